What follows belongs to an exercise in optimizing a design on an open flow for small area and a short achievable clock period; a production flow would make more cautious choices. Only simulation tests tie the RTL to the original design; equivalence was not proved. The runs stand in the order in which they began. Some may have run side by side, so a run need not build on the results above it, and the first need not be the original design. Not every run is shown, and edits may drop behaviour that the tests do not exercise.

<file path="run.sh">
#!/bin/bash
# synth_recipe.tcl (not shown) runs the flow's synth.tcl, then flattens the netlist and writes it again
# the make line also repeats each setting of config.mk as NAME=value (left out here)
make -C /OpenROAD-flow-scripts/flow DESIGN_CONFIG=/design/flow/config.mk WORK_HOME=/design/flow/orfs CLKGATE_MAP_FILE= SYNTH_SCRIPT=/design/flow/synth_recipe.tcl finish
</file>
<file path="constraint.sdc">
create_clock -name core_clock -period 11.0 [get_ports {clk}]
set_input_delay 2.2000 -clock core_clock [delete_from_list [all_inputs] [get_ports {clk}]]
set_output_delay 2.2000 -clock core_clock [all_outputs]
set_load 0.01 [all_outputs]
</file>
<file path="design.v">
`timescale 1 ns / 1 ns 
package SPARQ_PKG;
localparam ARRAY_DIMENSION = 8;
localparam IN_BUFFER_SIZE    = 32'h10000;
localparam OUT_BUFFER_SIZE   = 32'h10000;
localparam QSIZE=8;
localparam FSIZE=32;
localparam COMMAND_WIDTH=8;
localparam PE_COMMAND_WIDTH=4;
localparam ACCUM_COMMAND_WIDTH=1;
localparam STATE_WIDTH=4;
localparam BUFFER_READ_LATENCY=2;
typedef struct  packed {
  logic valid;
  logic [COMMAND_WIDTH-1:0] command;
  logic [FSIZE-1:0] data0;
  logic [FSIZE-1:0] data1;
} CommandDataPort;
typedef struct  packed {
  logic [FSIZE-1:0] state0;	 
  logic [FSIZE-1:0] state1;	 
  logic [FSIZE-1:0] state2;	 
  logic [FSIZE-1:0] state3;	 
  logic [FSIZE-1:0] state4;	 
  logic [FSIZE-1:0] state5;	 
  logic [FSIZE-1:0] state6;	 
  logic [FSIZE-1:0] state7;	 
} StatePort;
localparam COMMAND_PE_RESET = 1;
localparam COMMAND_GEMM0 = 2;
localparam COMMAND_GEMM1 = 3;
localparam COMMAND_GEMM2 = 4;
localparam COMMAND_AXI_A_LOAD0 = 5;
localparam COMMAND_AXI_A_LOAD1 = 6;
localparam COMMAND_AXI_A_LOAD2 = 7;
localparam COMMAND_AXI_A_META_LOAD0 = 8;
localparam COMMAND_AXI_A_META_LOAD1 = 9;
localparam COMMAND_AXI_A_META_LOAD2 = 10;
localparam COMMAND_AXI_B_LOAD0 = 11;
localparam COMMAND_AXI_B_LOAD1 = 12;
localparam COMMAND_AXI_B_LOAD2 = 13;
localparam COMMAND_AXI_C_LOAD0 = 14;
localparam COMMAND_AXI_C_LOAD1 = 15;
localparam COMMAND_AXI_C_LOAD2 = 16;
localparam COMMAND_AXI_C_STORE0 = 17;
localparam COMMAND_AXI_C_STORE1 = 18;
localparam COMMAND_AXI_C_STORE2 = 19;
localparam STATE_IDLE = 0;
localparam STATE_WORKING = 1;
localparam PE_COMMAND_IDLE      =  0;
localparam PE_COMMAND_NORMAL    =  1;
localparam PE_COMMAND_RESET     =  3;
localparam PE_COMMAND_LOAD      =  4;
localparam ACCUMULATOR_COMMAND_ACCUM = 1;
localparam ACCUMULATOR_COMMAND_NEW_ACCUM = 0;
localparam MULTIPLIER_DELAY = 4;  
localparam ADDER_DELAY = 6;
localparam EXP_SIZE = 5;
localparam MANT_SIZE = 10;
localparam BIAS = 15;
localparam FLOAT_SIZE = 1 + EXP_SIZE + MANT_SIZE;
localparam INT_SIZE = 4;
localparam META_SIZE = 4;
typedef struct packed {
  logic [PE_COMMAND_WIDTH-1:0] command;
  logic [META_SIZE-1:0] meta;
  logic signed [INT_SIZE-1:0] data;
} PE_A_Input;
typedef struct packed {
  logic [PE_COMMAND_WIDTH-1:0] command;
  logic signed [FLOAT_SIZE-1:0] data;
} PE_B_Input;
typedef struct packed  {
  logic [PE_COMMAND_WIDTH-1:0] command;
  logic phase;
  logic [1:0] id;
  logic signed [FLOAT_SIZE-1:0] data;
} PE_C_Result;
typedef struct packed  {
  logic valid;
  logic phase;
  logic [1:0] id;
  logic [1:0] skip_id;
} PE_C_Inter_Req;
typedef struct packed  {
  logic [1:0] pos_0;
  logic [1:0] pos_1;
} PE_D_Output;
endpackage: SPARQ_PKG
`timescale 1 ns / 1 ns 
import SPARQ_PKG::*;
module FifoBuffer #(
		parameter DATA_SIZE     = FSIZE,
		parameter integer CYCLES        = 2
	) (	
	  input logic	                        clk,	
    input logic   [DATA_SIZE-1:0]       in,
    output logic  [DATA_SIZE-1:0]       out
  );
  typedef struct packed {   
    logic [CYCLES-1:0][DATA_SIZE-1:0] data;
  } Registers;
  Registers reg_current,reg_next;
  always_comb begin
    reg_next = reg_current;
    reg_next.data[0] = in;
    for(int i = 0; i < CYCLES-1; i ++) begin
      reg_next.data[i+1] = reg_current.data[i];
    end
  end
  assign out = reg_current.data[CYCLES-1];
  always @ (posedge clk) begin
    reg_current <= reg_next;
	end
endmodule
`timescale 1 ns / 1 ns 
import SPARQ_PKG::*;
module count_leading_zeros( 
    input [(MANT_SIZE+1+INT_SIZE)-1:0] vector,
    output reg [$clog2(MANT_SIZE+1+INT_SIZE)-1:0] num_zeros
);
  generate
    if (MANT_SIZE == 10 && INT_SIZE == 4) begin
      always @(*) begin
        casez(vector)
          15'b1??????????????: num_zeros = 0;
          15'b01?????????????: num_zeros = 1;
          15'b001????????????: num_zeros = 2;
          15'b0001???????????: num_zeros = 3;
          15'b00001??????????: num_zeros = 4;
          15'b000001?????????: num_zeros = 5;
          15'b0000001????????: num_zeros = 6;
          15'b00000001???????: num_zeros = 7;
          15'b000000001??????: num_zeros = 8;
          15'b0000000001?????: num_zeros = 9;
          15'b00000000001????: num_zeros = 10;
          15'b000000000001???: num_zeros = 11;
          15'b0000000000001??: num_zeros = 12;
          15'b00000000000001?: num_zeros = 13;
          15'b000000000000001: num_zeros = 14;
          15'b000000000000000: num_zeros = 15;
          default: num_zeros = 15;
        endcase
      end
    end      
    else if (MANT_SIZE == 7 && INT_SIZE == 4) begin
      always @(*) begin
        casez(vector)
          12'b1???????????: num_zeros = 0;
          12'b01??????????: num_zeros = 1;
          12'b001?????????: num_zeros = 2;
          12'b0001????????: num_zeros = 3;
          12'b00001???????: num_zeros = 4;
          12'b000001??????: num_zeros = 5;
          12'b0000001?????: num_zeros = 6;
          12'b00000001????: num_zeros = 7;
          12'b000000001???: num_zeros = 8;
          12'b0000000001??: num_zeros = 9;
          12'b00000000001?: num_zeros = 10;
          12'b000000000001: num_zeros = 11;
          12'b000000000000: num_zeros = 12;
          default: num_zeros = 12;
        endcase
      end
    end      
  endgenerate
endmodule
module float_multiplier (
  input [FLOAT_SIZE-1:0] in_A,
  input [INT_SIZE-1:0] in_B,
  output reg [FLOAT_SIZE-1:0] out
);
  logic sign_A, sign_B;
  logic [EXP_SIZE-1:0] exp_A;
  logic signed [EXP_SIZE+1:0] exponent_A;
  logic [MANT_SIZE-1:0] mant_A;
  logic [MANT_SIZE:0] frac_A;
  logic [(MANT_SIZE+1+INT_SIZE)-1:0] frac_mult;
  logic signed [$clog2(INT_SIZE-1)-1:0] exponent_B;
  logic [INT_SIZE-1:0] frac_B;
  /*verilator lint_off UNOPTFLAT*/
  logic [$clog2(MANT_SIZE+1+INT_SIZE)-1:0] frac_mult_lzc;
  /*verilator lint_on UNOPTFLAT*/
  count_leading_zeros count_leading_zeros(frac_mult,frac_mult_lzc);
  logic [(MANT_SIZE+1+INT_SIZE)-1:0] res_frac;
  logic signed [EXP_SIZE+1:0] res_exponent;
  logic [EXP_SIZE-1:0] res_exp;
  logic [MANT_SIZE-1:0] res_mant;
  logic res_sign;
  logic signed [EXP_SIZE-1:0] shift_amount;
  always_comb begin
    sign_A = in_A[EXP_SIZE+MANT_SIZE];
    exp_A = in_A[EXP_SIZE+MANT_SIZE-1:MANT_SIZE];
    mant_A = in_A[MANT_SIZE-1:0];
    if (exp_A == '0) begin   
      frac_A = {1'b0,mant_A};
      exponent_A = - (BIAS-1);
    end
    else begin   
      frac_A = {1'b1,mant_A};
      exponent_A = exp_A - BIAS;
    end
    sign_B = in_B[INT_SIZE-1];
    exponent_B = INT_SIZE-1;
    frac_B = {1'b0,in_B[INT_SIZE-2:0]};
    if (sign_B == 1'b1) begin
      frac_B = ~in_B + 1'b1;
    end
    frac_mult = frac_A * frac_B;   
    res_exponent = exponent_A + exponent_B - (frac_mult_lzc - 1);
    if (frac_mult_lzc == (MANT_SIZE+1+INT_SIZE)) begin  
      res_exp = 0;
      shift_amount = 0;
      res_frac = 0;
      res_mant = 0;
    end    
    else if(res_exponent >= -(BIAS-1) ) begin  
      res_exp = res_exponent + BIAS;
      shift_amount = frac_mult_lzc;
      res_frac = frac_mult << shift_amount;
      res_mant = res_frac[(MANT_SIZE+1+INT_SIZE)-2:INT_SIZE];
    end
    else begin   
      res_exp = 0;
      shift_amount = (res_exponent + (BIAS -1 ) + frac_mult_lzc);
      if (shift_amount >= 0)
        res_frac = frac_mult << shift_amount;
      else
        res_frac = frac_mult >> -shift_amount;
      res_mant = res_frac[(MANT_SIZE+1+INT_SIZE)-2:INT_SIZE];
    end
    res_sign = sign_A ^ sign_B;
    out = {res_sign,res_exp,res_mant};
  end
endmodule
module fsize_multiplier (		
    input logic	                  aclk,	
    input logic                   s_axis_a_tvalid,
    input logic [FLOAT_SIZE-1:0]  s_axis_a_tdata,
    input logic                   s_axis_b_tvalid,
    input logic [INT_SIZE-1:0]    s_axis_b_tdata,
    output logic                  m_axis_result_tvalid,
    output logic [FLOAT_SIZE-1:0] m_axis_result_tdata
  );
  logic [FLOAT_SIZE-1:0] multiplier_result;
  float_multiplier float_multiplier(s_axis_a_tdata,s_axis_b_tdata,multiplier_result);
  FifoBuffer #(.DATA_SIZE(1), .CYCLES(MULTIPLIER_DELAY)) valid_fifo (.clk(aclk), .in(s_axis_a_tvalid), .out(m_axis_result_tvalid) );
  FifoBuffer #(.DATA_SIZE(FLOAT_SIZE), .CYCLES(MULTIPLIER_DELAY)) out_fifo (.clk(aclk), .in(multiplier_result), .out(m_axis_result_tdata) );
endmodule
`timescale 1 ns / 1 ns 
import SPARQ_PKG::*;
module count_leading_zeros_add(
    input [MANT_SIZE+1:0] vector,
    output reg [$clog2(MANT_SIZE+1)-1:0] num_zeros
);
  generate
    if (MANT_SIZE == 23) begin
      always @(*) begin
          casez(vector)
              25'b1????????????????????????: num_zeros = 0;
              25'b01???????????????????????: num_zeros = 1;
              25'b001??????????????????????: num_zeros = 2;
              25'b0001?????????????????????: num_zeros = 3;
              25'b00001????????????????????: num_zeros = 4;
              25'b000001???????????????????: num_zeros = 5;
              25'b0000001??????????????????: num_zeros = 6;
              25'b00000001?????????????????: num_zeros = 7;
              25'b000000001????????????????: num_zeros = 8;
              25'b0000000001???????????????: num_zeros = 9;
              25'b00000000001??????????????: num_zeros = 10;
              25'b000000000001?????????????: num_zeros = 11;
              25'b0000000000001????????????: num_zeros = 12;
              25'b00000000000001???????????: num_zeros = 13;
              25'b000000000000001??????????: num_zeros = 14;
              25'b0000000000000001?????????: num_zeros = 15;
              25'b00000000000000001????????: num_zeros = 16;
              25'b000000000000000001???????: num_zeros = 17;
              25'b0000000000000000001??????: num_zeros = 18;
              25'b00000000000000000001?????: num_zeros = 19;
              25'b000000000000000000001????: num_zeros = 20;
              25'b0000000000000000000001???: num_zeros = 21;
              25'b00000000000000000000001??: num_zeros = 22;
              25'b000000000000000000000001?: num_zeros = 23;
              25'b0000000000000000000000001: num_zeros = 24;
              25'b0000000000000000000000000: num_zeros = 25;
              default: num_zeros = 25;
          endcase
      end
    end
    else if (MANT_SIZE == 10) begin
      always @(*) begin
          casez(vector)
              12'b1???????????: num_zeros = 0;
              12'b01??????????: num_zeros = 1;
              12'b001?????????: num_zeros = 2;
              12'b0001????????: num_zeros = 3;
              12'b00001???????: num_zeros = 4;
              12'b000001??????: num_zeros = 5;
              12'b0000001?????: num_zeros = 6;
              12'b00000001????: num_zeros = 7;
              12'b000000001???: num_zeros = 8;
              12'b0000000001??: num_zeros = 9;
              12'b00000000001?: num_zeros = 10;
              12'b000000000001: num_zeros = 11;
              12'b000000000000: num_zeros = 12;
              default: num_zeros = 12;
          endcase
      end
    end
    else if (MANT_SIZE == 7) begin
      always @(*) begin
          casez(vector)
              9'b1????????: num_zeros = 0;
              9'b01???????: num_zeros = 1;
              9'b001??????: num_zeros = 2;
              9'b0001?????: num_zeros = 3;
              9'b00001????: num_zeros = 4;
              9'b000001???: num_zeros = 5;
              9'b0000001??: num_zeros = 6;
              9'b00000001?: num_zeros = 7;
              9'b000000001: num_zeros = 8;
              9'b000000000: num_zeros = 9;
              default: num_zeros = 9;
          endcase
      end
    end
  endgenerate
endmodule
module float_adder (
  input [FLOAT_SIZE-1:0] in_A,
  input [FLOAT_SIZE-1:0] in_B,
  output reg [FLOAT_SIZE-1:0] out
);
  logic sign_A, sign_B;
  logic [EXP_SIZE-1:0] exp_A, exp_B;
  logic signed [EXP_SIZE:0] exponent_A, exponent_B;
  logic [MANT_SIZE-1:0] mant_A, mant_B;
  logic [MANT_SIZE:0] frac_A, frac_B;
  logic is_A_larger;
  logic [EXP_SIZE-1:0] exp_diff;  
  logic [MANT_SIZE+1:0] frac_add;
  /*verilator lint_off UNOPTFLAT*/
  logic [$clog2(MANT_SIZE+1)-1:0] frac_add_lzc;
  /*verilator lint_on UNOPTFLAT*/
  count_leading_zeros_add count_leading_zeros_add(frac_add,frac_add_lzc);
  logic signed [EXP_SIZE:0] res_exponent;
  logic [MANT_SIZE+1:0] res_frac;
  logic [EXP_SIZE-1:0] res_exp;
  logic [MANT_SIZE-1:0] res_mant;
  logic res_sign;
  logic signed [EXP_SIZE-1:0] shift_amount;
  always_comb begin
    res_exponent = '0;   
    sign_A = in_A[EXP_SIZE+MANT_SIZE];
    sign_B = in_B[EXP_SIZE+MANT_SIZE];
    exp_A = in_A[EXP_SIZE+MANT_SIZE-1:MANT_SIZE];
    exp_B = in_B[EXP_SIZE+MANT_SIZE-1:MANT_SIZE];
    mant_A = in_A[MANT_SIZE-1:0];
    mant_B = in_B[MANT_SIZE-1:0];
    if (exp_A == '0) begin   
      frac_A = {1'b0,mant_A};
      exponent_A = - (BIAS-1);
    end
    else begin   
      frac_A = {1'b1,mant_A};
      exponent_A = exp_A - BIAS;
    end
    if (exp_B == '0) begin   
      frac_B = {1'b0,mant_B};
      exponent_B = - (BIAS-1);
    end
    else begin   
      frac_B = {1'b1,mant_B};
      exponent_B = exp_B - BIAS;
    end
    if( exponent_A > exponent_B ) begin
      is_A_larger = 1;
    end
    else if( exponent_A < exponent_B ) begin
      is_A_larger = 0;
    end
    else begin
      if( frac_A >= frac_B ) begin
        is_A_larger = 1;
      end
      else begin
        is_A_larger = 0;
      end
    end
    if(is_A_larger) begin
      exp_diff = exponent_A - exponent_B;
      frac_B = frac_B >> exp_diff;
    end
    else begin
      exp_diff = exponent_B - exponent_A;
      frac_A = frac_A >> exp_diff;
    end
    if (sign_A == sign_B) begin
      res_sign = sign_A;
      frac_add = frac_A + frac_B;  
    end
    else begin
      if(is_A_larger) begin
        res_sign = sign_A;
        frac_add = frac_A - frac_B;  
      end
      else begin
        res_sign = sign_B;
        frac_add = frac_B - frac_A;  
      end
    end
    if (frac_add_lzc == MANT_SIZE+2) begin   
      res_exp = '0;
      shift_amount = 0;
    end
    else begin
      if (is_A_larger) begin
        res_exponent = exponent_A - (frac_add_lzc -1);
      end
      else begin
        res_exponent = exponent_B - (frac_add_lzc -1);
      end
      if ( res_exponent >= -(BIAS -1) ) begin  
        res_exp = res_exponent + BIAS;
        shift_amount = frac_add_lzc;            
      end
      else begin   
        res_exp = 0;
        shift_amount = res_exponent + (BIAS-1) +  frac_add_lzc;            
      end
    end
    if (shift_amount >= 0)
      res_frac = frac_add << shift_amount;
    else
      res_frac = frac_add >> -shift_amount;
    res_mant = res_frac[MANT_SIZE:1];
    out = {res_sign,res_exp,res_mant};
  end
endmodule
module fsize_adder (		
    input logic	                  aclk,	
    input logic                   s_axis_a_tvalid,
    input logic [FLOAT_SIZE-1:0]  s_axis_a_tdata,
    input logic                   s_axis_b_tvalid,
    input logic [FLOAT_SIZE-1:0]  s_axis_b_tdata,
    output logic                  m_axis_result_tvalid,
    output logic [FLOAT_SIZE-1:0] m_axis_result_tdata
  );
  logic [FLOAT_SIZE-1:0] adder_result;
  float_adder float_adder(s_axis_a_tdata,s_axis_b_tdata,adder_result);
  FifoBuffer #(.DATA_SIZE(1), .CYCLES(ADDER_DELAY)) valid_fifo (.clk(aclk), .in(s_axis_a_tvalid), .out(m_axis_result_tvalid) );
  FifoBuffer #(.DATA_SIZE(FLOAT_SIZE), .CYCLES(ADDER_DELAY)) out_fifo (.clk(aclk), .in(adder_result), .out(m_axis_result_tdata) );
endmodule
`timescale 1 ns / 1 ns
import SPARQ_PKG::*;
module sparq_dot8 (
  input  logic                                 clk,
  input  logic                                 rstn,
  input  logic                                 w_load,
  input  logic [ARRAY_DIMENSION*FLOAT_SIZE-1:0] w_data,
  input  logic                                 in_valid,
  input  logic [ARRAY_DIMENSION*INT_SIZE-1:0]   in_act,
  input  logic [FLOAT_SIZE-1:0]                in_acc,
  output logic                                 out_valid,
  output logic [FLOAT_SIZE-1:0]                out_data
);
  localparam STAGE_DELAY = 1 + ADDER_DELAY + 1;
  localparam TOTAL_DELAY = 1 + MULTIPLIER_DELAY + ARRAY_DIMENSION*STAGE_DELAY;
  logic [FLOAT_SIZE-1:0] weight [0:ARRAY_DIMENSION-1];
  always @ (posedge clk) begin
    if (w_load) begin
      for (int i = 0; i < ARRAY_DIMENSION; i++)
        weight[i] <= w_data[FLOAT_SIZE*i +: FLOAT_SIZE];
    end
  end
  logic [ARRAY_DIMENSION*INT_SIZE-1:0] in_act_buf;
  logic [FLOAT_SIZE-1:0]               in_acc_buf;
  always @ (posedge clk) begin
    in_act_buf <= in_act;
    in_acc_buf <= in_acc;
  end
  logic [FLOAT_SIZE-1:0] psum [0:ARRAY_DIMENSION];
  FifoBuffer #(.DATA_SIZE(FLOAT_SIZE), .CYCLES(MULTIPLIER_DELAY)) acc_skew (.clk(clk), .in(in_acc_buf), .out(psum[0]));
  genvar gi;
  generate
    for (gi = 0; gi < ARRAY_DIMENSION; gi++) begin : pe_col
      logic [INT_SIZE-1:0] act;
      if (gi == 0) begin : no_skew
        assign act = in_act_buf[INT_SIZE*gi +: INT_SIZE];
      end
      else begin : skew
        FifoBuffer #(.DATA_SIZE(INT_SIZE), .CYCLES(gi*STAGE_DELAY)) act_skew (.clk(clk), .in(in_act_buf[INT_SIZE*gi +: INT_SIZE]), .out(act));
      end
      logic                  mult_valid_next;
      logic [FLOAT_SIZE-1:0] mult_out_next;
      logic [FLOAT_SIZE-1:0] mult_out;
      fsize_multiplier multiplier (
        .aclk(clk),
        .s_axis_a_tvalid(1'b1),
        .s_axis_a_tdata(weight[gi]),
        .s_axis_b_tvalid(1'b1),
        .s_axis_b_tdata(act),
        .m_axis_result_tvalid(mult_valid_next),
        .m_axis_result_tdata(mult_out_next)
      );
      logic [FLOAT_SIZE-1:0] psum_in_buf;
      logic                  add_valid_next;
      logic [FLOAT_SIZE-1:0] add_out_next;
      logic [FLOAT_SIZE-1:0] add_out;
      fsize_adder adder (
        .aclk(clk),
        .s_axis_a_tvalid(1'b1),
        .s_axis_a_tdata(mult_out),
        .s_axis_b_tvalid(1'b1),
        .s_axis_b_tdata(psum_in_buf),
        .m_axis_result_tvalid(add_valid_next),
        .m_axis_result_tdata(add_out_next)
      );
      always @ (posedge clk) begin
        mult_out    <= mult_out_next;
        psum_in_buf <= psum[gi];
        add_out     <= add_out_next;
      end
      assign psum[gi+1] = add_out;
    end
  endgenerate
  logic [TOTAL_DELAY-1:0] valid_pipe;
  always @ (posedge clk) begin
    if (!rstn) valid_pipe <= '0;
    else       valid_pipe <= {valid_pipe[TOTAL_DELAY-2:0], in_valid};
  end
  assign out_valid = valid_pipe[TOTAL_DELAY-1];
  assign out_data  = psum[ARRAY_DIMENSION];
endmodule
</file>
<file path="config.mk">
export PLATFORM = sky130hd
export DESIGN_NAME = sparq_dot8
export DESIGN_NICKNAME = sparq_dot8
export VERILOG_FILES = /design/flow/design.v
export SDC_FILE = /design/flow/constraint.sdc
export NUM_CORES = 4
export LEC_CHECK = 0
export CAP_MARGIN = 20
export CORE_MARGIN = 2
export CORE_UTILIZATION = 40
export PLACE_DENSITY = 0.6
export SLEW_MARGIN = 20
</file>
==> results of run 1 <==
## registers in the layout (all words and copies together) (netlist names)
register	cells
in_act_buf	32
pe_col.skew.act_skew.reg_current	896
weight	128
in_acc_buf	16
pe_col.mult_out	128
pe_col.psum_in_buf	128
acc_skew.reg_current	64
pe_col.adder.out_fifo.reg_current	768
pe_col.add_out	128
pe_col.multiplier.out_fifo.reg_current	512
valid_pipe	69
## cell type report
| type | count | area [um2] |
|---|---|---|
| clock inverters | 130 | 1670 |
| multi-input cells | 8902 | 65600 |
| inverters | 977 | 3680 |
| repair buffers | 636 | 5340 |
| diodes | 7 | 17.5 |
| well taps | 4305 | 5390 |
| fillers | 30578 | 173000 |
| clock buffers | 397 | 8160 |
| flip-flops and latches | 2869 | 58700 |
## path summary, 6_finish.rpt
kind | start | endpoint | slack (ps)
hold / removal | pe_col[3].adder.out_fifo.reg_current[72]$_DFF_P_ | pe_col[3].adder.out_fifo.reg_current[88]$_DFF_P_ | 270
setup / recovery | pe_col[5].psum_in_buf[10]$_DFF_P_ | pe_col[5].adder.out_fifo.reg_current[6]$_DFF_P_ | 640
setup reg to reg | pe_col[5].psum_in_buf[10]$_DFF_P_ | pe_col[5].adder.out_fifo.reg_current[6]$_DFF_P_ | 640
hold reg to reg | pe_col[3].adder.out_fifo.reg_current[72]$_DFF_P_ | pe_col[3].adder.out_fifo.reg_current[88]$_DFF_P_ | 270
## cell usage after synthesis, types with 33 or more instances
cell      count
dfxtp_1    2741
nand2_1     968
inv_1       942
ha_1        920
nor2_1      901
a21oi_1     783
o21ai_0     610
mux2i_1     494
clkbuf_1    354
and2_1      293
nor3_1      287
xnor2_1     284
nand3_1     264
nor2b_1     251
xor2_1      225
fa_1        216
a21o_1      170
a211oi_1    140
edfxtp_1    128
o211ai_1    128
o22ai_1     115
nand2b_1    111
and3_1      106
a31oi_1     103
mux2_2       99
o31ai_1      77
o21a_1       73
or2_2        73
or3_1        71
nand4_1      58
nor4_1       56
a22oi_1      54
a221oi_1     46
a22o_1       46
buf_2        43
o21bai_1     42
a211o_1      36
a21boi_0     35
mux4_2       33
## timing repair
item                       4_1_cts  5_1_grt
hold buffers                     0        0
buffers inserted                 0       14
setup endpoints to repair        0       86
gates resized for setup          0       89
## per-layer routing
| metal | routed length [um] | share of wire | vias to the layer above |
|---|---|---|---|
| li1 | - | - | 47043 |
| met1 | 141000 | 0.48 | 43838 |
| met2 | 130000 | 0.44 | 2346 |
| met3 | 15600 | 0.053 | 517 |
| met4 | 8140 | 0.028 | 24 |
| met5 | 149 | 0.00051 | - |
## critical path: cells and delay by family, from the launching register on
kind | cells | cell delay, ps
AOI/OAI and AO/OA | 15 | 3210
and+or+nand+nor | 11 | 2710
muxes | 2 | 500
DFF | 1 | 350
xor gates and xnor gates | 1 | 270
adders and majority gates | 6 | 1900
buffers and inverters | 7 | 1270
## per-stage QoR
stage | cell area, um2 | setup WS (ps) | std cells | utilization
after floorplan | 130000 | 587 | 13213 | -
after global placement | 138000 | 313 | 17675 | 0.430
after detailed placement | 138000 | 183 | 17675 | 0.430
after CTS | 148000 | 80.2 | 18202 | 0.460
after global routing | 149000 | -65.1 | 18219 | 0.462
final | 149000 | 639 | 18223 | 0.462
## cells by family (layout without fill, tap and decap cells)
group,after synthesis,count (layout),synth area share
AOI/OAI and AO/OA,2952,2952,0.151
xor gates and xnor gates,515,515,0.0353
adders and majority gates,1151,1151,0.123
buffers and inverters,1442,2140,0.0436
DFF,2869,2869,0.453
muxes,637,637,0.0536
other,0,7,0
and+or+nand+nor,3647,3647,0.140
==> summary.txt, run 1 <==
Run status
  • Status: timing/DRC/antenna clean

Synthesis
  • Number of synthesized flops with an enable pin: 128
  • Post-synth top flop: dfxtp_1
  • Seq/Total Area, Yosys: 0.453
  • Synth Register Bits: 2869
  • Synth Cell Area: 0.130 mm2
  • Syn Inst Count: 13213
  • Syn. warnings: 20
  • Area share of the largest cell type after synthesis: 0.424
  • Fraction of registers with async set/reset: 0
  • Cell variety after synth: 155
  • Synth Area per Inst: 9.80 um2
  • Synth top area cells: dfxtp_1 (42%), ha_1 (8.9%), mux2i_1 (3.8%), fa_1 (3.3%), a21oi_1 (3.0%)
  • Post-synth top area cell: dfxtp_1

CTS
  • CTS Buf Count: ~290
  • Clock Tree Root: clkbuf_16
  • TritonCTS clock tree: done
  • Clock buffer depth: 4
  • Clock slew at reported path FFs: around 60 ps
  • CTS sink cnt: ~2900
  • H-Tree Depth: 5
  • Worst-Skew Late Latency: 900 ps

Floorplan
  • Die Wd: 573 um
  • Die H: around 570 um
  • # rows: 208
  • I/O pin count: 197
  • Core ar.: 0.322 mm2
  • Die Area: 0.328 mm2
  • Starting density of the core: 0.403

Timing
  • Worst-margin pin slew: slightly above 1000 ps
  • WHS: 267 ps
  • Final clock skew: 67.5 ps
  • Tmin final: approximately 10000 ps
  • Final hold violation count: 0
  • Setup violators final: 0
  • Max_slew headroom: 0.324
  • Max Clock Freq: 96.5 MHz
  • Sum Neg Setup Slack: 0 ps
  • Final slew viol count: 0
  • Period utilization: 0.942

Setup path
  • Worst EP required: 11780 ps
  • Cell repeated most along the worst path: buf_4
  • Arr. time, crit path: 11140 ps
  • Crit Path Category: flip-flop to flip-flop
  • CP max FO: 23
  • Slowest library cell on the worst path: or4b_2
  • CP peak stage delay: 680 ps
  • Worst R2R Path Depth: 42
  • Worst setup EP type: flip-flop
  • Crit path launch type: flip-flop

GRT
  • Met2 Use GR: 0.276
  • Initial antenna violation count: 25
  • Grt met1 use: 0.242
  • Total GRT Usage: 0.173
  • Met3 global-route usage: 0.0249
  • Busiest grt layer: met2
  • Global route total overflow: 0
  • Largest net degree at the start of global routing: 85
  • Number of global-route vias before repair: 89288
  • First-pass GRT wire length: 476 mm

Route
  • Via density: slightly above 5
  • WL/cell: 16.2 um
  • Final ANT Viol Nets: 0
  • Via Count: 93768
  • Initial DRC Count: about 6700
  • DRC Markers: 0
  • Drt first pass iters: 6
  • WL final: roughly 290 mm

Run
  • Max_cap viols: 0

Cells and area
  • Commonest non-fill, non-tap cell in the layout: dfxtp_1
  • Layout cells sized above 1: 0.0996
  • Most frequent cells in the layout: dfxtp_1 (2741), nand2_1 (966), inv_1 (941), ha_1 (917), nor2_1 (897)
  • Layout Nets: roughly 15000
  • Synthesis-to-finish area growth: 14.7%

Min path
  • Hold Path Class: flip-flop to flip-flop
  • WHS Path Cells: 0

Placed design
  • Port bufs: 196
  • DPL Wire Length: ~220 mm
  • GPL Wtd Cong: 0.923
Power of run 1 is left out: the tool's default activity adds up to more than one toggle a clock period on the data nets, which glitch-free logic cannot reach.
==> run 2, diff against run 1 <==
==> design.v (replaced) <==
`timescale 1 ns / 1 ns
package SPARQ_PKG;
localparam ARRAY_DIMENSION = 8;
localparam EXP_SIZE = 5;
localparam MANT_SIZE = 10;
localparam BIAS = 15;
localparam FLOAT_SIZE = 1 + EXP_SIZE + MANT_SIZE;
localparam INT_SIZE = 4;
endpackage: SPARQ_PKG
`timescale 1 ns / 1 ns
module FifoBuffer #(
  parameter integer DATA_SIZE = 16,
  parameter integer CYCLES    = 2
) (
  input  logic                 clk,
  input  logic [DATA_SIZE-1:0] in,
  output logic [DATA_SIZE-1:0] out
);
  logic [DATA_SIZE-1:0] data [0:CYCLES-1];
  always @ (posedge clk) begin
    data[0] <= in;
    for (int i = 1; i < CYCLES; i++) data[i] <= data[i-1];
  end
  assign out = data[CYCLES-1];
endmodule
module float_multiplier (
  input  logic [15:0] in_A,
  input  logic [3:0]  in_B,
  output logic [15:0] out
);
  logic [4:0]  e;
  logic [10:0] f;
  logic [3:0]  m;
  logic [13:0] prod;
  logic [4:0]  exp_o;
  logic [9:0]  mant;
  always_comb begin
    e    = (in_A[14:10] == 5'd0) ? 5'd1 : in_A[14:10];
    f    = {in_A[14:10] != 5'd0, in_A[9:0]};
    m    = in_B[3] ? (~in_B + 4'd1) : in_B;
    if (m[3]) prod = {f, 3'b000};
    else      prod = (m[0] ? {3'b000, f} : 14'd0) + (m[1] ? {2'b00, f, 1'b0} : 14'd0)
                   + (m[2] ? {1'b0, f, 2'b00} : 14'd0);
    if (prod[13]) begin
      mant = prod[12:3]; exp_o = e + 5'd3;
    end else if (prod[12]) begin
      mant = prod[11:2]; exp_o = e + 5'd2;
    end else if (prod[11]) begin
      mant = prod[10:1]; exp_o = e + 5'd1;
    end else begin
      mant = prod[9:0];  exp_o = prod[10] ? e : 5'd0;
    end
    out = {in_A[15] ^ in_B[3], exp_o, mant};
  end
endmodule
module fadd_front (
  input  logic [15:0] in_A,
  input  logic [15:0] in_B,
  output logic [11:0] sum,     
  output logic [4:0]  eL,      
  output logic        sL       
);
  logic [4:0]  eA, eB, d;
  logic [10:0] fA, fB, fL, fS, fSa;
  logic        a_ge, sub;
  always_comb begin
    eA = (in_A[14:10] == 5'd0) ? 5'd1 : in_A[14:10];
    eB = (in_B[14:10] == 5'd0) ? 5'd1 : in_B[14:10];
    fA = {in_A[14:10] != 5'd0, in_A[9:0]};
    fB = {in_B[14:10] != 5'd0, in_B[9:0]};
    a_ge = in_A[14:0] >= in_B[14:0];
    d   = (eA >= eB) ? eA - eB : eB - eA;
    fL  = a_ge ? fA : fB;
    fS  = a_ge ? fB : fA;
    eL  = a_ge ? eA : eB;
    sL  = a_ge ? in_A[15] : in_B[15];
    sub = in_A[15] ^ in_B[15];
    fSa = fS >> d;
    sum = sub ? {1'b0, fL} - {1'b0, fSa} : {1'b0, fL} + {1'b0, fSa};
  end
endmodule
module fadd_norm (
  input  logic [11:0] sum,
  input  logic [4:0]  eL,
  input  logic        sL,
  output logic [15:0] out
);
  logic [11:0] x8, x4, x2, x1;
  logic [4:0]  b8, b4, b2;
  logic [3:0]  t;
  logic        s8, s4, s2, s1;
  logic [4:0]  exp_o;
  always_comb begin
    s8 = (sum[11:4] == 8'd0) && (eL >= 5'd8);
    x8 = s8 ? {sum[3:0], 8'd0} : sum;
    b8 = s8 ? eL - 5'd8 : eL;
    s4 = (x8[11:8] == 4'd0) && (b8 >= 5'd4);
    x4 = s4 ? {x8[7:0], 4'd0} : x8;
    b4 = s4 ? b8 - 5'd4 : b8;
    s2 = (x4[11:10] == 2'd0) && (b4 >= 5'd2);
    x2 = s2 ? {x4[9:0], 2'd0} : x4;
    b2 = s2 ? b4 - 5'd2 : b4;
    s1 = !x2[11] && (b2 >= 5'd1);
    x1 = s1 ? {x2[10:0], 1'b0} : x2;
    t  = {s8, s4, s2, s1};
    exp_o = x1[11] ? eL + 5'd1 - {1'b0, t} : 5'd0;
    out = {sL, exp_o, x1[10:1]};
  end
endmodule
module float_adder (
  input  logic [15:0] in_A,
  input  logic [15:0] in_B,
  output logic [15:0] out
);
  logic [11:0] sum;
  logic [4:0]  eL;
  logic        sL;
  fadd_front front (.in_A(in_A), .in_B(in_B), .sum(sum), .eL(eL), .sL(sL));
  fadd_norm  norm  (.sum(sum), .eL(eL), .sL(sL), .out(out));
endmodule
`timescale 1 ns / 1 ns
module sparq_dot8 (
  input  logic         clk,
  input  logic         rstn,
  input  logic         w_load,
  input  logic [127:0] w_data,
  input  logic         in_valid,
  input  logic [31:0]  in_act,
  input  logic [15:0]  in_acc,
  output logic         out_valid,
  output logic [15:0]  out_data
);
  localparam int N = 8;
  logic [15:0] weight [0:N-1];
  always @ (posedge clk) begin
    if (w_load) begin
      for (int i = 0; i < N; i++) weight[i] <= w_data[16*i +: 16];
    end
  end
  logic [N+1:0] vld;
  always @ (posedge clk) begin
    if (!rstn) vld <= '0;
    else       vld <= {vld[N:0], in_valid};
  end
  assign out_valid = vld[N+1];
  logic [15:0] p_in;
  logic [15:0] acc_r;
  logic [15:0] p0_r;
  float_multiplier mul0 (.in_A(weight[0]), .in_B(in_act[3:0]), .out(p_in));
  always @ (posedge clk) begin
    acc_r <= in_acc;
    p0_r  <= p_in;
  end
  logic [3:0] act [1:N-1][0:N-1];
  always @ (posedge clk) begin
    for (int k = 1; k < N; k++) begin
      act[k][0] <= in_act[4*k +: 4];
      for (int j = 1; j <= k; j++) act[k][j] <= act[k][j-1];
    end
  end
  logic [11:0] sum_r [0:N-1];
  logic [4:0]  eL_r  [0:N-1];
  logic        sL_r  [0:N-1];
  genvar k;
  generate
    for (k = 0; k < N; k++) begin : pe
      logic [15:0] p, s;
      logic [11:0] sum;
      logic [4:0]  eL;
      logic        sL;
      if (k == 0) begin : first
        assign p = p0_r;
        assign s = acc_r;
      end
      else begin : chain
        float_multiplier mul (.in_A(weight[k]), .in_B(act[k][k]), .out(p));
        fadd_norm norm (.sum(sum_r[k-1]), .eL(eL_r[k-1]), .sL(sL_r[k-1]), .out(s));
      end
      fadd_front front (.in_A(p), .in_B(s), .sum(sum), .eL(eL), .sL(sL));
      always @ (posedge clk) begin
        sum_r[k] <= sum;
        eL_r[k]  <= eL;
        sL_r[k]  <= sL;
      end
    end
  endgenerate
  logic [15:0] res;
  fadd_norm norm_out (.sum(sum_r[N-1]), .eL(eL_r[N-1]), .sL(sL_r[N-1]), .out(res));
  always @ (posedge clk) out_data <= res;
endmodule
==> summary.txt, run 2 <==
Setup path
  • Arr. time, crit path: 12370 ps (+1230 ps)
  • Worst R2R Path Depth: 62 (+48%)
  • CP max FO: 3 (-87%)
  • Slowest library cell on the worst path: or4b_4
  • Critical path's top delay family: compound AO/OA/AOI/OAI gates
  • Cell repeated most along the worst path: ha_4
  • Worst path depth: 62 (+48%)
  • Worst EP required: 11600 ps (-180 ps)
  • Worst path bufs/invs: 8 (+1)
  • CP peak stage delay: 540 ps (-140 ps)
  • Crit path launch type: flip-flop
  • Crit Path Category: flip-flop to flip-flop
  • Worst setup EP type: flip-flop

Timing
  • Sum Neg Setup Slack: -4680 ps (-4680 ps)
  • Tmin final: 11770 ps (+1410 ps)
  • Setup violators final: 15 (+15)
  • RSZ-0062 raised after global routing: yes
  • Final worst setup slack: -768 ps (-1410 ps)
  • Max Clock Freq: 85.0 MHz (-12%)
  • Final clock skew: 53.8 ps (-13.8 ps)
  • Period utilization: 1.07 (+0.128)
  • WHS: 312 ps (+44.1 ps)
  • Final hold violation count: 0 (unchanged)
  • Max_slew headroom: 0.203 (-0.120)
  • Final slew viol count: 0 (unchanged)
  • Worst-margin pin slew: 1190 ps (+176 ps)

GRT
  • Total GRT Usage: 0.227 (+0.0533)
  • First-pass GRT wire length: 259 mm (-46%)
  • Number of global-route vias before repair: 50891 (-43%)
  • Initial antenna violation count: 1 (-96%)
  • Global route total overflow: 0 (unchanged)
  • Largest net degree at the start of global routing: 75 (-12%)

Route
  • WL final: 159 mm (-46%)
  • DRC Markers: 0 (unchanged)
  • Top routing layer in use: met5
  • Final ANT Viol Nets: 0 (unchanged)
  • Via density: 5.60 (+8.7%)
  • Routed met2 length: 76.6 mm (-41%)
  • Via Count: 52514 (-44%)
  • Met3 wire length: 6.35 mm (-59%)
  • Initial DRC Count: 3611 (-46%)
  • M1 WL: 73.1 mm (-48%)
  • Drt first pass iters: 6 (unchanged)
  • WL/cell: 17.0 um (+4.8%)

Min path
  • WHS Path Cells: 0 (unchanged)
  • Hold Path Class: flip-flop to flip-flop

CTS
  • CTS sink cnt: 470 (-84%)
  • Clock slew at reported path FFs: 70 ps (about the same)
  • CTS Buf Count: 59 (-80%)
  • Clock buffer depth: 3 (-1)
  • CTS Hold Bufs: 0 (unchanged)
  • Clock Tree Root: clkbuf_16
  • TritonCTS clock tree: done
  • Worst-Skew Late Latency: 710 ps (-190 ps)
  • H-Tree Depth: 2 (-3)

Synthesis
  • Synth Cell Area: 0.0528 mm2 (-59%)
  • Synth Register Bits: 470 (-84%)
  • Fraction of registers with async set/reset: 0 (unchanged)
  • Synth Area per Inst: 7.95 um2 (-19%)
  • Syn Inst Count: 6646 (-50%)
  • Seq/Total Area, Yosys: 0.202 (-0.251)
  • Synth cell count leaders: nand2_1 (737), ha_1 (537), inv_1 (520)
  • Post-synth top flop: dfxtp_1
  • Number of synthesized flops with an enable pin: 128 (unchanged)
  • Most common cell in the synthesized netlist: nand2_1
  • Cell variety after synth: 111 (-28%)
  • Synth top area cells: dfxtp_1 (13%), ha_1 (13%), edfxtp_1 (7.3%), nand2_1 (5.2%), fa_1 (4.2%)
  • Syn. warnings: 14 (-30%)
  • Area share of the largest cell type after synthesis: 0.130 (-0.294)
  • Post-synth top area cell: dfxtp_1

Placed design
  • Port bufs: 196 (unchanged)
  • Placed Area: 0.0633 mm2 (-54%)
  • Pre-CTS setup slack: -1080 ps (-1260 ps)
  • DPL Wire Length: 125 mm (-44%)
  • GPL Wtd Cong: 0.912 (-1.3%)

Cells and area
  • Layout cells sized above 1: 0.231 (+0.132)
  • Layout Nets: 8408 (-44%)
  • Largest register FFs: 140 (-84%)
  • Synthesis-to-finish area growth: 29.8%
  • Cell area after layout: 0.0685 mm2 (-54%)
  • Most frequent cells in the layout: buf_4 (904), nand2_1 (709), inv_1 (478), ha_1 (459), nor2_1 (457)
  • Most flop-heavy register: act
  • Commonest non-fill, non-tap cell in the layout: buf_4
  • Antenna diodes: 0 (-7)
  • Fill cells: 12309 (-60%)
  • Biggest regs: act (140), weight (128), sum_r (96)

Run status
  • Status: complete, but fails checks
  • Failing Checks: setup timing

Floorplan
  • Core ar.: 0.131 mm2 (-59%)
  • Starting density of the core: 0.402 (-0.000475)
  • I/O pin count: 197 (unchanged)
  • Die H: 367 um (-36%)
  • # rows: 133 (-36%)
  • Die Area: 0.135 mm2 (-59%)
  • Die Wd: 367 um (-36%)

Run
  • Max_cap viols: 0 (unchanged)
run 2: changes by cell type in the layout (fill, tap and decap cells not counted), moves of 232 or more:
cell       before  now
mux2i_1       492  191
a21oi_1       778  373
inv_1         941  478
nand2_1       966  709
buf_4         433  904
ha_1          917  459
clkbuf_16     292   60
dfxtp_1      2741  327
o21ai_0       604  297
nor2_1        897  457
run 2: cells by family (layout without fill, tap and decap cells):
group,after synthesis,after routing,share of synthesized area
compound gates,2001,2001,0.263
xor+xnor,293,293,0.0486
fa+ha+maj,649,649,0.170
buf+inv,806,1790,0.0578
flops,470,470,0.202
mux,316,316,0.0662
simple gates,2111,2111,0.193
run 2: routing by layer:
layer | global-route usage | vias to the layer above
li1 | - | 26203
met1 | 0.301 | 24980
met2 | 0.397 | 1129
met3 | 0.0210 | 200
met4 | 0.0481 | 2
met5 | 0 | -
run 2: stage by stage:
stage               utilization  instances
global route              0.522       9385
floorplan                     -       6646
detailed placement        0.482       9060
finish                    0.522       9385
global placement          0.482       9060
CTS                       0.511       9327
run 2: cell type report:
class | count | area [um2] | share of cell area
clock buffer | 68 | 1570 | 0.0229
clock inverter | 44 | 487 | 0.00710
inverter | 534 | 2070 | 0.0301
multi-input combinational | 5370 | 42200 | 0.616
sequential | 470 | 10700 | 0.156
tap | 1755 | 2200 | 0.0320
timing repair buffer | 1144 | 9280 | 0.135
run 2: worst register-to-register path, delay by kind of cell, from the launching register on:
family / cells / cell delay [ps]
mux: 4 / 1010
compound gates: 20 / 3860
fa+ha+maj: 11 / 2370
simple gates: 17 / 3250
flops: 1 / 310
buf+inv: 8 / 650
xor+xnor: 2 / 250
run 2: what timing repair did:
| item | CTS | global route |
|---|---|---|
| pin swaps | 160 | 177 |
| cloned | 0 | 1 |
| gates resized for setup | 132 | 196 |
| buffers inserted | 157 | 89 |
| endpoints found under the setup margin | 33 | 51 |
run 2: path summary, 6_finish.rpt:
check                     startpoint  slack [ps]              endpoint
setup / recovery  eL_r[2][0]$_DFF_P_        -770  sum_r[3][11]$_DFF_P_
hold / removal    act[26][3]$_DFF_P_         310    act[27][3]$_DFF_P_
setup reg to reg  eL_r[2][0]$_DFF_P_        -770  sum_r[3][11]$_DFF_P_
hold reg to reg   act[26][3]$_DFF_P_         310    act[27][3]$_DFF_P_
Power of run 2 is left out for the same reason.
==> run 3, diff against run 2 <==
==> design.v (replaced) <==
`timescale 1 ns / 1 ns
package SPARQ_PKG;
localparam ARRAY_DIMENSION = 8;
localparam EXP_SIZE = 5;
localparam MANT_SIZE = 10;
localparam BIAS = 15;
localparam FLOAT_SIZE = 1 + EXP_SIZE + MANT_SIZE;
localparam INT_SIZE = 4;
endpackage: SPARQ_PKG
`timescale 1 ns / 1 ns
module FifoBuffer #(
  parameter integer DATA_SIZE = 16,
  parameter integer CYCLES    = 2
) (
  input  logic                 clk,
  input  logic [DATA_SIZE-1:0] in,
  output logic [DATA_SIZE-1:0] out
);
  logic [DATA_SIZE-1:0] data [0:CYCLES-1];
  always @ (posedge clk) begin
    data[0] <= in;
    for (int i = 1; i < CYCLES; i++) data[i] <= data[i-1];
  end
  assign out = data[CYCLES-1];
endmodule
module float_multiplier (
  input  logic [15:0] in_A,
  input  logic [3:0]  in_B,
  output logic [15:0] out
);
  logic [4:0]  e, exp_o;
  logic [10:0] f;
  logic [3:0]  m;
  logic [13:0] prod, op1, op2;
  logic [9:0]  mant;
  always_comb begin
    e    = {in_A[14:11], in_A[10] | (in_A[14:10] == 5'd0)};
    f    = {in_A[14:10] != 5'd0, in_A[9:0]};
    m    = in_B[3] ? (~in_B + 4'd1) : in_B;
    case (m)
      4'd1: begin op1 = {3'd0, f};       op2 = 14'd0; end
      4'd2: begin op1 = {2'd0, f, 1'b0}; op2 = 14'd0; end
      4'd3: begin op1 = {2'd0, f, 1'b0}; op2 = {3'd0, f}; end
      4'd4: begin op1 = {1'd0, f, 2'b0}; op2 = 14'd0; end
      4'd5: begin op1 = {1'd0, f, 2'b0}; op2 = {3'd0, f}; end
      4'd6: begin op1 = {1'd0, f, 2'b0}; op2 = {2'd0, f, 1'b0}; end
      4'd7: begin op1 = {f, 3'b0};       op2 = ~{3'd0, f} + 14'd1; end
      4'd8: begin op1 = {f, 3'b0};       op2 = 14'd0; end
      default: begin op1 = 14'd0; op2 = 14'd0; end
    endcase
    prod = op1 + op2;
    if (prod[13]) begin
      mant = prod[12:3]; exp_o = e + 5'd3;
    end else if (prod[12]) begin
      mant = prod[11:2]; exp_o = e + 5'd2;
    end else if (prod[11]) begin
      mant = prod[10:1]; exp_o = e + 5'd1;
    end else begin
      mant = prod[9:0];  exp_o = prod[10] ? e : 5'd0;
    end
    out = {in_A[15] ^ in_B[3], exp_o, mant};
  end
endmodule
module fadd_front (
  input  logic [15:0] in_A,
  input  logic [15:0] in_B,
  output logic [11:0] sum,     
  output logic [4:0]  eL,      
  output logic        sL       
);
  logic [4:0]  eA, eB, d;
  logic [5:0]  dAB, dBA;
  logic [10:0] fA, fB, X, Y;
  logic [11:0] Xs, op1, op2;
  logic        a_ge, ge_e, w, sub;
  always_comb begin
    eA = {in_A[14:11], in_A[10] | (in_A[14:10] == 5'd0)};
    eB = {in_B[14:11], in_B[10] | (in_B[14:10] == 5'd0)};
    fA = {in_A[14:10] != 5'd0, in_A[9:0]};
    fB = {in_B[14:10] != 5'd0, in_B[9:0]};
    a_ge = in_A[14:0] >= in_B[14:0];
    dAB = {1'b0, eA} - {1'b0, eB};
    dBA = {1'b0, eB} - {1'b0, eA};
    ge_e = !dAB[5];
    d  = ge_e ? dAB[4:0] : dBA[4:0];
    X  = ge_e ? fB : fA;
    Y  = ge_e ? fA : fB;
    Xs = {1'b0, X} >> d;
    w  = ge_e & ~a_ge;
    sub = in_A[15] ^ in_B[15];
    op1 = (sub & w)  ? ~{1'b0, Y} : {1'b0, Y};
    op2 = (sub & ~w) ? ~Xs : Xs;
    sum = op1 + op2 + {11'd0, sub};
    eL = ge_e ? eA : eB;
    sL = a_ge ? in_A[15] : in_B[15];
  end
endmodule
module fadd_norm (
  input  logic [11:0] sum,
  input  logic [4:0]  eL,      
  input  logic        sL,
  output logic [15:0] out
);
  logic [11:0] sent, v, x8, x4, x2, x1, w8, w4, w2;
  logic        s8, s4, s2, s1;
  logic [3:0]  t;
  logic [4:0]  exp_o;
  always_comb begin
    sent = 12'd0;
    for (int i = 0; i < 12; i++) if (eL == 5'(11 - i)) sent[i] = 1'b1;
    v  = sum | sent;
    s8 = v[11:4] == 8'd0;
    x8 = s8 ? {sum[3:0], 8'd0} : sum;
    w8 = s8 ? {v[3:0], 8'd0} : v;
    s4 = w8[11:8] == 4'd0;
    x4 = s4 ? {x8[7:0], 4'd0} : x8;
    w4 = s4 ? {w8[7:0], 4'd0} : w8;
    s2 = w4[11:10] == 2'd0;
    x2 = s2 ? {x4[9:0], 2'd0} : x4;
    w2 = s2 ? {w4[9:0], 2'd0} : w4;
    s1 = !w2[11];
    x1 = s1 ? {x2[10:0], 1'b0} : x2;
    t  = {s8, s4, s2, s1};
    exp_o = x1[11] ? eL + 5'd1 - {1'b0, t} : 5'd0;
    out = {sL, exp_o, x1[10:1]};
  end
endmodule
module float_adder (
  input  logic [15:0] in_A,
  input  logic [15:0] in_B,
  output logic [15:0] out
);
  logic [11:0] sum;
  logic [4:0]  eL;
  logic        sL;
  fadd_front front (.in_A(in_A), .in_B(in_B), .sum(sum), .eL(eL), .sL(sL));
  fadd_norm  norm  (.sum(sum), .eL(eL), .sL(sL), .out(out));
endmodule
`timescale 1 ns / 1 ns
module sparq_dot8 (
  input  logic         clk,
  input  logic         rstn,
  input  logic         w_load,
  input  logic [127:0] w_data,
  input  logic         in_valid,
  input  logic [31:0]  in_act,
  input  logic [15:0]  in_acc,
  output logic         out_valid,
  output logic [15:0]  out_data
);
  localparam int N   = 8;
  localparam int LAT = 2*N + 2;    
  logic [15:0] weight [0:N-1];
  always @ (posedge clk) begin
    if (w_load) begin
      for (int i = 0; i < N; i++) weight[i] <= w_data[16*i +: 16];
    end
  end
  logic [LAT-1:0] vld;
  always @ (posedge clk) begin
    if (!rstn) vld <= '0;
    else       vld <= {vld[LAT-2:0], in_valid};
  end
  assign out_valid = vld[LAT-1];
  logic [15:0] acc_r;
  logic [3:0]  act0_r;
  always @ (posedge clk) begin
    acc_r  <= in_acc;
    act0_r <= in_act[3:0];
  end
  logic [3:0] act [1:N-1];
  genvar k;
  generate
    for (k = 1; k < N; k++) begin : skew
      FifoBuffer #(.DATA_SIZE(4), .CYCLES(2*k+1)) dl (.clk(clk), .in(in_act[4*k +: 4]), .out(act[k]));
    end
  endgenerate
  logic [15:0] s_r   [0:N-1];    
  logic [15:0] p_r   [0:N-1];    
  logic [11:0] sum_r [0:N-1];    
  logic [4:0]  eL_r  [0:N-1];
  logic        sL_r  [0:N-1];
  logic [15:0] p0;
  float_multiplier mul0 (.in_A(weight[0]), .in_B(act0_r), .out(p0));
  always @ (posedge clk) begin
    s_r[0] <= acc_r;
    p_r[0] <= p0;
  end
  generate
    for (k = 0; k < N; k++) begin : pe
      logic [11:0] sum;
      logic [4:0]  eL;
      logic        sL;
      fadd_front front (.in_A(p_r[k]), .in_B(s_r[k]), .sum(sum), .eL(eL), .sL(sL));
      always @ (posedge clk) begin
        sum_r[k] <= sum;
        eL_r[k]  <= eL;
        sL_r[k]  <= sL;
      end
      logic [15:0] s_next;
      fadd_norm norm (.sum(sum_r[k]), .eL(eL_r[k]), .sL(sL_r[k]), .out(s_next));
      if (k < N-1) begin : next
        logic [15:0] p_next;
        float_multiplier mul (.in_A(weight[k+1]), .in_B(act[k+1]), .out(p_next));
        always @ (posedge clk) begin
          s_r[k+1] <= s_next;
          p_r[k+1] <= p_next;
        end
      end
      else begin : last
        always @ (posedge clk) out_data <= s_next;
      end
    end
  endgenerate
endmodule
--- a/config.mk
+++ b/config.mk
@@ -6,7 +6,8 @@
 export NUM_CORES = 4
 export LEC_CHECK = 0
+export ABC_AREA = 1
 export CAP_MARGIN = 20
 export CORE_MARGIN = 2
-export CORE_UTILIZATION = 40
-export PLACE_DENSITY = 0.6
+export CORE_UTILIZATION = 55
+export PLACE_DENSITY = 0.65
 export SLEW_MARGIN = 20
==> summary.txt, run 3 <==
Run status
  • Status: timing/DRC/antenna clean

Placed design
  • Port bufs: 196 (unchanged)
  • GPL Wtd Cong: 0.925 (+1.5%)
  • DPL Wire Length: 107 mm (-14%)

Route
  • Via Count: 51597 (-1.7%)
  • Final ANT Viol Nets: 0 (unchanged)
  • Initial DRC Count: 3717 (+2.9%)
  • WL/cell: 13.9 um (-18%)
  • DRC Markers: 0 (unchanged)
  • Drt first pass iters: 6 (unchanged)
  • WL final: 136 mm (-15%)
  • Via density: 5.30 (-5.3%)

GRT
  • Number of global-route vias before repair: 47547 (-6.6%)
  • Initial antenna violation count: 2 (+1)
  • Total GRT Usage: 0.247 (+0.0201)
  • First-pass GRT wire length: 226 mm (-13%)
  • Global route total overflow: 0 (unchanged)
  • Largest net degree at the start of global routing: 76 (+1.3%)

Synthesis
  • Area share of the largest cell type after synthesis: 0.245 (+0.115)
  • Synth cell count leaders: nand2_1 (2028), inv_1 (1008), dfxtp_1 (706)
  • Synth Area per Inst: 7.05 um2 (-11%)
  • Seq/Total Area, Yosys: 0.311 (+0.109)
  • Cell variety after synth: 68 (-39%)
  • Synth Cell Area: 0.0578 mm2 (+9.4%)
  • Synth top area cells: dfxtp_1 (24%), nand2_1 (13%), ha_1 (9.7%), edfxtp_1 (6.7%), inv_1 (6.6%)
  • Synth Area in Simple Gates: 0.254 (+0.0616)
  • Post-Synth Adder-Cell Area: 0.114 (-0.0560)
  • Synth Register Bits: 834 (+77%)
  • Number of synthesized flops with an enable pin: 128 (unchanged)
  • XOR/XNOR share of the synthesized area: 0.0654 (+0.0168)
  • Fraction of registers with async set/reset: 0 (unchanged)
  • Post-synth top area cell: dfxtp_1
  • Most common cell in the synthesized netlist: nand2_1
  • Post-synth top flop: dfxtp_1
  • Syn Inst Count: 8191 (+23%)
  • Syn. warnings: 31 (+17)
  • Post-synthesis compound-gate area fraction: 0.161 (-0.102)
  • Main combinational cell family by area after synthesis: simple AND/OR/NAND/NOR gates
  • Post-synthesis mux area share: 0.00295 (-0.0633)

Floorplan
  • I/O pin count: 197 (unchanged)
  • Die H: 328 um (-11%)
  • Die Area: 0.108 mm2 (-20%)
  • Starting density of the core: 0.556 (+0.154)
  • # rows: 118 (-11%)
  • Core ar.: 0.104 mm2 (-21%)
  • Die Wd: 328 um (-11%)

Setup path
  • Slowest library cell on the worst path: nand3_2
  • CP peak stage delay: 680 ps (+140 ps)
  • Worst path depth: 23 (-63%)
  • Worst path bufs/invs: 4 (-4)
  • Crit Path Category: flip-flop to flip-flop
  • Crit path launch type: flip-flop
  • Worst EP required: 11560 ps (-40 ps)
  • Crit path from: p_r[0][11]$_DFF_P_
  • Cell repeated most along the worst path: nor2_1
  • CP max FO: 58 (+55)
  • R2r startpoint: p_r[0][11]$_DFF_P_
  • Worst setup EP type: flip-flop
  • Worst setup endpoint: sum_r[0][10]$_DFF_P_
  • Critical path's top delay family: simple AND/OR/NAND/NOR gates
  • Worst R2R Path Depth: 23 (-63%)
  • Arr. time, crit path: 6130 ps (-6240 ps)
  • Critical-path cell list: nor4_1, nor2_1, ha_1, inv_1, nand2_1, nand3_2, inv_2, nor2_1, nor2_1, inv_1, nand3_1, nand2_1, fa_1, inv_1, fa_1, nor2_1, a211oi_1, o21ai_0, nand3_1, nand2_1, a21oi_1, o21ai_0, xor2_1
  • R2R Setup Slk: 5430 ps (+6200 ps)
  • FF-to-FF End: sum_r[0][10]$_DFF_P_

CTS
  • Clock Tree Root: clkbuf_16
  • Clock slew at reported path FFs: 60 ps (about the same)
  • Worst-Skew Late Latency: 680 ps (-30 ps)
  • Clock buffer depth: 3 (unchanged)
  • CTS Buf Count: 92 (+56%)
  • CTS sink cnt: 834 (+77%)
  • Post-CTS Resized: 0 (-100%)
  • TritonCTS clock tree: done
  • CTS Hold Bufs: 0 (unchanged)
  • Post-CTS setup buffers: 0 (-100%)
  • H-Tree Depth: 3 (+1)

Timing
  • Final clock skew: 29.7 ps (-24.1 ps)
  • Worst-margin pin slew: 912 ps (-275 ps)
  • Tmin final: 5570 ps (-6200 ps)
  • RSZ-0062 raised after global routing: no
  • Final hold violation count: 0 (unchanged)
  • Sum Neg Setup Slack: 0 ps (+4680 ps)
  • Setup violators final: 0 (-15)
  • Max_slew headroom: 0.391 (+0.187)
  • Max Clock Freq: 180 MHz (+110%)
  • Final slew viol count: 0 (unchanged)
  • Period utilization: 0.506 (-0.564)

Cells and area
  • Most frequent cells in the layout: nand2_1 (2028), inv_1 (1008), dfxtp_1 (706), o21ai_0 (682), nand3_1 (592)
  • Most flop-heavy register: skew.dl.data
  • Largest register FFs: 252 (+80%)
  • Synthesis-to-finish area growth: 10.1%
  • Commonest non-fill, non-tap cell in the layout: nand2_1
  • Layout Nets: 8955 (+6.5%)
  • Layout cells sized above 1: 0.0549 (-0.176)

Run
  • Max_cap viols: 0 (unchanged)

Min path
  • Hold Path Class: flip-flop to flip-flop
## run 3: cell types whose count changed in the layout (fill, tap and decap cells not counted), sizes merged, moves of 89 or more
cell	delta
nand3	+455
ha	-89
mux2i	-195
a211oi	-95
inv	+550
and2	-125
nand2	+1366
a21o	-246
o21ai	+501
xor2	+151
dfxtp	+364
mux2	-89
buf	-939
## run 3: worst register-to-register path, stage by stage, from the launching register on
cell      delay [ps]
dfxtp_1          450
nor4_1           130
nor2_1           240
ha_1             250
inv_1             60
nand2_1           70
nand3_2          680
inv_2            330
nor2_1           100
nor2_1           660
inv_1            400
nand3_1          190
nand2_1           80
fa_1             410
inv_1             90
fa_1             220
nor2_1            60
a211oi_1         270
o21ai_0          190
nand3_1          100
nand2_1           80
a21oi_1          140
o21ai_0          110
xor2_1           150
## run 3: through the flow
stage | hold slack, ps | cells | utilization | cell area, um2 | setup slack (ps)
after floorplan | 310 | 8191 | - | 57800 | 6590
after CTS | 300 | 9738 | 0.613 | 63600 | 5190
after global routing | 306 | 9738 | 0.613 | 63600 | 4630
after detailed placement | 312 | 9565 | 0.582 | 60400 | 5300
final | 308 | 9739 | 0.613 | 63600 | 5430
after global placement | 310 | 9565 | 0.582 | 60400 | 5460
## run 3: layout make-up
class                   count  area [um2]
fillers                  9809       40200
multi-input cells        6049       34500
flip-flops and latches    834       18000
inverters                1098        4130
clock buffers             125        2670
repair buffers            204        2020
well taps                1380        1730
clock inverters            48         567
diodes                      1        2.50
## run 3: routing by layer
metal | GRT usage | part of all wire | up-vias
met5 | 0 | 0.00012 | -
met2 | 0.413 | 0.45 | 1165
met1 | 0.335 | 0.47 | 23118
met4 | 0.0715 | 0.025 | 2
li1 | - | - | 27101
met3 | 0.0276 | 0.045 | 211
## run 3: cells by family after synthesis
logic type	after synthesis
compound gates	1670
xor+xnor	431
fa+ha+maj	496
buf+inv	1308
flops	834
mux	16
simple gates	3436
## run 3: worst min path at each step
stage	slack [ps]	start	endpoint	cells past startpoint
6_report	310	skew[6].dl.data[6][3]$_DFF_P_	skew[6].dl.data[7][3]$_DFF_P_	0
5_1_grt	310	skew[4].dl.data[5][0]$_DFF_P_	skew[4].dl.data[6][0]$_DFF_P_	0
4_1_cts	300	skew[4].dl.data[5][0]$_DFF_P_	skew[4].dl.data[6][0]$_DFF_P_	0
3_5_place_dp	310	skew[2].dl.data[1][0]$_DFF_P_	skew[2].dl.data[2][0]$_DFF_P_	0
3_3_place_gp	310	skew[3].dl.data[3][1]$_DFF_P_	skew[3].dl.data[4][1]$_DFF_P_	0
2_1_floorplan	310	sL_r[7]$_DFF_P_	out_data[15]$_DFF_P_	0
Power of run 3 is left out for the same reason.
==> run 4, diff against run 3 <==
--- a/design.v
+++ b/design.v
@@ -33,4 +33,5 @@
   logic [3:0]  m;
   logic [13:0] prod, op1, op2;
+  logic        cin, cout;
   logic [9:0]  mant;
   always_comb begin
@@ -38,4 +39,5 @@
     f    = {in_A[14:10] != 5'd0, in_A[9:0]};
     m    = in_B[3] ? (~in_B + 4'd1) : in_B;
+    cin  = 1'b0;
     case (m)
       4'd1: begin op1 = {3'd0, f};       op2 = 14'd0; end
@@ -45,9 +47,11 @@
       4'd5: begin op1 = {1'd0, f, 2'b0}; op2 = {3'd0, f}; end
       4'd6: begin op1 = {1'd0, f, 2'b0}; op2 = {2'd0, f, 1'b0}; end
-      4'd7: begin op1 = {f, 3'b0};       op2 = ~{3'd0, f} + 14'd1; end
+      4'd7: begin op1 = {f, 3'b0};       op2 = ~{3'd0, f}; cin = 1'b1; end
       4'd8: begin op1 = {f, 3'b0};       op2 = 14'd0; end
       default: begin op1 = 14'd0; op2 = 14'd0; end
     endcase
-    prod = op1 + op2;
+  end
+  pfx_add #(14) add (.a(op1), .b(op2), .cin(cin), .s(prod), .cout(cout));
+  always_comb begin
     if (prod[13]) begin
       mant = prod[12:3]; exp_o = e + 5'd3;
@@ -62,37 +66,126 @@
   end
 endmodule
-module fadd_front (
-  input  logic [15:0] in_A,
-  input  logic [15:0] in_B,
-  output logic [11:0] sum,     
-  output logic [4:0]  eL,      
-  output logic        sL       
-);
-  logic [4:0]  eA, eB, d;
-  logic [5:0]  dAB, dBA;
-  logic [10:0] fA, fB, X, Y;
-  logic [11:0] Xs, op1, op2;
-  logic        a_ge, ge_e, w, sub;
-  always_comb begin
-    eA = {in_A[14:11], in_A[10] | (in_A[14:10] == 5'd0)};
-    eB = {in_B[14:11], in_B[10] | (in_B[14:10] == 5'd0)};
-    fA = {in_A[14:10] != 5'd0, in_A[9:0]};
-    fB = {in_B[14:10] != 5'd0, in_B[9:0]};
-    a_ge = in_A[14:0] >= in_B[14:0];
-    dAB = {1'b0, eA} - {1'b0, eB};
-    dBA = {1'b0, eB} - {1'b0, eA};
-    ge_e = !dAB[5];
-    d  = ge_e ? dAB[4:0] : dBA[4:0];
-    X  = ge_e ? fB : fA;
-    Y  = ge_e ? fA : fB;
-    Xs = {1'b0, X} >> d;
-    w  = ge_e & ~a_ge;
-    sub = in_A[15] ^ in_B[15];
-    op1 = (sub & w)  ? ~{1'b0, Y} : {1'b0, Y};
-    op2 = (sub & ~w) ? ~Xs : Xs;
-    sum = op1 + op2 + {11'd0, sub};
-    eL = ge_e ? eA : eB;
-    sL = a_ge ? in_A[15] : in_B[15];
-  end
+module pfx_add #(
+  parameter int W = 12
+) (
+  input  logic [W-1:0] a,
+  input  logic [W-1:0] b,
+  input  logic         cin,
+  output logic [W-1:0] s,
+  output logic         cout
+);
+  localparam int L = $clog2(W + 1);
+  logic [W:0] g [0:L];
+  logic [W:0] p [0:L];
+  always_comb begin
+    g[0][0] = cin;
+    p[0][0] = 1'b0;
+    for (int i = 0; i < W; i++) begin
+      g[0][i+1] = a[i] & b[i];
+      p[0][i+1] = a[i] ^ b[i];
+    end
+    for (int l = 0; l < L; l++) begin
+      for (int i = 0; i <= W; i++) begin
+        if ((i >> l) & 1) begin
+          g[l+1][i] = g[l][i] | (p[l][i] & g[l][((i >> l) << l) - 1]);
+          p[l+1][i] = p[l][i] & p[l][((i >> l) << l) - 1];
+        end
+        else begin
+          g[l+1][i] = g[l][i];
+          p[l+1][i] = p[l][i];
+        end
+      end
+    end
+    for (int i = 0; i < W; i++) s[i] = p[0][i+1] ^ g[L][i];
+    cout = g[L][W];
+  end
+endmodule
+module fadd_n (
+  input  logic [11:0] sum,     
+  input  logic [4:0]  eL,      
+  input  logic        sL,
+  input  logic [15:0] p,       
+  output logic [10:0] fP,      
+  output logic [10:0] fS,
+  output logic [3:0]  amtP,    
+  output logic        zP,      
+  output logic [3:0]  amtS,
+  output logic        zS,
+  output logic        invP,    
+  output logic        invS,
+  output logic        cin,
+  output logic [4:0]  neL,     
+  output logic        nsL      
+);
+  logic [11:0] sent, v, x8, x4, x2, x1, w8, w4, w2;
+  logic        s8, s4, s2, s1;
+  logic [3:0]  t;
+  logic        wrap, zero, special;
+  logic [4:0]  ep, es;
+  logic [6:0]  X, D, ND;
+  logic        p_gt_e, eq_e, a_ge, sub;
+  always_comb begin
+    sent = 12'd0;
+    for (int i = 0; i < 12; i++) if (eL == 5'(11 - i)) sent[i] = 1'b1;
+    v  = sum | sent;
+    s8 = v[11:4] == 8'd0;
+    x8 = s8 ? {sum[3:0], 8'd0} : sum;
+    w8 = s8 ? {v[3:0], 8'd0} : v;
+    s4 = w8[11:8] == 4'd0;
+    x4 = s4 ? {x8[7:0], 4'd0} : x8;
+    w4 = s4 ? {w8[7:0], 4'd0} : w8;
+    s2 = w4[11:10] == 2'd0;
+    x2 = s2 ? {x4[9:0], 2'd0} : x4;
+    w2 = s2 ? {w4[9:0], 2'd0} : w4;
+    s1 = !w2[11];
+    x1 = s1 ? {x2[10:0], 1'b0} : x2;
+    t  = {s8, s4, s2, s1};
+    wrap    = (eL == 5'd31) && sum[11];
+    zero    = sum == 12'd0;
+    special = wrap || zero;
+    fS = {x1[11] && !wrap, x1[10:1]};
+    es = special ? 5'd1 : eL + 5'd1 - {1'b0, t};
+    ep = {p[14:11], p[10] | (p[14:10] == 5'd0)};
+    fP = {p[14:10] != 5'd0, p[9:0]};
+    X  = {2'b00, eL} + 7'd1 - {2'b00, ep};
+    D  = special ? 7'd1 - {2'b00, ep} : X - {3'b000, t};
+    ND = special ? {2'b00, ep} - 7'd1 : {3'b000, t} - X;
+    p_gt_e = D[6];
+    eq_e   = D == 7'd0;
+    amtP = p_gt_e ? 4'd0 : D[3:0];
+    zP   = !p_gt_e && (D[5:4] != 2'b00);
+    amtS = p_gt_e ? ND[3:0] : 4'd0;
+    zS   = p_gt_e && (ND[5:4] != 2'b00);
+    a_ge = p_gt_e || (eq_e && fP >= fS);
+    sub  = p[15] ^ sL;
+    invP = sub && !a_ge;
+    invS = sub && a_ge;
+    cin  = sub;
+    neL  = p_gt_e ? ep : es;
+    nsL  = a_ge ? p[15] : sL;
+  end
+endmodule
+module fadd_f (
+  input  logic [10:0] fP,
+  input  logic [10:0] fS,
+  input  logic [3:0]  amtP,
+  input  logic        zP,
+  input  logic [3:0]  amtS,
+  input  logic        zS,
+  input  logic        invP,
+  input  logic        invS,
+  input  logic        cin,
+  output logic [11:0] sum
+);
+  logic [10:0] xP, xS;
+  logic [11:0] op1, op2;
+  logic        cout;
+  always_comb begin
+    xP  = zP ? 11'd0 : fP >> amtP;
+    xS  = zS ? 11'd0 : fS >> amtS;
+    op1 = invP ? ~{1'b0, xP} : {1'b0, xP};
+    op2 = invS ? ~{1'b0, xS} : {1'b0, xS};
+  end
+  pfx_add #(12) add (.a(op1), .b(op2), .cin(cin), .s(sum), .cout(cout));
 endmodule
 module fadd_norm (
@@ -126,15 +219,4 @@
   end
 endmodule
-module float_adder (
-  input  logic [15:0] in_A,
-  input  logic [15:0] in_B,
-  output logic [15:0] out
-);
-  logic [11:0] sum;
-  logic [4:0]  eL;
-  logic        sL;
-  fadd_front front (.in_A(in_A), .in_B(in_B), .sum(sum), .eL(eL), .sL(sL));
-  fadd_norm  norm  (.sum(sum), .eL(eL), .sL(sL), .out(out));
-endmodule
 `timescale 1 ns / 1 ns
 module sparq_dot8 (
@@ -150,5 +232,5 @@
 );
   localparam int N   = 8;
-  localparam int LAT = 2*N + 2;    
+  localparam int LAT = 2*N + 3;    
   logic [15:0] weight [0:N-1];
   always @ (posedge clk) begin
@@ -176,40 +258,61 @@
     end
   endgenerate
-  logic [15:0] s_r   [0:N-1];    
-  logic [15:0] p_r   [0:N-1];    
-  logic [11:0] sum_r [0:N-1];    
-  logic [4:0]  eL_r  [0:N-1];
-  logic        sL_r  [0:N-1];
+  logic [11:0] sum_r [0:N];
+  logic [4:0]  eL_r  [0:N];
+  logic        sL_r  [0:N];
+  logic [15:0] p_r   [0:N-1];
   logic [15:0] p0;
   float_multiplier mul0 (.in_A(weight[0]), .in_B(act0_r), .out(p0));
   always @ (posedge clk) begin
-    s_r[0] <= acc_r;
-    p_r[0] <= p0;
+    sum_r[0] <= {1'b0, acc_r[14:10] != 5'd0, acc_r[9:0]};
+    eL_r[0]  <= {acc_r[14:11], acc_r[10] | (acc_r[14:10] == 5'd0)};
+    sL_r[0]  <= acc_r[15];
+    p_r[0]   <= p0;
   end
   generate
     for (k = 0; k < N; k++) begin : pe
-      logic [11:0] sum;
-      logic [4:0]  eL;
-      logic        sL;
-      fadd_front front (.in_A(p_r[k]), .in_B(s_r[k]), .sum(sum), .eL(eL), .sL(sL));
+      logic [10:0] fP, fS;
+      logic [3:0]  amtP, amtS;
+      logic        zP, zS, invP, invS, cin;
+      logic [4:0]  neL;
+      logic        nsL;
+      fadd_n n (.sum(sum_r[k]), .eL(eL_r[k]), .sL(sL_r[k]), .p(p_r[k]),
+                .fP(fP), .fS(fS), .amtP(amtP), .zP(zP), .amtS(amtS), .zS(zS),
+                .invP(invP), .invS(invS), .cin(cin), .neL(neL), .nsL(nsL));
+      logic [10:0] fP_r, fS_r;
+      logic [3:0]  amtP_r, amtS_r;
+      logic        zP_r, zS_r, invP_r, invS_r, cin_r;
+      logic [4:0]  neL_r;
+      logic        nsL_r;
       always @ (posedge clk) begin
-        sum_r[k] <= sum;
-        eL_r[k]  <= eL;
-        sL_r[k]  <= sL;
+        fP_r   <= fP;
+        fS_r   <= fS;
+        amtP_r <= amtP;
+        zP_r   <= zP;
+        amtS_r <= amtS;
+        zS_r   <= zS;
+        invP_r <= invP;
+        invS_r <= invS;
+        cin_r  <= cin;
+        neL_r  <= neL;
+        nsL_r  <= nsL;
       end
-      logic [15:0] s_next;
-      fadd_norm norm (.sum(sum_r[k]), .eL(eL_r[k]), .sL(sL_r[k]), .out(s_next));
+      logic [11:0] nsum;
+      fadd_f f (.fP(fP_r), .fS(fS_r), .amtP(amtP_r), .zP(zP_r), .amtS(amtS_r), .zS(zS_r),
+                .invP(invP_r), .invS(invS_r), .cin(cin_r), .sum(nsum));
+      always @ (posedge clk) begin
+        sum_r[k+1] <= nsum;
+        eL_r[k+1]  <= neL_r;
+        sL_r[k+1]  <= nsL_r;
+      end
       if (k < N-1) begin : next
         logic [15:0] p_next;
         float_multiplier mul (.in_A(weight[k+1]), .in_B(act[k+1]), .out(p_next));
-        always @ (posedge clk) begin
-          s_r[k+1] <= s_next;
-          p_r[k+1] <= p_next;
-        end
+        always @ (posedge clk) p_r[k+1] <= p_next;
       end
-      else begin : last
-        always @ (posedge clk) out_data <= s_next;
-      end
     end
   endgenerate
-endmodule
+  logic [15:0] res;
+  fadd_norm norm_out (.sum(sum_r[N]), .eL(eL_r[N]), .sL(sL_r[N]), .out(res));
+  always @ (posedge clk) out_data <= res;
+endmodule
==> summary.txt, run 4 <==
GRT
  • Total GRT Usage: 0.247 (+0.000361)
  • Number of global-route vias before repair: 53407 (+12%)
  • Initial antenna violation count: 1 (-1)
  • Global route total overflow: 0 (unchanged)
  • First-pass GRT wire length: 255 mm (+13%)
  • Largest net degree at the start of global routing: 82 (+7.9%)

CTS
  • Clock buffer depth: 3 (unchanged)
  • Post-CTS Resized: 0 (unchanged)
  • Post-CTS setup buffers: 0 (unchanged)
  • Clock slew at reported path FFs: 60 ps (about the same)
  • CTS Buf Count: 112 (+22%)
  • H-Tree Depth: 3 (unchanged)
  • CTS sink cnt: 1052 (+26%)
  • Clock Tree Root: clkbuf_16
  • CTS Hold Bufs: 0 (unchanged)
  • Worst-Skew Late Latency: 740 ps (+60 ps)
  • TritonCTS clock tree: done

Cells and area
  • Biggest regs: skew.dl.data (252), p_r (128), weight (128)
  • Synthesis-to-finish area growth: 10.5%
  • Commonest non-fill, non-tap cell in the layout: nand2_1
  • Layout Nets: 9781 (+9.2%)
  • Layout cells sized above 1: 0.0485 (-0.00646)
  • Most flop-heavy register: skew.dl.data
  • Most frequent cells in the layout: nand2_1 (2154), inv_1 (1102), dfxtp_1 (924), nor2_1 (620), o21ai_0 (606)
  • Core Util, Final: 0.615 (+0.00172)
  • Largest register FFs: 252 (unchanged)
  • Antenna diodes: 0 (-1)

Synthesis
  • Syn Inst Count: 8877 (+8.4%)
  • Synth Area per Inst: 7.42 um2 (+5.2%)
  • Cell variety after synth: 68 (unchanged)
  • Post-synth top flop: dfxtp_1
  • Post-synth top area cell: dfxtp_1
  • Most common cell in the synthesized netlist: nand2_1
  • Synth Cell Area: 0.0658 mm2 (+14%)
  • Synth cell count leaders: nand2_1 (2154), inv_1 (1102), dfxtp_1 (924)
  • Syn. warnings: 36 (+16%)
  • Fraction of registers with async set/reset: 0 (unchanged)
  • Seq/Total Area, Yosys: 0.339 (+0.0281)
  • Synth top area cells: dfxtp_1 (28%), nand2_1 (12%), ha_1 (10%), inv_1 (6.3%), edfxtp_1 (5.8%)
  • Area share of the largest cell type after synthesis: 0.281 (+0.0363)
  • Number of synthesized flops with an enable pin: 128 (unchanged)
  • Synth Register Bits: 1052 (+26%)

Floorplan
  • # rows: 126 (+6.8%)
  • Die Area: 0.122 mm2 (+14%)
  • Die H: 350 um (+6.7%)
  • I/O pin count: 197 (unchanged)
  • Starting density of the core: 0.556 (about the same)
  • Die Wd: 350 um (+6.7%)
  • Core ar.: 0.118 mm2 (+14%)

Setup path
  • CP max FO: 22 (-62%)
  • Worst EP required: 11620 ps (+60 ps)
  • R2R Setup Slk: 5410 ps (-20 ps)
  • Crit Path Category: flip-flop to flip-flop
  • Crit path launch type: flip-flop
  • Worst setup EP type: flip-flop
  • Arr. time, crit path: 6220 ps (+90 ps)

Placed design
  • Port bufs: 196 (unchanged)
  • GPL Wtd Cong: 0.921 (-0.45%)
  • Pre-CTS setup slack: 5500 ps (+201 ps)
  • DPL Wire Length: 119 mm (+11%)

Min path
  • Hold Path Class: flip-flop to flip-flop

Route
  • Top routing layer in use: met4
  • WL/cell: 14.3 um (+2.9%)
  • Via Count: 56337 (+9.2%)
  • Via density: 5.28 (-0.25%)
  • Final ANT Viol Nets: 0 (unchanged)
  • WL final: 153 mm (+13%)
  • Initial DRC Count: 3852 (+3.6%)
  • M1 WL: 67.7 mm (+5.3%)
  • Drt first pass iters: 6 (unchanged)
  • Met3 wire length: 5.22 mm (-15%)
  • Routed met2 length: 75.5 mm (+22%)
  • DRC Markers: 0 (unchanged)

Timing
  • Sum Neg Setup Slack: 0 ps (unchanged)
  • Setup violators final: 0 (unchanged)
  • Tmin final: 5590 ps (+24.9 ps)
  • RSZ-0062 raised after global routing: no
  • Final clock skew: 35.9 ps (+6.25 ps)
  • Max Clock Freq: 179 MHz (-0.45%)
  • WHS: 303 ps (-4.28 ps)
  • Period utilization: 0.508 (+0.00227)
  • Final slew viol count: 0 (unchanged)
  • Final hold violation count: 0 (unchanged)
  • Max_slew headroom: 0.353 (-0.0376)
  • Final worst setup slack: 5410 ps (-24.9 ps)
  • Worst-margin pin slew: 969 ps (+57.6 ps)

Run status
  • Status: timing/DRC/antenna clean

Run
  • Max_cap viols: 0 (unchanged)
## run 4: final cells by class
cell class / instances / area [um2]
Fill cell: 10729 / 45600
Multi-Input combinational cell: 6397 / 37900
Sequential cell: 1052 / 22300
Inverter: 1189 / 4470
Clock buffer: 144 / 3200
Timing Repair Buffer: 209 / 2060
Tap cell: 1600 / 2000
Clock inverter: 69 / 790
## run 4: stage by stage
stage          instances  cell area (um2)
6_report           10660            72800
5_1_grt            10660            72800
4_1_cts            10660            72700
3_5_place_dp       10447            68700
3_3_place_gp       10446            68700
2_1_floorplan       8877            65800
## run 4: routing by layer
| layer | global-route usage | vias up |
|---|---|---|
| met1 | 0.304 | 25576 |
| met2 | 0.448 | 1113 |
| li1 | - | 29377 |
| met3 | 0.0296 | 271 |
| met5 | 0 | - |
| met4 | 0.0767 | 0 |
## run 4: final timing paths
check                                             from                   to  cells past startpoint
worst max-delay path                eL_r[2][3]$_DFF_P_  pe[2].nsL_r$_DFF_P_                     27
worst min-delay path            pe[6].neL_r[2]$_DFF_P_   eL_r[7][2]$_DFF_P_                      0
worst max register to register      eL_r[2][3]$_DFF_P_  pe[2].nsL_r$_DFF_P_                     27
worst min register to register  pe[6].neL_r[2]$_DFF_P_   eL_r[7][2]$_DFF_P_                      0
## run 4: kinds of logic after synthesis
group | Yosys count | synth area share
AND/OR/NAND/NOR | 3605 | 0.229
AO/OA/AOI/OAI | 1682 | 0.150
buffers and inverters | 1428 | 0.0853
flip-flops | 1052 | 0.339
adder cells (fa/ha/maj) | 640 | 0.134
XOR/XNOR | 435 | 0.0579
multiplexers | 35 | 0.00532
## run 4: critical path, stage by stage (launching register included)
cell and delay, ps:
dfxtp_1 460, nor2_1 130, nand3_1 110, nand2_1 80, nor2_1 160, nand2_1 90, nor2_2 390, nand2_1 90
nand2_1 100, nor2_1 70, nand2_1 360, o21bai_1 110, nand2_1 100, nand2_1 350, inv_1 500, ha_1 230
inv_1 70, fa_1 460, a31o_2 240, a21oi_1 210, nand3_1 130, xor2_1 180, nand2_1 70, nand2_1 220
inv_1 330, nand2_1 120, nand2_1 70, nand2_1 50
Power of run 4 is not shown: the default activity estimate is doubtful for this run.
==> run 5, diff against run 4 <==
--- a/design.v
+++ b/design.v
@@ -101,91 +101,59 @@
   end
 endmodule
-module fadd_n (
-  input  logic [11:0] sum,     
-  input  logic [4:0]  eL,      
-  input  logic        sL,
-  input  logic [15:0] p,       
-  output logic [10:0] fP,      
-  output logic [10:0] fS,
-  output logic [3:0]  amtP,    
-  output logic        zP,      
-  output logic [3:0]  amtS,
-  output logic        zS,
-  output logic        invP,    
-  output logic        invS,
-  output logic        cin,
-  output logic [4:0]  neL,     
-  output logic        nsL      
-);
-  logic [11:0] sent, v, x8, x4, x2, x1, w8, w4, w2;
-  logic        s8, s4, s2, s1;
-  logic [3:0]  t;
-  logic        wrap, zero, special;
-  logic [4:0]  ep, es;
-  logic [6:0]  X, D, ND;
-  logic        p_gt_e, eq_e, a_ge, sub;
-  always_comb begin
-    sent = 12'd0;
-    for (int i = 0; i < 12; i++) if (eL == 5'(11 - i)) sent[i] = 1'b1;
-    v  = sum | sent;
-    s8 = v[11:4] == 8'd0;
-    x8 = s8 ? {sum[3:0], 8'd0} : sum;
-    w8 = s8 ? {v[3:0], 8'd0} : v;
-    s4 = w8[11:8] == 4'd0;
-    x4 = s4 ? {x8[7:0], 4'd0} : x8;
-    w4 = s4 ? {w8[7:0], 4'd0} : w8;
-    s2 = w4[11:10] == 2'd0;
-    x2 = s2 ? {x4[9:0], 2'd0} : x4;
-    w2 = s2 ? {w4[9:0], 2'd0} : w4;
-    s1 = !w2[11];
-    x1 = s1 ? {x2[10:0], 1'b0} : x2;
-    t  = {s8, s4, s2, s1};
-    wrap    = (eL == 5'd31) && sum[11];
-    zero    = sum == 12'd0;
-    special = wrap || zero;
-    fS = {x1[11] && !wrap, x1[10:1]};
-    es = special ? 5'd1 : eL + 5'd1 - {1'b0, t};
-    ep = {p[14:11], p[10] | (p[14:10] == 5'd0)};
-    fP = {p[14:10] != 5'd0, p[9:0]};
-    X  = {2'b00, eL} + 7'd1 - {2'b00, ep};
-    D  = special ? 7'd1 - {2'b00, ep} : X - {3'b000, t};
-    ND = special ? {2'b00, ep} - 7'd1 : {3'b000, t} - X;
-    p_gt_e = D[6];
-    eq_e   = D == 7'd0;
-    amtP = p_gt_e ? 4'd0 : D[3:0];
-    zP   = !p_gt_e && (D[5:4] != 2'b00);
-    amtS = p_gt_e ? ND[3:0] : 4'd0;
-    zS   = p_gt_e && (ND[5:4] != 2'b00);
-    a_ge = p_gt_e || (eq_e && fP >= fS);
-    sub  = p[15] ^ sL;
-    invP = sub && !a_ge;
-    invS = sub && a_ge;
-    cin  = sub;
-    neL  = p_gt_e ? ep : es;
-    nsL  = a_ge ? p[15] : sL;
-  end
-endmodule
-module fadd_f (
-  input  logic [10:0] fP,
-  input  logic [10:0] fS,
-  input  logic [3:0]  amtP,
-  input  logic        zP,
-  input  logic [3:0]  amtS,
-  input  logic        zS,
-  input  logic        invP,
-  input  logic        invS,
-  input  logic        cin,
-  output logic [11:0] sum
-);
-  logic [10:0] xP, xS;
+module fadd_pre (
+  input  logic [15:0] in_A,
+  input  logic [15:0] in_B,
+  output logic [3:0]  amtA,    
+  output logic        zA,      
+  output logic [3:0]  amtB,
+  output logic        zB,
+  output logic        geE      
+);
+  logic [4:0] eA, eB;
+  logic [4:0] dAB, dBA;
+  logic       cAB, cBA;
+  always_comb begin
+    eA = {in_A[14:11], in_A[10] | (in_A[14:10] == 5'd0)};
+    eB = {in_B[14:11], in_B[10] | (in_B[14:10] == 5'd0)};
+  end
+  pfx_add #(5) subAB (.a(eA), .b(~eB), .cin(1'b1), .s(dAB), .cout(cAB));
+  pfx_add #(5) subBA (.a(eB), .b(~eA), .cin(1'b1), .s(dBA), .cout(cBA));
+  always_comb begin
+    geE  = cAB;
+    amtA = cAB ? 4'd0 : dBA[3:0];
+    zA   = !cAB && dBA[4];
+    amtB = cBA ? 4'd0 : dAB[3:0];
+    zB   = !cBA && dAB[4];
+  end
+endmodule
+module fadd_front (
+  input  logic [15:0] in_A,
+  input  logic [15:0] in_B,
+  output logic [11:0] sum,     
+  output logic [4:0]  eL,      
+  output logic        sL       
+);
+  logic [10:0] fA, fB, xA, xB;
   logic [11:0] op1, op2;
-  logic        cout;
-  always_comb begin
-    xP  = zP ? 11'd0 : fP >> amtP;
-    xS  = zS ? 11'd0 : fS >> amtS;
-    op1 = invP ? ~{1'b0, xP} : {1'b0, xP};
-    op2 = invS ? ~{1'b0, xS} : {1'b0, xS};
-  end
-  pfx_add #(12) add (.a(op1), .b(op2), .cin(cin), .s(sum), .cout(cout));
+  logic        a_ge, sub, cmp_c, add_c;
+  logic [14:0] cmp_s;
+  logic [3:0]  amtA, amtB;
+  logic        zA, zB, geE;
+  fadd_pre pre (.in_A(in_A), .in_B(in_B), .amtA(amtA), .zA(zA), .amtB(amtB), .zB(zB), .geE(geE));
+  pfx_add #(15) cmp (.a(in_A[14:0]), .b(~in_B[14:0]), .cin(1'b1), .s(cmp_s), .cout(cmp_c));
+  always_comb begin
+    fA = {in_A[14:10] != 5'd0, in_A[9:0]};
+    fB = {in_B[14:10] != 5'd0, in_B[9:0]};
+    xA = zA ? 11'd0 : fA >> amtA;
+    xB = zB ? 11'd0 : fB >> amtB;
+    a_ge = cmp_c;
+    sub  = in_A[15] ^ in_B[15];
+    op1 = (sub & ~a_ge) ? ~{1'b0, xA} : {1'b0, xA};
+    op2 = (sub &  a_ge) ? ~{1'b0, xB} : {1'b0, xB};
+    eL  = geE ? {in_A[14:11], in_A[10] | (in_A[14:10] == 5'd0)}
+              : {in_B[14:11], in_B[10] | (in_B[14:10] == 5'd0)};
+    sL  = a_ge ? in_A[15] : in_B[15];
+  end
+  pfx_add #(12) add (.a(op1), .b(op2), .cin(sub), .s(sum), .cout(add_c));
 endmodule
 module fadd_norm (
@@ -219,4 +187,15 @@
   end
 endmodule
+module float_adder (
+  input  logic [15:0] in_A,
+  input  logic [15:0] in_B,
+  output logic [15:0] out
+);
+  logic [11:0] sum;
+  logic [4:0]  eL;
+  logic        sL;
+  fadd_front front (.in_A(in_A), .in_B(in_B), .sum(sum), .eL(eL), .sL(sL));
+  fadd_norm  norm  (.sum(sum), .eL(eL), .sL(sL), .out(out));
+endmodule
 `timescale 1 ns / 1 ns
 module sparq_dot8 (
@@ -232,5 +211,5 @@
 );
   localparam int N   = 8;
-  localparam int LAT = 2*N + 3;    
+  localparam int LAT = 2*N + 2;    
   logic [15:0] weight [0:N-1];
   always @ (posedge clk) begin
@@ -258,61 +237,40 @@
     end
   endgenerate
-  logic [11:0] sum_r [0:N];
-  logic [4:0]  eL_r  [0:N];
-  logic        sL_r  [0:N];
-  logic [15:0] p_r   [0:N-1];
+  logic [15:0] s_r   [0:N-1];    
+  logic [15:0] p_r   [0:N-1];    
+  logic [11:0] sum_r [0:N-1];    
+  logic [4:0]  eL_r  [0:N-1];
+  logic        sL_r  [0:N-1];
   logic [15:0] p0;
   float_multiplier mul0 (.in_A(weight[0]), .in_B(act0_r), .out(p0));
   always @ (posedge clk) begin
-    sum_r[0] <= {1'b0, acc_r[14:10] != 5'd0, acc_r[9:0]};
-    eL_r[0]  <= {acc_r[14:11], acc_r[10] | (acc_r[14:10] == 5'd0)};
-    sL_r[0]  <= acc_r[15];
-    p_r[0]   <= p0;
+    s_r[0] <= acc_r;
+    p_r[0] <= p0;
   end
   generate
     for (k = 0; k < N; k++) begin : pe
-      logic [10:0] fP, fS;
-      logic [3:0]  amtP, amtS;
-      logic        zP, zS, invP, invS, cin;
-      logic [4:0]  neL;
-      logic        nsL;
-      fadd_n n (.sum(sum_r[k]), .eL(eL_r[k]), .sL(sL_r[k]), .p(p_r[k]),
-                .fP(fP), .fS(fS), .amtP(amtP), .zP(zP), .amtS(amtS), .zS(zS),
-                .invP(invP), .invS(invS), .cin(cin), .neL(neL), .nsL(nsL));
-      logic [10:0] fP_r, fS_r;
-      logic [3:0]  amtP_r, amtS_r;
-      logic        zP_r, zS_r, invP_r, invS_r, cin_r;
-      logic [4:0]  neL_r;
-      logic        nsL_r;
+      logic [11:0] sum;
+      logic [4:0]  eL;
+      logic        sL;
+      fadd_front front (.in_A(p_r[k]), .in_B(s_r[k]), .sum(sum), .eL(eL), .sL(sL));
       always @ (posedge clk) begin
-        fP_r   <= fP;
-        fS_r   <= fS;
-        amtP_r <= amtP;
-        zP_r   <= zP;
-        amtS_r <= amtS;
-        zS_r   <= zS;
-        invP_r <= invP;
-        invS_r <= invS;
-        cin_r  <= cin;
-        neL_r  <= neL;
-        nsL_r  <= nsL;
-      end
-      logic [11:0] nsum;
-      fadd_f f (.fP(fP_r), .fS(fS_r), .amtP(amtP_r), .zP(zP_r), .amtS(amtS_r), .zS(zS_r),
-                .invP(invP_r), .invS(invS_r), .cin(cin_r), .sum(nsum));
-      always @ (posedge clk) begin
-        sum_r[k+1] <= nsum;
-        eL_r[k+1]  <= neL_r;
-        sL_r[k+1]  <= nsL_r;
-      end
+        sum_r[k] <= sum;
+        eL_r[k]  <= eL;
+        sL_r[k]  <= sL;
+      end
+      logic [15:0] s_next;
+      fadd_norm norm (.sum(sum_r[k]), .eL(eL_r[k]), .sL(sL_r[k]), .out(s_next));
       if (k < N-1) begin : next
         logic [15:0] p_next;
         float_multiplier mul (.in_A(weight[k+1]), .in_B(act[k+1]), .out(p_next));
-        always @ (posedge clk) p_r[k+1] <= p_next;
+        always @ (posedge clk) begin
+          s_r[k+1] <= s_next;
+          p_r[k+1] <= p_next;
+        end
+      end
+      else begin : last
+        always @ (posedge clk) out_data <= s_next;
       end
     end
   endgenerate
-  logic [15:0] res;
-  fadd_norm norm_out (.sum(sum_r[N]), .eL(eL_r[N]), .sL(sL_r[N]), .out(res));
-  always @ (posedge clk) out_data <= res;
-endmodule
+endmodule
==> summary.txt, run 5 <==
CTS
  • Clock Tree Root: clkbuf_16
  • Post-CTS Resized: 0 (unchanged)
  • Post-CTS setup buffers: 0 (unchanged)
  • CTS Hold Bufs: 0 (unchanged)
  • TritonCTS clock tree: done
  • CTS sink cnt: 834 (-21%)
  • CTS Buf Count: 93 (-17%)
  • Clock slew at reported path FFs: 60 ps (about the same)
  • H-Tree Depth: 3 (unchanged)
  • Worst-Skew Late Latency: 690 ps (-50 ps)
  • Clock buffer depth: 3 (unchanged)

Setup path
  • Crit path launch type: flip-flop
  • Worst setup EP type: flip-flop
  • CP max FO: 12 (-45%)
  • Worst EP required: 11610 ps (about the same)
  • Crit Path Category: flip-flop to flip-flop
  • Worst R2R Path Depth: 27 (unchanged)
  • Arr. time, crit path: 6020 ps (-200 ps)

Timing
  • Final slew viol count: 0 (unchanged)
  • Max Clock Freq: 185 MHz (+3.3%)
  • Final worst setup slack: 5590 ps (+179 ps)
  • Max_slew headroom: 0.288 (-0.0655)
  • Worst-margin pin slew: 1060 ps (+90.3 ps)
  • Tmin final: 5410 ps (-179 ps)
  • Setup violators final: 0 (unchanged)
  • RSZ-0062 raised after global routing: no
  • Sum Neg Setup Slack: 0 ps (unchanged)
  • Final hold violation count: 0 (unchanged)
  • Final clock skew: 37.7 ps (+1.80 ps)
  • Period utilization: 0.492 (-0.0163)

Route
  • WL final: 137 mm (-11%)
  • DRC Markers: 0 (unchanged)
  • WL/cell: 14.3 um (about the same)
  • Via density: 5.28 (about the same)
  • Drt first pass iters: 9 (+3)
  • Initial DRC Count: 3660 (-5.0%)
  • Final ANT Viol Nets: 0 (unchanged)
  • Via Count: 50387 (-11%)

GRT
  • Initial antenna violation count: 10 (+9)
  • Largest net degree at the start of global routing: 72 (-12%)
  • Number of global-route vias before repair: 46769 (-12%)
  • Global route total overflow: 0 (unchanged)
  • Total GRT Usage: 0.252 (+0.00475)
  • First-pass GRT wire length: 226 mm (-11%)

Cells and area
  • Fill cells: 9506 (-11%)
  • Cell area after layout: 0.0629 mm2 (-14%)
  • Synthesis-to-finish area growth: 10.7%
  • Multi-input logic area: 0.0335 mm2 (-12%)
  • Flip-flop and latch area: 0.0180 mm2 (-20%)
  • Most frequent cells in the layout: nand2_1 (2099), inv_1 (1137), dfxtp_1 (706), o21ai_0 (589), nand3_1 (548)
  • Core Util, Final: 0.616 (+0.00129)
  • Largest register FFs: 252 (unchanged)
  • Layout Nets: 8811 (-9.9%)
  • Layout cells sized above 1: 0.0458 (-0.00266)
  • Most flop-heavy register: skew.dl.data
  • Commonest non-fill, non-tap cell in the layout: nand2_1

Run
  • Max_cap viols: 0 (unchanged)

Floorplan
  • Die Wd: 325 um (-7.0%)
  • Die H: 325 um (-7.0%)
  • Starting density of the core: 0.556 (about the same)
  • I/O pin count: 197 (unchanged)
  • # rows: 117 (-7.1%)
  • Die Area: 0.106 mm2 (-14%)
  • Core ar.: 0.102 mm2 (-14%)

Synthesis
  • Synth Register Bits: 834 (-21%)
  • Cell variety after synth: 57 (-16%)
  • Fraction of registers with async set/reset: 0 (unchanged)
  • Seq/Total Area, Yosys: 0.316 (-0.0231)
  • Synth Cell Area: 0.0568 mm2 (-14%)
  • Synth top area cells: dfxtp_1 (25%), nand2_1 (14%), ha_1 (9.7%), inv_1 (7.5%), edfxtp_1 (6.8%)
  • Area share of the largest cell type after synthesis: 0.249 (-0.0324)
  • Syn. warnings: 44 (+22%)
  • Post-synth top flop: dfxtp_1
  • Most common cell in the synthesized netlist: nand2_1
  • Synth cell count leaders: nand2_1 (2099), inv_1 (1137), dfxtp_1 (706)
  • Number of synthesized flops with an enable pin: 128 (unchanged)
  • Synth Area per Inst: 7.14 um2 (-3.8%)
  • Post-synth top area cell: dfxtp_1
  • Syn Inst Count: 7964 (-10%)

Placed design
  • GPL Wtd Cong: 0.942 (+2.3%)
  • Port bufs: 196 (unchanged)
  • DPL Wire Length: 109 mm (-8.7%)
  • Placed Area: 0.0596 mm2 (-13%)
  • Pre-CTS setup slack: 5700 ps (+195 ps)

Min path
  • Hold Path Class: flip-flop to flip-flop
  • WHS Path Cells: 0 (unchanged)

Run status
  • Status: timing/DRC/antenna clean
run 5: kinds of logic (layout without fill, tap and decap cells):
group                    count (synthesis)  in the layout  share of synthesized area
buffers and inverters                 1368           1570                     0.0953
AO/OA/AOI/OAI                         1506           1506                      0.153
XOR/XNOR                               350            350                     0.0539
AND/OR/NAND/NOR                       3346           3346                      0.245
flip-flops                             834            834                      0.316
other                                    0              8                          0
adder cells (fa/ha/maj)                544            544                      0.133
multiplexers                            16             16                    0.00286
run 5: per-layer routing:
layer | vias to the layer above | share of wire | global-route usage | wire length (um)
met5 | - | 0.000095 | 0 | 13
met4 | 2 | 0.026 | 0.0703 | 3490
met3 | 223 | 0.048 | 0.0302 | 6510
met2 | 1235 | 0.45 | 0.413 | 61500
met1 | 22681 | 0.48 | 0.349 | 65200
li1 | 26246 | - | - | -
run 5: path summary, 6_finish.rpt:
| check | from | endpoint | slack, ps |
|---|---|---|---|
| setup / recovery | p_r[1][13]$_DFF_P_ | sum_r[1][10]$_DFF_P_ | 5590 |
| setup reg to reg | p_r[1][13]$_DFF_P_ | sum_r[1][10]$_DFF_P_ | 5590 |
| hold / removal | skew[6].dl.data[4][2]$_DFF_P_ | skew[6].dl.data[5][2]$_DFF_P_ | 310 |
| hold reg to reg | skew[6].dl.data[4][2]$_DFF_P_ | skew[6].dl.data[5][2]$_DFF_P_ | 310 |
run 5: metrics by stage:
stage / instances / hold slack (ps)
finish: 9542 / 311
global route: 9541 / 320
CTS: 9534 / 308
detailed placement: 9360 / 312
global placement: 9360 / 310
floorplan: 7964 / 310
run 5: layout make-up:
cell class / count / area share
Antenna cell: 8 / 0.000318
Clock buffer: 109 / 0.0396
Clock inverter: 65 / 0.0121
Inverter: 1192 / 0.0712
Multi-Input combinational cell: 5762 / 0.532
Sequential cell: 834 / 0.286
Tap cell: 1368 / 0.0272
Timing Repair Buffer: 204 / 0.0322
run 5: worst max-delay path, stage by stage (launching register included):
cell,delay (ps)
dfxtp_1,410
inv_1,120
nand4_1,170
nand2_1,110
inv_1,70
ha_1,150
inv_1,60
fa_1,510
inv_1,40
nor2_1,570
clkinv_1,450
nand3_1,260
nand2_1,70
o21ai_0,190
nand2_1,80
nand2_1,60
nand2_1,60
fa_1,350
inv_1,90
nor2_1,50
a211oi_1,290
o21ai_0,200
nand2_1,90
nand2_1,80
a21oi_1,220
o21ai_0,200
a21oi_1,230
xnor2_1,140
Power of run 5 is not shown: default switching activity piles up to over one toggle a cycle in this logic, so the estimate is an artifact.
==> run 6, diff against run 5 <==
==> flow/run.sh (new file) <==
#!/bin/bash
set -euo pipefail
export SETUP_SLACK_MARGIN=7.0
bash standard.sh finish > orfs_make.log 2>&1
==> standard.sh (new file) <==
#!/bin/bash
# synth_recipe.tcl (not shown) runs the flow's synth.tcl, then flattens the netlist and writes it again
# the make line also repeats each setting of config.mk as NAME=value (left out here)
make -C /OpenROAD-flow-scripts/flow DESIGN_CONFIG=/design/flow/config.mk WORK_HOME=/design/flow/orfs CLKGATE_MAP_FILE= SYNTH_SCRIPT=/design/flow/synth_recipe.tcl "${@:-finish}"
removed: run.sh
==> summary.txt, run 6 <==
Run status
  • Status: timing/DRC/antenna clean

Synthesis
  • Main combinational cell family by area after synthesis: simple AND/OR/NAND/NOR gates
  • Synth Register Bits: 834 (unchanged)
  • Syn Inst Count: 7964 (unchanged)
  • Synth Area per Inst: 7.14 um2 (unchanged)
  • Synth Cell Area: 0.0568 mm2 (unchanged)
  • XOR/XNOR share of the synthesized area: 0.0539 (unchanged)
  • Number of synthesized flops with an enable pin: 128 (unchanged)
  • Cell variety after synth: 57 (unchanged)
  • Synth top area cells: dfxtp_1 (25%), nand2_1 (14%), ha_1 (9.7%), inv_1 (7.5%), edfxtp_1 (6.8%)
  • Post-synth top flop: dfxtp_1
  • Most common cell in the synthesized netlist: nand2_1
  • Seq/Total Area, Yosys: 0.316 (unchanged)
  • Synth cell count leaders: nand2_1 (2099), inv_1 (1137), dfxtp_1 (706)
  • Fraction of registers with async set/reset: 0 (unchanged)
  • Post-Synth Adder-Cell Area: 0.133 (unchanged)
  • Area share of the largest cell type after synthesis: 0.249 (unchanged)
  • Post-synth top area cell: dfxtp_1
  • Synth Area in Simple Gates: 0.245 (unchanged)
  • Post-synthesis compound-gate area fraction: 0.153 (unchanged)
  • Syn. warnings: 44 (unchanged)
  • Post-synthesis mux area share: 0.00286 (unchanged)

Cells and area
  • Layout cells sized above 1: 0.232 (+0.186)
  • Most flop-heavy register: skew.dl.data
  • Fill cells: 8329 (-12%)
  • Layout Nets: 9416 (+6.9%)
  • Synthesis-to-finish area growth: 28.0%
  • Most frequent cells in the layout: nand2_1 (1857), inv_1 (938), dfxtp_1 (632), buf_4 (503), nand3_1 (468)
  • Commonest non-fill, non-tap cell in the layout: nand2_1
  • Largest register FFs: 252 (unchanged)

Timing
  • Sum Neg Setup Slack: 0 ps (unchanged)
  • Tmin final: 4170 ps (-1240 ps)
  • Final clock skew: 24.1 ps (-13.6 ps)
  • Setup violators final: 0 (unchanged)
  • Max_slew headroom: 0.455 (+0.168)
  • Max Clock Freq: 240 MHz (+30%)
  • Period utilization: 0.379 (-0.113)
  • Final slew viol count: 0 (unchanged)
  • Final hold violation count: 0 (unchanged)
  • Worst-margin pin slew: 817 ps (-242 ps)
  • RSZ-0062 raised after global routing: yes

Floorplan
  • Starting density of the core: 0.556 (unchanged)
  • I/O pin count: 197 (unchanged)
  • Die H: 325 um (unchanged)
  • Die Area: 0.106 mm2 (unchanged)
  • Core ar.: 0.102 mm2 (unchanged)
  • Die Wd: 325 um (unchanged)
  • # rows: 117 (unchanged)

Setup path
  • Worst path depth: 21 (-22%)
  • Arr. time, crit path: 4790 ps (-1230 ps)
  • R2R Setup Slk: 6830 ps (+1240 ps)
  • Critical-path cell list: nor2_1, nand4_1, nand2_1, nand3_1, fa_2, or2_2, a21oi_4, clkinv_4, o211ai_1, nand2_1, xor2_2, fa_2, inv_2, nor2_2, a211oi_2, o21ai_2, nand2_1, nand2_2, a21oi_4, fa_1, inv_1
  • Crit path launch type: flip-flop
  • Worst path bufs/invs: 3 (-3)
  • CP max FO: 9 (-3)
  • Worst EP required: 11630 ps (+20 ps)
  • Worst setup EP type: flip-flop
  • Slowest library cell on the worst path: fa_1
  • CP peak stage delay: 450 ps (-120 ps)
  • Worst setup endpoint: sum_r[7][7]$_DFF_P_
  • Crit Path Category: flip-flop to flip-flop
  • R2r startpoint: p_r[7][11]$_DFF_P_
  • Cell repeated most along the worst path: nand2_1
  • Worst R2R Path Depth: 21 (-22%)
  • Crit path from: p_r[7][11]$_DFF_P_
  • FF-to-FF End: sum_r[7][7]$_DFF_P_
  • Critical path's top delay family: adder cells

Route
  • Initial DRC Count: 4137 (+13%)
  • Via density: 5.38 (+2.0%)
  • Via Count: 54573 (+8.3%)
  • Final ANT Viol Nets: 0 (unchanged)
  • WL/cell: 15.2 um (+6.4%)
  • DRC Markers: 0 (unchanged)
  • WL final: 154 mm (+13%)
  • Drt first pass iters: 9 (unchanged)

CTS
  • TritonCTS clock tree: done
  • H-Tree Depth: 3 (unchanged)
  • CTS sink cnt: 834 (unchanged)
  • Clock slew at reported path FFs: 60 ps (about the same)
  • Clock buffer depth: 3 (unchanged)
  • CTS Hold Bufs: 0 (unchanged)
  • Worst-Skew Late Latency: 690 ps (about the same)
  • Clock Tree Root: clkbuf_16
  • CTS Buf Count: 88 (-5.4%)

GRT
  • Global route total overflow: 0 (unchanged)
  • Number of global-route vias before repair: 49967 (+6.8%)
  • First-pass GRT wire length: 240 mm (+6.1%)
  • Total GRT Usage: 0.267 (+0.0149)
  • Initial antenna violation count: 2 (-8)
  • Largest net degree at the start of global routing: 72 (unchanged)

Min path
  • Hold Path Class: flip-flop to flip-flop

Placed design
  • Port bufs: 196 (unchanged)
  • DPL Wire Length: 107 mm (-1.2%)
  • GPL Wtd Cong: 0.935 (-0.75%)

Run
  • Max_cap viols: 0 (unchanged)
## run 6: cell count changes in the layout (fill, tap and decap cells not counted), sizes merged
cell,before,now
buf,9,588
bufinv,8,5
clkbuf,109,122
clkinv,49,35
clkinvlp,4,39
diode,8,2
inv,1196,1164
nand2,2141,2157
nand3,553,554
nor2,498,502
## run 6: how the worst min path moves through the flow
stage	endpoint	cells past startpoint	start	slack [ps]
final	skew[5].dl.data[2][2]$_DFF_P_	0	skew[5].dl.data[1][2]$_DFF_P_	320
after global routing	skew[3].dl.data[4][2]$_DFF_P_	0	skew[3].dl.data[3][2]$_DFF_P_	330
after CTS	skew[5].dl.data[2][2]$_DFF_P_	0	skew[5].dl.data[1][2]$_DFF_P_	320
after detailed placement	s_r[0][1]$_DFF_P_	0	acc_r[1]$_DFF_P_	310
after global placement	skew[7].dl.data[3][0]$_DFF_P_	0	skew[7].dl.data[2][0]$_DFF_P_	310
after floorplan	out_data[15]$_DFF_P_	0	sL_r[7]$_DFF_P_	310
## run 6: final cells by class
class                           instances  area, um2  share of cell area
Antenna cell                            2       5.00           0.0000688
Clock inverter                         43        448             0.00616
Multi-Input combinational cell       5783      38300               0.526
Tap cell                             1368       1710              0.0235
Timing Repair inverter                  8       53.8            0.000739
Inverter                             1192       4730              0.0651
Timing Repair Buffer                  785       6830              0.0939
Sequential cell                       834      18200               0.249
Clock buffer                          120       2570              0.0353
## run 6: cell families (layout without fill, tap and decap cells)
family,count (synthesis),count (layout)
AND/OR/NAND/NOR,3346,3367
adder cells (fa/ha/maj),544,544
flip-flops,834,834
XOR/XNOR,350,350
buffers and inverters,1368,2148
other,0,2
multiplexers,16,16
AO/OA/AOI/OAI,1506,1506
## run 6: metal layers
metal / track usage / share of wire
met5: 0 / 0
met4: 0.0760 / 0.029
met3: 0.0277 / 0.050
met2: 0.455 / 0.48
met1: 0.357 / 0.44
## run 6: per-stage QoR
step / instances / area, um2 / hold slack (ps) / utilization / setup slack (ps)
after floorplan: 7964 / 56900 / 310 / - / 6990
after global placement: 9361 / 59700 / 310 / 0.585 / 5960
after detailed placement: 9361 / 59800 / 312 / 0.585 / 5850
after CTS: 9857 / 67900 / 320 / 0.664 / 6890
after global routing: 10133 / 72800 / 328 / 0.712 / 6570
final: 10135 / 72800 / 318 / 0.712 / 6830
## run 6: repair_timing
action,4_1_cts,5_1_grt
setup endpoints to repair,205,190
resized for setup,817,835
buffers inserted,315,261
pin swaps,229,380
hold endpoints to repair,0,0
cloned,18,15
Power of run 6 is left out for the same reason.
==> run 7, diff against run 6 <==
==> run.sh (new file) <==
#!/bin/bash
# synth_recipe.tcl (not shown) runs the flow's synth.tcl, then flattens the netlist and writes it again
# the make line also repeats each setting of config.mk as NAME=value (left out here)
make -C /OpenROAD-flow-scripts/flow DESIGN_CONFIG=/design/flow/config.mk WORK_HOME=/design/flow/orfs CLKGATE_MAP_FILE= SYNTH_SCRIPT=/design/flow/synth_recipe.tcl finish
--- a/config.mk
+++ b/config.mk
@@ -9,5 +9,5 @@
 export CAP_MARGIN = 20
 export CORE_MARGIN = 2
-export CORE_UTILIZATION = 55
-export PLACE_DENSITY = 0.65
+export CORE_UTILIZATION = 70
+export PLACE_DENSITY = 0.8
 export SLEW_MARGIN = 20
removed: flow/run.sh
removed: standard.sh
==> summary.txt, run 7 <==
Route
  • Top routing layer in use: met4
  • M1 WL: 59.6 mm (-13%)
  • Routed met2 length: 66.6 mm (-9.6%)
  • Via density: 5.68 (+5.6%)
  • WL final: 140 mm (-9.6%)
  • Via Count: 52380 (-4.0%)
  • Final ANT Viol Nets: 0 (unchanged)
  • Initial DRC Count: 4644 (+12%)
  • Met3 wire length: 8.92 mm (+15%)
  • DRC Markers: 0 (unchanged)
  • WL/cell: 15.1 um (-0.61%)
  • Drt first pass iters: 7 (-2)

Setup path
  • Crit Path Category: flip-flop to flip-flop
  • Crit path launch type: flip-flop
  • Slowest library cell on the worst path: nor2_1
  • CP max FO: 14 (+5)
  • CP peak stage delay: 570 ps (+120 ps)
  • Worst setup EP type: flip-flop
  • Worst path bufs/invs: 3 (unchanged)
  • Arr. time, crit path: 6020 ps (+1230 ps)
  • Critical path's top delay family: simple AND/OR/NAND/NOR gates
  • Worst EP required: 11590 ps (-40 ps)
  • Cell repeated most along the worst path: nand2_1

Floorplan
  • Die Wd: 289 um (-11%)
  • Die Area: 0.0835 mm2 (-21%)
  • Core ar.: 0.0804 mm2 (-21%)
  • # rows: 104 (-11%)
  • Starting density of the core: 0.707 (+0.151)
  • I/O pin count: 197 (unchanged)
  • Die H: 289 um (-11%)

Synthesis
  • Synth Register Bits: 834 (unchanged)
  • Post-synth top flop: dfxtp_1
  • Syn. warnings: 44 (unchanged)
  • Post-synth top area cell: dfxtp_1
  • Cell variety after synth: 57 (unchanged)
  • Syn Inst Count: 7964 (unchanged)
  • Seq/Total Area, Yosys: 0.316 (unchanged)
  • Number of synthesized flops with an enable pin: 128 (unchanged)
  • Area share of the largest cell type after synthesis: 0.249 (unchanged)
  • Most common cell in the synthesized netlist: nand2_1
  • Synth top area cells: dfxtp_1 (25%), nand2_1 (14%), ha_1 (9.7%), inv_1 (7.5%), edfxtp_1 (6.8%)
  • Synth Cell Area: 0.0568 mm2 (unchanged)
  • Synth cell count leaders: nand2_1 (2099), inv_1 (1137), dfxtp_1 (706)
  • Synth Area per Inst: 7.14 um2 (unchanged)
  • Fraction of registers with async set/reset: 0 (unchanged)

Cells and area
  • Layout Nets: 8803 (-6.5%)
  • Core Util, Final: 0.776 (+0.0640)
  • Commonest non-fill, non-tap cell in the layout: nand2_1
  • Most frequent cells in the layout: nand2_1 (2099), inv_1 (1137), dfxtp_1 (706), o21ai_0 (588), nand3_1 (548)
  • Fill cells: 5967 (-28%)
  • Most flop-heavy register: skew.dl.data
  • Final Non-Filler Cells: 9215 (-9.1%)
  • Largest register FFs: 252 (unchanged)
  • Synthesis-to-finish area growth: 9.80%
  • Layout cells sized above 1: 0.0437 (-0.189)

Timing
  • WHS: 318 ps (-0.00600 ps)
  • Max Clock Freq: 184 MHz (-23%)
  • Sum Neg Setup Slack: 0 ps (unchanged)
  • Max_slew headroom: 0.273 (-0.182)
  • RSZ-0062 raised after global routing: no
  • Final clock skew: 28.3 ps (+4.24 ps)
  • Period utilization: 0.494 (+0.115)
  • Final hold violation count: 0 (unchanged)
  • Tmin final: 5440 ps (+1270 ps)
  • Worst-margin pin slew: 1080 ps (+264 ps)
  • Final slew viol count: 0 (unchanged)
  • Setup violators final: 0 (unchanged)

CTS
  • CTS Buf Count: 87 (-1.1%)
  • TritonCTS clock tree: done
  • H-Tree Depth: 3 (unchanged)
  • Clock Tree Root: clkbuf_16
  • CTS sink cnt: 834 (unchanged)
  • Post-CTS setup buffers: 0 (-100%)
  • Clock buffer depth: 3 (unchanged)
  • Clock slew at reported path FFs: 60 ps (about the same)
  • CTS Hold Bufs: 0 (unchanged)
  • Post-CTS Resized: 0 (-100%)
  • Worst-Skew Late Latency: 660 ps (-30 ps)

GRT
  • Total GRT Usage: 0.330 (+0.0629)
  • Global route total overflow: 0 (unchanged)
  • Initial antenna violation count: 3 (+1)
  • First-pass GRT wire length: 231 mm (-3.8%)
  • Largest net degree at the start of global routing: 67 (-6.9%)
  • Number of global-route vias before repair: 49180 (-1.6%)

Placed design
  • DPL Wire Length: 106 mm (-1.5%)
  • Port bufs: 196 (unchanged)
  • GPL Wtd Cong: 0.970 (+3.8%)
  • Number of placed instances, taps included: 9050 (-3.3%)

Min path
  • Hold Path Class: flip-flop to flip-flop

Run
  • Max_cap viols: 0 (unchanged)

Run status
  • Status: timing/DRC/antenna clean
## run 7: cell type report
cell class	count	area [um2]	share of cell area
multi-input cells	5762	33500	0.536
flip-flops and latches	834	18000	0.288
inverters	1192	4480	0.0718
clock buffers	111	2440	0.0392
repair buffers	202	2010	0.0322
well taps	1060	1330	0.0213
clock inverters	52	708	0.0113
diodes	2	5.00	0.0000802
## run 7: logic make-up (layout without fill, tap and decap cells)
group                    after synthesis  after routing  synth area share
XOR/XNOR                             350            350            0.0539
other                                  0              2                 0
AND/OR/NAND/NOR                     3346           3346             0.245
multiplexers                          16             16           0.00286
adder cells (fa/ha/maj)              544            544             0.133
flip-flops                           834            834             0.316
buffers and inverters               1368           1557            0.0953
AO/OA/AOI/OAI                       1506           1506             0.153
## run 7: stage by stage
stage	worst slack [ps]	cell area, um2
after floorplan	6780	56800
after global placement	5840	59200
after detailed placement	5660	59200
after CTS	5610	62400
after global routing	4840	62400
final	5560	62400
## run 7: path summary, 6_finish.rpt
check / depth (start not counted) / startpoint / end / slack [ps]
max: 29 / p_r[6][12]$_DFF_P_ / sum_r[6][11]$_DFF_P_ / 5560
min: 0 / skew[5].dl.data[9][3]$_DFF_P_ / skew[5].dl.data[10][3]$_DFF_P_ / 320
max reg2reg: 29 / p_r[6][12]$_DFF_P_ / sum_r[6][11]$_DFF_P_ / 5560
min reg2reg: 0 / skew[5].dl.data[9][3]$_DFF_P_ / skew[5].dl.data[10][3]$_DFF_P_ / 320
## run 7: routing by layer
| metal | global-route usage | up-vias |
|---|---|---|
| met5 | 0 | - |
| met4 | 0.108 | 0 |
| met3 | 0.0475 | 360 |
| met2 | 0.571 | 1926 |
| met1 | 0.423 | 23868 |
| li1 | - | 26226 |
Power of run 7 is left out for the same reason.
==> run 8, diff against run 7 <==
==> design.v (replaced) <==
`timescale 1 ns / 1 ns
package SPARQ_PKG;
localparam ARRAY_DIMENSION = 8;
localparam EXP_SIZE = 5;
localparam MANT_SIZE = 10;
localparam BIAS = 15;
localparam FLOAT_SIZE = 1 + EXP_SIZE + MANT_SIZE;
localparam INT_SIZE = 4;
endpackage: SPARQ_PKG
`timescale 1 ns / 1 ns
module FifoBuffer #(
  parameter integer DATA_SIZE = 16,
  parameter integer CYCLES    = 2
) (
  input  logic                 clk,
  input  logic [DATA_SIZE-1:0] in,
  output logic [DATA_SIZE-1:0] out
);
  logic [DATA_SIZE-1:0] data [0:CYCLES-1];
  always @ (posedge clk) begin
    data[0] <= in;
    for (int i = 1; i < CYCLES; i++) data[i] <= data[i-1];
  end
  assign out = data[CYCLES-1];
endmodule
module fmul_dec (
  input  logic [3:0] in_B,
  output logic [5:0] ctl       
);
  logic [3:0] m;
  logic       z1;
  logic [1:0] sh, sel;
  always_comb begin
    m = in_B[3] ? (~in_B + 4'd1) : in_B;
    z1 = 1'b0; sh = 2'd0; sel = 2'd0;
    case (m)
      4'd1: begin sh = 2'd0; sel = 2'd0; end
      4'd2: begin sh = 2'd1; sel = 2'd0; end
      4'd3: begin sh = 2'd1; sel = 2'd1; end
      4'd4: begin sh = 2'd2; sel = 2'd0; end
      4'd5: begin sh = 2'd2; sel = 2'd1; end
      4'd6: begin sh = 2'd2; sel = 2'd2; end
      4'd7: begin sh = 2'd3; sel = 2'd3; end
      4'd8: begin sh = 2'd3; sel = 2'd0; end
      default: z1 = 1'b1;
    endcase
    ctl = {in_B[3], z1, sh, sel};
  end
endmodule
module fmul_prod (
  input  logic [15:0] in_A,
  input  logic [5:0]  ctl,     
  output logic [13:0] prod,
  output logic        sign
);
  logic [10:0] f;
  logic [13:0] op1, op2;
  logic        cin, cout;
  always_comb begin
    f   = {in_A[14:10] != 5'd0, in_A[9:0]};
    op1 = ctl[4] ? 14'd0 : {3'd0, f} << ctl[3:2];
    case (ctl[1:0])
      2'd0: op2 = 14'd0;
      2'd1: op2 = {3'd0, f};
      2'd2: op2 = {2'd0, f, 1'b0};
      default: op2 = ~{3'd0, f};
    endcase
    cin  = ctl[1:0] == 2'd3;
    sign = in_A[15] ^ ctl[5];
  end
  pfx_add #(14) add (.a(op1), .b(op2), .cin(cin), .s(prod), .cout(cout));
endmodule
module fmul_norm (
  input  logic [15:0] in_A,    
  input  logic [13:0] prod,
  input  logic        sign,
  output logic [15:0] out
);
  logic [4:0] e, exp_o;
  logic [9:0] mant;
  always_comb begin
    e = {in_A[14:11], in_A[10] | (in_A[14:10] == 5'd0)};
    if (prod[13]) begin
      mant = prod[12:3]; exp_o = e + 5'd3;
    end else if (prod[12]) begin
      mant = prod[11:2]; exp_o = e + 5'd2;
    end else if (prod[11]) begin
      mant = prod[10:1]; exp_o = e + 5'd1;
    end else begin
      mant = prod[9:0];  exp_o = prod[10] ? e : 5'd0;
    end
    out = {sign, exp_o, mant};
  end
endmodule
module float_multiplier (
  input  logic [15:0] in_A,
  input  logic [3:0]  in_B,
  output logic [15:0] out
);
  logic [5:0]  ctl;
  logic [13:0] prod;
  logic        sign;
  fmul_dec  md (.in_B(in_B), .ctl(ctl));
  fmul_prod mp (.in_A(in_A), .ctl(ctl), .prod(prod), .sign(sign));
  fmul_norm mn (.in_A(in_A), .prod(prod), .sign(sign), .out(out));
endmodule
module pfx_add #(
  parameter int W = 12
) (
  input  logic [W-1:0] a,
  input  logic [W-1:0] b,
  input  logic         cin,
  output logic [W-1:0] s,
  output logic         cout
);
  localparam int L = $clog2(W + 1);
  logic [W:0] g [0:L];
  logic [W:0] p [0:L];
  always_comb begin
    g[0][0] = cin;
    p[0][0] = 1'b0;
    for (int i = 0; i < W; i++) begin
      g[0][i+1] = a[i] & b[i];
      p[0][i+1] = a[i] ^ b[i];
    end
    for (int l = 0; l < L; l++) begin
      for (int i = 0; i <= W; i++) begin
        if ((i >> l) & 1) begin
          g[l+1][i] = g[l][i] | (p[l][i] & g[l][((i >> l) << l) - 1]);
          p[l+1][i] = p[l][i] & p[l][((i >> l) << l) - 1];
        end
        else begin
          g[l+1][i] = g[l][i];
          p[l+1][i] = p[l][i];
        end
      end
    end
    for (int i = 0; i < W; i++) s[i] = p[0][i+1] ^ g[L][i];
    cout = g[L][W];
  end
endmodule
module fadd_pre (
  input  logic [15:0] in_A,
  input  logic [15:0] in_B,
  output logic [3:0]  amtA,    
  output logic        zA,      
  output logic [3:0]  amtB,
  output logic        zB,
  output logic        geE      
);
  logic [4:0] eA, eB;
  logic [4:0] dAB, dBA;
  logic       cAB, cBA;
  always_comb begin
    eA = {in_A[14:11], in_A[10] | (in_A[14:10] == 5'd0)};
    eB = {in_B[14:11], in_B[10] | (in_B[14:10] == 5'd0)};
  end
  pfx_add #(5) subAB (.a(eA), .b(~eB), .cin(1'b1), .s(dAB), .cout(cAB));
  pfx_add #(5) subBA (.a(eB), .b(~eA), .cin(1'b1), .s(dBA), .cout(cBA));
  always_comb begin
    geE  = cAB;
    amtA = cAB ? 4'd0 : dBA[3:0];
    zA   = !cAB && dBA[4];
    amtB = cBA ? 4'd0 : dAB[3:0];
    zB   = !cBA && dAB[4];
  end
endmodule
module fadd_align (
  input  logic [15:0] in_A,
  input  logic [15:0] in_B,
  output logic [10:0] xA,      
  output logic [10:0] xB,
  output logic        invA,    
  output logic        invB,
  output logic        cin,
  output logic [4:0]  eL,      
  output logic        sL       
);
  logic [10:0] fA, fB;
  logic        a_ge, sub, cmp_c;
  logic [14:0] cmp_s;
  logic [3:0]  amtA, amtB;
  logic        zA, zB, geE;
  fadd_pre pre (.in_A(in_A), .in_B(in_B), .amtA(amtA), .zA(zA), .amtB(amtB), .zB(zB), .geE(geE));
  pfx_add #(15) cmp (.a(in_A[14:0]), .b(~in_B[14:0]), .cin(1'b1), .s(cmp_s), .cout(cmp_c));
  always_comb begin
    fA = {in_A[14:10] != 5'd0, in_A[9:0]};
    fB = {in_B[14:10] != 5'd0, in_B[9:0]};
    xA = zA ? 11'd0 : fA >> amtA;
    xB = zB ? 11'd0 : fB >> amtB;
    a_ge = cmp_c;
    sub  = in_A[15] ^ in_B[15];
    invA = sub & ~a_ge;
    invB = sub &  a_ge;
    cin  = sub;
    eL   = geE ? {in_A[14:11], in_A[10] | (in_A[14:10] == 5'd0)}
               : {in_B[14:11], in_B[10] | (in_B[14:10] == 5'd0)};
    sL   = a_ge ? in_A[15] : in_B[15];
  end
endmodule
module fadd_add (
  input  logic [10:0] xA,
  input  logic [10:0] xB,
  input  logic        invA,
  input  logic        invB,
  input  logic        cin,
  output logic [11:0] sum      
);
  logic [11:0] op1, op2;
  logic        cout;
  always_comb begin
    op1 = invA ? ~{1'b0, xA} : {1'b0, xA};
    op2 = invB ? ~{1'b0, xB} : {1'b0, xB};
  end
  pfx_add #(12) add (.a(op1), .b(op2), .cin(cin), .s(sum), .cout(cout));
endmodule
module fadd_lzc (
  input  logic [11:0] sum,
  input  logic [4:0]  eL,      
  output logic [3:0]  t
);
  logic [11:0] sent, v;
  logic        z2, z1, z0;
  logic [1:0]  l2, l1, l0;
  function automatic logic [1:0] lz4(input logic [3:0] n);
    lz4 = n[3] ? 2'd0 : n[2] ? 2'd1 : n[1] ? 2'd2 : 2'd3;
  endfunction
  always_comb begin
    sent = 12'd0;
    for (int i = 0; i < 12; i++) if (eL == 5'(11 - i)) sent[i] = 1'b1;
    v  = sum | sent;
    z2 = v[11:8] == 4'd0;
    z1 = v[7:4] == 4'd0;
    z0 = v[3:0] == 4'd0;
    l2 = lz4(v[11:8]);
    l1 = lz4(v[7:4]);
    l0 = lz4(v[3:0]);
    t[3]   = z2 && z1;
    t[2]   = z2 && (!z1 || z0);
    t[1:0] = !z2 ? l2 : !z1 ? l1 : !z0 ? l0 : 2'd0;
  end
endmodule
module fadd_shift (
  input  logic [11:0] sum,
  input  logic [4:0]  eL,
  input  logic        sL,
  input  logic [3:0]  t,
  output logic [15:0] out
);
  logic [11:0] x8, x4, x2, x1;
  logic [4:0]  exp_o;
  always_comb begin
    x8 = t[3] ? {sum[3:0], 8'd0} : sum;
    x4 = t[2] ? {x8[7:0], 4'd0} : x8;
    x2 = t[1] ? {x4[9:0], 2'd0} : x4;
    x1 = t[0] ? {x2[10:0], 1'b0} : x2;
    exp_o = x1[11] ? eL + 5'd1 - {1'b0, t} : 5'd0;
    out = {sL, exp_o, x1[10:1]};
  end
endmodule
module float_adder (
  input  logic [15:0] in_A,
  input  logic [15:0] in_B,
  output logic [15:0] out
);
  logic [10:0] xA, xB;
  logic        invA, invB, cin, sL;
  logic [4:0]  eL;
  logic [11:0] sum;
  logic [3:0]  t;
  fadd_align al (.in_A(in_A), .in_B(in_B), .xA(xA), .xB(xB), .invA(invA), .invB(invB), .cin(cin), .eL(eL), .sL(sL));
  fadd_add   ad (.xA(xA), .xB(xB), .invA(invA), .invB(invB), .cin(cin), .sum(sum));
  fadd_lzc   lz (.sum(sum), .eL(eL), .t(t));
  fadd_shift sh (.sum(sum), .eL(eL), .sL(sL), .t(t), .out(out));
endmodule
`timescale 1 ns / 1 ns
module sparq_dot8 (
  input  logic         clk,
  input  logic         rstn,
  input  logic         w_load,
  input  logic [127:0] w_data,
  input  logic         in_valid,
  input  logic [31:0]  in_act,
  input  logic [15:0]  in_acc,
  output logic         out_valid,
  output logic [15:0]  out_data
);
  localparam int N   = 8;
  localparam int LAT = 3*N + 3;    
  logic [15:0] weight [0:N-1];
  always @ (posedge clk) begin
    if (w_load) begin
      for (int i = 0; i < N; i++) weight[i] <= w_data[16*i +: 16];
    end
  end
  logic [LAT-1:0] vld;
  always @ (posedge clk) begin
    if (!rstn) vld <= '0;
    else       vld <= {vld[LAT-2:0], in_valid};
  end
  assign out_valid = vld[LAT-1];
  logic [5:0] ctl [0:N-1];
  genvar k;
  generate
    for (k = 0; k < N; k++) begin : skew
      logic [3:0] a;
      logic [5:0] c;
      if (k == 0) begin : direct
        assign a = in_act[3:0];
      end
      else begin : delayed
        FifoBuffer #(.DATA_SIZE(4), .CYCLES(3*k)) dl (.clk(clk), .in(in_act[4*k +: 4]), .out(a));
      end
      fmul_dec dec (.in_B(a), .ctl(c));
      always @ (posedge clk) ctl[k] <= c;
    end
  endgenerate
  logic [15:0] acc_r;
  always @ (posedge clk) acc_r <= in_acc;
  logic [11:0] sum_r  [0:N];
  logic [4:0]  eL_r   [0:N];
  logic        sL_r   [0:N];
  logic [3:0]  t_r    [0:N];
  logic [13:0] prod_r [0:N-1];
  logic        psg_r  [0:N-1];
  logic [13:0] prod0;
  logic        psg0;
  logic [11:0] sum0;
  logic [4:0]  eL0;
  logic [3:0]  t0;
  fmul_prod mul0 (.in_A(weight[0]), .ctl(ctl[0]), .prod(prod0), .sign(psg0));
  always_comb begin
    sum0 = {1'b0, acc_r[14:10] != 5'd0, acc_r[9:0]};
    eL0  = {acc_r[14:11], acc_r[10] | (acc_r[14:10] == 5'd0)};
  end
  fadd_lzc lz0 (.sum(sum0), .eL(eL0), .t(t0));
  always @ (posedge clk) begin
    sum_r[0]  <= sum0;
    eL_r[0]   <= eL0;
    sL_r[0]   <= acc_r[15];
    t_r[0]    <= t0;
    prod_r[0] <= prod0;
    psg_r[0]  <= psg0;
  end
  generate
    for (k = 0; k < N; k++) begin : pe
      logic [15:0] s, p;
      fadd_shift nrm (.sum(sum_r[k]), .eL(eL_r[k]), .sL(sL_r[k]), .t(t_r[k]), .out(s));
      fmul_norm  mn  (.in_A(weight[k]), .prod(prod_r[k]), .sign(psg_r[k]), .out(p));
      logic [15:0] s_r, p_r;
      always @ (posedge clk) begin
        s_r <= s;
        p_r <= p;
      end
      logic [10:0] xA, xB;
      logic        invA, invB, cin, sL;
      logic [4:0]  eL;
      fadd_align al (.in_A(p_r), .in_B(s_r), .xA(xA), .xB(xB), .invA(invA), .invB(invB),
                     .cin(cin), .eL(eL), .sL(sL));
      logic [10:0] xA_r, xB_r;
      logic        invA_r, invB_r, cin_r, sL_r2;
      logic [4:0]  eL_r2;
      always @ (posedge clk) begin
        xA_r   <= xA;
        xB_r   <= xB;
        invA_r <= invA;
        invB_r <= invB;
        cin_r  <= cin;
        eL_r2  <= eL;
        sL_r2  <= sL;
      end
      logic [11:0] nsum;
      logic [3:0]  nt;
      fadd_add ad (.xA(xA_r), .xB(xB_r), .invA(invA_r), .invB(invB_r), .cin(cin_r), .sum(nsum));
      fadd_lzc lz (.sum(nsum), .eL(eL_r2), .t(nt));
      always @ (posedge clk) begin
        sum_r[k+1] <= nsum;
        eL_r[k+1]  <= eL_r2;
        sL_r[k+1]  <= sL_r2;
        t_r[k+1]   <= nt;
      end
      if (k < N-1) begin : next
        logic [13:0] prod;
        logic        psg;
        fmul_prod mp (.in_A(weight[k+1]), .ctl(ctl[k+1]), .prod(prod), .sign(psg));
        always @ (posedge clk) begin
          prod_r[k+1] <= prod;
          psg_r[k+1]  <= psg;
        end
      end
    end
  endgenerate
  logic [15:0] res;
  fadd_shift nrm_out (.sum(sum_r[N]), .eL(eL_r[N]), .sL(sL_r[N]), .t(t_r[N]), .out(res));
  always @ (posedge clk) out_data <= res;
endmodule
--- a/config.mk
+++ b/config.mk
@@ -9,5 +9,5 @@
 export CAP_MARGIN = 20
 export CORE_MARGIN = 2
-export CORE_UTILIZATION = 70
-export PLACE_DENSITY = 0.8
+export CORE_UTILIZATION = 55
+export PLACE_DENSITY = 0.65
 export SLEW_MARGIN = 20
==> summary.txt, run 8 <==
Floorplan
  • Die Wd: 361 um (+25%)
  • Die Area: 0.130 mm2 (+56%)
  • Die H: 361 um (+25%)
  • Starting density of the core: 0.556 (-0.151)
  • Core ar.: 0.126 mm2 (+57%)
  • I/O pin count: 197 (unchanged)
  • # rows: 130 (+25%)

Timing
  • RSZ-0062 raised after global routing: no
  • Tmin final: 3820 ps (-1620 ps)
  • Final clock skew: 35.1 ps (+6.72 ps)
  • Max_slew headroom: 0.276 (+0.00268)
  • Final hold violation count: 0 (unchanged)
  • Period utilization: 0.347 (-0.147)
  • Setup violators final: 0 (unchanged)
  • Max Clock Freq: 262 MHz (+42%)
  • Worst-margin pin slew: 1090 ps (+5.23 ps)
  • Sum Neg Setup Slack: 0 ps (unchanged)
  • Final slew viol count: 0 (unchanged)

GRT
  • Global route total overflow: 0 (unchanged)
  • Initial antenna violation count: 3 (unchanged)
  • First-pass GRT wire length: 248 mm (+7.3%)
  • Number of global-route vias before repair: 52073 (+5.9%)
  • Total GRT Usage: 0.225 (-0.105)
  • Largest net degree at the start of global routing: 77 (+15%)

Synthesis
  • Syn. warnings: 51 (+16%)
  • Number of synthesized flops with an enable pin: 128 (unchanged)
  • Syn Inst Count: 8875 (+11%)
  • Cell variety after synth: 65 (+14%)
  • Post-synth top flop: dfxtp_1
  • Seq/Total Area, Yosys: 0.417 (+0.100)
  • Synth Register Bits: 1392 (+67%)
  • Synth top area cells: dfxtp_1 (36%), nand2_1 (9.8%), ha_1 (8.0%), inv_1 (7.2%), edfxtp_1 (5.5%)
  • Post-synth top area cell: dfxtp_1
  • Synth cell count leaders: nand2_1 (1823), inv_1 (1345), dfxtp_1 (1264)
  • Fraction of registers with async set/reset: 0 (unchanged)
  • Most common cell in the synthesized netlist: nand2_1
  • Synth Cell Area: 0.0700 mm2 (+23%)
  • Area share of the largest cell type after synthesis: 0.362 (+0.113)
  • Synth Area per Inst: 7.88 um2 (+10%)

Min path
  • Hold Path Class: flip-flop to flip-flop

Placed design
  • DPL Wire Length: 115 mm (+8.5%)
  • GPL Wtd Cong: 0.924 (-4.8%)
  • Port bufs: 196 (unchanged)

Setup path
  • Critical path's top delay family: buffers and inverters
  • Worst EP required: 8800 ps (-2790 ps)
  • Slowest library cell on the worst path: clkdlybuf4s50_1
  • Crit path launch type: flip-flop
  • CP max FO: 1 (-13)
  • Worst path bufs/invs: 1 (-2)
  • Critical-path cell list: clkdlybuf4s50_1
  • CP peak stage delay: 530 ps (-40 ps)
  • Arr. time, crit path: 1620 ps (-4400 ps)
  • Worst setup EP type: output pin
  • Crit Path Category: flip-flop to output pin

Route
  • Initial DRC Count: 3628 (-22%)
  • WL final: 147 mm (+5.6%)
  • Final ANT Viol Nets: 0 (unchanged)
  • Via Count: 55422 (+5.8%)
  • Via density: 5.14 (-9.5%)
  • DRC Markers: 0 (unchanged)
  • WL/cell: 13.7 um (-9.7%)
  • Drt first pass iters: 7 (unchanged)

CTS
  • Post-CTS setup buffers: 0 (unchanged)
  • Worst-Skew Late Latency: 790 ps (+130 ps)
  • TritonCTS clock tree: done
  • CTS Buf Count: 147 (+69%)
  • H-Tree Depth: 4 (+1)
  • Post-CTS Resized: 0 (unchanged)
  • Clock Tree Root: clkbuf_16
  • Clock buffer depth: 3 (unchanged)
  • CTS sink cnt: 1392 (+67%)
  • Clock slew at reported path FFs: 60 ps (about the same)
  • CTS Hold Bufs: 0 (unchanged)

Run status
  • Status: timing/DRC/antenna clean

Cells and area
  • Most flop-heavy register: skew.delayed.dl.data
  • Largest register FFs: 336 (+33%)
  • Synthesis-to-finish area growth: 11.9%
  • Commonest non-fill, non-tap cell in the layout: nand2_1
  • Most frequent cells in the layout: nand2_1 (1823), inv_1 (1345), dfxtp_1 (1264), nand3_1 (690), o21ai_0 (681)
  • Fill cells: 11210 (+88%)
  • Layout Nets: 9738 (+11%)
  • Layout cells sized above 1: 0.0466 (+0.00292)

Run
  • Max_cap viols: 0 (unchanged)
run 8: cell count changes in the layout (fill, tap and decap cells not counted), sizes merged, moves of 63 or more:
cell	change
dfxtp	+558
o211ai	-63
nand3	+154
inv	+196
o21ai	+92
clkbuf	+90
nand2	-288
o221ai	-73
nor2	+69
run 8: cells by family after synthesis:
| logic type | after synthesis | synth area share |
|---|---|---|
| xor+xnor | 342 | 0.0428 |
| simple gates | 3377 | 0.208 |
| flops | 1392 | 0.417 |
| compound gates | 1544 | 0.125 |
| mux | 56 | 0.00803 |
| buf+inv | 1610 | 0.0893 |
| other cells | 2 | 0.000107 |
| fa+ha+maj | 552 | 0.110 |
run 8: metal layers:
layer,vias to the layer above,global-route usage,part of all wire
li1,29104,-,-
met1,24956,0.310,0.49
met2,1133,0.368,0.45
met3,229,0.0311,0.041
met4,0,0.0633,0.022
met5,-,0,0
run 8: stage by stage:
stage	worst slack [ps]	hold slack, ps	utilization	instances	instance area (um2)
floorplan	7820	310	-	8877	70000
global placement	7030	310	0.580	10507	73000
detailed placement	7010	312	0.580	10507	73000
CTS	7110	312	0.622	10774	78300
global route	7100	320	0.622	10774	78300
finish	7180	310	0.622	10775	78300
run 8: final cells by class:
cell class	instances	area, um2	share of cell area
Inverter	1393	5230	0.0668
Multi-Input combinational cell	5875	34600	0.442
Clock inverter	66	1160	0.0149
Antenna cell	1	2.50	0.0000320
Clock buffer	201	4130	0.0528
Timing Repair Buffer	197	1970	0.0252
Sequential cell	1392	29100	0.372
Tap cell	1650	2060	0.0264
run 8: path summary, 6_finish.rpt:
path	start	end	slack [ps]	cells past startpoint
hold / removal	skew[7].delayed.dl.data[2][1]$_DFF_P_	skew[7].delayed.dl.data[3][1]$_DFF_P_	310	0
hold reg to reg	skew[7].delayed.dl.data[2][1]$_DFF_P_	skew[7].delayed.dl.data[3][1]$_DFF_P_	310	0
setup / recovery	out_data[0]$_DFF_P_	out_data[0]	7180	1
setup reg to reg	pe[6].p_r[14]$_DFF_P_	pe[6].xA_r[3]$_SDFF_PP0_	7830	8
Power of run 8 is left out for the same reason.
==> run 9, diff against run 8 <==
--- a/design.v
+++ b/design.v
@@ -24,48 +24,30 @@
   assign out = data[CYCLES-1];
 endmodule
-module fmul_dec (
-  input  logic [3:0] in_B,
-  output logic [5:0] ctl       
-);
-  logic [3:0] m;
-  logic       z1;
-  logic [1:0] sh, sel;
-  always_comb begin
-    m = in_B[3] ? (~in_B + 4'd1) : in_B;
-    z1 = 1'b0; sh = 2'd0; sel = 2'd0;
-    case (m)
-      4'd1: begin sh = 2'd0; sel = 2'd0; end
-      4'd2: begin sh = 2'd1; sel = 2'd0; end
-      4'd3: begin sh = 2'd1; sel = 2'd1; end
-      4'd4: begin sh = 2'd2; sel = 2'd0; end
-      4'd5: begin sh = 2'd2; sel = 2'd1; end
-      4'd6: begin sh = 2'd2; sel = 2'd2; end
-      4'd7: begin sh = 2'd3; sel = 2'd3; end
-      4'd8: begin sh = 2'd3; sel = 2'd0; end
-      default: z1 = 1'b1;
-    endcase
-    ctl = {in_B[3], z1, sh, sel};
-  end
-endmodule
 module fmul_prod (
   input  logic [15:0] in_A,
-  input  logic [5:0]  ctl,     
+  input  logic [3:0]  in_B,
   output logic [13:0] prod,
   output logic        sign
 );
   logic [10:0] f;
+  logic [3:0]  m;
   logic [13:0] op1, op2;
   logic        cin, cout;
   always_comb begin
-    f   = {in_A[14:10] != 5'd0, in_A[9:0]};
-    op1 = ctl[4] ? 14'd0 : {3'd0, f} << ctl[3:2];
-    case (ctl[1:0])
-      2'd0: op2 = 14'd0;
-      2'd1: op2 = {3'd0, f};
-      2'd2: op2 = {2'd0, f, 1'b0};
-      default: op2 = ~{3'd0, f};
+    f    = {in_A[14:10] != 5'd0, in_A[9:0]};
+    m    = in_B[3] ? (~in_B + 4'd1) : in_B;
+    cin  = 1'b0;
+    case (m)
+      4'd1: begin op1 = {3'd0, f};       op2 = 14'd0; end
+      4'd2: begin op1 = {2'd0, f, 1'b0}; op2 = 14'd0; end
+      4'd3: begin op1 = {2'd0, f, 1'b0}; op2 = {3'd0, f}; end
+      4'd4: begin op1 = {1'd0, f, 2'b0}; op2 = 14'd0; end
+      4'd5: begin op1 = {1'd0, f, 2'b0}; op2 = {3'd0, f}; end
+      4'd6: begin op1 = {1'd0, f, 2'b0}; op2 = {2'd0, f, 1'b0}; end
+      4'd7: begin op1 = {f, 3'b0};       op2 = ~{3'd0, f}; cin = 1'b1; end
+      4'd8: begin op1 = {f, 3'b0};       op2 = 14'd0; end
+      default: begin op1 = 14'd0; op2 = 14'd0; end
     endcase
-    cin  = ctl[1:0] == 2'd3;
-    sign = in_A[15] ^ ctl[5];
+    sign = in_A[15] ^ in_B[3];
   end
   pfx_add #(14) add (.a(op1), .b(op2), .cin(cin), .s(prod), .cout(cout));
@@ -98,9 +80,7 @@
   output logic [15:0] out
 );
-  logic [5:0]  ctl;
   logic [13:0] prod;
   logic        sign;
-  fmul_dec  md (.in_B(in_B), .ctl(ctl));
-  fmul_prod mp (.in_A(in_A), .ctl(ctl), .prod(prod), .sign(sign));
+  fmul_prod mp (.in_A(in_A), .in_B(in_B), .prod(prod), .sign(sign));
   fmul_norm mn (.in_A(in_A), .prod(prod), .sign(sign), .out(out));
 endmodule
@@ -300,22 +280,17 @@
   end
   assign out_valid = vld[LAT-1];
-  logic [5:0] ctl [0:N-1];
+  logic [15:0] acc_r;
+  logic [3:0]  act0_r;
+  always @ (posedge clk) begin
+    acc_r  <= in_acc;
+    act0_r <= in_act[3:0];
+  end
+  logic [3:0] act [1:N-1];
   genvar k;
   generate
-    for (k = 0; k < N; k++) begin : skew
-      logic [3:0] a;
-      logic [5:0] c;
-      if (k == 0) begin : direct
-        assign a = in_act[3:0];
-      end
-      else begin : delayed
-        FifoBuffer #(.DATA_SIZE(4), .CYCLES(3*k)) dl (.clk(clk), .in(in_act[4*k +: 4]), .out(a));
-      end
-      fmul_dec dec (.in_B(a), .ctl(c));
-      always @ (posedge clk) ctl[k] <= c;
+    for (k = 1; k < N; k++) begin : skew
+      FifoBuffer #(.DATA_SIZE(4), .CYCLES(3*k+1)) dl (.clk(clk), .in(in_act[4*k +: 4]), .out(act[k]));
     end
   endgenerate
-  logic [15:0] acc_r;
-  always @ (posedge clk) acc_r <= in_acc;
   logic [11:0] sum_r  [0:N];
   logic [4:0]  eL_r   [0:N];
@@ -329,5 +304,5 @@
   logic [4:0]  eL0;
   logic [3:0]  t0;
-  fmul_prod mul0 (.in_A(weight[0]), .ctl(ctl[0]), .prod(prod0), .sign(psg0));
+  fmul_prod mul0 (.in_A(weight[0]), .in_B(act0_r), .prod(prod0), .sign(psg0));
   always_comb begin
     sum0 = {1'b0, acc_r[14:10] != 5'd0, acc_r[9:0]};
@@ -383,5 +358,5 @@
         logic [13:0] prod;
         logic        psg;
-        fmul_prod mp (.in_A(weight[k+1]), .ctl(ctl[k+1]), .prod(prod), .sign(psg));
+        fmul_prod mp (.in_A(weight[k+1]), .in_B(act[k+1]), .prod(prod), .sign(psg));
         always @ (posedge clk) begin
           prod_r[k+1] <= prod;
==> flow/run.sh (new file) <==
#!/bin/bash
set -euo pipefail
export SETUP_SLACK_MARGIN=7.5
bash standard.sh finish > orfs_make.log 2>&1
==> standard.sh (new file) <==
#!/bin/bash
# synth_recipe.tcl (not shown) runs the flow's synth.tcl, then flattens the netlist and writes it again
# the make line also repeats each setting of config.mk as NAME=value (left out here)
make -C /OpenROAD-flow-scripts/flow DESIGN_CONFIG=/design/flow/config.mk WORK_HOME=/design/flow/orfs CLKGATE_MAP_FILE= SYNTH_SCRIPT=/design/flow/synth_recipe.tcl "${@:-finish}"
removed: run.sh
==> summary.txt, run 9 <==
Placed design
  • DPL Wire Length: 118 mm (+2.8%)
  • Number of placed instances, taps included: 10237 (-2.6%)
  • Port bufs: 196 (unchanged)
  • GPL Wtd Cong: 0.919 (-0.60%)

CTS
  • TritonCTS clock tree: done
  • H-Tree Depth: 4 (unchanged)
  • Clock Tree Root: clkbuf_16
  • CTS Buf Count: 147 (unchanged)
  • Clock slew at reported path FFs: 60 ps (about the same)
  • Clock buffer depth: 3 (unchanged)
  • CTS Hold Bufs: 0 (unchanged)
  • CTS sink cnt: 1376 (-1.1%)
  • Worst-Skew Late Latency: 760 ps (-30 ps)

Floorplan
  • I/O pin count: 197 (unchanged)
  • # rows: 130 (unchanged)
  • Die Wd: 358 um (-0.63%)
  • Starting density of the core: 0.552 (-0.00347)
  • Die Area: 0.128 mm2 (-1.3%)
  • Core ar.: 0.125 mm2 (-0.65%)
  • Die H: 358 um (-0.63%)

Route
  • Final ANT Viol Nets: 0 (unchanged)
  • WL/cell: 14.5 um (+5.7%)
  • WL final: 153 mm (+3.5%)
  • Initial DRC Count: 3905 (+7.6%)
  • Via density: 5.20 (+1.0%)
  • DRC Markers: 0 (unchanged)
  • Drt first pass iters: 8 (+1)
  • Via Count: 54817 (-1.1%)

Synthesis
  • Syn Inst Count: 8580 (-3.3%)
  • Post-synth top flop: dfxtp_1
  • Synth Cell Area: 0.0691 mm2 (-1.3%)
  • Synth Area per Inst: 8.05 um2 (+2.1%)
  • Post-synth top area cell: dfxtp_1
  • Cell variety after synth: 64 (-1.5%)
  • Fraction of registers with async set/reset: 0 (unchanged)
  • Area share of the largest cell type after synthesis: 0.362 (about the same)
  • Synth cell count leaders: nand2_1 (1776), dfxtp_1 (1248), inv_1 (1214)
  • Most common cell in the synthesized netlist: nand2_1
  • Seq/Total Area, Yosys: 0.417 (+0.000705)
  • Number of synthesized flops with an enable pin: 128 (unchanged)
  • Synth top area cells: dfxtp_1 (36%), nand2_1 (9.6%), ha_1 (8.1%), inv_1 (6.6%), edfxtp_1 (5.6%)
  • Synth Register Bits: 1376 (-1.1%)
  • Syn. warnings: 49 (-3.9%)

Cells and area
  • Largest register FFs: 364 (+8.3%)
  • Final Non-Filler Cells: 10549 (-2.1%)
  • Most frequent cells in the layout: nand2_1 (1742), dfxtp_1 (1235), inv_1 (1200), nand3_1 (711), nor2_1 (483)
  • Layout Nets: 9506 (-2.4%)
  • Synthesis-to-finish area growth: 12.8%
  • Layout cells sized above 1: 0.0735 (+0.0269)
  • Fill cells: 11114 (-0.86%)
  • Core Util, Final: 0.623 (+0.00113)
  • Most flop-heavy register: skew.dl.data
  • Commonest non-fill, non-tap cell in the layout: nand2_1

Setup path
  • Worst path bufs/invs: 1 (unchanged)
  • Crit Path Category: flip-flop to output pin
  • Worst path depth: 1 (unchanged)
  • CP peak stage delay: 300 ps (-230 ps)
  • Critical-path cell list: buf_2
  • CP max FO: 1 (unchanged)
  • Worst EP required: 8800 ps (about the same)
  • Crit path launch type: flip-flop
  • Arr. time, crit path: 1190 ps (-430 ps)
  • Worst R2R Path Depth: 17 (+9)
  • Slowest library cell on the worst path: dfxtp_1
  • Critical path's top delay family: flip-flops
  • Worst setup EP type: output pin

Timing
  • Final clock skew: 23.4 ps (-11.7 ps)
  • Max Clock Freq: 295 MHz (+13%)
  • Tmin final: 3390 ps (-435 ps)
  • Final slew viol count: 0 (unchanged)
  • Worst-margin pin slew: 935 ps (-151 ps)
  • Sum Neg Setup Slack: 0 ps (unchanged)
  • Max_slew headroom: 0.376 (+0.101)
  • Final hold violation count: 0 (unchanged)
  • Setup violators final: 0 (unchanged)
  • Period utilization: 0.308 (-0.0396)
  • RSZ-0062 raised after global routing: yes

Min path
  • Hold Path Class: flip-flop to flip-flop
  • WHS Path Cells: 0 (unchanged)

GRT
  • Number of global-route vias before repair: 51050 (-2.0%)
  • Largest net degree at the start of global routing: 74 (-3.9%)
  • Global route total overflow: 0 (unchanged)
  • Initial antenna violation count: 3 (unchanged)
  • Total GRT Usage: 0.234 (+0.00930)
  • First-pass GRT wire length: 249 mm (+0.63%)

Run status
  • Status: timing/DRC/antenna clean

Run
  • Max_cap viols: 0 (unchanged)
[run 9: area by class of cell]
type                    instances  area [um2]  share of cell area
multi-input cells            5732       34900               0.448
flip-flops and latches       1376       28800               0.370
inverters                    1279        4830              0.0619
clock buffers                 203        4260              0.0546
repair buffers                238        2220              0.0285
well taps                    1650        2060              0.0265
clock inverters                68         817              0.0105
diodes                          3        7.51           0.0000963
[run 9: cells by family after synthesis]
kind of cell	count (synthesis)	share of synthesized area
xor gates and xnor gates	349	0.0442
and+or+nand+nor	3339	0.211
AOI/OAI and AO/OA	1438	0.125
buffers and inverters	1474	0.0844
DFF	1376	0.417
other	2	0.000109
muxes	50	0.00726
adders and majority gates	552	0.111
[run 9: per-layer routing]
metal | global-route usage | wire length (um) | up-vias
met4 | 0.0783 | 4440 | 2
met1 | 0.310 | 70700 | 24790
met5 | 0 | 13 | -
met3 | 0.0344 | 6550 | 273
li1 | - | - | 28602
met2 | 0.391 | 70900 | 1150
[run 9: what timing repair did]
item                                    CTS  global route
endpoints found under the setup margin   53            76
resized for setup                        91           136
pin swaps                                 0            19
setup buffers                             0            38
[run 9: worst paths after layout]
check	from	to	slack (ps)
hold reg to reg	skew[5].dl.data[10][3]$_DFF_P_	skew[5].dl.data[11][3]$_DFF_P_	320
setup reg to reg	skew[1].dl.data[3][0]$_DFF_P_	prod_r[1][8]$_DFF_P_	7640
setup / recovery	vld[26]$_SDFF_PN0_	out_valid	7610
hold / removal	skew[5].dl.data[10][3]$_DFF_P_	skew[5].dl.data[11][3]$_DFF_P_	320
[run 9: stage by stage]
step | hold WS, ps | setup WS (ps) | cell area [um2]
global placement | 310 | 6930 | 72100
global route | 322 | 7370 | 77900
CTS | 315 | 7410 | 77200
finish | 316 | 7610 | 77900
floorplan | 310 | 7770 | 69100
detailed placement | 312 | 6880 | 72100
Power of run 9 is left out for the same reason.
==> run 10, diff against run 9 <==
==> design.v: back to that of run 8 <==
==> run.sh (new file) <==
#!/bin/bash
# synth_recipe.tcl (not shown) runs the flow's synth.tcl, then flattens the netlist and writes it again
# the make line also repeats each setting of config.mk as NAME=value (left out here)
make -C /OpenROAD-flow-scripts/flow DESIGN_CONFIG=/design/flow/config.mk WORK_HOME=/design/flow/orfs CLKGATE_MAP_FILE= SYNTH_SCRIPT=/design/flow/synth_recipe.tcl finish
--- a/config.mk
+++ b/config.mk
@@ -10,4 +10,6 @@
 export CORE_MARGIN = 2
 export CORE_UTILIZATION = 55
+export CTS_BUF_LIST = sky130_fd_sc_hd__clkbuf_8
+export CTS_CLUSTER_SIZE = 30
 export PLACE_DENSITY = 0.65
 export SLEW_MARGIN = 20
removed: flow/run.sh
removed: standard.sh
==> summary.txt, run 10 <==
Timing
  • Setup violators final: 0 (unchanged)
  • RSZ-0062 raised after global routing: no
  • Worst-margin pin slew: 1090 ps (+159 ps)
  • Max Clock Freq: 251 MHz (-15%)
  • Final hold violation count: 0 (unchanged)
  • Tmin final: 3980 ps (+595 ps)
  • Max_slew headroom: 0.270 (-0.106)
  • Sum Neg Setup Slack: 0 ps (unchanged)
  • Period utilization: 0.362 (+0.0541)
  • Final clock skew: 36.7 ps (+13.3 ps)
  • Final worst setup slack: 7020 ps (-595 ps)
  • Final slew viol count: 0 (unchanged)

Cells and area
  • Fill cells: 11310 (+1.8%)
  • Commonest non-fill, non-tap cell in the layout: nand2_1
  • Layout cells sized above 1: 0.0588 (-0.0147)
  • Multi-input logic area: 0.0346 mm2 (-0.90%)
  • Synthesis-to-finish area growth: 11.5%
  • Most flop-heavy register: skew.delayed.dl.data
  • Layout Nets: 9811 (+3.2%)
  • Most frequent cells in the layout: nand2_1 (1823), inv_1 (1388), dfxtp_1 (1264), nand3_1 (690), o21ai_0 (681)
  • Largest register FFs: 336 (-7.7%)
  • Flip-flop and latch area: 0.0291 mm2 (+1.1%)

Floorplan
  • Core ar.: 0.126 mm2 (+0.65%)
  • I/O pin count: 197 (unchanged)
  • Starting density of the core: 0.556 (+0.00347)
  • Die Wd: 361 um (+0.63%)
  • Die H: 361 um (+0.63%)
  • # rows: 130 (unchanged)
  • Die Area: 0.130 mm2 (+1.3%)

Setup path
  • CP peak stage delay: 530 ps (+230 ps)
  • Crit path from: out_data[9]$_DFF_P_
  • Worst path bufs/invs: 1 (unchanged)
  • Critical-path cell list: clkdlybuf4s50_1
  • R2r startpoint: pe[3].s_r[11]$_SDFF_PN0_
  • Crit Path Category: flip-flop to output pin
  • Worst setup EP type: output pin
  • Crit path launch type: flip-flop
  • Worst EP required: 8800 ps (about the same)
  • CP max FO: 1 (unchanged)
  • Slowest library cell on the worst path: clkdlybuf4s50_1
  • Critical path's top delay family: buffers and inverters
  • Arr. time, crit path: 1780 ps (+590 ps)

Min path
  • Beginning of the worst hold path: pe[1].sL_r2$_DFF_P_
  • Hold Path Class: flip-flop to flip-flop

GRT
  • Largest net degree at the start of global routing: 77 (+4.1%)
  • Busiest grt layer: met2
  • First-pass GRT wire length: 248 mm (-0.44%)
  • Met3 global-route usage: 0.0348 (+0.000348)
  • Number of global-route vias before repair: 52439 (+2.7%)
  • Grt met1 use: 0.308 (-0.00208)
  • Global route total overflow: 0 (unchanged)
  • Initial antenna violation count: 5 (+2)
  • Total GRT Usage: 0.225 (-0.00900)
  • Met2 Use GR: 0.367 (-0.0238)

Synthesis
  • Synth Cell Area: 0.0700 mm2 (+1.3%)
  • Syn Inst Count: 8875 (+3.4%)
  • Most common cell in the synthesized netlist: nand2_1
  • Synth Area per Inst: 7.88 um2 (-2.1%)
  • XOR/XNOR share of the synthesized area: 0.0428 (-0.00144)
  • Fraction of registers with async set/reset: 0 (unchanged)
  • Post-synthesis mux area share: 0.00803 (+0.000766)
  • Post-synth top flop: dfxtp_1
  • Cell variety after synth: 65 (+1.6%)
  • Main combinational cell family by area after synthesis: simple AND/OR/NAND/NOR gates
  • Synth Register Bits: 1392 (+1.2%)
  • Area share of the largest cell type after synthesis: 0.362 (about the same)
  • Post-Synth Adder-Cell Area: 0.110 (-0.00141)
  • Seq/Total Area, Yosys: 0.417 (-0.000705)
  • Post-synthesis compound-gate area fraction: 0.125 (+0.000157)
  • Post-synth top area cell: dfxtp_1
  • Synth Area in Simple Gates: 0.208 (-0.00224)
  • Number of synthesized flops with an enable pin: 128 (unchanged)
  • Synth cell count leaders: nand2_1 (1823), inv_1 (1345), dfxtp_1 (1264)
  • Synth top area cells: dfxtp_1 (36%), nand2_1 (9.8%), ha_1 (8.0%), inv_1 (7.2%), edfxtp_1 (5.5%)
  • Syn. warnings: 51 (+4.1%)

Placed design
  • Port bufs: 196 (unchanged)
  • DPL Wire Length: 115 mm (-2.7%)
  • GPL Wtd Cong: 0.924 (+0.60%)
  • Pre-CTS setup slack: 7010 ps (+134 ps)

CTS
  • Worst-Skew Late Latency: 950 ps (+190 ps)
  • Clock slew at reported path FFs: 60 ps (about the same)
  • Post-CTS Resized: 0 (-100%)
  • Clock buffer depth: 3 (unchanged)
  • TritonCTS clock tree: done
  • CTS Hold Bufs: 0 (unchanged)
  • Post-CTS setup buffers: 0 (unchanged)
  • CTS Buf Count: 220 (+50%)
  • Clock Tree Root: clkbuf_8
  • H-Tree Depth: 4 (unchanged)
  • CTS sink cnt: 1392 (+1.2%)

Route
  • Final ANT Viol Nets: 0 (unchanged)
  • Drt first pass iters: 6 (-2)
  • WL/cell: 13.6 um (-6.3%)
  • Via density: 5.13 (-1.2%)
  • WL final: 148 mm (-3.0%)
  • DRC Markers: 0 (unchanged)
  • Via Count: 56060 (+2.3%)
  • Initial DRC Count: 3549 (-9.1%)

Run
  • Max_cap viols: 0 (unchanged)

Run status
  • Status: timing/DRC/antenna clean
run 10: layout make-up:
class | instances | area share
antenna | 3 | 0.0000962
clock buffer | 259 | 0.0457
clock inverter | 149 | 0.0186
inverter | 1393 | 0.0670
multi-input combinational | 5875 | 0.443
sequential | 1392 | 0.374
tap | 1650 | 0.0265
timing repair buffer | 197 | 0.0253
run 10: worst paths after layout:
| check | endpoint | cells past startpoint | slack, ps |
|---|---|---|---|
| setup / recovery | out_data[9] | 1 | 7020 |
| hold / removal | sL_r[2]$_DFF_P_ | 0 | 310 |
| setup reg to reg | pe[3].xA_r[0]$_SDFF_PP0_ | 14 | 7770 |
| hold reg to reg | sL_r[2]$_DFF_P_ | 0 | 310 |
run 10: cells by family after synthesis:
family / count (synthesis)
other cells: 2
compound gates: 1544
simple gates: 3377
flops: 1392
fa+ha+maj: 552
xor+xnor: 342
mux: 56
buf+inv: 1610
run 10: layer usage:
layer  up-vias  part of all wire
met5         -                 0
met4         0             0.021
met3       242             0.043
met2      1173              0.45
met1     25324              0.48
li1      29321                 -
run 10: stage by stage:
stage	cell area (um2)	util	cells	hold WS, ps
after CTS	78000	0.620	10915	300
after global routing	78000	0.620	10917	313
after detailed placement	73000	0.580	10507	312
final	78000	0.620	10918	308
after global placement	73000	0.580	10507	310
after floorplan	70000	-	8877	310
Power of run 10 is left out for the same reason.
==> run 11, diff against run 10 <==
--- a/design.v
+++ b/design.v
@@ -78,16 +78,18 @@
 );
   logic [4:0] e, exp_o;
+  logic [1:0] c;
   logic [9:0] mant;
   always_comb begin
     e = {in_A[14:11], in_A[10] | (in_A[14:10] == 5'd0)};
     if (prod[13]) begin
-      mant = prod[12:3]; exp_o = e + 5'd3;
+      mant = prod[12:3]; c = 2'd3;
     end else if (prod[12]) begin
-      mant = prod[11:2]; exp_o = e + 5'd2;
+      mant = prod[11:2]; c = 2'd2;
     end else if (prod[11]) begin
-      mant = prod[10:1]; exp_o = e + 5'd1;
+      mant = prod[10:1]; c = 2'd1;
     end else begin
-      mant = prod[9:0];  exp_o = prod[10] ? e : 5'd0;
+      mant = prod[9:0];  c = 2'd0;
     end
+    exp_o = (prod[13:10] == 4'd0) ? 5'd0 : e + {3'd0, c};
     out = {sign, exp_o, mant};
   end
@@ -318,26 +320,15 @@
   logic [15:0] acc_r;
   always @ (posedge clk) acc_r <= in_acc;
-  logic [11:0] sum_r  [0:N];
-  logic [4:0]  eL_r   [0:N];
-  logic        sL_r   [0:N];
-  logic [3:0]  t_r    [0:N];
+  logic [11:0] sum_r  [1:N];
+  logic [4:0]  eL_r   [1:N];
+  logic        sL_r   [1:N];
   logic [13:0] prod_r [0:N-1];
   logic        psg_r  [0:N-1];
+  logic [15:0] acc_r2;
   logic [13:0] prod0;
   logic        psg0;
-  logic [11:0] sum0;
-  logic [4:0]  eL0;
-  logic [3:0]  t0;
   fmul_prod mul0 (.in_A(weight[0]), .ctl(ctl[0]), .prod(prod0), .sign(psg0));
-  always_comb begin
-    sum0 = {1'b0, acc_r[14:10] != 5'd0, acc_r[9:0]};
-    eL0  = {acc_r[14:11], acc_r[10] | (acc_r[14:10] == 5'd0)};
-  end
-  fadd_lzc lz0 (.sum(sum0), .eL(eL0), .t(t0));
   always @ (posedge clk) begin
-    sum_r[0]  <= sum0;
-    eL_r[0]   <= eL0;
-    sL_r[0]   <= acc_r[15];
-    t_r[0]    <= t0;
+    acc_r2    <= acc_r;
     prod_r[0] <= prod0;
     psg_r[0]  <= psg0;
@@ -346,5 +337,12 @@
     for (k = 0; k < N; k++) begin : pe
       logic [15:0] s, p;
-      fadd_shift nrm (.sum(sum_r[k]), .eL(eL_r[k]), .sL(sL_r[k]), .t(t_r[k]), .out(s));
+      if (k == 0) begin : first
+        assign s = acc_r2;
+      end
+      else begin : chain
+        logic [3:0] t;
+        fadd_lzc   lz  (.sum(sum_r[k]), .eL(eL_r[k]), .t(t));
+        fadd_shift nrm (.sum(sum_r[k]), .eL(eL_r[k]), .sL(sL_r[k]), .t(t), .out(s));
+      end
       fmul_norm  mn  (.in_A(weight[k]), .prod(prod_r[k]), .sign(psg_r[k]), .out(p));
       logic [15:0] s_r, p_r;
@@ -371,12 +369,9 @@
       end
       logic [11:0] nsum;
-      logic [3:0]  nt;
       fadd_add ad (.xA(xA_r), .xB(xB_r), .invA(invA_r), .invB(invB_r), .cin(cin_r), .sum(nsum));
-      fadd_lzc lz (.sum(nsum), .eL(eL_r2), .t(nt));
       always @ (posedge clk) begin
         sum_r[k+1] <= nsum;
         eL_r[k+1]  <= eL_r2;
         sL_r[k+1]  <= sL_r2;
-        t_r[k+1]   <= nt;
       end
       if (k < N-1) begin : next
@@ -392,5 +387,7 @@
   endgenerate
   logic [15:0] res;
-  fadd_shift nrm_out (.sum(sum_r[N]), .eL(eL_r[N]), .sL(sL_r[N]), .t(t_r[N]), .out(res));
+  logic [3:0]  t_out;
+  fadd_lzc   lz_out  (.sum(sum_r[N]), .eL(eL_r[N]), .t(t_out));
+  fadd_shift nrm_out (.sum(sum_r[N]), .eL(eL_r[N]), .sL(sL_r[N]), .t(t_out), .out(res));
   always @ (posedge clk) out_data <= res;
 endmodule
==> flow/run.sh (new file) <==
#!/bin/bash
set -euo pipefail
export SETUP_SLACK_MARGIN=7.5
bash standard.sh finish > orfs_make.log 2>&1
==> standard.sh (new file) <==
#!/bin/bash
# synth_recipe.tcl (not shown) runs the flow's synth.tcl, then flattens the netlist and writes it again
# the make line also repeats each setting of config.mk as NAME=value (left out here)
make -C /OpenROAD-flow-scripts/flow DESIGN_CONFIG=/design/flow/config.mk WORK_HOME=/design/flow/orfs CLKGATE_MAP_FILE= SYNTH_SCRIPT=/design/flow/synth_recipe.tcl "${@:-finish}"
--- a/config.mk
+++ b/config.mk
@@ -10,6 +10,4 @@
 export CORE_MARGIN = 2
 export CORE_UTILIZATION = 55
-export CTS_BUF_LIST = sky130_fd_sc_hd__clkbuf_8
-export CTS_CLUSTER_SIZE = 30
 export PLACE_DENSITY = 0.65
 export SLEW_MARGIN = 20
removed: run.sh
==> summary.txt, run 11 <==
Run status
  • Status: timing/DRC/antenna clean

Cells and area
  • Layout Nets: 9082 (-7.4%)
  • Multi-input logic area: 0.0322 mm2 (-7.0%)
  • Layout cells sized above 1: 0.0619 (+0.00304)
  • Synthesis-to-finish area growth: 12.5%
  • Most frequent cells in the layout: nand2_1 (1808), dfxtp_1 (1227), inv_1 (1106), nand3_1 (590), o21ai_0 (553)
  • Antenna diodes: 0 (-3)
  • Most flop-heavy register: skew.delayed.dl.data
  • Largest register FFs: 336 (unchanged)
  • Fill cells: 10404 (-8.0%)
  • Commonest non-fill, non-tap cell in the layout: nand2_1
  • Core Util, Final: 0.626 (+0.00623)
  • Flip-flop and latch area: 0.0284 mm2 (-2.5%)

Timing
  • Worst-margin pin slew: 944 ps (-151 ps)
  • Sum Neg Setup Slack: 0 ps (unchanged)
  • Max Clock Freq: 295 MHz (+17%)
  • Setup violators final: 0 (unchanged)
  • Tmin final: 3400 ps (-585 ps)
  • Final slew viol count: 0 (unchanged)
  • Max_slew headroom: 0.369 (+0.0981)
  • Final hold violation count: 0 (unchanged)
  • RSZ-0062 raised after global routing: no
  • Final clock skew: 34.3 ps (-2.38 ps)
  • Period utilization: 0.309 (-0.0532)

Synthesis
  • Area share of the largest cell type after synthesis: 0.373 (+0.0113)
  • Most common cell in the synthesized netlist: nand2_1
  • Synth Area per Inst: 8.06 um2 (+2.2%)
  • Syn Inst Count: 8178 (-7.9%)
  • Cell variety after synth: 64 (-1.5%)
  • Synth cell count leaders: nand2_1 (1808), dfxtp_1 (1227), inv_1 (1106)
  • Post-synth top area cell: dfxtp_1
  • Post-synth top flop: dfxtp_1
  • Syn. warnings: 49 (-3.9%)
  • Synth top area cells: dfxtp_1 (37%), nand2_1 (10%), ha_1 (8.1%), inv_1 (6.3%), edfxtp_1 (5.8%)
  • Fraction of registers with async set/reset: 0 (unchanged)
  • Number of synthesized flops with an enable pin: 128 (unchanged)
  • Seq/Total Area, Yosys: 0.431 (+0.0147)
  • Synth Register Bits: 1355 (-2.7%)
  • Synth Cell Area: 0.0659 mm2 (-5.9%)

Setup path
  • Worst path bufs/invs: 1 (unchanged)
  • Crit path launch type: flip-flop
  • Critical-path cell list: buf_2
  • Critical path's top delay family: flip-flops
  • R2R Setup Slk: 7820 ps (+50 ps)
  • Worst setup EP type: output pin
  • R2r startpoint: pe[7].p_r[11]$_SDFF_PN0_
  • Worst EP required: 8800 ps (about the same)
  • Slowest library cell on the worst path: dfxtp_1
  • Crit Path Category: flip-flop to output pin
  • CP max FO: 1 (unchanged)
  • Worst R2R Path Depth: 13 (-1)
  • FF-to-FF End: pe[7].xB_r[4]$_SDFF_PP0_
  • CP peak stage delay: 310 ps (-220 ps)
  • Arr. time, crit path: 1200 ps (-580 ps)

CTS
  • TritonCTS clock tree: done
  • CTS sink cnt: 1355 (-2.7%)
  • CTS Buf Count: 145 (-34%)
  • Clock Tree Root: clkbuf_16
  • Worst-Skew Late Latency: 770 ps (-180 ps)
  • H-Tree Depth: 4 (unchanged)
  • CTS Hold Bufs: 0 (unchanged)
  • Clock slew at reported path FFs: 60 ps (about the same)
  • Clock buffer depth: 3 (unchanged)

Placed design
  • DPL Wire Length: 112 mm (-2.3%)
  • Port bufs: 196 (unchanged)
  • GPL Wtd Cong: 0.925 (+0.11%)

GRT
  • Global route total overflow: 0 (unchanged)
  • Initial antenna violation count: 1 (-4)
  • Number of global-route vias before repair: 48224 (-8.0%)
  • Largest net degree at the start of global routing: 76 (-1.3%)
  • First-pass GRT wire length: 238 mm (-4.2%)
  • Total GRT Usage: 0.234 (+0.00942)

Route
  • Drt first pass iters: 6 (unchanged)
  • Via density: 5.11 (-0.45%)
  • WL/cell: 14.3 um (+5.5%)
  • WL final: 144 mm (-2.5%)
  • Final ANT Viol Nets: 0 (unchanged)
  • DRC Markers: 0 (unchanged)
  • Initial DRC Count: 3562 (+0.37%)
  • Via Count: 51556 (-8.0%)

Min path
  • Hold Path Class: flip-flop to flip-flop
  • WHS Path Cells: 0 (unchanged)
  • Beginning of the worst hold path: skew[2].delayed.dl.data[2][2]$_DFF_P_
  • Hold worst-path end: skew[2].delayed.dl.data[3][2]$_DFF_P_

Floorplan
  • Die Wd: 350 um (-2.9%)
  • I/O pin count: 197 (unchanged)
  • # rows: 126 (-3.1%)
  • Die Area: 0.123 mm2 (-5.8%)
  • Starting density of the core: 0.556 (+0.000597)
  • Die H: 350 um (-2.9%)
  • Core ar.: 0.118 mm2 (-6.0%)

Run
  • Max_cap viols: 0 (unchanged)
==> run 11: cells by family (layout without fill, tap and decap cells) <==
group | Yosys count | count (layout) | synth area share
AO/OA/AOI/OAI | 1366 | 1366 | 0.118
XOR/XNOR | 391 | 391 | 0.0520
adder cells (fa/ha/maj) | 537 | 537 | 0.115
buffers and inverters | 1368 | 1676 | 0.0806
flip-flops | 1355 | 1355 | 0.431
multiplexers | 13 | 13 | 0.00201
AND/OR/NAND/NOR | 3148 | 3148 | 0.201
==> run 11: layout make-up <==
| cell class | instances | share of cell area |
|---|---|---|
| well taps | 1600 | 0.0270 |
| multi-input cells | 5455 | 0.434 |
| inverters | 1211 | 0.0616 |
| repair buffers | 197 | 0.0254 |
| flip-flops and latches | 1355 | 0.383 |
| clock inverters | 80 | 0.0141 |
| clock buffers | 188 | 0.0545 |
==> run 11: timing repair <==
item                                    in CTS  in global routing
endpoints found under the hold margin        0                  0
gates resized for setup                     67                  1
buffers inserted                             0                  0
endpoints found under the setup margin      17                  1
==> run 11: worst max path at each step <==
| stage | from | to | depth (start not counted) |
|---|---|---|---|
| after floorplan | in_act[0] | ctl[0][4]$_DFF_P_ | 7 |
| after global placement | w_load | weight[3][12]$_DFFE_PP_ | 2 |
| after detailed placement | w_load | weight[3][13]$_DFFE_PP_ | 2 |
| after CTS | vld[26]$_SDFF_PN0_ | out_valid | 1 |
| after global routing | pe[7].p_r[11]$_SDFF_PN0_ | pe[7].xB_r[4]$_SDFF_PP0_ | 13 |
| final | out_data[1]$_DFF_P_ | out_data[1] | 1 |
==> run 11: through the flow <==
stage | area (um2) | worst slack (ps) | hold WS [ps] | std cells
finish | 74100 | 7600 | 316 | 10086
global route | 74100 | 7510 | 318 | 10086
CTS | 74100 | 7450 | 311 | 10086
detailed placement | 69100 | 6990 | 312 | 9818
global placement | 69100 | 7000 | 310 | 9818
floorplan | 65900 | 7930 | 310 | 8178
==> run 11: layer usage <==
| metal | part of all wire | GRT usage | up-vias |
|---|---|---|---|
| li1 | - | - | 26842 |
| met1 | 0.49 | 0.330 | 23285 |
| met2 | 0.44 | 0.378 | 1225 |
| met3 | 0.047 | 0.0327 | 204 |
| met4 | 0.019 | 0.0624 | 0 |
| met5 | 0 | 0 | - |
Power of run 11 is not shown: the default activity estimate is doubtful for this run.
==> run 12, diff against run 11 <==
--- a/design.v
+++ b/design.v
@@ -142,35 +142,9 @@
   end
 endmodule
-module fadd_pre (
-  input  logic [15:0] in_A,
-  input  logic [15:0] in_B,
-  output logic [3:0]  amtA,    
-  output logic        zA,      
-  output logic [3:0]  amtB,
-  output logic        zB,
-  output logic        geE      
-);
-  logic [4:0] eA, eB;
-  logic [4:0] dAB, dBA;
-  logic       cAB, cBA;
-  always_comb begin
-    eA = {in_A[14:11], in_A[10] | (in_A[14:10] == 5'd0)};
-    eB = {in_B[14:11], in_B[10] | (in_B[14:10] == 5'd0)};
-  end
-  pfx_add #(5) subAB (.a(eA), .b(~eB), .cin(1'b1), .s(dAB), .cout(cAB));
-  pfx_add #(5) subBA (.a(eB), .b(~eA), .cin(1'b1), .s(dBA), .cout(cBA));
-  always_comb begin
-    geE  = cAB;
-    amtA = cAB ? 4'd0 : dBA[3:0];
-    zA   = !cAB && dBA[4];
-    amtB = cBA ? 4'd0 : dAB[3:0];
-    zB   = !cBA && dAB[4];
-  end
-endmodule
 module fadd_align (
   input  logic [15:0] in_A,
   input  logic [15:0] in_B,
   output logic [10:0] xA,      
-  output logic [10:0] xB,
+  output logic [10:0] xB,      
   output logic        invA,    
   output logic        invB,
@@ -179,23 +153,32 @@
   output logic        sL       
 );
-  logic [10:0] fA, fB;
-  logic        a_ge, sub, cmp_c;
+  logic [4:0]  eA, eB, dAB, dBA, d;
+  logic        cAB, cBA;
+  logic [10:0] fA, fB, X;
+  logic        a_ge, sub, cmp_c, geE, big, swap;
   logic [14:0] cmp_s;
-  logic [3:0]  amtA, amtB;
-  logic        zA, zB, geE;
-  fadd_pre pre (.in_A(in_A), .in_B(in_B), .amtA(amtA), .zA(zA), .amtB(amtB), .zB(zB), .geE(geE));
   pfx_add #(15) cmp (.a(in_A[14:0]), .b(~in_B[14:0]), .cin(1'b1), .s(cmp_s), .cout(cmp_c));
   always_comb begin
-    fA = {in_A[14:10] != 5'd0, in_A[9:0]};
-    fB = {in_B[14:10] != 5'd0, in_B[9:0]};
-    xA = zA ? 11'd0 : fA >> amtA;
-    xB = zB ? 11'd0 : fB >> amtB;
+    eA = {in_A[14:11], in_A[10] | (in_A[14:10] == 5'd0)};
+    eB = {in_B[14:11], in_B[10] | (in_B[14:10] == 5'd0)};
+  end
+  pfx_add #(5) subAB (.a(eA), .b(~eB), .cin(1'b1), .s(dAB), .cout(cAB));
+  pfx_add #(5) subBA (.a(eB), .b(~eA), .cin(1'b1), .s(dBA), .cout(cBA));
+  always_comb begin
+    fA  = {in_A[14:10] != 5'd0, in_A[9:0]};
+    fB  = {in_B[14:10] != 5'd0, in_B[9:0]};
+    geE = cAB;
+    d   = geE ? dAB : dBA;
+    big = d[4];
+    xA  = geE ? fA : fB;
+    X   = geE ? fB : fA;
+    xB  = big ? 11'd0 : X >> d[3:0];
     a_ge = cmp_c;
     sub  = in_A[15] ^ in_B[15];
-    invA = sub & ~a_ge;
-    invB = sub &  a_ge;
+    swap = geE & ~a_ge;
+    invA = sub &  swap;
+    invB = sub & ~swap;
     cin  = sub;
-    eL   = geE ? {in_A[14:11], in_A[10] | (in_A[14:10] == 5'd0)}
-               : {in_B[14:11], in_B[10] | (in_B[14:10] == 5'd0)};
+    eL   = geE ? eA : eB;
     sL   = a_ge ? in_A[15] : in_B[15];
   end
==> summary.txt, run 12 <==
Setup path
  • Crit path launch type: flip-flop
  • R2r startpoint: eL_r[2][0]$_DFF_P_
  • CP peak stage delay: 310 ps (about the same)
  • Worst path depth: 1 (unchanged)
  • Crit path from: out_data[2]$_DFF_P_
  • Critical-path cell list: buf_2
  • Slowest library cell on the worst path: dfxtp_1
  • Critical path's top delay family: flip-flops
  • Worst EP required: 8800 ps (about the same)
  • Worst R2R Path Depth: 16 (+3)
  • Worst path bufs/invs: 1 (unchanged)
  • Worst setup EP type: output pin
  • CP max FO: 1 (unchanged)
  • FF-to-FF End: pe[2].s_r[13]$_SDFF_PN0_
  • R2R Setup Slk: 7840 ps (+20 ps)
  • Worst setup endpoint: out_data[2]
  • Arr. time, crit path: 1210 ps (about the same)
  • Crit Path Category: flip-flop to output pin

CTS
  • Clock Tree Root: clkbuf_16
  • CTS Hold Bufs: 0 (unchanged)
  • Clock buffer depth: 3 (unchanged)
  • H-Tree Depth: 4 (unchanged)
  • Clock slew at reported path FFs: 60 ps (about the same)
  • CTS Buf Count: 142 (-2.1%)
  • TritonCTS clock tree: done
  • CTS sink cnt: 1355 (unchanged)
  • Worst-Skew Late Latency: 780 ps (about the same)

Route
  • Top routing layer in use: met4
  • DRC Markers: 0 (unchanged)
  • Routed met2 length: 65.2 mm (+1.7%)
  • WL/cell: 14.4 um (+0.86%)
  • Via Count: 49570 (-3.9%)
  • Initial DRC Count: 3477 (-2.4%)
  • WL final: 139 mm (-3.5%)
  • Via density: 5.14 (+0.49%)
  • M1 WL: 65.7 mm (-6.9%)
  • Met3 wire length: 5.45 mm (-19%)
  • Final ANT Viol Nets: 0 (unchanged)
  • Drt first pass iters: 5 (-1)

Placed design
  • GPL Wtd Cong: 0.914 (-1.2%)
  • Pre-CTS setup slack: 7000 ps (+10.2 ps)
  • Port bufs: 196 (unchanged)
  • DPL Wire Length: 108 mm (-4.0%)

Timing
  • Max_slew headroom: 0.344 (-0.0242)
  • Period utilization: 0.310 (+0.00154)
  • Final clock skew: 33.8 ps (-0.480 ps)
  • Final worst setup slack: 7590 ps (-16.9 ps)
  • Worst-margin pin slew: 976 ps (+32.2 ps)
  • RSZ-0062 raised after global routing: no
  • Final slew viol count: 0 (unchanged)
  • Sum Neg Setup Slack: 0 ps (unchanged)
  • Final hold violation count: 0 (unchanged)
  • Max Clock Freq: 293 MHz (-0.50%)
  • Setup violators final: 0 (unchanged)
  • Tmin final: 3410 ps (+16.9 ps)

Cells and area
  • Layout cells sized above 1: 0.0654 (+0.00358)
  • Most flop-heavy register: skew.delayed.dl.data
  • Fill cells: 10442 (+0.37%)
  • Core Util, Final: 0.620 (-0.00639)
  • Antenna diodes: 0 (unchanged)
  • Commonest non-fill, non-tap cell in the layout: nand2_1
  • Layout Nets: 8702 (-4.2%)
  • Most frequent cells in the layout: nand2_1 (1611), dfxtp_1 (1227), inv_1 (1031), o21ai_0 (588), nand3_1 (517)
  • Multi-input logic area: 0.0314 mm2 (-2.2%)
  • Flip-flop and latch area: 0.0284 mm2 (unchanged)
  • Synthesis-to-finish area growth: 12.2%
  • Largest register FFs: 336 (unchanged)

Synthesis
  • Synth Register Bits: 1355 (unchanged)
  • Synth cell count leaders: nand2_1 (1611), dfxtp_1 (1227), inv_1 (1031)
  • Synth Area per Inst: 8.29 um2 (+2.9%)
  • Seq/Total Area, Yosys: 0.438 (+0.00632)
  • Cell variety after synth: 65 (+1.6%)
  • Area share of the largest cell type after synthesis: 0.378 (+0.00546)
  • Main combinational cell family by area after synthesis: simple AND/OR/NAND/NOR gates
  • Post-synthesis mux area share: 0.00154 (-0.000472)
  • Fraction of registers with async set/reset: 0 (unchanged)
  • Most common cell in the synthesized netlist: nand2_1
  • Synth Area in Simple Gates: 0.188 (-0.0130)
  • Post-synth top flop: dfxtp_1
  • Synth Cell Area: 0.0649 mm2 (-1.4%)
  • Post-Synth Adder-Cell Area: 0.115 (about the same)
  • Post-synth top area cell: dfxtp_1
  • Syn. warnings: 48 (-2.0%)
  • Synth top area cells: dfxtp_1 (38%), nand2_1 (9.3%), ha_1 (8.0%), inv_1 (6.0%), edfxtp_1 (5.9%)
  • Post-synthesis compound-gate area fraction: 0.125 (+0.00689)
  • XOR/XNOR share of the synthesized area: 0.0544 (+0.00238)
  • Syn Inst Count: 7834 (-4.2%)
  • Number of synthesized flops with an enable pin: 128 (unchanged)

GRT
  • Number of global-route vias before repair: 46923 (-2.7%)
  • Total GRT Usage: 0.228 (-0.00594)
  • First-pass GRT wire length: 229 mm (-3.6%)
  • Largest net degree at the start of global routing: 70 (-7.9%)
  • Global route total overflow: 0 (unchanged)
  • Initial antenna violation count: 1 (unchanged)

Run
  • Max_cap viols: 0 (unchanged)

Floorplan
  • Die H: 348 um (-0.72%)
  • Starting density of the core: 0.552 (-0.00436)
  • I/O pin count: 197 (unchanged)
  • Die Area: 0.121 mm2 (-1.4%)
  • # rows: 126 (unchanged)
  • Die Wd: 348 um (-0.72%)
  • Core ar.: 0.118 mm2 (-0.67%)

Run status
  • Status: timing/DRC/antenna clean

Min path
  • Hold Path Class: flip-flop to flip-flop
==> run 12: logic make-up (layout without fill, tap and decap cells) <==
kind of cell | Yosys count | count (layout)
AND/OR/NAND/NOR | 2847 | 2847
AO/OA/AOI/OAI | 1395 | 1395
flip-flops | 1355 | 1355
buffers and inverters | 1296 | 1576
adder cells (fa/ha/maj) | 528 | 528
XOR/XNOR | 403 | 403
multiplexers | 10 | 10
==> run 12: per-layer routing <==
| layer | global-route usage | vias up |
|---|---|---|
| li1 | - | 25803 |
| met1 | 0.304 | 22619 |
| met2 | 0.390 | 970 |
| met3 | 0.0306 | 178 |
| met4 | 0.0633 | 0 |
| met5 | 0 | - |
==> run 12: cell type report <==
type / instances / share of cell area
Clock buffer: 194 / 0.0558
Sequential cell: 1355 / 0.390
Tap cell: 1536 / 0.0264
Inverter: 1115 / 0.0575
Multi-Input combinational cell: 5183 / 0.432
Timing Repair Buffer: 197 / 0.0259
Clock inverter: 70 / 0.0131
==> run 12: worst min path at each step <==
stage / startpoint / to / slack, ps / cells after the start
2_1_floorplan: acc_r[0]$_DFF_P_ / acc_r2[0]$_DFF_P_ / 310 / 0
3_3_place_gp: skew[6].delayed.dl.data[9][2]$_DFF_P_ / skew[6].delayed.dl.data[10][2]$_DFF_P_ / 310 / 0
3_5_place_dp: pe[2].eL_r2[2]$_DFF_P_ / eL_r[3][2]$_DFF_P_ / 310 / 0
4_1_cts: pe[2].eL_r2[0]$_DFF_P_ / eL_r[3][0]$_DFF_P_ / 290 / 0
5_1_grt: skew[5].delayed.dl.data[3][1]$_DFF_P_ / skew[5].delayed.dl.data[4][1]$_DFF_P_ / 310 / 0
6_report: pe[2].eL_r2[0]$_DFF_P_ / eL_r[3][0]$_DFF_P_ / 300 / 0
==> run 12: metrics by stage <==
| stage | hold slack [ps] | cells | area (um2) |
|---|---|---|---|
| after floorplan | 310 | 7834 | 64900 |
| after detailed placement | 312 | 9386 | 67900 |
| after global placement | 310 | 9386 | 67900 |
| after CTS | 295 | 9650 | 72800 |
| final | 296 | 9650 | 72900 |
| after global routing | 307 | 9650 | 72900 |
==> run 12: what timing repair did <==
item,CTS,global route
pin swaps,0,0
setup buffers,0,0
resized for setup,68,7
setup endpoints to repair,17,32
Power of run 12 is not shown: the default activity estimate is doubtful for this run.
==> run 13, diff against run 12 <==
--- a/design.v
+++ b/design.v
@@ -272,5 +272,5 @@
 );
   localparam int N   = 8;
-  localparam int LAT = 3*N + 3;    
+  localparam int LAT = 3*N + 2;    
   logic [15:0] weight [0:N-1];
   always @ (posedge clk) begin
@@ -295,5 +295,5 @@
       end
       else begin : delayed
-        FifoBuffer #(.DATA_SIZE(4), .CYCLES(3*k)) dl (.clk(clk), .in(in_act[4*k +: 4]), .out(a));
+        FifoBuffer #(.DATA_SIZE(4), .CYCLES(3*k-1)) dl (.clk(clk), .in(in_act[4*k +: 4]), .out(a));
       end
       fmul_dec dec (.in_B(a), .ctl(c));
@@ -306,20 +306,15 @@
   logic [4:0]  eL_r   [1:N];
   logic        sL_r   [1:N];
-  logic [13:0] prod_r [0:N-1];
-  logic        psg_r  [0:N-1];
-  logic [15:0] acc_r2;
-  logic [13:0] prod0;
-  logic        psg0;
-  fmul_prod mul0 (.in_A(weight[0]), .ctl(ctl[0]), .prod(prod0), .sign(psg0));
-  always @ (posedge clk) begin
-    acc_r2    <= acc_r;
-    prod_r[0] <= prod0;
-    psg_r[0]  <= psg0;
-  end
+  logic [13:0] prod_r [1:N-1];
+  logic        psg_r  [1:N-1];
   generate
     for (k = 0; k < N; k++) begin : pe
       logic [15:0] s, p;
       if (k == 0) begin : first
-        assign s = acc_r2;
+        logic [13:0] prod0;
+        logic        psg0;
+        assign s = acc_r;
+        fmul_prod mp (.in_A(weight[0]), .ctl(ctl[0]), .prod(prod0), .sign(psg0));
+        fmul_norm mn (.in_A(weight[0]), .prod(prod0), .sign(psg0), .out(p));
       end
       else begin : chain
@@ -327,6 +322,6 @@
         fadd_lzc   lz  (.sum(sum_r[k]), .eL(eL_r[k]), .t(t));
         fadd_shift nrm (.sum(sum_r[k]), .eL(eL_r[k]), .sL(sL_r[k]), .t(t), .out(s));
+        fmul_norm  mn  (.in_A(weight[k]), .prod(prod_r[k]), .sign(psg_r[k]), .out(p));
       end
-      fmul_norm  mn  (.in_A(weight[k]), .prod(prod_r[k]), .sign(psg_r[k]), .out(p));
       logic [15:0] s_r, p_r;
       always @ (posedge clk) begin
@@ -340,5 +335,5 @@
                      .cin(cin), .eL(eL), .sL(sL));
       logic [10:0] xA_r, xB_r;
-      logic        invA_r, invB_r, cin_r, sL_r2;
+      logic        invA_r, invB_r, sL_r2;
       logic [4:0]  eL_r2;
       always @ (posedge clk) begin
@@ -347,10 +342,9 @@
         invA_r <= invA;
         invB_r <= invB;
-        cin_r  <= cin;
         eL_r2  <= eL;
         sL_r2  <= sL;
       end
       logic [11:0] nsum;
-      fadd_add ad (.xA(xA_r), .xB(xB_r), .invA(invA_r), .invB(invB_r), .cin(cin_r), .sum(nsum));
+      fadd_add ad (.xA(xA_r), .xB(xB_r), .invA(invA_r), .invB(invB_r), .cin(invA_r | invB_r), .sum(nsum));
       always @ (posedge clk) begin
         sum_r[k+1] <= nsum;
--- a/config.mk
+++ b/config.mk
@@ -10,4 +10,6 @@
 export CORE_MARGIN = 2
 export CORE_UTILIZATION = 55
+export CTS_CLUSTER_DIAMETER = 100
+export CTS_CLUSTER_SIZE = 25
 export PLACE_DENSITY = 0.65
 export SLEW_MARGIN = 20
==> summary.txt, run 13 <==
Route
  • WL/cell: 13.9 um (-3.9%)
  • Final ANT Viol Nets: 0 (unchanged)
  • Via Count: 47482 (-4.2%)
  • Drt first pass iters: 6 (+1)
  • Via density: 5.06 (-1.4%)
  • Initial DRC Count: 2616 (-25%)
  • WL final: 130 mm (-6.6%)
  • DRC Markers: 0 (unchanged)

Synthesis
  • Synth Area per Inst: 8.15 um2 (-1.7%)
  • Main combinational cell family by area after synthesis: simple AND/OR/NAND/NOR gates
  • Post-Synth Adder-Cell Area: 0.120 (+0.00506)
  • Synth Cell Area: 0.0630 mm2 (-2.9%)
  • Area share of the largest cell type after synthesis: 0.368 (-0.0102)
  • Post-synth top flop: dfxtp_1
  • Synth Register Bits: 1287 (-5.0%)
  • Synth top area cells: dfxtp_1 (37%), nand2_1 (9.8%), ha_1 (8.4%), edfxtp_1 (6.1%), inv_1 (5.9%)
  • Post-synthesis mux area share: 0.00175 (+0.000205)
  • Seq/Total Area, Yosys: 0.429 (-0.00836)
  • Post-synth top area cell: dfxtp_1
  • Syn Inst Count: 7734 (-1.3%)
  • Cell variety after synth: 59 (-9.2%)
  • Most common cell in the synthesized netlist: nand2_1
  • Synth cell count leaders: nand2_1 (1651), dfxtp_1 (1159), inv_1 (990)
  • Number of synthesized flops with an enable pin: 128 (unchanged)
  • Fraction of registers with async set/reset: 0 (unchanged)
  • XOR/XNOR share of the synthesized area: 0.0570 (+0.00262)
  • Synth Area in Simple Gates: 0.193 (+0.00481)
  • Post-synthesis compound-gate area fraction: 0.121 (-0.00414)
  • Syn. warnings: 48 (unchanged)

Setup path
  • R2R Setup Slk: 7620 ps (-220 ps)
  • Crit path launch type: flip-flop
  • Worst setup EP type: output pin
  • Worst path bufs/invs: 1 (unchanged)
  • Worst EP required: 8800 ps (about the same)
  • R2r startpoint: weight[0][1]$_DFFE_PP_
  • CP max FO: 1 (unchanged)
  • CP peak stage delay: 330 ps (+20 ps)
  • Worst R2R Path Depth: 18 (+2)
  • FF-to-FF End: pe[0].p_r[14]$_SDFF_PN0_
  • Slowest library cell on the worst path: dfxtp_1
  • Critical path's top delay family: flip-flops
  • Critical-path cell list: clkdlybuf4s15_2
  • Arr. time, crit path: 1230 ps (+20 ps)
  • Crit Path Category: flip-flop to output pin

CTS
  • Clock Tree Root: clkbuf_16
  • Clock buffer depth: 3 (unchanged)
  • CTS Buf Count: 60 (-58%)
  • TritonCTS clock tree: done
  • H-Tree Depth: 2 (-2)
  • Clock slew at reported path FFs: 90 ps (+30 ps)
  • CTS sink cnt: 1287 (-5.0%)
  • Worst-Skew Late Latency: 700 ps (-80 ps)
  • CTS Hold Bufs: 0 (unchanged)

Floorplan
  • I/O pin count: 197 (unchanged)
  • Starting density of the core: 0.553 (+0.000578)
  • Die Area: 0.117 mm2 (-2.9%)
  • Die Wd: 342 um (-1.5%)
  • Core ar.: 0.114 mm2 (-3.0%)
  • Die H: 342 um (-1.5%)
  • # rows: 124 (-1.6%)

Timing
  • Final hold violation count: 0 (unchanged)
  • RSZ-0062 raised after global routing: no
  • Setup violators final: 0 (unchanged)
  • Sum Neg Setup Slack: 0 ps (unchanged)
  • Final slew viol count: 0 (unchanged)
  • Worst-margin pin slew: 968 ps (-8.21 ps)
  • Max_slew headroom: 0.355 (+0.0105)
  • Final clock skew: 20.5 ps (-13.3 ps)
  • Tmin final: 3430 ps (+20.7 ps)
  • Max Clock Freq: 291 MHz (-0.60%)
  • WHS: 320 ps (+24.8 ps)
  • Period utilization: 0.312 (+0.00188)

Min path
  • Hold worst-path end: pe[5].s_r[15]$_DFF_P_
  • Beginning of the worst hold path: sL_r[5]$_DFF_P_
  • Hold Path Class: flip-flop to flip-flop
  • WHS Path Cells: 0 (unchanged)

GRT
  • Number of global-route vias before repair: 44151 (-5.9%)
  • Initial antenna violation count: 2 (+1)
  • First-pass GRT wire length: 214 mm (-6.4%)
  • Global route total overflow: 0 (unchanged)
  • Largest net degree at the start of global routing: 70 (unchanged)
  • Total GRT Usage: 0.219 (-0.00995)

Cells and area
  • Fill cells: 10361 (-0.78%)
  • Most flop-heavy register: skew.delayed.dl.data
  • Commonest non-fill, non-tap cell in the layout: nand2_1
  • Layout Nets: 8539 (-1.9%)
  • Layout cells sized above 1: 0.0421 (-0.0234)
  • Largest register FFs: 308 (-8.3%)
  • Most frequent cells in the layout: nand2_1 (1642), dfxtp_1 (1156), inv_1 (987), o21ai_0 (599), nand3_1 (550)
  • Synthesis-to-finish area growth: 8.07%
  • Cell area after layout: 0.0681 mm2 (-6.5%)

Placed design
  • Port bufs: 196 (unchanged)
  • GPL Wtd Cong: 0.928 (+1.5%)
  • DPL Wire Length: 103 mm (-4.2%)
  • Placed Area: 0.0659 mm2 (-2.9%)

Run
  • Max_cap viols: 0 (unchanged)

Run status
  • Status: timing/DRC/antenna clean
-- run 13: cell count changes in the layout (fill, tap and decap cells not counted), moves of 22 or more --
cell / previous run / this run
a21oi_1: 277 / 299
clkbuf_16: 146 / 61
dfxtp_1: 1227 / 1156
inv_1: 1031 / 987
nand2_1: 1611 / 1642
nand3_1: 517 / 550
nor2_1: 457 / 496
o211ai_1: 93 / 71
o21ai_1: 138 / 91
xnor2_1: 140 / 81
xor2_1: 263 / 329
-- run 13: final cells by class --
class,count,area (um2),share of cell area
antenna,2,5.00,0.0000735
clock buffer,88,1660,0.0243
clock inverter,15,225,0.00331
inverter,1057,3980,0.0584
multi-input combinational,5199,31200,0.458
sequential,1287,27100,0.397
tap,1512,1890,0.0278
timing repair buffer,218,2100,0.0309
-- run 13: worst max path at each step --
stage | start | end | slack [ps] | cells after the start
6_report | out_data[1]$_DFF_P_ | out_data[1] | 7570 | 1
4_1_cts | ctl[0][0]$_SDFF_PP0_ | pe[0].p_r[14]$_SDFF_PN0_ | 7490 | 18
2_1_floorplan | weight[0][11]$_DFFE_PP_ | pe[0].p_r[14]$_SDFF_PN0_ | 7620 | 17
5_1_grt | weight[0][1]$_DFFE_PP_ | pe[0].p_r[14]$_SDFF_PN0_ | 7280 | 18
3_3_place_gp | w_load | weight[7][2]$_DFFE_PP_ | 6970 | 2
3_5_place_dp | w_load | weight[7][2]$_DFFE_PP_ | 6930 | 2
-- run 13: kinds of logic (layout without fill, tap and decap cells) --
| family | after synthesis | in the layout |
|---|---|---|
| AO/OA/AOI/OAI | 1337 | 1337 |
| XOR/XNOR | 410 | 410 |
| adder cells (fa/ha/maj) | 536 | 536 |
| buffers and inverters | 1248 | 1378 |
| flip-flops | 1287 | 1287 |
| multiplexers | 11 | 11 |
| other | 0 | 2 |
| AND/OR/NAND/NOR | 2905 | 2905 |
-- run 13: metrics by stage --
| step | worst slack [ps] | util | std cells |
|---|---|---|---|
| 2_1_floorplan | 7620 | - | 7734 |
| 3_3_place_gp | 6970 | 0.578 | 9255 |
| 3_5_place_dp | 6930 | 0.578 | 9255 |
| 4_1_cts | 7490 | 0.595 | 9359 |
| 5_1_grt | 7280 | 0.597 | 9378 |
| 6_report | 7570 | 0.597 | 9378 |
-- run 13: what timing repair did --
item | CTS | global route
endpoints found under the setup margin | 30 | 69
buffers inserted | 1 | 17
gates resized for setup | 57 | 45
pin swaps | 1 | 12
-- run 13: layer usage --
layer  routed length, um  vias to the layer above  track usage
li1                    -                    25198            -
met1               62500                    21278        0.303
met2               60100                      862        0.368
met3                4860                      144       0.0225
met4                2470                        0       0.0480
met5                   0                        -            0
Power of run 13 is not shown: the default activity estimate is doubtful for this run.
==> run 14, diff against run 13 <==
--- a/config.mk
+++ b/config.mk
@@ -10,6 +10,6 @@
 export CORE_MARGIN = 2
 export CORE_UTILIZATION = 55
-export CTS_CLUSTER_DIAMETER = 100
-export CTS_CLUSTER_SIZE = 25
+export CTS_CLUSTER_DIAMETER = 80
+export CTS_CLUSTER_SIZE = 30
 export PLACE_DENSITY = 0.65
 export SLEW_MARGIN = 20
==> summary.txt, run 14 <==
Setup path
  • Worst path bufs/invs: 1 (unchanged)
  • Crit path launch type: flip-flop
  • Worst EP required: 8800 ps (about the same)
  • Arr. time, crit path: 1230 ps (about the same)
  • R2r startpoint: ctl[0][0]$_SDFF_PP0_
  • Critical-path cell list: clkdlybuf4s15_1
  • Slowest library cell on the worst path: dfxtp_1
  • CP peak stage delay: 320 ps (about the same)
  • CP max FO: 1 (unchanged)
  • Worst setup EP type: output pin
  • Worst path depth: 1 (unchanged)
  • Crit Path Category: flip-flop to output pin
  • R2R Setup Slk: 7630 ps (about the same)
  • Worst R2R Path Depth: 18 (unchanged)
  • Critical path's top delay family: flip-flops
  • Crit path from: out_data[11]$_SDFF_PN0_

CTS
  • H-Tree Depth: 2 (unchanged)
  • CTS sink cnt: 1287 (unchanged)
  • Clock buffer depth: 3 (unchanged)
  • Clock slew at reported path FFs: 110 ps (+20 ps)
  • TritonCTS clock tree: done
  • CTS Hold Bufs: 0 (unchanged)
  • Clock Tree Root: clkbuf_16
  • Worst-Skew Late Latency: 720 ps (+20 ps)
  • CTS Buf Count: 59 (-1.7%)

Timing
  • Final clock skew: 26.5 ps (+5.97 ps)
  • Tmin final: 3430 ps (-7.31 ps)
  • Final slew viol count: 0 (unchanged)
  • Max Clock Freq: 292 MHz (+0.21%)
  • Worst-margin pin slew: 961 ps (-7.09 ps)
  • Setup violators final: 0 (unchanged)
  • Max_slew headroom: 0.360 (+0.00473)
  • RSZ-0062 raised after global routing: yes
  • Sum Neg Setup Slack: 0 ps (unchanged)
  • Period utilization: 0.311 (-0.000665)
  • Final hold violation count: 0 (unchanged)

Synthesis
  • Post-synth top flop: dfxtp_1
  • Area share of the largest cell type after synthesis: 0.368 (unchanged)
  • Most common cell in the synthesized netlist: nand2_1
  • Seq/Total Area, Yosys: 0.429 (unchanged)
  • Fraction of registers with async set/reset: 0 (unchanged)
  • Synth Area per Inst: 8.15 um2 (unchanged)
  • Synth cell count leaders: nand2_1 (1651), dfxtp_1 (1159), inv_1 (990)
  • Post-synth top area cell: dfxtp_1
  • Synth Cell Area: 0.0630 mm2 (unchanged)
  • Synth top area cells: dfxtp_1 (37%), nand2_1 (9.8%), ha_1 (8.4%), edfxtp_1 (6.1%), inv_1 (5.9%)
  • Number of synthesized flops with an enable pin: 128 (unchanged)
  • Synth Register Bits: 1287 (unchanged)
  • Syn. warnings: 48 (unchanged)
  • Cell variety after synth: 59 (unchanged)
  • Syn Inst Count: 7734 (unchanged)

Min path
  • Hold Path Class: flip-flop to flip-flop
  • Beginning of the worst hold path: skew[5].delayed.dl.data[6][3]$_DFF_P_
  • WHS Path Cells: 0 (unchanged)

Floorplan
  • Die Area: 0.117 mm2 (unchanged)
  • I/O pin count: 197 (unchanged)
  • Starting density of the core: 0.553 (unchanged)
  • Die H: 342 um (unchanged)
  • Die Wd: 342 um (unchanged)
  • Core ar.: 0.114 mm2 (unchanged)
  • # rows: 124 (unchanged)

Route
  • Via density: 5.07 (+0.13%)
  • DRC Markers: 0 (unchanged)
  • Initial DRC Count: 2759 (+5.5%)
  • Drt first pass iters: 6 (unchanged)
  • WL final: 130 mm (about the same)
  • Via Count: 47599 (+0.25%)
  • Final ANT Viol Nets: 0 (unchanged)
  • WL/cell: 13.8 um (-0.15%)

GRT
  • Initial antenna violation count: 2 (unchanged)
  • Largest net degree at the start of global routing: 70 (unchanged)
  • Global route total overflow: 0 (unchanged)
  • First-pass GRT wire length: 214 mm (-0.17%)
  • Number of global-route vias before repair: 44076 (-0.17%)
  • Total GRT Usage: 0.218 (-0.000481)

Cells and area
  • Flip-flop and latch area: 0.0271 mm2 (about the same)
  • Multi-input logic area: 0.0312 mm2 (about the same)
  • Most flop-heavy register: skew.delayed.dl.data
  • Largest register FFs: 308 (unchanged)
  • Layout cells sized above 1: 0.0444 (+0.00235)
  • Commonest non-fill, non-tap cell in the layout: nand2_1
  • Fill cells: 10348 (-0.13%)
  • Synthesis-to-finish area growth: 8.39%
  • Most frequent cells in the layout: nand2_1 (1644), dfxtp_1 (1155), inv_1 (986), o21ai_0 (600), nand3_1 (549)
  • Layout Nets: 8544 (+0.059%)

Placed design
  • DPL Wire Length: 103 mm (unchanged)
  • GPL Wtd Cong: 0.928 (unchanged)
  • Port bufs: 196 (unchanged)

Run status
  • Status: timing/DRC/antenna clean

Run
  • Max_cap viols: 0 (unchanged)
-- run 14: cell counts after synthesis --
No cell type changed its count.
-- run 14: layer usage --
layer | global-route usage | wire, um | up-vias
met5 | 0 | 0 | -
met4 | 0.0491 | 2610 | 0
met3 | 0.0234 | 4850 | 151
met2 | 0.366 | 59600 | 891
met1 | 0.302 | 62800 | 21341
li1 | - | - | 25216
-- run 14: repair_timing --
action,CTS,global route
endpoints found under the setup margin,30,69
pin swaps,1,12
buffers inserted,0,24
gates resized for setup,64,37
-- run 14: path summary, 6_finish.rpt --
check,to
worst min-delay path,skew[5].delayed.dl.data[7][3]$_DFF_P_
worst max register to register,pe[0].p_r[14]$_SDFF_PN0_
worst min register to register,skew[5].delayed.dl.data[7][3]$_DFF_P_
worst max-delay path,out_data[11]
-- run 14: cell families (layout without fill, tap and decap cells) --
kind of cell / count (synthesis) / count (layout) / share of synthesized area
buffers and inverters: 1248 / 1389 / 0.0783
AND/OR/NAND/NOR: 2905 / 2905 / 0.193
flip-flops: 1287 / 1287 / 0.429
AO/OA/AOI/OAI: 1337 / 1337 / 0.121
multiplexers: 11 / 11 / 0.00175
XOR/XNOR: 410 / 410 / 0.0570
adder cells (fa/ha/maj): 536 / 536 / 0.120
other: 0 / 2 / 0
-- run 14: area by class of cell --
class | instances | share of cell area
antenna | 2 | 0.0000733
inverter | 1057 | 0.0583
clock buffer | 78 | 0.0233
multi-input combinational | 5199 | 0.456
sequential | 1287 | 0.396
tap | 1512 | 0.0277
clock inverter | 30 | 0.00687
timing repair buffer | 224 | 0.0314
-- run 14: stage by stage --
step                hold slack (ps)   util  std cells  instance area [um2]  setup WS [ps]
floorplan                       310      -       7734                63000           7620
global placement                309  0.578       9255                65900           6970
detailed placement              312  0.578       9255                65900           6930
CTS                             319  0.596       9363                68000           7460
global route                    322  0.599       9389                68300           7380
finish                          315  0.599       9389                68300           7570
Power of run 14 is not shown: the default activity estimate is doubtful for this run.
==> run 15, diff against run 14 <==
==> flow/run.sh (replaced) <==
#!/bin/bash
set -euo pipefail
export SETUP_SLACK_MARGIN=7.7
bash standard.sh finish > orfs_make.log 2>&1
==> summary.txt, run 15 <==
Run status
  • Status: timing/DRC/antenna clean

Placed design
  • Port bufs: 196 (unchanged)
  • Number of placed instances, taps included: 9256 (+0.011%)
  • DPL Wire Length: 103 mm (-0.37%)
  • Placed Area: 0.0660 mm2 (about the same)
  • GPL Wtd Cong: 0.924 (-0.38%)

Floorplan
  • # rows: 124 (unchanged)
  • Core ar.: 0.114 mm2 (unchanged)
  • I/O pin count: 197 (unchanged)
  • Die H: 342 um (unchanged)
  • Die Area: 0.117 mm2 (unchanged)
  • Starting density of the core: 0.553 (unchanged)
  • Die Wd: 342 um (unchanged)

CTS
  • CTS sink cnt: 1287 (unchanged)
  • Clock Tree Root: clkbuf_16
  • Clock slew at reported path FFs: 110 ps (about the same)
  • H-Tree Depth: 2 (unchanged)
  • CTS Buf Count: 59 (unchanged)
  • Worst-Skew Late Latency: 700 ps (-20 ps)
  • Clock buffer depth: 3 (unchanged)
  • TritonCTS clock tree: done
  • CTS Hold Bufs: 0 (unchanged)

Cells and area
  • Largest register FFs: 308 (unchanged)
  • Final Non-Filler Cells: 9387 (-0.021%)
  • Commonest non-fill, non-tap cell in the layout: nand2_1
  • Layout Nets: 8541 (-0.035%)
  • Multi-input logic area: 0.0313 mm2 (+0.49%)
  • Flip-flop and latch area: 0.0271 mm2 (about the same)
  • Cell area after layout: 0.0684 mm2 (+0.11%)
  • Most frequent cells in the layout: nand2_1 (1641), dfxtp_1 (1151), inv_1 (984), o21ai_0 (593), nand3_1 (549)
  • Synthesis-to-finish area growth: 8.51%
  • Most flop-heavy register: skew.delayed.dl.data
  • Fill cells: 10331 (-0.16%)
  • Layout cells sized above 1: 0.0474 (+0.00293)
  • Core Util, Final: 0.600 (+0.000669)

Route
  • Final ANT Viol Nets: 0 (unchanged)
  • WL/cell: 13.8 um (about the same)
  • DRC Markers: 0 (unchanged)
  • WL final: 130 mm (about the same)
  • Via density: 5.10 (+0.54%)
  • Initial DRC Count: 2784 (+0.91%)
  • Via Count: 47844 (+0.51%)
  • Drt first pass iters: 7 (+1)

Run
  • Max_cap viols: 0 (unchanged)

Timing
  • Period utilization: 0.304 (-0.00731)
  • Final clock skew: 18.5 ps (-7.99 ps)
  • RSZ-0062 raised after global routing: yes
  • Max_slew headroom: 0.466 (+0.106)
  • Final slew viol count: 0 (unchanged)
  • Sum Neg Setup Slack: 0 ps (unchanged)
  • Tmin final: 3350 ps (-80.4 ps)
  • Max Clock Freq: 299 MHz (+2.4%)
  • Worst-margin pin slew: 801 ps (-160 ps)
  • Setup violators final: 0 (unchanged)
  • Final hold violation count: 0 (unchanged)

GRT
  • First-pass GRT wire length: 215 mm (+0.48%)
  • Number of global-route vias before repair: 44612 (+1.2%)
  • Largest net degree at the start of global routing: 80 (+14%)
  • Total GRT Usage: 0.218 (+0.000243)
  • Global route total overflow: 0 (unchanged)
  • Initial antenna violation count: 2 (unchanged)

Setup path
  • Critical path's top delay family: flip-flops
  • CP max FO: 1 (unchanged)
  • CP peak stage delay: 340 ps (+20 ps)
  • Critical-path cell list: buf_6
  • Worst path bufs/invs: 1 (unchanged)
  • Arr. time, crit path: 1150 ps (-80 ps)
  • Crit Path Category: flip-flop to output pin
  • Worst EP required: 8800 ps (about the same)
  • Worst setup EP type: output pin
  • Slowest library cell on the worst path: dfxtp_2
  • Crit path launch type: flip-flop

Synthesis
  • Synth Cell Area: 0.0630 mm2 (unchanged)
  • Post-synth top area cell: dfxtp_1
  • Cell variety after synth: 59 (unchanged)
  • Number of synthesized flops with an enable pin: 128 (unchanged)
  • Most common cell in the synthesized netlist: nand2_1
  • Syn Inst Count: 7734 (unchanged)
  • Area share of the largest cell type after synthesis: 0.368 (unchanged)
  • Synth cell count leaders: nand2_1 (1651), dfxtp_1 (1159), inv_1 (990)
  • Post-synth top flop: dfxtp_1
  • Fraction of registers with async set/reset: 0 (unchanged)
  • Synth Area per Inst: 8.15 um2 (unchanged)
  • Synth top area cells: dfxtp_1 (37%), nand2_1 (9.8%), ha_1 (8.4%), edfxtp_1 (6.1%), inv_1 (5.9%)
  • Seq/Total Area, Yosys: 0.429 (unchanged)
  • Syn. warnings: 48 (unchanged)
  • Synth Register Bits: 1287 (unchanged)

Min path
  • Hold Path Class: flip-flop to flip-flop
-- run 15: cell types whose count changed in the layout (fill, tap and decap cells not counted), sizes merged --
cell and delta:
nor2 +1, buf +8, bufinv -1, clkbuf -3, nand2 +1, inv +2
clkdlybuf4s15 -10
-- run 15: cells by family (layout without fill, tap and decap cells) --
logic type	after synthesis	in the layout	share of synthesized area
adder cells (fa/ha/maj)	536	536	0.120
flip-flops	1287	1287	0.429
XOR/XNOR	410	410	0.0570
buffers and inverters	1248	1385	0.0783
AND/OR/NAND/NOR	2905	2907	0.193
multiplexers	11	11	0.00175
AO/OA/AOI/OAI	1337	1337	0.121
other	0	2	0
-- run 15: what timing repair did --
item,in CTS,in global routing
setup endpoints to repair,40,145
gates cloned,0,2
pin swaps,5,11
gates resized for setup,98,68
buffers inserted,9,9
-- run 15: through the flow --
| stage | hold slack, ps | setup WS, ps |
|---|---|---|
| floorplan | 310 | 7710 |
| global placement | 309 | 6990 |
| detailed placement | 312 | 6960 |
| CTS | 319 | 7580 |
| global route | 317 | 7590 |
| finish | 321 | 7650 |
-- run 15: path summary, 6_finish.rpt --
check / endpoint / startpoint / cells past startpoint / slack (ps)
setup reg to reg: pe[0].p_r[14]$_SDFF_PN0_ / weight[0][0]$_DFFE_PP_ / 17 / 7880
hold / removal: skew[7].delayed.dl.data[1][1]$_DFF_P_ / skew[7].delayed.dl.data[0][1]$_DFF_P_ / 0 / 320
hold reg to reg: skew[7].delayed.dl.data[1][1]$_DFF_P_ / skew[7].delayed.dl.data[0][1]$_DFF_P_ / 0 / 320
setup / recovery: out_valid / vld[25]$_SDFF_PN0_ / 1 / 7650
-- run 15: metal layers --
| metal | track usage | wire [um] |
|---|---|---|
| met3 | 0.0240 | 4850 |
| met4 | 0.0440 | 2280 |
| met1 | 0.297 | 62300 |
| met5 | 0 | 0 |
| met2 | 0.376 | 60400 |
-- run 15: final cells by class --
class	count	area share
Inverter	1057	0.0582
Tap cell	1512	0.0277
Sequential cell	1287	0.396
Clock inverter	31	0.00624
Clock buffer	78	0.0234
Antenna cell	2	0.0000732
Multi-Input combinational cell	5201	0.458
Timing Repair Buffer	219	0.0306
Power of run 15 is not shown: the default activity estimate is doubtful for this run.
==> run 16, diff against run 15 <==
==> flow/run.sh (replaced) <==
#!/bin/bash
set -euo pipefail
export SETUP_SLACK_MARGIN=7.8
export BUFFER_PORTS_ARGS="-buffer_cell sky130_fd_sc_hd__buf_2"
bash standard.sh finish > orfs_make.log 2>&1
==> summary.txt, run 16 <==
Run status
  • Status: timing/DRC/antenna clean

CTS
  • Clock buffer depth: 3 (unchanged)
  • H-Tree Depth: 2 (unchanged)
  • Clock slew at reported path FFs: 100 ps (about the same)
  • CTS sink cnt: 1287 (unchanged)
  • Clock Tree Root: clkbuf_16
  • CTS Buf Count: 60 (+1.7%)
  • TritonCTS clock tree: done
  • Worst-Skew Late Latency: 730 ps (+30 ps)

Floorplan
  • Starting density of the core: 0.553 (unchanged)
  • # rows: 124 (unchanged)
  • Core ar.: 0.114 mm2 (unchanged)
  • Die Area: 0.117 mm2 (unchanged)
  • I/O pin count: 197 (unchanged)
  • Die H: 342 um (unchanged)
  • Die Wd: 342 um (unchanged)

Setup path
  • Worst setup EP type: output pin
  • CP peak stage delay: 330 ps (about the same)
  • Worst path depth: 1 (unchanged)
  • CP max FO: 1 (unchanged)
  • Slowest library cell on the worst path: dfxtp_2
  • Worst EP required: 8800 ps (about the same)
  • FF-to-FF End: pe[0].p_r[14]$_SDFF_PN0_
  • Worst path bufs/invs: 1 (unchanged)
  • Critical-path cell list: buf_6
  • Arr. time, crit path: 1160 ps (about the same)
  • R2r startpoint: weight[0][10]$_DFFE_PP_
  • Worst setup endpoint: out_data[12]
  • Crit Path Category: flip-flop to output pin
  • Crit path launch type: flip-flop
  • Crit path from: out_data[12]$_SDFF_PN0_
  • R2R Setup Slk: 7840 ps (-40 ps)
  • Critical path's top delay family: flip-flops
  • Worst R2R Path Depth: 16 (-1)

GRT
  • Number of global-route vias before repair: 44515 (-0.22%)
  • Initial antenna violation count: 4 (+2)
  • Global route total overflow: 0 (unchanged)
  • Total GRT Usage: 0.219 (+0.000450)
  • Largest net degree at the start of global routing: 66 (-18%)
  • First-pass GRT wire length: 215 mm (-0.12%)

Placed design
  • GPL Wtd Cong: 0.913 (-1.2%)
  • Port bufs: 196 (unchanged)
  • DPL Wire Length: 102 mm (-0.56%)

Min path
  • Hold Path Class: flip-flop to flip-flop

Synthesis
  • Synth Cell Area: 0.0630 mm2 (unchanged)
  • Number of synthesized flops with an enable pin: 128 (unchanged)
  • Synth top area cells: dfxtp_1 (37%), nand2_1 (9.8%), ha_1 (8.4%), edfxtp_1 (6.1%), inv_1 (5.9%)
  • XOR/XNOR share of the synthesized area: 0.0570 (unchanged)
  • Seq/Total Area, Yosys: 0.429 (unchanged)
  • Fraction of registers with async set/reset: 0 (unchanged)
  • Synth cell count leaders: nand2_1 (1651), dfxtp_1 (1159), inv_1 (990)
  • Syn Inst Count: 7734 (unchanged)
  • Post-Synth Adder-Cell Area: 0.120 (unchanged)
  • Synth Register Bits: 1287 (unchanged)
  • Most common cell in the synthesized netlist: nand2_1
  • Synth Area per Inst: 8.15 um2 (unchanged)
  • Cell variety after synth: 59 (unchanged)
  • Syn. warnings: 48 (unchanged)
  • Post-synth top flop: dfxtp_1
  • Synth Area in Simple Gates: 0.193 (unchanged)
  • Post-synthesis mux area share: 0.00175 (unchanged)
  • Post-synth top area cell: dfxtp_1
  • Main combinational cell family by area after synthesis: simple AND/OR/NAND/NOR gates
  • Post-synthesis compound-gate area fraction: 0.121 (unchanged)
  • Area share of the largest cell type after synthesis: 0.368 (unchanged)

Timing
  • Period utilization: 0.305 (+0.00124)
  • Final hold violation count: 0 (unchanged)
  • RSZ-0062 raised after global routing: yes
  • Final slew viol count: 0 (unchanged)
  • Setup violators final: 0 (unchanged)
  • Worst-margin pin slew: 947 ps (+146 ps)
  • Sum Neg Setup Slack: 0 ps (unchanged)
  • Tmin final: 3360 ps (+13.6 ps)
  • Max_slew headroom: 0.369 (-0.0974)
  • Max Clock Freq: 298 MHz (-0.41%)
  • Final clock skew: 30.7 ps (+12.2 ps)

Route
  • Final ANT Viol Nets: 0 (unchanged)
  • DRC Markers: 0 (unchanged)
  • Initial DRC Count: 2942 (+5.7%)
  • Via Count: 48265 (+0.88%)
  • WL/cell: 14.0 um (+1.3%)
  • Drt first pass iters: 9 (+2)
  • WL final: 132 mm (+1.6%)
  • Via density: 5.13 (+0.62%)

Cells and area
  • Flip-flop and latch area: 0.0271 mm2 (about the same)
  • Synthesis-to-finish area growth: 7.95%
  • Fill cells: 10266 (-0.63%)
  • Layout Nets: 8564 (+0.27%)
  • Most flop-heavy register: skew.delayed.dl.data
  • Commonest non-fill, non-tap cell in the layout: nand2_1
  • Layout cells sized above 1: 0.0776 (+0.0303)
  • Multi-input logic area: 0.0316 mm2 (+0.97%)
  • Largest register FFs: 308 (unchanged)
  • Most frequent cells in the layout: nand2_1 (1633), dfxtp_1 (1147), inv_1 (980), o21ai_0 (587), nand3_1 (546)

Run
  • Max_cap viols: 0 (unchanged)
[run 16: stage by stage]
stage / worst slack, ps / instances / instance area (um2) / hold WS (ps) / utilization
2_1_floorplan: 7810 / 7734 / 63000 / 310 / -
3_3_place_gp: 6950 / 9255 / 65000 / 309 / 0.570
3_5_place_dp: 6910 / 9255 / 65000 / 312 / 0.570
4_1_cts: 7570 / 9374 / 67300 / 320 / 0.590
5_1_grt: 7590 / 9411 / 68000 / 316 / 0.597
6_report: 7640 / 9411 / 68000 / 320 / 0.597
[run 16: cell type report]
cell class / count / share of cell area
Clock buffer: 75 / 0.0232
Timing Repair Buffer: 236 / 0.0198
Sequential cell: 1287 / 0.398
Clock inverter: 35 / 0.00743
Antenna cell: 3 / 0.000110
Multi-Input combinational cell: 5206 / 0.465
Inverter: 1057 / 0.0588
Tap cell: 1512 / 0.0278
[run 16: how the worst min path moves through the flow]
stage | start | end | depth (start not counted)
floorplan | pe[0].eL_r2[0]$_DFF_P_ | eL_r[1][0]$_DFF_P_ | 0
global placement | skew[7].delayed.dl.data[7][2]$_DFF_P_ | skew[7].delayed.dl.data[8][2]$_DFF_P_ | 0
detailed placement | sL_r[4]$_DFF_P_ | pe[4].s_r[15]$_DFF_P_ | 0
CTS | skew[5].delayed.dl.data[2][1]$_DFF_P_ | skew[5].delayed.dl.data[3][1]$_DFF_P_ | 0
global route | pe[2].eL_r2[1]$_DFF_P_ | eL_r[3][1]$_DFF_P_ | 0
finish | pe[2].eL_r2[1]$_DFF_P_ | eL_r[3][1]$_DFF_P_ | 0
[run 16: what timing repair did]
| action | in CTS | in global routing |
|---|---|---|
| cloned | 0 | 7 |
| hold buffers | 0 | 0 |
| resized for setup | 40 | 126 |
| endpoints found under the setup margin | 136 | 125 |
| pin swaps | 6 | 40 |
| buffers inserted | 9 | 27 |
[run 16: cells by family after synthesis]
family	count (synthesis)
flip-flops	1287
multiplexers	11
AND/OR/NAND/NOR	2905
XOR/XNOR	410
buffers and inverters	1248
adder cells (fa/ha/maj)	536
AO/OA/AOI/OAI	1337
[run 16: metal layers]
layer / vias to the layer above / GRT usage / part of all wire
li1: 25308 / - / -
met1: 21785 / 0.302 / 0.48
met2: 988 / 0.367 / 0.46
met3: 184 / 0.0187 / 0.039
met4: 0 / 0.0610 / 0.024
met5: - / 0 / 0
Power of run 16 is not shown: the default activity estimate is doubtful for this run.
==> run 17, diff against run 16 <==
==> flow/run.sh (replaced) <==
#!/bin/bash
set -euo pipefail
export SETUP_SLACK_MARGIN=7.8
export BUFFER_PORTS_ARGS="-buffer_cell sky130_fd_sc_hd__buf_1"
bash standard.sh finish > orfs_make.log 2>&1
==> summary.txt, run 17 <==
CTS
  • Clock slew at reported path FFs: 100 ps (about the same)
  • Clock buffer depth: 3 (unchanged)
  • H-Tree Depth: 3 (+1)
  • TritonCTS clock tree: done
  • CTS Buf Count: 66 (+10%)
  • Worst-Skew Late Latency: 680 ps (-50 ps)
  • CTS sink cnt: 1287 (unchanged)
  • Clock Tree Root: clkbuf_16

Setup path
  • Worst EP required: 8800 ps (about the same)
  • Critical-path cell list: buf_6
  • Worst setup EP type: output pin
  • Slowest library cell on the worst path: dfxtp_2
  • CP max FO: 1 (unchanged)
  • Arr. time, crit path: 1110 ps (-50 ps)
  • Crit Path Category: flip-flop to output pin
  • Crit path launch type: flip-flop
  • CP peak stage delay: 330 ps (about the same)
  • Critical path's top delay family: flip-flops
  • Worst path bufs/invs: 1 (unchanged)

Timing
  • Worst-margin pin slew: 985 ps (+38.2 ps)
  • RSZ-0062 raised after global routing: yes
  • Final slew viol count: 0 (unchanged)
  • Final clock skew: 30.3 ps (-0.453 ps)
  • Tmin final: 3310 ps (-53.2 ps)
  • Final hold violation count: 0 (unchanged)
  • Max_slew headroom: 0.343 (-0.0255)
  • Sum Neg Setup Slack: 0 ps (unchanged)
  • Period utilization: 0.301 (-0.00484)
  • Max Clock Freq: 303 MHz (+1.6%)
  • Setup violators final: 0 (unchanged)

Synthesis
  • Post-synthesis mux area share: 0.00175 (unchanged)
  • Post-synthesis compound-gate area fraction: 0.121 (unchanged)
  • Area share of the largest cell type after synthesis: 0.368 (unchanged)
  • Synth cell count leaders: nand2_1 (1651), dfxtp_1 (1159), inv_1 (990)
  • Seq/Total Area, Yosys: 0.429 (unchanged)
  • Main combinational cell family by area after synthesis: simple AND/OR/NAND/NOR gates
  • Fraction of registers with async set/reset: 0 (unchanged)
  • Post-synth top area cell: dfxtp_1
  • Synth top area cells: dfxtp_1 (37%), nand2_1 (9.8%), ha_1 (8.4%), edfxtp_1 (6.1%), inv_1 (5.9%)
  • Number of synthesized flops with an enable pin: 128 (unchanged)
  • Synth Register Bits: 1287 (unchanged)
  • Most common cell in the synthesized netlist: nand2_1
  • Cell variety after synth: 59 (unchanged)
  • Synth Area per Inst: 8.15 um2 (unchanged)
  • Post-synth top flop: dfxtp_1
  • Synth Area in Simple Gates: 0.193 (unchanged)
  • Post-Synth Adder-Cell Area: 0.120 (unchanged)
  • Synth Cell Area: 0.0630 mm2 (unchanged)
  • Syn Inst Count: 7734 (unchanged)
  • Syn. warnings: 48 (unchanged)
  • XOR/XNOR share of the synthesized area: 0.0570 (unchanged)

Cells and area
  • Largest register FFs: 308 (unchanged)
  • Commonest non-fill, non-tap cell in the layout: nand2_1
  • Layout cells sized above 1: 0.0563 (-0.0213)
  • Most frequent cells in the layout: nand2_1 (1630), dfxtp_1 (1147), inv_1 (978), o21ai_0 (589), nand3_1 (548)
  • Multi-input logic area: 0.0316 mm2 (-0.22%)
  • Flip-flop and latch area: 0.0271 mm2 (unchanged)
  • Layout Nets: 8565 (+0.012%)
  • Fill cells: 10342 (+0.74%)
  • Synthesis-to-finish area growth: 7.79%
  • Most flop-heavy register: skew.delayed.dl.data

GRT
  • First-pass GRT wire length: 216 mm (+0.42%)
  • Initial antenna violation count: 3 (-1)
  • Global route total overflow: 0 (unchanged)
  • Number of global-route vias before repair: 44864 (+0.78%)
  • Largest net degree at the start of global routing: 57 (-14%)
  • Total GRT Usage: 0.221 (+0.00182)

Floorplan
  • Core ar.: 0.114 mm2 (unchanged)
  • Die Area: 0.117 mm2 (unchanged)
  • # rows: 124 (unchanged)
  • Starting density of the core: 0.553 (unchanged)
  • Die H: 342 um (unchanged)
  • I/O pin count: 197 (unchanged)
  • Die Wd: 342 um (unchanged)

Run status
  • Status: timing/DRC/antenna clean

Route
  • WL final: 131 mm (-0.47%)
  • Final ANT Viol Nets: 0 (unchanged)
  • Drt first pass iters: 6 (-3)
  • Via density: 5.10 (-0.55%)
  • Via Count: 48032 (-0.48%)
  • WL/cell: 13.9 um (-0.53%)
  • DRC Markers: 0 (unchanged)
  • Initial DRC Count: 3058 (+3.9%)

Min path
  • Hold Path Class: flip-flop to flip-flop

Placed design
  • GPL Wtd Cong: 0.909 (-0.51%)
  • DPL Wire Length: 103 mm (+0.45%)
  • Port bufs: 196 (unchanged)

Run
  • Max_cap viols: 0 (unchanged)
[run 17: cell types whose count changed in the layout (fill, tap and decap cells not counted), moves of 6 or more]
cell	before	now
buf_1	0	178
buf_6	13	7
clkinv_8	10	4
inv_6	5	12
buf_2	189	11
clkbuf_16	61	67
[run 17: logic make-up after synthesis]
logic type,count (synthesis)
buffers and inverters,1248
XOR/XNOR,410
flip-flops,1287
AO/OA/AOI/OAI,1337
AND/OR/NAND/NOR,2905
adder cells (fa/ha/maj),536
multiplexers,11
[run 17: area by class of cell]
| type | instances | share of cell area |
|---|---|---|
| Antenna cell | 3 | 0.000111 |
| Clock buffer | 79 | 0.0255 |
| Clock inverter | 42 | 0.00823 |
| Inverter | 1057 | 0.0588 |
| Multi-Input combinational cell | 5202 | 0.465 |
| Sequential cell | 1287 | 0.399 |
| Tap cell | 1512 | 0.0279 |
| Timing Repair Buffer | 235 | 0.0164 |
[run 17: repair_timing]
item                                    in CTS  in global routing
hold buffers                                 0                  0
resized for setup                           55                122
buffers inserted                             5                 28
gates cloned                                 0                  3
endpoints found under the setup margin     117                114
pin swaps                                    5                 35
[run 17: stage by stage]
step	hold WS [ps]	util	setup slack [ps]	cell area, um2	std cells
floorplan	310	-	7810	63000	7734
global placement	310	0.568	6500	64700	9257
detailed placement	312	0.568	6460	64700	9257
CTS	320	0.590	7640	67200	9383
global route	320	0.596	7630	67900	9416
finish	313	0.596	7690	67900	9417
[run 17: path summary, 6_finish.rpt]
kind | startpoint | to | slack [ps] | depth (start not counted)
setup / recovery | vld[25]$_SDFF_PN0_ | out_valid | 7690 | 1
hold reg to reg | skew[3].delayed.dl.data[5][0]$_DFF_P_ | skew[3].delayed.dl.data[6][0]$_DFF_P_ | 310 | 0
setup reg to reg | ctl[0][2]$_DFF_P_ | pe[0].p_r[14]$_SDFF_PN0_ | 7860 | 15
hold / removal | skew[3].delayed.dl.data[5][0]$_DFF_P_ | skew[3].delayed.dl.data[6][0]$_DFF_P_ | 310 | 0
[run 17: layer usage]
layer / part of all wire / vias to the layer above / track usage
li1: - / 25309 / -
met1: 0.48 / 21716 / 0.299
met2: 0.46 / 832 / 0.373
met3: 0.036 / 175 / 0.0260
met4: 0.023 / 0 / 0.0563
met5: 0 / - / 0
Power of run 17 is not shown: the default activity estimate is doubtful for this run.
==> run 18, diff against run 17 <==
--- a/config.mk
+++ b/config.mk
@@ -14,2 +14,3 @@
 export PLACE_DENSITY = 0.65
 export SLEW_MARGIN = 20
+export TNS_END_PERCENT = 30
==> summary.txt, run 18 <==
Floorplan
  • # rows: 124 (unchanged)
  • Die Wd: 342 um (unchanged)
  • Die Area: 0.117 mm2 (unchanged)
  • I/O pin count: 197 (unchanged)
  • Core ar.: 0.114 mm2 (unchanged)
  • Die H: 342 um (unchanged)
  • Starting density of the core: 0.553 (unchanged)

CTS
  • CTS Buf Count: 66 (unchanged)
  • TritonCTS clock tree: done
  • Clock Tree Root: clkbuf_16
  • Worst-Skew Late Latency: 680 ps (about the same)
  • CTS Hold Bufs: 0 (unchanged)
  • CTS sink cnt: 1287 (unchanged)
  • Clock slew at reported path FFs: 100 ps (about the same)
  • Clock buffer depth: 3 (unchanged)
  • H-Tree Depth: 3 (unchanged)

GRT
  • Global route total overflow: 0 (unchanged)
  • Met2 Use GR: 0.373 (about the same)
  • Grt met1 use: 0.299 (about the same)
  • Initial antenna violation count: 3 (unchanged)
  • First-pass GRT wire length: 216 mm (about the same)
  • Largest net degree at the start of global routing: 57 (unchanged)
  • Busiest grt layer: met2
  • Total GRT Usage: 0.220 (about the same)
  • Met3 global-route usage: 0.0256 (-0.000444)
  • Number of global-route vias before repair: 44838 (-0.058%)

Timing
  • Final clock skew: 29.8 ps (-0.430 ps)
  • RSZ-0062 raised after global routing: yes
  • Final slew viol count: 0 (unchanged)
  • Sum Neg Setup Slack: 0 ps (unchanged)
  • Tmin final: 3310 ps (+6.36 ps)
  • Max_slew headroom: 0.343 (about the same)
  • Period utilization: 0.301 (+0.000578)
  • Setup violators final: 0 (unchanged)
  • Max Clock Freq: 302 MHz (-0.19%)
  • Final hold violation count: 0 (unchanged)
  • Worst-margin pin slew: 985 ps (+0.0241 ps)

Synthesis
  • Most common cell in the synthesized netlist: nand2_1
  • Synth Cell Area: 0.0630 mm2 (unchanged)
  • Syn. warnings: 48 (unchanged)
  • Synth Register Bits: 1287 (unchanged)
  • Synth cell count leaders: nand2_1 (1651), dfxtp_1 (1159), inv_1 (990)
  • Seq/Total Area, Yosys: 0.429 (unchanged)
  • Synth top area cells: dfxtp_1 (37%), nand2_1 (9.8%), ha_1 (8.4%), edfxtp_1 (6.1%), inv_1 (5.9%)
  • Number of synthesized flops with an enable pin: 128 (unchanged)
  • Area share of the largest cell type after synthesis: 0.368 (unchanged)
  • Cell variety after synth: 59 (unchanged)
  • Post-synth top area cell: dfxtp_1
  • Post-synth top flop: dfxtp_1
  • Synth Area per Inst: 8.15 um2 (unchanged)
  • Fraction of registers with async set/reset: 0 (unchanged)
  • Syn Inst Count: 7734 (unchanged)

Cells and area
  • Layout Nets: 8565 (unchanged)
  • Most flop-heavy register: skew.delayed.dl.data
  • Layout cells sized above 1: 0.0561 (-0.000253)
  • Most frequent cells in the layout: nand2_1 (1628), dfxtp_1 (1153), inv_1 (979), o21ai_0 (583), nand3_1 (546)
  • Largest register FFs: 308 (unchanged)
  • Synthesis-to-finish area growth: 7.73% (about the same)
  • Commonest non-fill, non-tap cell in the layout: nand2_1
  • Core Util, Final: 0.595 (about the same)
  • Cell area after layout: 0.0679 mm2 (about the same)
  • Final Non-Filler Cells: 9417 (unchanged)

Setup path
  • Critical path's top delay family: flip-flops
  • CP peak stage delay: 310 ps (-20 ps)
  • Slowest library cell on the worst path: dfxtp_1
  • R2R Setup Slk: 7900 ps (+40 ps)
  • Critical-path cell list: buf_1
  • Worst path bufs/invs: 1 (unchanged)
  • CP max FO: 1 (unchanged)
  • Worst EP required: 8800 ps (about the same)
  • Crit path launch type: flip-flop
  • Crit Path Category: flip-flop to output pin
  • Arr. time, crit path: 1110 ps (about the same)
  • Worst setup EP type: output pin

Min path
  • Hold Path Class: flip-flop to flip-flop

Route
  • WL/cell: 13.9 um (about the same)
  • WL final: 131 mm (about the same)
  • Initial DRC Count: 3105 (+1.5%)
  • Drt first pass iters: 6 (unchanged)
  • DRC Markers: 0 (unchanged)
  • Final ANT Viol Nets: 0 (unchanged)
  • Via density: 5.10 (about the same)
  • Via Count: 48011 (-0.044%)

Run status
  • Status: timing/DRC/antenna clean

Placed design
  • Placed Area: 0.0647 mm2 (unchanged)
  • Number of placed instances, taps included: 9257 (unchanged)
  • DPL Wire Length: 103 mm (unchanged)
  • GPL Wtd Cong: 0.909 (unchanged)
  • Port bufs: 196 (unchanged)

Run
  • Max_cap viols: 0 (unchanged)
## run 18: cell counts after synthesis
Identical to the previous run, type by type.
## run 18: final cells by class
class                           count  area, um2
Antenna cell                        3       7.51
Clock buffer                       79       1730
Clock inverter                     42        559
Fill cell                       10336      46100
Inverter                         1057       3990
Multi-Input combinational cell   5202      31600
Sequential cell                  1287      27100
Tap cell                         1512       1890
Timing Repair Buffer              235       1090
## run 18: repair_timing
item                                    in CTS  in global routing
endpoints found under the setup margin     117                136
gates cloned                                 0                  3
resized for setup                           29                152
pin swaps                                    5                 38
buffers inserted                             5                 28
## run 18: logic make-up after synthesis
group,after synthesis,synth area share
AND/OR/NAND/NOR,2905,0.193
adder cells (fa/ha/maj),536,0.120
AO/OA/AOI/OAI,1337,0.121
XOR/XNOR,410,0.0570
buffers and inverters,1248,0.0783
multiplexers,11,0.00175
flip-flops,1287,0.429
## run 18: layer usage
| metal | share of wire | routed length, um |
|---|---|---|
| met1 | 0.48 | 62800 |
| met2 | 0.46 | 60900 |
| met3 | 0.035 | 4620 |
| met4 | 0.023 | 3030 |
| met5 | 0 | 0 |
## run 18: path summary, 6_finish.rpt
check,cells after the start,to,start
min reg2reg,0,skew[3].delayed.dl.data[6][0]$_DFF_P_,skew[3].delayed.dl.data[5][0]$_DFF_P_
min,0,skew[3].delayed.dl.data[6][0]$_DFF_P_,skew[3].delayed.dl.data[5][0]$_DFF_P_
max,1,out_data[6],out_data[6]$_DFF_P_
max reg2reg,16,pe[3].s_r[13]$_SDFF_PN0_,eL_r[3][1]$_DFF_P_
## run 18: stage by stage
step | worst slack [ps] | hold slack [ps]
2_1_floorplan | 7810 | 310
3_3_place_gp | 6500 | 310
3_5_place_dp | 6460 | 312
4_1_cts | 7580 | 320
5_1_grt | 7630 | 320
6_report | 7690 | 314
Power of run 18 is not shown: the default activity estimate is doubtful for this run.
==> run 19, diff against run 18 <==
==> flow/run.sh (replaced) <==
#!/bin/bash
set -euo pipefail
export SETUP_SLACK_MARGIN=8.0
export BUFFER_PORTS_ARGS="-buffer_cell sky130_fd_sc_hd__buf_1"
bash standard.sh finish > orfs_make.log 2>&1
--- a/config.mk
+++ b/config.mk
@@ -14,3 +14,2 @@
 export PLACE_DENSITY = 0.65
 export SLEW_MARGIN = 20
-export TNS_END_PERCENT = 30
==> summary.txt, run 19 <==
Synthesis
  • Synth Area per Inst: 8.15 um2 (unchanged)
  • Synth Cell Area: 0.0630 mm2 (unchanged)
  • Seq/Total Area, Yosys: 0.429 (unchanged)
  • Syn. warnings: 48 (unchanged)
  • Syn Inst Count: 7734 (unchanged)
  • Synth top area cells: dfxtp_1 (37%), nand2_1 (9.8%), ha_1 (8.4%), edfxtp_1 (6.1%), inv_1 (5.9%)
  • Number of synthesized flops with an enable pin: 128 (unchanged)
  • Cell variety after synth: 59 (unchanged)
  • Synth cell count leaders: nand2_1 (1651), dfxtp_1 (1159), inv_1 (990)
  • Post-synth top flop: dfxtp_1
  • Most common cell in the synthesized netlist: nand2_1
  • Area share of the largest cell type after synthesis: 0.368 (unchanged)
  • Fraction of registers with async set/reset: 0 (unchanged)
  • Synth Register Bits: 1287 (unchanged)
  • Post-synth top area cell: dfxtp_1

Timing
  • Final clock skew: 28.8 ps (-0.981 ps)
  • Tmin final: 3360 ps (+45.1 ps)
  • Period utilization: 0.305 (+0.00410)
  • RSZ-0062 raised after global routing: yes
  • Max_slew headroom: 0.346 (+0.00338)
  • Max Clock Freq: 298 MHz (-1.3%)
  • Sum Neg Setup Slack: 0 ps (unchanged)
  • Setup violators final: 0 (unchanged)
  • Final hold violation count: 0 (unchanged)
  • Worst-margin pin slew: 980 ps (-5.07 ps)
  • Final slew viol count: 0 (unchanged)

Cells and area
  • Fill cells: 10257 (-0.76%)
  • Final Non-Filler Cells: 9477 (+0.64%)
  • Commonest non-fill, non-tap cell in the layout: nand2_1
  • Synthesis-to-finish area growth: 8.91%
  • Layout Nets: 8626 (+0.71%)
  • Core Util, Final: 0.602 (+0.00653)
  • Most frequent cells in the layout: nand2_1 (1613), dfxtp_1 (1119), inv_1 (974), o21ai_0 (585), nand3_1 (540)
  • Most flop-heavy register: skew.delayed.dl.data
  • Largest register FFs: 308 (unchanged)
  • Layout cells sized above 1: 0.0725 (+0.0164)

Setup path
  • Crit path launch type: flip-flop
  • Crit Path Category: flip-flop to output pin
  • Critical-path cell list: buf_6
  • CP max FO: 1 (unchanged)
  • Arr. time, crit path: 1160 ps (+50 ps)
  • Slowest library cell on the worst path: dfxtp_2
  • Critical path's top delay family: flip-flops
  • Worst setup EP type: output pin
  • Worst path bufs/invs: 1 (unchanged)
  • Worst EP required: 8800 ps (about the same)
  • Crit path from: out_data[15]$_DFF_P_
  • CP peak stage delay: 340 ps (+30 ps)
  • R2r startpoint: ctl[0][2]$_DFF_P_

Route
  • Initial DRC Count: 3237 (+4.3%)
  • WL final: 132 mm (+0.17%)
  • Drt first pass iters: 6 (unchanged)
  • WL/cell: 13.9 um (-0.46%)
  • Via Count: 48668 (+1.4%)
  • Final ANT Viol Nets: 0 (unchanged)
  • Via density: 5.14 (+0.73%)
  • DRC Markers: 0 (unchanged)

CTS
  • Worst-Skew Late Latency: 710 ps (+30 ps)
  • H-Tree Depth: 2 (-1)
  • CTS Buf Count: 61 (-7.6%)
  • Clock buffer depth: 3 (unchanged)
  • TritonCTS clock tree: done
  • Clock slew at reported path FFs: 120 ps (+20 ps)
  • Clock Tree Root: clkbuf_16
  • CTS sink cnt: 1287 (unchanged)
  • CTS Hold Bufs: 0 (unchanged)

Placed design
  • GPL Wtd Cong: 0.923 (+1.6%)
  • DPL Wire Length: 101 mm (-1.4%)
  • Port bufs: 196 (unchanged)
  • Number of placed instances, taps included: 9255 (-0.022%)

Floorplan
  • I/O pin count: 197 (unchanged)
  • Starting density of the core: 0.553 (unchanged)
  • Die H: 342 um (unchanged)
  • # rows: 124 (unchanged)
  • Die Area: 0.117 mm2 (unchanged)
  • Core ar.: 0.114 mm2 (unchanged)
  • Die Wd: 342 um (unchanged)

GRT
  • Initial antenna violation count: 6 (+3)
  • Largest net degree at the start of global routing: 57 (unchanged)
  • Total GRT Usage: 0.218 (-0.00267)
  • Global route total overflow: 0 (unchanged)
  • First-pass GRT wire length: 214 mm (-0.84%)
  • Number of global-route vias before repair: 44381 (-1.0%)

Run
  • Max_cap viols: 0 (unchanged)

Min path
  • Hold Path Class: flip-flop to flip-flop
  • Beginning of the worst hold path: skew[7].delayed.dl.data[1][3]$_DFF_P_

Run status
  • Status: timing/DRC/antenna clean
-- run 19: cell counts after synthesis --
Identical to the previous run, type by type.
-- run 19: cell type report --
| type | instances | area (um2) | area share |
|---|---|---|---|
| antenna | 4 | 10.0 | 0.000146 |
| clock buffer | 76 | 1600 | 0.0234 |
| clock inverter | 38 | 547 | 0.00797 |
| inverter | 1057 | 4020 | 0.0586 |
| multi-input combinational | 5207 | 31800 | 0.464 |
| sequential | 1287 | 27100 | 0.395 |
| tap | 1512 | 1890 | 0.0276 |
| timing repair buffer | 296 | 1610 | 0.0235 |
-- run 19: kinds of logic (layout without fill, tap and decap cells) --
kind of cell	count (synthesis)	count (layout)	synth area share
and+or+nand+nor	2905	2913	0.193
AOI/OAI and AO/OA	1337	1337	0.121
DFF	1287	1287	0.429
buffers and inverters	1248	1467	0.0783
adders and majority gates	536	536	0.120
xor gates and xnor gates	410	410	0.0570
muxes	11	11	0.00175
other	0	4	0
-- run 19: stage by stage --
stage | hold slack, ps | setup WS, ps | instance area (um2)
after floorplan | 310 | 8000 | 63100
after global placement | 310 | 6520 | 64800
after detailed placement | 312 | 6480 | 64800
after CTS | 324 | 7570 | 67500
after global routing | 324 | 7580 | 68600
final | 319 | 7640 | 68600
-- run 19: path summary, 6_finish.rpt --
check / end / cells past startpoint / slack (ps)
max: out_data[15] / 1 / 7640
min: skew[7].delayed.dl.data[2][3]$_DFF_P_ / 0 / 320
max reg2reg: pe[0].p_r[14]$_SDFF_PN0_ / 19 / 7830
min reg2reg: skew[7].delayed.dl.data[2][3]$_DFF_P_ / 0 / 320
-- run 19: repair_timing --
| item | 4_1_cts | 5_1_grt |
|---|---|---|
| cloned | 3 | 5 |
| endpoints found under the setup margin | 162 | 218 |
| setup buffers | 31 | 65 |
| resized for setup | 103 | 166 |
| pin swaps | 21 | 58 |
-- run 19: routing by layer --
layer | track usage | routed length, um | vias up
li1 | - | - | 25447
met1 | 0.301 | 62500 | 22039
met2 | 0.365 | 60600 | 983
met3 | 0.0203 | 5240 | 199
met4 | 0.0596 | 3280 | 0
met5 | 0 | 0 | -
Power of run 19 is not shown: the default activity estimate is doubtful for this run.
==> run 20, diff against run 19 <==
==> flow/run.sh (replaced) <==
#!/bin/bash
set -euo pipefail
export SETUP_SLACK_MARGIN=7.8
export BUFFER_PORTS_ARGS="-buffer_cell sky130_fd_sc_hd__buf_1"
bash standard.sh finish > orfs_make.log 2>&1
--- a/config.mk
+++ b/config.mk
@@ -9,7 +9,7 @@
 export CAP_MARGIN = 20
 export CORE_MARGIN = 2
-export CORE_UTILIZATION = 55
+export CORE_UTILIZATION = 65
 export CTS_CLUSTER_DIAMETER = 80
 export CTS_CLUSTER_SIZE = 30
-export PLACE_DENSITY = 0.65
+export PLACE_DENSITY = 0.72
 export SLEW_MARGIN = 20
==> summary.txt, run 20 <==
Run status
  • Status: timing/DRC/antenna clean

GRT
  • Number of global-route vias before repair: 45575 (+2.7%)
  • Global route total overflow: 0 (unchanged)
  • Initial antenna violation count: 8 (+2)
  • Total GRT Usage: 0.258 (+0.0398)
  • First-pass GRT wire length: 214 mm (+0.29%)
  • Largest net degree at the start of global routing: 59 (+3.5%)

Synthesis
  • Post-synth top area cell: dfxtp_1
  • Syn Inst Count: 7734 (unchanged)
  • Synth Cell Area: 0.0630 mm2 (unchanged)
  • Cell variety after synth: 59 (unchanged)
  • Number of synthesized flops with an enable pin: 128 (unchanged)
  • Synth Register Bits: 1287 (unchanged)
  • Synth top area cells: dfxtp_1 (37%), nand2_1 (9.8%), ha_1 (8.4%), edfxtp_1 (6.1%), inv_1 (5.9%)
  • Most common cell in the synthesized netlist: nand2_1
  • Synth cell count leaders: nand2_1 (1651), dfxtp_1 (1159), inv_1 (990)
  • Synth Area per Inst: 8.15 um2 (unchanged)
  • Post-synth top flop: dfxtp_1
  • Area share of the largest cell type after synthesis: 0.368 (unchanged)
  • Fraction of registers with async set/reset: 0 (unchanged)
  • Syn. warnings: 48 (unchanged)
  • Seq/Total Area, Yosys: 0.429 (unchanged)

Timing
  • Max Clock Freq: 299 MHz (+0.23%)
  • Sum Neg Setup Slack: 0 ps (unchanged)
  • RSZ-0062 raised after global routing: yes
  • Setup violators final: 0 (unchanged)
  • Final hold violation count: 0 (unchanged)
  • Period utilization: 0.304 (-0.000699)
  • Final slew viol count: 0 (unchanged)
  • Final clock skew: 20.4 ps (-8.47 ps)
  • Tmin final: 3350 ps (-7.69 ps)
  • Max_slew headroom: 0.360 (+0.0139)
  • Worst-margin pin slew: 960 ps (-20.8 ps)

Route
  • Final ANT Viol Nets: 0 (unchanged)
  • Drt first pass iters: 5 (-1)
  • WL/cell: 14.3 um (+3.2%)
  • WL final: 131 mm (about the same)
  • Initial DRC Count: 3308 (+2.2%)
  • DRC Markers: 0 (unchanged)
  • Via density: 5.35 (+4.1%)
  • Via Count: 49037 (+0.76%)

Cells and area
  • Synthesis-to-finish area growth: 6.76%
  • Multi-input logic area: 0.0315 mm2 (-0.97%)
  • Fill cells: 7845 (-24%)
  • Most frequent cells in the layout: nand2_1 (1635), dfxtp_1 (1143), inv_1 (981), o21ai_0 (593), nand3_1 (546)
  • Largest register FFs: 308 (unchanged)
  • Most flop-heavy register: skew.delayed.dl.data
  • Flip-flop and latch area: 0.0271 mm2 (-0.12%)
  • Commonest non-fill, non-tap cell in the layout: nand2_1
  • Layout cells sized above 1: 0.0532 (-0.0193)
  • Layout Nets: 8561 (-0.75%)

Floorplan
  • Starting density of the core: 0.654 (+0.101)
  • I/O pin count: 197 (unchanged)
  • # rows: 114 (-8.1%)
  • Die Wd: 315 um (-7.9%)
  • Core ar.: 0.0964 mm2 (-15%)
  • Die H: 315 um (-7.9%)
  • Die Area: 0.0995 mm2 (-15%)

Setup path
  • R2r startpoint: weight[0][10]$_DFFE_PP_
  • Worst path depth: 1 (unchanged)
  • Worst EP required: 8800 ps (about the same)
  • Crit Path Category: flip-flop to output pin
  • Arr. time, crit path: 1150 ps (about the same)
  • CP peak stage delay: 350 ps (about the same)
  • Critical-path cell list: buf_6
  • R2R Setup Slk: 7740 ps (-90 ps)
  • Crit path launch type: flip-flop
  • CP max FO: 1 (unchanged)
  • FF-to-FF End: pe[0].p_r[14]$_SDFF_PN0_
  • Slowest library cell on the worst path: dfxtp_2
  • Worst setup EP type: output pin
  • Critical path's top delay family: flip-flops
  • Crit path from: out_data[13]$_SDFF_PN0_
  • Worst path bufs/invs: 1 (unchanged)
  • Worst R2R Path Depth: 16 (-3)

Placed design
  • Port bufs: 196 (unchanged)
  • GPL Wtd Cong: 0.948 (+2.6%)
  • DPL Wire Length: 102 mm (+1.1%)

Min path
  • Beginning of the worst hold path: skew[7].delayed.dl.data[2][1]$_DFF_P_
  • Hold worst-path end: skew[7].delayed.dl.data[3][1]$_DFF_P_
  • WHS Path Cells: 0 (unchanged)
  • Hold Path Class: flip-flop to flip-flop

CTS
  • Clock Tree Root: clkbuf_16
  • CTS Hold Bufs: 0 (unchanged)
  • CTS Buf Count: 55 (-9.8%)
  • H-Tree Depth: 2 (unchanged)
  • Worst-Skew Late Latency: 690 ps (-20 ps)
  • CTS sink cnt: 1287 (unchanged)
  • Clock slew at reported path FFs: 110 ps (about the same)
  • TritonCTS clock tree: done
  • Clock buffer depth: 3 (unchanged)

Run
  • Max_cap viols: 0 (unchanged)
==> run 20: cell counts after synthesis <==
No cell type changed its count.
==> run 20: worst max path at each step <==
| stage | to |
|---|---|
| CTS | out_data[13] |
| finish | out_data[13] |
| global route | pe[0].p_r[13]$_SDFF_PN0_ |
| detailed placement | weight[7][0]$_DFFE_PP_ |
| global placement | weight[7][1]$_DFFE_PP_ |
| floorplan | pe[0].p_r[14]$_SDFF_PN0_ |
==> run 20: what timing repair did <==
item | in CTS | in global routing
cloned | 0 | 6
endpoints found under the hold margin | 0 | 0
gates resized for setup | 64 | 102
setup endpoints to repair | 110 | 113
setup buffers | 10 | 28
pin swaps | 7 | 30
==> run 20: cell families (layout without fill, tap and decap cells) <==
| group | after synthesis | in the layout | share of synthesized area |
|---|---|---|---|
| AOI/OAI and AO/OA | 1337 | 1337 | 0.121 |
| xor gates and xnor gates | 410 | 410 | 0.0570 |
| adders and majority gates | 536 | 536 | 0.120 |
| buffers and inverters | 1248 | 1399 | 0.0783 |
| DFF | 1287 | 1287 | 0.429 |
| muxes | 11 | 11 | 0.00175 |
| other | 0 | 4 | 0 |
| and+or+nand+nor | 2905 | 2911 | 0.193 |
==> run 20: layer usage <==
| metal | global-route usage | share of wire | vias up |
|---|---|---|---|
| met4 | 0.0655 | 0.022 | 0 |
| li1 | - | - | 25275 |
| met5 | 0 | 0 | - |
| met3 | 0.0254 | 0.046 | 202 |
| met1 | 0.340 | 0.45 | 22424 |
| met2 | 0.454 | 0.48 | 1136 |
==> run 20: layout make-up <==
class                           instances  area share
Clock buffer                           81      0.0243
Antenna cell                            4    0.000149
Multi-Input combinational cell       5205       0.469
Inverter                             1057      0.0594
Clock inverter                         22     0.00363
Timing Repair Buffer                  239      0.0176
Sequential cell                      1287       0.402
Tap cell                             1276      0.0237
==> run 20: stage by stage <==
stage	cells	worst slack (ps)	utilization	hold WS, ps	cell area, um2
floorplan	7734	7810	-	310	63000
finish	9171	7650	0.698	319	67300
CTS	9133	7590	0.690	324	66600
global route	9171	7460	0.698	332	67300
detailed placement	9020	6490	0.668	312	64400
global placement	9020	6560	0.668	309	64400
Power of run 20 is not shown: the default activity estimate is doubtful for this run.
==> run 21, diff against run 20 <==
==> run.sh (new file) <==
#!/bin/bash
# synth_recipe.tcl (not shown) runs the flow's synth.tcl, then flattens the netlist and writes it again
# the make line also repeats each setting of config.mk as NAME=value (left out here)
make -C /OpenROAD-flow-scripts/flow DESIGN_CONFIG=/design/flow/config.mk WORK_HOME=/design/flow/orfs CLKGATE_MAP_FILE= SYNTH_SCRIPT=/design/flow/synth_recipe.tcl finish
--- a/config.mk
+++ b/config.mk
@@ -9,7 +9,8 @@
 export CAP_MARGIN = 20
 export CORE_MARGIN = 2
-export CORE_UTILIZATION = 65
+export CORE_UTILIZATION = 55
 export CTS_CLUSTER_DIAMETER = 80
 export CTS_CLUSTER_SIZE = 30
-export PLACE_DENSITY = 0.72
+export PLACE_DENSITY = 0.65
+export SETUP_SLACK_MARGIN = 5
 export SLEW_MARGIN = 20
removed: flow/run.sh
removed: standard.sh
==> summary.txt, run 21 <==
Run status
  • Status: timing/DRC/antenna clean

Route
  • Via density: 5.06 (-5.3%)
  • WL final: 129 mm (-1.6%)
  • Final ANT Viol Nets: 0 (unchanged)
  • Drt first pass iters: 6 (+1)
  • WL/cell: 13.8 um (-3.6%)
  • DRC Markers: 0 (unchanged)
  • Via Count: 47419 (-3.3%)
  • Initial DRC Count: 2684 (-19%)

Setup path
  • Critical-path cell list: nand2_1, o21ai_0, inv_1, ha_1, nand2_1, nand2_1, and2_1, nand2_1, o211ai_4, nand3_1, nand2_1, nand2_1, nand2_1, o21ai_0, ha_1, fa_1, nand3_1, xor2_1, nor2_1
  • Slowest library cell on the worst path: dfxtp_1
  • CP max FO: 15 (+14)
  • CP peak stage delay: 570 ps (+220 ps)
  • Crit Path Category: flip-flop to flip-flop
  • Worst setup EP type: flip-flop
  • Cell repeated most along the worst path: nand2_1
  • Worst R2R Path Depth: 19 (+3)
  • Worst EP required: 11600 ps (+2800 ps)
  • Crit path launch type: flip-flop
  • Arr. time, crit path: 4600 ps (+3450 ps)

Synthesis
  • Synth top area cells: dfxtp_1 (37%), nand2_1 (9.8%), ha_1 (8.4%), edfxtp_1 (6.1%), inv_1 (5.9%)
  • Fraction of registers with async set/reset: 0 (unchanged)
  • Syn Inst Count: 7734 (unchanged)
  • Post-synth top flop: dfxtp_1
  • Synth cell count leaders: nand2_1 (1651), dfxtp_1 (1159), inv_1 (990)
  • Most common cell in the synthesized netlist: nand2_1
  • Number of synthesized flops with an enable pin: 128 (unchanged)
  • Syn. warnings: 48 (unchanged)
  • Synth Register Bits: 1287 (unchanged)
  • Synth Cell Area: 0.0630 mm2 (unchanged)
  • Synth Area per Inst: 8.15 um2 (unchanged)
  • Seq/Total Area, Yosys: 0.429 (unchanged)
  • Post-synth top area cell: dfxtp_1
  • Area share of the largest cell type after synthesis: 0.368 (unchanged)
  • Cell variety after synth: 59 (unchanged)

CTS
  • CTS Hold Bufs: 0 (unchanged)
  • CTS sink cnt: 1287 (unchanged)
  • H-Tree Depth: 2 (unchanged)
  • Clock buffer depth: 3 (unchanged)
  • Clock slew at reported path FFs: 110 ps (about the same)
  • Post-CTS Resized: 0 (-100%)
  • Clock Tree Root: clkbuf_16
  • Post-CTS setup buffers: 0 (-10)
  • CTS Buf Count: 59 (+7.3%)
  • Worst-Skew Late Latency: 720 ps (+30 ps)
  • TritonCTS clock tree: done

Timing
  • Tmin final: 3990 ps (+644 ps)
  • Worst-margin pin slew: 952 ps (-7.33 ps)
  • Period utilization: 0.363 (+0.0585)
  • Final worst setup slack: 7010 ps (-644 ps)
  • Max Clock Freq: 250 MHz (-16%)
  • Final hold violation count: 0 (unchanged)
  • Final clock skew: 27.5 ps (+7.12 ps)
  • Final slew viol count: 0 (unchanged)
  • Setup violators final: 0 (unchanged)
  • Max_slew headroom: 0.365 (+0.00489)
  • Sum Neg Setup Slack: 0 ps (unchanged)
  • WHS: 313 ps (-6.10 ps)
  • RSZ-0062 raised after global routing: no

Placed design
  • GPL Wtd Cong: 0.928 (-2.1%)
  • DPL Wire Length: 103 mm (+0.80%)
  • Port bufs: 196 (unchanged)
  • Pre-CTS setup slack: 6930 ps (+442 ps)

GRT
  • Initial antenna violation count: 2 (-6)
  • First-pass GRT wire length: 214 mm (-0.21%)
  • Number of global-route vias before repair: 44053 (-3.3%)
  • Global route total overflow: 0 (unchanged)
  • Total GRT Usage: 0.218 (-0.0396)
  • Largest net degree at the start of global routing: 70 (+19%)

Floorplan
  • # rows: 124 (+8.8%)
  • Core ar.: 0.114 mm2 (+18%)
  • I/O pin count: 197 (unchanged)
  • Die H: 342 um (+8.6%)
  • Die Wd: 342 um (+8.6%)
  • Die Area: 0.117 mm2 (+18%)
  • Starting density of the core: 0.553 (-0.101)

Run
  • Max_cap viols: 0 (unchanged)

Cells and area
  • Synthesis-to-finish area growth: 7.92%
  • Most frequent cells in the layout: nand2_1 (1651), dfxtp_1 (1159), inv_1 (990), o21ai_0 (604), nand3_1 (551)
  • Most flop-heavy register: skew.delayed.dl.data
  • Largest register FFs: 308 (unchanged)
  • Layout cells sized above 1: 0.0358 (-0.0174)
  • Layout Nets: 8520 (-0.48%)
  • Commonest non-fill, non-tap cell in the layout: nand2_1

Min path
  • WHS Path Cells: 0 (unchanged)
  • Hold Path Class: flip-flop to flip-flop
[run 21: per-layer routing]
metal / part of all wire / up-vias / wire length, um / track usage
met3: 0.039 / 156 / 5010 / 0.0234
met2: 0.46 / 854 / 59200 / 0.366
li1: - / 25177 / - / -
met4: 0.021 / 0 / 2680 / 0.0491
met1: 0.48 / 21232 / 62400 / 0.302
met5: 0 / - / 0 / 0
[run 21: cell families after synthesis]
kind of cell               Yosys count  synth area share
buffers and inverters             1248            0.0783
AOI/OAI and AO/OA                 1337             0.121
adders and majority gates          536             0.120
xor gates and xnor gates           410            0.0570
muxes                               11           0.00175
and+or+nand+nor                   2905             0.193
DFF                               1287             0.429
[run 21: final cells by class]
class / instances / area, um2
Inverter: 1057 / 3980
Clock inverter: 30 / 469
Fill cell: 10370 / 46000
Sequential cell: 1287 / 27000
Timing Repair Buffer: 200 / 1990
Tap cell: 1512 / 1890
Multi-Input combinational cell: 5199 / 31000
Antenna cell: 2 / 5.00
Clock buffer: 78 / 1590
[run 21: critical path, delay by kind of cell (launching register included)]
family / cells / cell delay (ps)
compound gates: 3 / 670
xor+xnor: 1 / 150
flops: 1 / 570
buf+inv: 1 / 80
fa+ha+maj: 3 / 940
simple gates: 11 / 1480
[run 21: metrics by stage]
stage | area (um2) | utilization | instances
2_1_floorplan | 63000 | - | 7734
3_3_place_gp | 65900 | 0.578 | 9255
3_5_place_dp | 65900 | 0.578 | 9255
4_1_cts | 68000 | 0.596 | 9363
5_1_grt | 68000 | 0.596 | 9365
6_report | 68000 | 0.596 | 9365
[run 21: final timing paths]
| check | to | startpoint | slack [ps] |
|---|---|---|---|
| worst max-delay path | pe[0].p_r[14]$_SDFF_PN0_ | ctl[0][0]$_SDFF_PP0_ | 7010 |
| worst min register to register | skew[5].delayed.dl.data[7][3]$_DFF_P_ | skew[5].delayed.dl.data[6][3]$_DFF_P_ | 310 |
| worst max register to register | pe[0].p_r[14]$_SDFF_PN0_ | ctl[0][0]$_SDFF_PP0_ | 7010 |
| worst min-delay path | skew[5].delayed.dl.data[7][3]$_DFF_P_ | skew[5].delayed.dl.data[6][3]$_DFF_P_ | 310 |
Power of run 21 is not shown: the default activity estimate is doubtful for this run.

## what the ideal ports hide
The flow's constraints put no driver on any port. The routed layouts listed below were extracted and timed again, unchanged, in two steps. Step 1 assumes that a clkbuf_16 drives the clock port and a buf_2 every other input. Step 2 also shifts input and output timing later by t, the mid clock arrival at the registers, as if the neighbouring blocks saw the same clock. Slacks: no drivers / after step 1 / after step 2; pairs: no drivers / after step 1.
run	t, ns	slack for setup (ns)	worst setup path after step 2	worst register clock-pin slew, ns	worst data-port slew with drivers (ns)
run 1	0.974	0.639 / 0.639 / 0.639	register to register	0.08 / 0.08	0.15
run 2	0.758	-0.768 / -0.768 / -0.768	register to register	0.07 / 0.07	0.09
run 3	0.742	5.434 / 5.434 / 5.434	register to register	0.07 / 0.07	0.07
run 4	0.795	5.409 / 5.409 / 5.409	register to register	0.07 / 0.07	0.17
run 5	0.748	5.588 / 5.588 / 5.588	register to register	0.07 / 0.07	0.15
run 6	0.756	6.832 / 6.832 / 6.832	register to register	0.07 / 0.07	0.15
run 7	0.729	5.564 / 5.564 / 5.564	register to register	0.07 / 0.07	0.11
run 8	0.849	7.180 / 7.104 / 7.030	input to register	0.07 / 0.07	0.07
run 9	0.831	7.615 / 7.536 / 6.860	input to register	0.07 / 0.07	0.11
run 10	1.003	7.019 / 6.945 / 7.020	input to register	0.07 / 0.07	0.08
run 11	0.838	7.605 / 7.524 / 7.016	input to register	0.06 / 0.06	0.07
run 12	0.831	7.588 / 7.518 / 7.024	input to register	0.07 / 0.07	0.08
run 13	0.772	7.567 / 7.485 / 6.986	input to register	0.10 / 0.10	0.10
run 14	0.774	7.574 / 7.502 / 6.966	input to register	0.11 / 0.11	0.10
run 15	0.762	7.655 / 7.580 / 7.167	input to register	0.11 / 0.11	0.11
run 16	0.790	7.641 / 7.564 / 7.172	input to register	0.11 / 0.11	0.09
run 17	0.742	7.694 / 7.616 / 7.242	input to register	0.11 / 0.11	0.10
run 18	0.742	7.688 / 7.610 / 7.172	input to register	0.11 / 0.11	0.10
run 19	0.781	7.643 / 7.563 / 7.311	input to register	0.12 / 0.12	0.09
run 20	0.758	7.651 / 7.574 / 7.158	input to register	0.11 / 0.11	0.16
run 21	0.774	7.007 / 7.007 / 6.972	input to register	0.11 / 0.11	0.10
For run 9, which loses most, drivers alone change the setup slack by -0.079 ns; drivers and shift together by -0.755 ns.
